Source: an optimization exercise on an open RTL-to-GDS flow (aim: small area). Production flows keep margins and buffers that such runs may drop.
In this exercise RTL edits were held to simulation tests only and were not proved equivalent to the original.
Runs are listed by start time; runs that overlapped did not see each other's results, and the first one shown may already differ from the original design.
Not every run is shown, and edits may drop behaviour that the tests do not exercise.
No activity file was given, so power comes from the tool's default toggle rates.

$ cat flow/config.mk
export PLATFORM = sky130hd
export DESIGN_NAME = vga_top
export DESIGN_NICKNAME = vga_top
export VERILOG_FILES = /design/flow/design.v
export SDC_FILE = /design/flow/constraint.sdc
export NUM_CORES = 4
export LEC_CHECK = 0
export CAP_MARGIN = 20
export CORE_MARGIN = 2
export CORE_UTILIZATION = 40
export PLACE_DENSITY = 0.6
export SLEW_MARGIN = 20
$ cat flow/constraint.sdc
create_clock -name core_clock -period 12.0 [get_ports {ClkPort}]
set_input_delay 2.4000 -clock core_clock [delete_from_list [all_inputs] [get_ports {ClkPort}]]
set_output_delay 2.4000 -clock core_clock [all_outputs]
set_load 0.01 [all_outputs]
$ cat flow/design.v
`timescale 1ns / 1ps
module display_controller(
	input clk,  
	input rst,
	output hSync, vSync,
	output reg bright,
	output reg[9:0] hCount, 
	output reg [9:0] vCount  
	);
	always @ (posedge clk, posedge rst)
		begin
		if (rst)
			begin
			hCount <= 0;
			vCount <= 0;
			end
		else if (hCount < 10'd799)
			begin
			hCount <= hCount + 1;
			end
		else if (vCount < 10'd524)
			begin
			hCount <= 0;
			vCount <= vCount + 1;
			end
		else
			begin
			hCount <= 0;
			vCount <= 0;
			end
		end
	assign hSync = (hCount < 96) ? 0:1;
	assign vSync = (vCount < 2) ? 0:1;
	always @(posedge clk, posedge rst)
		begin
		if (rst)
			bright <= 0;
		else if(hCount > 10'd143 && hCount < 10'd784 && vCount > 10'd34 && vCount < 10'd516)
			bright <= 1;
		else
			bright <= 0;
		end	
endmodule
`timescale 1ns / 1ps
module game_control(
	input clk,
	input en,  
	input bright,
	input rst,
	input up, input left, input right, input down,
	input [9:0] hCount, vCount,
	output reg [11:0] rgb,
	output reg [3:0] lives 
   );
	wire block_fill;
	wire block_white_fill_2;
	wire block_white_fill_3;
	wire block_white_fill_4;
	wire block_white_fill_5;
	wire block_white_fill_6;
	wire block_white_fill_7;
	wire block_white_fill_8;
	wire block_white_fill_9;
	wire block_white_fill_10;
	wire block_white_fill_11;
	wire block_red_fill_2;
	wire block_red_fill_3;
	wire block_red_fill_4;
	wire block_red_fill_5;
	wire block_red_fill_6;
	wire block_red_fill_7;
	wire block_red_fill_8;
	wire block_red_fill_9;
	wire block_red_fill_10;
	wire block_red_fill_11;
	wire block_blue_fill_2;
	wire block_blue_fill_3;
	wire block_blue_fill_4;
	wire block_blue_fill_5;
	wire block_blue_fill_6;
	wire block_blue_fill_7;
	wire block_blue_fill_8;
	wire block_blue_fill_9;
	wire block_blue_fill_10;
	wire block_blue_fill_11;
	wire ball_fill;
	wire start_screen;
	wire win_screen;
	wire lost_screen;
	reg [1:0] enablewhite2;
	reg [1:0] enablewhite3;
	reg [1:0] enablewhite4;
	reg [1:0] enablewhite5;
	reg [1:0] enablewhite6;
	reg [1:0] enablewhite7;
	reg [1:0] enablewhite8;
	reg [1:0] enablewhite9;
	reg [1:0] enablewhite10;
	reg [1:0] enablewhite11;
	reg [1:0] enablered2;
	reg [1:0] enablered3;
	reg [1:0] enablered4;
	reg [1:0] enablered5;
	reg [1:0] enablered6;
	reg [1:0] enablered7;
	reg [1:0] enablered8;
	reg [1:0] enablered9;
	reg [1:0] enablered10;
	reg [1:0] enablered11;
	reg [1:0] enableblue2;
	reg [1:0] enableblue3;
	reg [1:0] enableblue4;
	reg [1:0] enableblue5;
	reg [1:0] enableblue6;
	reg [1:0] enableblue7;
	reg [1:0] enableblue8;
	reg [1:0] enableblue9;
	reg [1:0] enableblue10;
	reg [1:0] enableblue11;
	reg reg_down;
	reg [9:0] xpos, ypos;
	reg [9:0] xpos2, ypos2;
	reg [1:0] move;
	reg [1:0] ydirection;
	reg [1:0] ydir_b, ydir_n;
	reg ydir_nset;
	reg [1:0] xdirection;
	reg [1:0] xspeed;
	parameter BLACK  = 12'b0000_0000_0000;
	parameter WHITE  = 12'b1111_1111_1111;
	parameter RED    = 12'b1111_0000_0000;
	parameter GREEN  = 12'b0000_1111_0000;
	parameter GREY   = 12'b0101_0101_0101;
	parameter YELLOW = 12'b1111_1111_0000;
	parameter CYAN   = 12'b0000_1111_1111;
	parameter BLUE   = 12'b0000_0000_1111;
	always@ (*) begin
		if(reg_down == 1)
			if(~bright )	 
				rgb = 12'b0000_0000_0000;
			else if (lives < 1 && lost_screen && !(enableblue2 == 0 && enableblue3 == 0 && enableblue4 == 0 && enableblue5 == 0 && enableblue6 == 0 && enableblue7 == 0 
			&& enableblue8 == 0 && enableblue9 == 0 && enableblue10 == 0 && enableblue11 == 0 && enablered2 == 0 && enablered3 == 0 && enablered4 == 0 
			&& enablered5 == 0 && enablered6 == 0 && enablered7 == 0 && enablered8 == 0 && enablered9 == 0 && enablered10 == 0 && enablered11 == 0 &&
			enablewhite2 == 0 && enablewhite3 == 0 && enablewhite4 == 0 && enablewhite5 == 0 && enablewhite6 == 0 && enablewhite7 == 0 && enablewhite8 == 0 && 
			enablewhite9 == 0 && enablewhite10 == 0 && enablewhite11 == 0))
				rgb = RED;
			else if (lives >= 1 && block_fill && !(enableblue2 == 0 && enableblue3 == 0 && enableblue4 == 0 && enableblue5 == 0 && enableblue6 == 0 && enableblue7 == 0 
			&& enableblue8 == 0 && enableblue9 == 0 && enableblue10 == 0 && enableblue11 == 0 && enablered2 == 0 && enablered3 == 0 && enablered4 == 0 
			&& enablered5 == 0 && enablered6 == 0 && enablered7 == 0 && enablered8 == 0 && enablered9 == 0 && enablered10 == 0 && enablered11 == 0 &&
			enablewhite2 == 0 && enablewhite3 == 0 && enablewhite4 == 0 && enablewhite5 == 0 && enablewhite6 == 0 && enablewhite7 == 0 && enablewhite8 == 0 && 
			enablewhite9 == 0 && enablewhite10 == 0 && enablewhite11 == 0)) 
				rgb = GREY; 
			else if (lives >= 1 && block_white_fill_2 || block_white_fill_3 || block_white_fill_4 || block_white_fill_5 || block_white_fill_6 || block_white_fill_7|| 
			block_white_fill_8 || block_white_fill_9 || block_white_fill_10 || block_white_fill_11) 
				rgb = WHITE; 
			else if (lives >= 1 && block_red_fill_2 || block_red_fill_3 || block_red_fill_4 || block_red_fill_5 || block_red_fill_6 || block_red_fill_7|| 
			block_red_fill_8 || block_red_fill_9 || block_red_fill_10 || block_red_fill_11)
				rgb = RED; 
			else if (lives >= 1 && block_blue_fill_2 || block_blue_fill_3 || block_blue_fill_4 || block_blue_fill_5 || block_blue_fill_6 || block_blue_fill_7|| 
			block_blue_fill_8 || block_blue_fill_9 || block_blue_fill_10 || block_blue_fill_11)
				rgb = BLUE;
			else if (lives >= 1 && ball_fill && !(enableblue2 == 0 && enableblue3 == 0 && enableblue4 == 0 && enableblue5 == 0 && enableblue6 == 0 && enableblue7 == 0 
			&& enableblue8 == 0 && enableblue9 == 0 && enableblue10 == 0 && enableblue11 == 0 && enablered2 == 0 && enablered3 == 0 && enablered4 == 0 
			&& enablered5 == 0 && enablered6 == 0 && enablered7 == 0 && enablered8 == 0 && enablered9 == 0 && enablered10 == 0 && enablered11 == 0 &&
			enablewhite2 == 0 && enablewhite3 == 0 && enablewhite4 == 0 && enablewhite5 == 0 && enablewhite6 == 0 && enablewhite7 == 0 && enablewhite8 == 0 && 
			enablewhite9 == 0 && enablewhite10 == 0 && enablewhite11 == 0))
				rgb = CYAN;
			else if(lives >= 1 && enableblue2 == 0 && enableblue3 == 0 && enableblue4 == 0 && enableblue5 == 0 && enableblue6 == 0 && enableblue7 == 0 
			&& enableblue8 == 0 && enableblue9 == 0 && enableblue10 == 0 && enableblue11 == 0 && enablered2 == 0 && enablered3 == 0 && enablered4 == 0 
			&& enablered5 == 0 && enablered6 == 0 && enablered7 == 0 && enablered8 == 0 && enablered9 == 0 && enablered10 == 0 && enablered11 == 0 &&
			enablewhite2 == 0 && enablewhite3 == 0 && enablewhite4 == 0 && enablewhite5 == 0 && enablewhite6 == 0 && enablewhite7 == 0 && enablewhite8 == 0 && 
			enablewhite9 == 0 && enablewhite10 == 0 && enablewhite11 == 0 && win_screen)
				rgb = GREEN;
			else	
				rgb= BLACK;	
		else
		  if(~bright )	 
		      rgb = 12'b0000_0000_0000;
		  else if (start_screen)
		      rgb = YELLOW;
		  else
		      rgb = BLACK;
	end
	assign block_fill= vCount>=(ypos-5) && vCount<=(ypos+5) && hCount>=(xpos-50) && hCount<=(xpos+50);
	assign start_screen = ((hCount>= 10'd148) && (hCount <= 10'd776)) && ((vCount >= 10'd40) && (vCount <= 10'd600));
	assign win_screen = ((hCount>= 10'd148) && (hCount <= 10'd776)) && ((vCount >= 10'd40) && (vCount <= 10'd600));
	assign lost_screen = ((hCount>= 10'd148) && (hCount <= 10'd776)) && ((vCount >= 10'd40) && (vCount <= 10'd600));
	assign block_white_fill_2= ((hCount>= 10'd148) && (hCount <= 10'd209)) && ((vCount >= 10'd40) && (vCount <= 10'd90) && (enablewhite2)) ? 1 : 0;
	assign block_white_fill_3= ((hCount>= 10'd211) && (hCount <= 10'd272)) && ((vCount >= 10'd40) && (vCount <= 10'd90) && (enablewhite3)) ? 1 : 0;
	assign block_white_fill_4= ((hCount>= 10'd274) && (hCount <= 10'd335)) && ((vCount >= 10'd40) && (vCount <= 10'd90) && (enablewhite4)) ? 1 : 0;
	assign block_white_fill_5= ((hCount>= 10'd337) && (hCount <= 10'd398)) && ((vCount >= 10'd40) && (vCount <= 10'd90) && (enablewhite5)) ? 1 : 0;
	assign block_white_fill_6= ((hCount>= 10'd400) && (hCount <= 10'd461)) && ((vCount >= 10'd40) && (vCount <= 10'd90) && (enablewhite6)) ? 1 : 0;
	assign block_white_fill_7= ((hCount>= 10'd463) && (hCount <= 10'd524)) && ((vCount >= 10'd40) && (vCount <= 10'd90) && (enablewhite7)) ? 1 : 0;
	assign block_white_fill_8= ((hCount>= 10'd526) && (hCount <= 10'd587)) && ((vCount >= 10'd40) && (vCount <= 10'd90) && (enablewhite8)) ? 1 : 0;
	assign block_white_fill_9= ((hCount>= 10'd589) && (hCount <= 10'd650)) && ((vCount >= 10'd40) && (vCount <= 10'd90) && (enablewhite9)) ? 1 : 0;
	assign block_white_fill_10= ((hCount>= 10'd652) && (hCount <= 10'd713)) && ((vCount >= 10'd40) && (vCount <= 10'd90) && (enablewhite10)) ? 1 : 0;
	assign block_white_fill_11= ((hCount>= 10'd715) && (hCount <= 10'd776)) && ((vCount >= 10'd40) && (vCount <= 10'd90) && (enablewhite11)) ? 1 : 0;
	assign block_red_fill_2= ((hCount>= 10'd148) && (hCount <= 10'd209)) && ((vCount >= 10'd91) && (vCount <= 10'd141) && (enablered2)) ? 1 : 0;
	assign block_red_fill_3= ((hCount>= 10'd211) && (hCount <= 10'd272)) && ((vCount >= 10'd91) && (vCount <= 10'd141) && (enablered3)) ? 1 : 0;
	assign block_red_fill_4= ((hCount>= 10'd274) && (hCount <= 10'd335)) && ((vCount >= 10'd91) && (vCount <= 10'd141) && (enablered4)) ? 1 : 0;
	assign block_red_fill_5= ((hCount>= 10'd337) && (hCount <= 10'd398)) && ((vCount >= 10'd91) && (vCount <= 10'd141) && (enablered5)) ? 1 : 0;
	assign block_red_fill_6= ((hCount>= 10'd400) && (hCount <= 10'd461)) && ((vCount >= 10'd91) && (vCount <= 10'd141) && (enablered6)) ? 1 : 0;
	assign block_red_fill_7= ((hCount>= 10'd463) && (hCount <= 10'd524)) && ((vCount >= 10'd91) && (vCount <= 10'd141) && (enablered7)) ? 1 : 0;
	assign block_red_fill_8= ((hCount>= 10'd526) && (hCount <= 10'd587)) && ((vCount >= 10'd91) && (vCount <= 10'd141) && (enablered8)) ? 1 : 0;
	assign block_red_fill_9= ((hCount>= 10'd589) && (hCount <= 10'd650)) && ((vCount >= 10'd91) && (vCount <= 10'd141) && (enablered9)) ? 1 : 0;
	assign block_red_fill_10= ((hCount>= 10'd652) && (hCount <= 10'd713)) && ((vCount >= 10'd91) && (vCount <= 10'd141) && (enablered10)) ? 1 : 0;
	assign block_red_fill_11= ((hCount>= 10'd715) && (hCount <= 10'd776)) && ((vCount >= 10'd91) && (vCount <= 10'd141) && (enablered11)) ? 1 : 0;
	assign block_blue_fill_2= ((hCount>= 10'd148) && (hCount <= 10'd209)) && ((vCount >= 10'd142) && (vCount <= 10'd192) && (enableblue2)) ? 1 : 0;
	assign block_blue_fill_3= ((hCount>= 10'd211) && (hCount <= 10'd272)) && ((vCount >= 10'd142) && (vCount <= 10'd192) && (enableblue3)) ? 1 : 0;
	assign block_blue_fill_4= ((hCount>= 10'd274) && (hCount <= 10'd335)) && ((vCount >= 10'd142) && (vCount <= 10'd192) && (enableblue4)) ? 1 : 0;
	assign block_blue_fill_5= ((hCount>= 10'd337) && (hCount <= 10'd398)) && ((vCount >= 10'd142) && (vCount <= 10'd192) && (enableblue5)) ? 1 : 0;
	assign block_blue_fill_6= ((hCount>= 10'd400) && (hCount <= 10'd461)) && ((vCount >= 10'd142) && (vCount <= 10'd192) && (enableblue6)) ? 1 : 0;
	assign block_blue_fill_7= ((hCount>= 10'd463) && (hCount <= 10'd524)) && ((vCount >= 10'd142) && (vCount <= 10'd192) && (enableblue7)) ? 1 : 0;
	assign block_blue_fill_8= ((hCount>= 10'd526) && (hCount <= 10'd587)) && ((vCount >= 10'd142) && (vCount <= 10'd192) && (enableblue8)) ? 1 : 0;
	assign block_blue_fill_9= ((hCount>= 10'd589) && (hCount <= 10'd650)) && ((vCount >= 10'd142) && (vCount <= 10'd192) && (enableblue9)) ? 1 : 0;
	assign block_blue_fill_10= ((hCount>= 10'd652) && (hCount <= 10'd713)) && ((vCount >= 10'd142) && (vCount <= 10'd192) && (enableblue10)) ? 1 : 0;
	assign block_blue_fill_11= ((hCount>= 10'd715) && (hCount <= 10'd776)) && ((vCount >= 10'd142) && (vCount <= 10'd192) && (enableblue11)) ? 1 : 0;
	assign ball_fill =  (vCount>=(ypos2) && vCount<=(ypos2) && hCount>=(xpos2-10) && hCount<=(xpos2+10) || 
	                     vCount>=(ypos2-1) && vCount<=(ypos2+1) && hCount>=(xpos2-10) && hCount<=(xpos2+10)||
						 vCount>=(ypos2-2) && vCount<=(ypos2+2) && hCount>=(xpos2-10) && hCount<=(xpos2+10)|| 
	                     vCount>=(ypos2-3) && vCount<=(ypos2+3) && hCount>=(xpos2-8) && hCount<=(xpos2+8)||
						 vCount>=(ypos2-4) && vCount<=(ypos2+4) && hCount>=(xpos2-8) && hCount<=(xpos2+8) ||
	                     vCount>=(ypos2-5) && vCount<=(ypos2+5) && hCount>=(xpos2-6) && hCount<=(xpos2+6) ||
						 vCount>=(ypos2-6) && vCount<=(ypos2+6) && hCount>=(xpos2-6) && hCount<=(xpos2+6) ||
	                     vCount>=(ypos2-7) && vCount<=(ypos2+7) && hCount>=(xpos2-4) && hCount<=(xpos2+4)||
						 vCount>=(ypos2-7) && vCount<=(ypos2+7) && hCount>=(xpos2-4) && hCount<=(xpos2+4)||
	                     vCount>=(ypos2-8) && vCount<=(ypos2+8) && hCount>=(xpos2-2) && hCount<=(xpos2+2) ||
	                     vCount>=(ypos2-9) && vCount<=(ypos2+9) && hCount>=(xpos2-1) && hCount<=(xpos2+1));
	always@ (posedge clk, posedge rst)
		begin
			if(rst)
			begin
				reg_down <= 0;
				move <= 0;
			end	
		    else if (en && down) 
				reg_down <= 1;
			else if(en && up && reg_down == 1)
				move <=1;
		end
	always@(posedge clk, posedge rst) 
	begin
		if(rst)
			begin 
				lives <= 3'd3;
				enablewhite2 <= 1;
				enablewhite3 <= 1;
				enablewhite4 <= 1;
				enablewhite5 <= 1;
				enablewhite6 <= 1;
				enablewhite7 <= 1;
				enablewhite8 <= 1;
				enablewhite9 <= 1;
				enablewhite10 <= 1;
				enablewhite11 <= 1;
				enablered2 <= 1;
				enablered3 <= 1;
				enablered4 <= 1;
				enablered5 <= 1;
				enablered6 <= 1;
				enablered7 <= 1;
				enablered8 <= 1;
				enablered9 <= 1;
				enablered10 <= 1;
				enablered11 <= 1;
				enableblue2 <= 1;
				enableblue3 <= 1;
				enableblue4 <= 1;
				enableblue5 <= 1;
				enableblue6 <= 1;
				enableblue7 <= 1;
				enableblue8 <= 1;
				enableblue9 <= 1;
				enableblue10 <= 1;
				enableblue11 <= 1;
				xpos <= 450;
				ypos <= 470;
				xpos2 <= 450;
				ypos2 <= 456;
				ydirection <= 1;
				xdirection <= 2;
				xspeed <= 0;
			end
		else if (en && reg_down == 1)
			begin
			ydir_b = ydirection;
			ydir_n = ydirection;
			ydir_nset = 1'b0;
			if ((ypos2 + 4 > 465) && (ypos2 + 4 < 467) && ydir_b == 0) 
				begin
					if ((xpos2 >= xpos - 50) && (xpos2 <= xpos + 50))
						begin ydir_n = 1; ydir_nset = 1'b1; end
					if ((xpos2 >= xpos - 1) && (xpos2 <= xpos + 1))
						begin
							xdirection <= 2;
							xspeed <= 0;
						end
					if ((xpos2 >= xpos - 50) && (xpos2 <= xpos -27))
						begin
							xdirection <= 0;
							xspeed <= 2;
						end
					if ((xpos2 >= xpos - 26) && (xpos2 <= xpos - 2))
						begin
							xdirection <= 0;
							xspeed <= 1;
						end
					if ((xpos2 >= xpos + 2) && (xpos2 <= xpos + 26))
						begin
							xdirection <= 1;
							xspeed <= 1;
						end
					if ((xpos2 >= xpos + 27) && (xpos2 <= xpos +50))
					begin
						xdirection <= 1;
						xspeed <= 2;
					end
			end
			begin
				if ((ypos2 - 4 <= 192))
					begin
						if ((xpos2 - 10 >= 148) && (xpos2 + 10 <= 210) && (enableblue2))
						begin
							enableblue2 <= 0;
							ydir_b = 0;
						end
						if ((xpos2 - 10 >= 211) && (xpos2 + 10 <= 273) && (enableblue3))
						begin
							enableblue3 <= 0;
							ydir_b = 0;
						end
						if ((xpos2 - 10 >= 274) && (xpos2 + 10 <= 336) && (enableblue4))
						begin
							enableblue4 <= 0;
							ydir_b = 0;
						end
						if ((xpos2 - 10 >= 337) && (xpos2 + 10 <= 399) && (enableblue5))
						begin
							enableblue5 <= 0;
							ydir_b = 0;
						end
						if ((xpos2 - 10 >= 400) && (xpos2 + 10 <= 462) && (enableblue6))
						begin
							enableblue6 <= 0;
							ydir_b = 0;
						end
						if ((xpos2 - 10 >= 461) && (xpos2 + 10 <= 525) && (enableblue7))
						begin
							enableblue7 <= 0;
							ydir_b = 0;
						end
						if ((xpos2 - 10 >= 526) && (xpos2 + 10 <= 588) && (enableblue8))
						begin
							enableblue8 <= 0;
							ydir_b = 0;
						end
						if ((xpos2 - 10 >= 589) && (xpos2 + 10 <= 651) && (enableblue9))
						begin
							enableblue9 <= 0;
							ydir_b = 0;
						end
						if ((xpos2 - 10 >= 652) && (xpos2 + 10 <= 714) && (enableblue10))
						begin
							enableblue10 <= 0;
							ydir_b = 0;
						end
						if ((xpos2 - 10 >= 715) && (xpos2 + 10 <= 778) && (enableblue11))
						begin
							enableblue11 <= 0;
							ydir_b = 0;
						end
					end
			end
			begin
				if ((ypos2 + 4 <= 146) && (ypos2 + 4 >= 142) && (ydir_b == 0))
					begin
						if ((xpos2 - 10 >= 148) && (xpos2 + 10 <= 210) && (enableblue2))
						begin
							enableblue2 <= 0;
							ydir_b = 1;
						end
						if ((xpos2 - 10 >= 211) && (xpos2 + 10 <= 273) && (enableblue3))
						begin
							enableblue3 <= 0;
							ydir_b = 1;
						end
						if ((xpos2 - 10 >= 274) && (xpos2 + 10 <= 336) && (enableblue4))
						begin
							enableblue4 <= 0;
							ydir_b = 1;
						end
						if ((xpos2 - 10 >= 337) && (xpos2 + 10 <= 399) && (enableblue5))
						begin
							enableblue5 <= 0;
							ydir_b = 1;
						end
						if ((xpos2 - 10 >= 400) && (xpos2 + 10 <= 462) && (enableblue6))
						begin
							enableblue6 <= 0;
							ydir_b = 1;
						end
						if ((xpos2 - 10 >= 463) && (xpos2 + 10 <= 525) && (enableblue7))
						begin
							enableblue7 <= 0;
							ydir_b = 1;
						end
						if ((xpos2 - 10 >= 526) && (xpos2 + 10 <= 588) && (enableblue8))
						begin
							enableblue8 <= 0;
							ydir_b = 1;
						end
						if ((xpos2 - 10 >= 589) && (xpos2 + 10 <= 651) && (enableblue9))
						begin
							enableblue9 <= 0;
							ydir_b = 1;
						end
						if ((xpos2 - 10 >= 652) && (xpos2 + 10 <= 714) && (enableblue10))
						begin
							enableblue10 <= 0;
							ydir_b = 1;
						end
						if ((xpos2 - 10 >= 715) && (xpos2 + 10 <= 776) && (enableblue11))
						begin
							enableblue11 <= 0;
							ydir_b = 1;
						end
					end
			end
			begin
				if ((ypos2 - 4 <= 192) && (ypos2 - 4 >= 142))
					begin
						if ((xpos2 - 10 >= 205) && (xpos2 - 10 <= 209) && (enableblue2))
						begin
							enableblue2 <= 0;
							xdirection <= 1;
						end
						if ((xpos2 + 10 >= 148) && (xpos2 + 10 <= 152) && (enableblue2))
						begin
							enableblue2 <= 0;
							xdirection <= 0;
						end
						if ((xpos2 - 10 >= 268) && (xpos2 - 10 <= 272) && (enableblue3))
						begin
							enableblue3 <= 0;
							xdirection <= 1;
						end
						if ((xpos2 + 10 >= 211) && (xpos2 + 10 <= 215) && (enableblue3))
						begin
							enableblue3 <= 0;
							xdirection <= 0;
						end
						if ((xpos2 - 10 >= 331) && (xpos2 - 10 <= 335) && (enableblue4))
						begin
							enableblue4 <= 0;
							xdirection <= 1;
						end
						if ((xpos2 + 10 >= 274) && (xpos2 + 10 <= 278) && (enableblue4))
						begin
							enableblue4 <= 0;
							xdirection <= 0;
						end
						if ((xpos2 - 10 >= 394) && (xpos2 - 10 <= 398) && (enableblue5))
						begin
							enableblue5 <= 0;
							xdirection <= 1;
						end
						if ((xpos2 + 10 >= 337) && (xpos2 + 10 <= 341) && (enableblue5))
						begin
							enableblue5 <= 0;
							xdirection <= 0;
						end
						if ((xpos2 - 10 >= 457) && (xpos2 - 10 <= 461) && (enableblue6))
						begin
							enableblue6 <= 0;
							xdirection <= 1;
						end
						if ((xpos2 + 10 >= 400) && (xpos2 + 10 <= 404) && (enableblue6))
						begin
							enableblue6 <= 0;
							xdirection <= 0;
						end
						if ((xpos2 - 10 >= 520) && (xpos2 - 10 <= 524) && (enableblue7))
						begin
							enableblue7 <= 0;
							xdirection <= 1;
						end
						if ((xpos2 + 10 >= 463) && (xpos2 + 10 <= 467) && (enableblue7))
						begin
							enableblue7 <= 0;
							xdirection <= 0;
						end
						if ((xpos2 - 10 >= 583) && (xpos2 - 10 <= 587) && (enableblue8))
						begin
							enableblue8 <= 0;
							xdirection <= 1;
						end
						if ((xpos2 + 10 >= 526) && (xpos2 + 10 <= 530) && (enableblue8))
						begin
							enableblue8 <= 0;
							xdirection <= 0;
						end
						if ((xpos2 - 10 >= 646) && (xpos2 - 10 <= 650) && (enableblue9))
						begin
							enableblue9 <= 0;
							xdirection <= 1;
						end
						if ((xpos2 + 10 >= 589) && (xpos2 + 10 <= 593) && (enableblue9))
						begin
							enableblue9 <= 0;
							xdirection <= 0;
						end
						if ((xpos2 - 10 >= 709) && (xpos2 - 10 <= 713) && (enableblue10))
						begin
							enableblue10 <= 0;
							xdirection <= 1;
						end
						if ((xpos2 + 10 >= 652) && (xpos2 + 10 <= 656) && (enableblue10))
						begin
							enableblue10 <= 0;
							xdirection <= 0;
						end
						if ((xpos2 - 10 >= 772) && (xpos2 - 10 <= 776) && (enableblue11))
						begin
							enableblue11 <= 0;
							xdirection <= 1;
						end
						if ((xpos2 + 10 >= 715) && (xpos2 + 10 <= 719) && (enableblue11))
						begin
							enableblue11 <= 0;
							xdirection <= 0;
						end
					end
			end
			begin
				if ((ypos2 - 4 <= 141))
					begin
						if ((xpos2 - 10 >= 148) && (xpos2 + 10 <= 210) && (enablered2))
						begin
							enablered2 <= 0;
							ydir_b = 0;
						end
						if ((xpos2 - 10 >= 211) && (xpos2 + 10 <= 273) && (enablered3))
						begin
							enablered3 <= 0;
							ydir_b = 0;
						end
						if ((xpos2 - 10 >= 274) && (xpos2 + 10 <= 336) && (enablered4))
						begin
							enablered4 <= 0;
							ydir_b = 0;
						end
						if ((xpos2 - 10 >= 337) && (xpos2 + 10 <= 399) && (enablered5))
						begin
							enablered5 <= 0;
							ydir_b = 0;
						end
						if ((xpos2 - 10 >= 400) && (xpos2 + 10 <= 462) && (enablered6))
						begin
							enablered6 <= 0;
							ydir_b = 0;
						end
						if ((xpos2 - 10 >= 463) && (xpos2 + 10 <= 525) && (enablered7))
						begin
							enablered7 <= 0;
							ydir_b = 0;
						end
						if ((xpos2 - 10 >= 526) && (xpos2 + 10 <= 588) && (enablered8))
						begin
							enablered8 <= 0;
							ydir_b = 0;
						end
						if ((xpos2 - 10 >= 589) && (xpos2 + 10 <= 651) && (enablered9))
						begin
							enablered9 <= 0;
							ydir_b = 0;
						end
						if ((xpos2 - 10 >= 652) && (xpos2 + 10 <= 714) && (enablered10))
						begin
							enablered10 <= 0;
							ydir_b = 0;
						end
						if ((xpos2 - 10 >= 715) && (xpos2 + 10 <= 778) && (enablered11))
						begin
							enablered11 <= 0;
							ydir_b = 0;
						end
					end
			end	
			begin
				if ((ypos2 + 4 <= 92) && ydir_b == 0)
					begin
						if ((xpos2 - 10 >= 148) && (xpos2 + 10 <= 210) && (enablered2))
						begin
							enablered2 <= 0;
							ydir_b = 1;
						end
						if ((xpos2 - 10 >= 211) && (xpos2 + 10 <= 273) && (enablered3))
						begin
							enablered3 <= 0;
							ydir_b = 1;
						end
						if ((xpos2 - 10 >= 274) && (xpos2 + 10 <= 336) && (enablered4))
						begin
							enablered4 <= 0;
							ydir_b = 1;
						end
						if ((xpos2 - 10 >= 337) && (xpos2 + 10 <= 399) && (enablered5))
						begin
							enablered5 <= 0;
							ydir_b = 1;
						end
						if ((xpos2 - 10 >= 400) && (xpos2 + 10 <= 462) && (enablered6))
						begin
							enablered6 <= 0;
							ydir_b = 1;
						end
						if ((xpos2 - 10 >= 463) && (xpos2 + 10 <= 525) && (enablered7))
						begin
							enablered7 <= 0;
							ydir_b = 1;
						end
						if ((xpos2 - 10 >= 526) && (xpos2 + 10 <= 588) && (enablered8))
						begin
							enablered8 <= 0;
							ydir_b = 1;
						end
						if ((xpos2 - 10 >= 589) && (xpos2 + 10 <= 651) && (enablered9))
						begin
							enablered9 <= 0;
							ydir_b = 1;
						end
						if ((xpos2 - 10 >= 652) && (xpos2 + 10 <= 714) && (enablered10))
						begin
							enablered10 <= 0;
							ydir_b = 1;
						end
						if ((xpos2 - 10 >= 715) && (xpos2 + 10 <= 778) && (enablered11))
						begin
							enablered11 <= 0;
							ydir_b = 1;
						end
					end
			end	
			begin
				if ((ypos2 - 4 <= 141) && (ypos2 - 4 >= 91))
					begin
						if ((xpos2 - 10 >= 205) && (xpos2 - 10 <= 209) && (enablered2))
						begin
							enablered2 <= 0;
							xdirection <= 1;
						end
						if ((xpos2 + 10 >= 148) && (xpos2 + 10 <= 152) && (enablered2))
						begin
							enablered2 <= 0;
							xdirection <= 0;
						end
						if ((xpos2 - 10 >= 268) && (xpos2 - 10 <= 272) && (enablered3))
						begin
							enablered3 <= 0;
							xdirection <= 1;
						end
						if ((xpos2 + 10 >= 211) && (xpos2 + 10 <= 215) && (enablered3))
						begin
							enablered3 <= 0;
							xdirection <= 0;
						end
						if ((xpos2 - 10 >= 331) && (xpos2 - 10 <= 335) && (enablered4))
						begin
							enablered4 <= 0;
							xdirection <= 1;
						end
						if ((xpos2 + 10 >= 274) && (xpos2 + 10 <= 278) && (enablered4))
						begin
							enablered4 <= 0;
							xdirection <= 0;
						end
						if ((xpos2 - 10 >= 394) && (xpos2 - 10 <= 398) && (enablered5))
						begin
							enablered5 <= 0;
							xdirection <= 1;
						end
						if ((xpos2 + 10 >= 337) && (xpos2 + 10 <= 341) && (enablered5))
						begin
							enablered5 <= 0;
							xdirection <= 0;
						end
						if ((xpos2 - 10 >= 457) && (xpos2 - 10 <= 461) && (enablered6))
						begin
							enablered6 <= 0;
							xdirection <= 1;
						end
						if ((xpos2 + 10 >= 400) && (xpos2 + 10 <= 404) && (enablered6))
						begin
							enablered6 <= 0;
							xdirection <= 0;
						end
						if ((xpos2 - 10 >= 520) && (xpos2 - 10 <= 524) && (enablered7))
						begin
							enablered7 <= 0;
							xdirection <= 1;
						end
						if ((xpos2 + 10 >= 463) && (xpos2 + 10 <= 467) && (enablered7))
						begin
							enablered7 <= 0;
							xdirection <= 0;
						end
						if ((xpos2 - 10 >= 583) && (xpos2 - 10 <= 587) && (enablered8))
						begin
							enablered8 <= 0;
							xdirection <= 1;
						end
						if ((xpos2 + 10 >= 526) && (xpos2 + 10 <= 530) && (enablered8))
						begin
							enablered8 <= 0;
							xdirection <= 0;
						end
						if ((xpos2 - 10 >= 646) && (xpos2 - 10 <= 650) && (enablered9))
						begin
							enablered9 <= 0;
							xdirection <= 1;
						end
						if ((xpos2 + 10 >= 589) && (xpos2 + 10 <= 593) && (enablered9))
						begin
							enablered9 <= 0;
							xdirection <= 0;
						end
						if ((xpos2 - 10 >= 709) && (xpos2 - 10 <= 713) && (enablered10))
						begin
							enablered10 <= 0;
							xdirection <= 1;
						end
						if ((xpos2 + 10 >= 652) && (xpos2 + 10 <= 656) && (enablered10))
						begin
							enablered10 <= 0;
							xdirection <= 0;
						end
						if ((xpos2 - 10 >= 772) && (xpos2 - 10 <= 776) && (enablered11))
						begin
							enablered11 <= 0;
							xdirection <= 1;
						end
						if ((xpos2 + 10 >= 715) && (xpos2 + 10 <= 719) && (enablered11))
						begin
							enablered11 <= 0;
							xdirection <= 0;
						end
					end
			end
			begin
				if ((ypos2 - 4 <= 90))
					begin
						if ((xpos2 - 10 >= 148) && (xpos2 + 10 <= 210) && (enablewhite2))
						begin
							enablewhite2 <= 0;
							ydir_b = 0;
						end
						if ((xpos2 - 10 >= 211) && (xpos2 + 10 <= 273) && (enablewhite3))
						begin
							enablewhite3 <= 0;
							ydir_b = 0;
						end
						if ((xpos2 - 10 >= 274) && (xpos2 + 10 <= 336) && (enablewhite4))
						begin
							enablewhite4 <= 0;
							ydir_b = 0;
						end
						if ((xpos2 - 10 >= 337) && (xpos2 + 10 <= 399) && (enablewhite5))
						begin
							enablewhite5 <= 0;
							ydir_b = 0;
						end
						if ((xpos2 - 10 >= 400) && (xpos2 + 10 <= 462) && (enablewhite6))
						begin
							enablewhite6 <= 0;
							ydir_b = 0;
						end
						if ((xpos2 - 10 >= 463) && (xpos2 + 10 <= 525) && (enablewhite7))
						begin
							enablewhite7 <= 0;
							ydir_b = 0;
						end
						if ((xpos2 - 10 >= 526) && (xpos2 + 10 <= 588) && (enablewhite8))
						begin
							enablewhite8 <= 0;
							ydir_b = 0;
						end
						if ((xpos2 - 10 >= 589) && (xpos2 + 10 <= 651) && (enablewhite9))
						begin
							enablewhite9 <= 0;
							ydir_b = 0;
						end
						if ((xpos2 - 10 >= 652) && (xpos2 + 10 <= 714) && (enablewhite10))
						begin
							enablewhite10 <= 0;
							ydir_b = 0;
						end
						if ((xpos2 - 10 >= 715) && (xpos2 + 10 <= 778) && (enablewhite11))
						begin
							enablewhite11 <= 0;
							ydir_b = 0;
						end
					end
			end
			begin
				if ((ypos2 - 4 <= 90) && (ypos2 - 4 >= 40))
					begin
						if ((xpos2 - 10 >= 205) && (xpos2 - 10 <= 209) && (enablewhite2))
						begin
							enablewhite2 <= 0;
							xdirection <= 1;
						end
						if ((xpos2 + 10 >= 148) && (xpos2 + 10 <= 152) && (enablewhite2))
						begin
							enablewhite2 <= 0;
							xdirection <= 0;
						end
						if ((xpos2 - 10 >= 268) && (xpos2 - 10 <= 272) && (enablewhite3))
						begin
							enablewhite3 <= 0;
							xdirection <= 1;
						end
						if ((xpos2 + 10 >= 211) && (xpos2 + 10 <= 215) && (enablewhite3))
						begin
							enablewhite3 <= 0;
							xdirection <= 0;
						end
						if ((xpos2 - 10 >= 331) && (xpos2 - 10 <= 335) && (enablewhite4))
						begin
							enablewhite4 <= 0;
							xdirection <= 1;
						end
						if ((xpos2 + 10 >= 274) && (xpos2 + 10 <= 278) && (enablewhite4))
						begin
							enablewhite4 <= 0;
							xdirection <= 0;
						end
						if ((xpos2 - 10 >= 394) && (xpos2 - 10 <= 398) && (enablewhite5))
						begin
							enablewhite5 <= 0;
							xdirection <= 1;
						end
						if ((xpos2 + 10 >= 337) && (xpos2 + 10 <= 341) && (enablewhite5))
						begin
							enablewhite5 <= 0;
							xdirection <= 0;
						end
						if ((xpos2 - 10 >= 457) && (xpos2 - 10 <= 461) && (enablewhite6))
						begin
							enablewhite6 <= 0;
							xdirection <= 1;
						end
						if ((xpos2 + 10 >= 400) && (xpos2 + 10 <= 404) && (enablewhite6))
						begin
							enablewhite6 <= 0;
							xdirection <= 0;
						end
						if ((xpos2 - 10 >= 520) && (xpos2 - 10 <= 524) && (enablewhite7))
						begin
							enablewhite7 <= 0;
							xdirection <= 1;
						end
						if ((xpos2 + 10 >= 463) && (xpos2 + 10 <= 467) && (enablewhite7))
						begin
							enablewhite7 <= 0;
							xdirection <= 0;
						end
						if ((xpos2 - 10 >= 583) && (xpos2 - 10 <= 587) && (enablewhite8))
						begin
							enablewhite8 <= 0;
							xdirection <= 1;
						end
						if ((xpos2 + 10 >= 526) && (xpos2 + 10 <= 530) && (enablewhite8))
						begin
							enablewhite8 <= 0;
							xdirection <= 0;
						end
						if ((xpos2 - 10 >= 646) && (xpos2 - 10 <= 650) && (enablewhite9))
						begin
							enablewhite9 <= 0;
							xdirection <= 1;
						end
						if ((xpos2 + 10 >= 589) && (xpos2 + 10 <= 593) && (enablewhite9))
						begin
							enablewhite9 <= 0;
							xdirection <= 0;
						end
						if ((xpos2 - 10 >= 709) && (xpos2 - 10 <= 713) && (enablewhite10))
						begin
							enablewhite10 <= 0;
							xdirection <= 1;
						end
						if ((xpos2 + 10 >= 652) && (xpos2 + 10 <= 656) && (enablewhite10))
						begin
							enablewhite10 <= 0;
							xdirection <= 0;
						end
						if ((xpos2 - 10 >= 772) && (xpos2 - 10 <= 776) && (enablewhite11))
						begin
							enablewhite11 <= 0;
							xdirection <= 1;
						end
						if ((xpos2 + 10 >= 715) && (xpos2 + 10 <= 719) && (enablewhite11))
						begin
							enablewhite11 <= 0;
							xdirection <= 0;
						end
					end
			end
		if ((ypos2 - 4 <= 41) && (ydir_b)) 
			begin ydir_n = 0; ydir_nset = 1'b1; end
		if ((xpos2 - 5 <= 147) && (xdirection == 0)) 
			xdirection <= 1;
		if ((xpos2 + 5 >= 777) && (xdirection == 1)) 
			xdirection <= 0;
		if(move && ypos2 <= 475)
			begin
				if (ydir_b == 1)
					ypos2 <= ypos2 - 2;
				else if (ydir_b == 0)
					ypos2 <= ypos2 + 2;
				else if (ydir_b == 2)
					ypos2 <= ypos2 - 1;
				if (xdirection == 0)
				begin
					if (xspeed == 2)
					begin
						if( xpos2 - 4 >= 148)
							xpos2 <= xpos2 - 4;
					end
					else if (xspeed == 1)
					begin
						if( xpos2 - 2 >= 148)
							xpos2 <= xpos2 - 2;
					end
				end
				else if (xdirection == 1)
				begin
					if (xspeed == 2)
					begin
						if( xpos2 + 4 <= 776)
							xpos2 <= xpos2 + 4;
					end
					else if (xspeed == 1)
					begin
						if( xpos2 + 2 <= 776)
							xpos2 <= xpos2 + 2;
					end
				end
				else if (xdirection == 2)
				begin
					xpos2 <= xpos2;
				end
			end
		else if (ypos2 >= 471)
			begin 
				lives <= lives - 3'd1;
				if (ypos2 >= 472)
					begin
						xpos <= 450;
						ypos <= 470;
						xpos2 <= 450;
						ypos2 <= 456;
						begin ydir_n = 1; ydir_nset = 1'b1; end
						xdirection <= 2;
					end
			end
		if(right) 
			begin
				xpos<=xpos+4;  
				if(xpos>=730)  
					xpos<=730;
			end
		else if(left) 
			begin
				xpos<=xpos-4;
				if(xpos<=200)
					xpos<=200;
			end
			ydirection <= ydir_nset ? ydir_n : ydir_b;
		end
	end
endmodule
module display_lives(
	input clk,
	input[3:0] displayNumber,
	output reg [3:0] anode,
	output reg [6:0] ssdOut	
    );
	reg [20:0] refresh;
	reg [3:0] LEDNumber;
	wire [1:0] LEDCounter;
	always @ (posedge clk)
	begin
		refresh <= refresh + 21'd1;
	end
	assign LEDCounter = refresh[20:19];
	always @ (*)
	 begin
		begin
			anode = 4'b1110;
			LEDNumber = displayNumber;
		end	
	end
	always @ (*)
    begin
        case (LEDNumber)
        4'd0: ssdOut = 7'b0000001;     
        4'd1: ssdOut = 7'b1001111; 
        4'd2: ssdOut = 7'b0010010; 
        4'd3: ssdOut = 7'b0000110;  
        default: ssdOut = 7'b0000110; 
        endcase
    end
endmodule
`timescale 1ns / 1ps
module vga_top(
	input ClkPort,
	input BtnC,
	input BtnU,
	input BtnD,
	input BtnR,
	input BtnL,
	input MoveTick,  
	output hSync, vSync,
	output [3:0] vgaR, vgaG, vgaB,
	output An0, An1, An2, An3, An4, An5, An6, An7,
	output Ca, Cb, Cc, Cd, Ce, Cf, Cg, Dp,
	output MemOE, MemWR, RamCS, QuadSpiFlashCS
	);
	wire Reset;
	assign Reset=BtnC;
	wire bright;
	wire[9:0] hc, vc;
	wire[3:0] lives;
	wire [6:0] ssdOut;
	wire [3:0] anode;
	wire [11:0] rgb;
	display_controller dc(.clk(ClkPort), .rst(Reset), .hSync(hSync), .vSync(vSync), .bright(bright), .hCount(hc), .vCount(vc));
	game_control sc(.clk(ClkPort), .en(MoveTick), .bright(bright), .rst(BtnC), .up(BtnU), .down(BtnD),.left(BtnL),.right(BtnR),.hCount(hc), .vCount(vc), .rgb(rgb), .lives(lives));
	display_lives cnt(.clk(ClkPort), .displayNumber(lives), .anode(anode), .ssdOut(ssdOut));
	assign vgaR = rgb[11 : 8];
	assign vgaG = rgb[7  : 4];
	assign vgaB = rgb[3  : 0];
	assign {MemOE, MemWR, RamCS, QuadSpiFlashCS} = 4'b1111;
	assign {An7, An6, An5, An4, An3, An2, An1, An0} = {4'b1111, anode};
	assign {Ca, Cb, Cc, Cd, Ce, Cf, Cg} = ssdOut[6 : 0];
	assign Dp = 1'b1;  
endmodule
$ cat flow/run.sh
#!/bin/bash
# synth_recipe.tcl (not shown) runs the flow's synth.tcl, then flattens the netlist and writes it again
# the make line also repeats each setting of config.mk as NAME=value (left out here)
make -C /OpenROAD-flow-scripts/flow DESIGN_CONFIG=/design/flow/config.mk WORK_HOME=/design/flow/orfs CLKGATE_MAP_FILE= SYNTH_SCRIPT=/design/flow/synth_recipe.tcl finish
==> key figures, run 1 <==
Global routing
  • First-pass GRT wire length: between 100,000 and 150,000 microns
  • Largest net degree at the start of global routing: 74
  • Grt ovf: 0
  • Met3 usage: 5.39%
  • Vias in the first global route: 22,300
  • Met1 Use GR: 41.2%
  • Busiest grt layer: met2
  • GRT Resource Usage Total: a little under a third
  • Initial antenna violation count: 0
  • GR Layer Usage met2: 48.5%

Timing
  • Hold Violations, Final: 0
  • Max Freq: around 110 MHz
  • Minimum clock period: 9160 ps
  • Max-slew violations: 0
  • Setup Viol. Count Final: 0
  • Fin Clk Skew: approximately 18 ps
  • Setup TNS: 0 ps
  • RSZ-0062 raised after global routing: no
  • Setup slack after layout: between 2000 and 3000 ps
  • Measured slew at the worst slew-check pin: around 1200 ps
  • Fin crit share: 76.4%
  • Max-Slew Margin vs Limit: 17.3%

Worst setup path
  • Cell with the largest stage delay on the worst path: dfstp_2
  • CP startpoint kind: flip-flop
  • Critical-path cell list: inv_1, ha_1, xnor2_1, inv_1, ha_1, a21o_1, a21o_1, a21oi_1, nor2b_1, o211ai_1, a221oi_1, a2111oi_0, buf_4, a21oi_1, a31oi_1, a21boi_0, clkdlybuf4s50_1
  • CP Capture Type: primary output
  • Slowest Stage Delay on Critical Path: 1070 ps
  • Top Family by Delay on Critical Path: compound AO/OA/AOI/OAI gates
  • WP data arrival: between 6000 and 7000 ps
  • Worst Path Max Fanout: 35
  • Critical path buffer and inverter count: 4
  • Critical path required time: 9600 ps
  • Critical path class: reg -> out

Floorplanning
  • Num rows: 85
  • Starting Density: ~40%
  • Die width: 237 microns
  • Die Area: 56,300 sq um
  • Ports: 41
  • Die span in y: 237 microns
  • Core Footprint: between 50,000 and 60,000 sq um

Placement
  • Final HPWL DP: 65,400 microns
  • Port Buf Inserts: 26
  • Placed insts: 3,458
  • Gpl congestion: about 1.0
  • Placed inst area: 22,700 sq um
  • Pre-CTS WS: between 3000 and 4000 ps

Power
  • Logic pwr share: 80.1%
  • Pint: 2.41 mW
  • Clock power share: 8.6%
  • Switching share of total power: 58.3%
  • Leakage: ~10 nW
  • Seq pwr share: 11.3%
  • Worst vdd ir: 113 uV
  • Sw Pwr: between 3 and 4 mW
  • Pwr Density: 249 nW/um^2

Logic synthesis
  • Most used DFF post-synth: dfrtp_1
  • Synthesized cell area: 21,800 sq um
  • #FFs+latches synth: 121
  • Count of cell types in the netlist: around 110
  • Yosys Warn Count: 3
  • Ys async rst share: 100%
  • Synth Area per Inst: about 7.7 sq um
  • Register area share after synthesis: 14.2%
  • Synthesized netlist cell count: about 2,800
  • Post-synth EDFFs: 0

Final layout
  • Nets: between 3,000 and 4,000
  • Final non-filler cell total: 3,490
  • Finished Core Util: a little over two fifths
  • Fillers: 5,445
  • P&R area growth vs syn: 6.63%
  • Finished Cell Area: about 23,000 sq um
  • Number of diodes: 0
  • Layout cells sized above 1: 8.02%

Clock network
  • Cts hold-fix bufs: 0
  • Clock Latency Late Sink: 480 ps
  • H-Tree Depth: 4
  • Clk buf depth: 2
  • CTS root buf: clkbuf_16
  • Sink Count: 121
  • Post-CTS setup buffers: 0
  • CTS tree: done
  • Clk slew on worst S/H paths: 60 ps
  • Post-CTS resize count: 0
  • Num CTS Buffers: 17

Routing
  • DR vias: approximately 23,000
  • Wirelength per Cell: between 20 and 25 microns
  • First-pass iteration count of the detailed router: 6
  • Post-Route WL: 86,800 microns
  • Vias per cell: 6.48
  • # DRC: 0
  • Routed Antenna Nets: 0
  • Initial drt markers: 2,481

Worst hold path
  • Worst Hold Class: reg -> reg

Run status
  • Outcome: finished clean

Run
  • Max Cap Viol: 0
==> routing by layer <==
metal  routed length, microns  up-vias
met1                    37100    10900
li1                         -    10200
met4                     3320        0
met3                     7890      234
met5                        0        -
met2                    38400     1236
==> placed cells by master (no fill, tap or decap), types with 75 or more instances in the layout <==
master	synthesis	routed
a21oi_1	195	195
inv_1	90	89
nor2_1	253	253
nor2b_1	87	87
nand2_1	247	247
o21ai_0	158	157
a21o_1	97	97
dfrtp_1	75	75
xnor2_1	185	185
ha_1	380	380
==> cells in the mapped netlist, drive strengths merged, types with 9 or more instances <==
| cell type | instances | area, sq um |
|---|---|---|
| or4 | 11 | 86.3 |
| a2bb2oi | 9 | 97.6 |
| xnor2 | 189 | 1690 |
| nor2b | 87 | 544 |
| a21oi | 199 | 1030 |
| a22oi | 11 | 82.6 |
| o21bai | 9 | 67.6 |
| nor4 | 29 | 200 |
| a21boi | 12 | 90.1 |
| a21o | 97 | 728 |
| nand3 | 71 | 355 |
| nand4 | 61 | 394 |
| or3 | 16 | 100 |
| o211ai | 24 | 185 |
| dfstp | 46 | 1210 |
| inv | 103 | 387 |
| xor2 | 56 | 490 |
| dfrtp | 75 | 1880 |
| nand2b | 32 | 200 |
| or2 | 25 | 156 |
| o31ai | 19 | 143 |
| clkbuf | 76 | 285 |
| a31oi | 28 | 188 |
| nor2 | 255 | 967 |
| o21ai | 170 | 858 |
| ha | 380 | 4750 |
| nor3 | 61 | 310 |
| and2 | 38 | 240 |
| o221ai | 18 | 170 |
| o22ai | 22 | 151 |
| and3 | 18 | 118 |
| o21a | 56 | 420 |
| o2111ai | 15 | 131 |
| a211oi | 34 | 255 |
| a2111oi | 22 | 275 |
| buf | 61 | 377 |
| nand2 | 248 | 933 |
==> stage by stage <==
step / power, mW / hold slack, ps
2_1_floorplan: 3.82 / 433
3_3_place_gp: 5.05 / 469
3_5_place_dp: 5.14 / 476
4_1_cts: 5.67 / 486
5_1_grt: 6.23 / 495
6_report: 5.77 / 485
==> path summary, 6_finish.rpt <==
check,to,slack (ps),from,cells after the start
setup / recovery,vgaG[1],2840,sc.xpos2[1],17
hold / removal,sc.enablewhite7[0],480,sc.enablewhite7[0],1
setup reg to reg,sc.ypos2[1],5890,sc.xpos2[1],13
hold reg to reg,sc.enablewhite7[0],480,sc.enablewhite7[0],1
max in group asynchronous,sc.enablewhite3[1],8120,BtnC,3
min in group asynchronous,sc.enablered3[1],2400,BtnC,2
==> cell type report <==
type / instances / area [sq um] / share of cell area (%)
clock buffers: 18 / 429 / 1.85
clock inverters: 14 / 113 / 0.485
inverters: 105 / 397 / 1.71
multi-input cells: 2461 / 17700 / 76.2
flip-flops and latches: 121 / 3090 / 13.3
well taps: 696 / 871 / 3.75
repair buffers: 75 / 628 / 2.71
==> cell families (layout without fill, tap and decap cells) <==
kind of cell / count (synthesis) / count (layout) / synth area share [%]
AND/OR/NAND/NOR: 976 / 976 / 22.1
adder cells (fa/ha/maj): 380 / 380 / 21.8
buffers and inverters: 242 / 212 / 4.85
other: 2 / 14 / 0.0345
flip-flops: 121 / 121 / 14.2
AO/OA/AOI/OAI: 838 / 838 / 26.4
XOR/XNOR: 245 / 245 / 9.99
multiplexers: 8 / 8 / 0.615
==> power by group through the flow <==
stage	clock network (mW)	registers (mW)	logic, mW
6_report	0.498	0.652	4.62
5_1_grt	0.522	0.663	5.04
4_1_cts	0.508	0.646	4.52
3_5_place_dp	0	0.652	4.49
3_3_place_gp	0	0.651	4.40
2_1_floorplan	0	0.560	3.26
==> registers in the layout (all words and copies together), names as in the netlist, 4 cells and up <==
signal / count
dc.hCount: 10
dc.vCount: 10
sc.ypos2: 10
sc.xpos2: 9
sc.xpos: 9
sc.lives: 4
==> run 2: changes to the inputs <==
==> flow/design.v (replaced) <==
`timescale 1ns / 1ps
module display_controller(
	input clk,  
	input rst,
	output hSync, vSync,
	output reg bright,
	output reg [9:0] hCount,
	output reg [9:0] vCount
	);
	wire hEnd = (hCount == 10'd799);
	wire vEnd = (vCount == 10'd524);
	always @(posedge clk, posedge rst)
		if (rst) begin
			hCount <= 0;
			vCount <= 0;
		end else begin
			hCount <= hEnd ? 10'd0 : hCount + 10'd1;
			if (hEnd)
				vCount <= vEnd ? 10'd0 : vCount + 10'd1;
		end
	assign hSync = (hCount >= 10'd96);
	assign vSync = (vCount >= 10'd2);
	always @(posedge clk, posedge rst)
		if (rst)
			bright <= 0;
		else
			bright <= (hCount > 10'd143) && (hCount < 10'd784) && (vCount > 10'd34) && (vCount < 10'd516);
endmodule
`timescale 1ns / 1ps
module game_control(
	input clk,
	input en,  
	input bright,
	input rst,
	input up, input left, input right, input down,
	input [9:0] hCount, vCount,
	output reg [11:0] rgb,
	output reg [3:0] lives
	);
	localparam [11:0] BLACK  = 12'b0000_0000_0000;
	localparam [11:0] WHITE  = 12'b1111_1111_1111;
	localparam [11:0] RED    = 12'b1111_0000_0000;
	localparam [11:0] GREEN  = 12'b0000_1111_0000;
	localparam [11:0] GREY   = 12'b0101_0101_0101;
	localparam [11:0] YELLOW = 12'b1111_1111_0000;
	localparam [11:0] CYAN   = 12'b0000_1111_1111;
	localparam [11:0] BLUE   = 12'b0000_0000_1111;
	reg reg_down, move;
	reg [8:0] px, bx, by;
	reg ydir;
	reg [1:0] xdir, xspd;
	reg [9:0] ew, er, eb;  
	wire [9:0] P = {px, 1'b0};
	wire [9:0] X = {bx, 1'b0};
	wire [9:0] Y = {by, 1'b0};
	wire any_brick = |{ew, er, eb};
	wire live = |lives;
	wire scr = (hCount >= 10'd148) && (hCount <= 10'd776) && (vCount >= 10'd40);
	wire [10:0] tpx = {1'b0, hCount} + 11'd50 - {1'b0, P};
	wire paddle = (vCount >= 10'd465) && (vCount <= 10'd475) && (tpx <= 11'd100);
	wire [10:0] tx = {1'b0, hCount} + 11'd10 - {1'b0, X};
	wire [10:0] ty = {1'b0, vCount} + 11'd9 - {1'b0, Y};
	reg ball_shape;
	always @(*) begin
		if (ty >= 11'd7 && ty <= 11'd11)      ball_shape = (tx <= 11'd20);
		else if (ty >= 11'd5 && ty <= 11'd13) ball_shape = (tx >= 11'd2) && (tx <= 11'd18);
		else if (ty >= 11'd3 && ty <= 11'd15) ball_shape = (tx >= 11'd4) && (tx <= 11'd16);
		else if (ty >= 11'd2 && ty <= 11'd16) ball_shape = (tx >= 11'd6) && (tx <= 11'd14);
		else if (ty >= 11'd1 && ty <= 11'd17) ball_shape = (tx >= 11'd8) && (tx <= 11'd12);
		else if (ty <= 11'd18)                ball_shape = (tx >= 11'd9) && (tx <= 11'd11);
		else                                  ball_shape = 1'b0;
	end
	wire ball = ball_shape && ((ty <= 11'd9) || (Y >= 10'd10) || (ty[3:0] - 4'd9 <= Y[3:0]));
	reg [9:0] hcol;
	integer i;
	always @(*)
		for (i = 0; i < 10; i = i + 1)
			hcol[i] = (hCount >= 148 + 63*i) && (hCount <= 209 + 63*i);
	wire row_w = (vCount >= 10'd40) && (vCount <= 10'd90);
	wire row_r = (vCount >= 10'd91) && (vCount <= 10'd141);
	wire row_b = (vCount >= 10'd142) && (vCount <= 10'd192);
	wire pix_w = row_w && |(hcol & ew);
	wire pix_r = row_r && |(hcol & er);
	wire pix_b = row_b && |(hcol & eb);
	always @(*) begin
		if (~bright)
			rgb = BLACK;
		else if (~reg_down)
			rgb = scr ? YELLOW : BLACK;
		else if (~live)
			rgb = (scr && any_brick) ? RED : BLACK;
		else if (paddle && any_brick)
			rgb = GREY;
		else if (pix_w)
			rgb = WHITE;
		else if (pix_r)
			rgb = RED;
		else if (pix_b)
			rgb = BLUE;
		else if (ball && any_brick)
			rgb = CYAN;
		else if (~any_brick && scr)
			rgb = GREEN;
		else
			rgb = BLACK;
	end
	function in_rng(input [9:0] v, input integer lo, input integer hi);
		in_rng = (v >= lo) && (v <= hi);
	endfunction
	reg [9:0] xb_b, xt_b, xb_r, xt_r, xb_w, xs_r, xs_l;
	always @(*)
		for (i = 0; i < 10; i = i + 1) begin
			xb_b[i] = in_rng(X, 158 + 63*i + (i == 5 ? -2 : 0), 200 + 63*i + (i == 9 ? 1 : 0));
			xt_b[i] = in_rng(X, 158 + 63*i, 200 + 63*i + (i == 9 ? -1 : 0));
			xb_r[i] = in_rng(X, 158 + 63*i, 200 + 63*i + (i == 9 ? 1 : 0));
			xt_r[i] = xb_r[i];
			xb_w[i] = xb_r[i];
			xs_r[i] = in_rng(X, 215 + 63*i, 219 + 63*i);  
			xs_l[i] = in_rng(X, 138 + 63*i, 142 + 63*i);  
		end
	wire y_bb = in_rng(Y, 4, 196);    
	wire y_bt = in_rng(Y, 138, 142);  
	wire y_bs = in_rng(Y, 146, 196);  
	wire y_rb = in_rng(Y, 4, 145);    
	wire y_rt = (Y <= 10'd88);        
	wire y_rs = in_rng(Y, 95, 145);   
	wire y_wb = in_rng(Y, 4, 94);     
	wire y_ws = in_rng(Y, 44, 94);    
	wire y_top = in_rng(Y, 4, 45);    
	wire hb_b = y_bb && |(xb_b & eb);
	wire b1 = ydir && !hb_b;
	wire tb_on = y_bt && !b1;
	wire ht_b = tb_on && |(xt_b & eb);
	wire b2 = b1 || ht_b;
	wire hb_r = y_rb && |(xb_r & er);
	wire b3 = b2 && !hb_r;
	wire tr_on = y_rt && !b3;
	wire ht_r = tr_on && |(xt_r & er);
	wire b4 = b3 || ht_r;
	wire hb_w = y_wb && |(xb_w & ew);
	wire b5 = b4 && !hb_w;
	wire [9:0] sr = xs_r & (y_bs ? eb : y_rs ? er : y_ws ? ew : 10'd0);
	wire [9:0] sl = xs_l & (y_bs ? eb : y_rs ? er : y_ws ? ew : 10'd0);
	wire [9:0] ew_n = ew & ~((y_wb ? xb_w : 10'd0) | (y_ws ? (xs_r | xs_l) : 10'd0));
	wire [9:0] er_n = er & ~((y_rb ? xb_r : 10'd0) | (tr_on ? xt_r : 10'd0) | (y_rs ? (xs_r | xs_l) : 10'd0));
	wire [9:0] eb_n = eb & ~((y_bb ? xb_b : 10'd0) | (tb_on ? xt_b : 10'd0) | (y_bs ? (xs_r | xs_l) : 10'd0));
	wire [10:0] tp = {1'b0, X} + 11'd50 - {1'b0, P};
	wire bar = (Y == 10'd462) && !ydir;
	wire bar_hit = bar && (tp <= 11'd100);
	wire moving = move && (Y <= 10'd475);
	wire lost = !moving && (Y >= 10'd471);
	wire restart = !moving && (Y >= 10'd472);
	always @(posedge clk, posedge rst)
		if (rst) begin
			reg_down <= 0;
			move <= 0;
		end else if (en && down)
			reg_down <= 1;
		else if (en && up && reg_down)
			move <= 1;
	always @(posedge clk, posedge rst)
		if (rst) begin
			lives <= 4'd3;
			ew <= 10'h3ff;
			er <= 10'h3ff;
			eb <= 10'h3ff;
			px <= 9'd225;
			bx <= 9'd225;
			by <= 9'd228;
			ydir <= 1;
			xdir <= 2;
			xspd <= 0;
		end else if (en && reg_down) begin
			ew <= ew_n;
			er <= er_n;
			eb <= eb_n;
			if (bar) begin
				if (tp == 11'd50)
					xspd <= 0;
				else if (tp <= 11'd23)
					xspd <= 2;
				else if (tp <= 11'd48)
					xspd <= 1;
				else if (tp >= 11'd52 && tp <= 11'd76)
					xspd <= 1;
				else if (tp >= 11'd77 && tp <= 11'd100)
					xspd <= 2;
			end
			if (restart)
				xdir <= 2;
			else if (X <= 10'd152 && xdir == 0)
				xdir <= 1;
			else if (X >= 10'd772 && xdir == 1)
				xdir <= 0;
			else if (|sl)
				xdir <= 0;
			else if (|sr)
				xdir <= 1;
			else if (bar) begin
				if (tp == 11'd50)
					xdir <= 2;
				else if (tp <= 11'd48)
					xdir <= 0;
				else if (tp >= 11'd52 && tp <= 11'd100)
					xdir <= 1;
			end
			if (bar_hit)
				ydir <= 1;
			else if (y_top && b5)
				ydir <= 0;
			else if (restart)
				ydir <= 1;
			else
				ydir <= b5;
			if (moving) begin
				by <= b5 ? by - 9'd1 : by + 9'd1;
				if (xdir == 0) begin
					if (xspd == 2) begin
						if (X >= 10'd152) bx <= bx - 9'd2;
					end else if (xspd == 1) begin
						if (X >= 10'd150) bx <= bx - 9'd1;
					end
				end else if (xdir == 1) begin
					if (xspd == 2) begin
						if (X <= 10'd772) bx <= bx + 9'd2;
					end else if (xspd == 1) begin
						if (X <= 10'd774) bx <= bx + 9'd1;
					end
				end
			end else if (lost) begin
				lives <= lives - 4'd1;
				if (restart) begin
					bx <= 9'd225;
					by <= 9'd228;
				end
			end
			if (right)
				px <= (P >= 10'd730) ? 9'd365 : px + 9'd2;
			else if (left)
				px <= (P <= 10'd200) ? 9'd100 : px - 9'd2;
			else if (restart)
				px <= 9'd225;
		end
endmodule
module display_lives(
	input [3:0] displayNumber,
	output [3:0] anode,
	output reg [6:0] ssdOut
	);
	assign anode = 4'b1110;
	always @(*)
		case (displayNumber)
		4'd0: ssdOut = 7'b0000001;
		4'd1: ssdOut = 7'b1001111;
		4'd2: ssdOut = 7'b0010010;
		default: ssdOut = 7'b0000110;
		endcase
endmodule
`timescale 1ns / 1ps
module vga_top(
	input ClkPort,
	input BtnC,
	input BtnU,
	input BtnD,
	input BtnR,
	input BtnL,
	input MoveTick,  
	output hSync, vSync,
	output [3:0] vgaR, vgaG, vgaB,
	output An0, An1, An2, An3, An4, An5, An6, An7,
	output Ca, Cb, Cc, Cd, Ce, Cf, Cg, Dp,
	output MemOE, MemWR, RamCS, QuadSpiFlashCS
	);
	wire bright;
	wire [9:0] hc, vc;
	wire [3:0] lives;
	wire [6:0] ssdOut;
	wire [3:0] anode;
	wire [11:0] rgb;
	display_controller dc(.clk(ClkPort), .rst(BtnC), .hSync(hSync), .vSync(vSync), .bright(bright), .hCount(hc), .vCount(vc));
	game_control sc(.clk(ClkPort), .en(MoveTick), .bright(bright), .rst(BtnC), .up(BtnU), .down(BtnD), .left(BtnL), .right(BtnR), .hCount(hc), .vCount(vc), .rgb(rgb), .lives(lives));
	display_lives cnt(.displayNumber(lives), .anode(anode), .ssdOut(ssdOut));
	assign vgaR = rgb[11 : 8];
	assign vgaG = rgb[7  : 4];
	assign vgaB = rgb[3  : 0];
	assign {MemOE, MemWR, RamCS, QuadSpiFlashCS} = 4'b1111;
	assign {An7, An6, An5, An4, An3, An2, An1, An0} = {4'b1111, anode};
	assign {Ca, Cb, Cc, Cd, Ce, Cf, Cg} = ssdOut[6 : 0];
	assign Dp = 1'b1;  
endmodule
==> run 2 against run 1 <==
Net effect:
- cell count shrank 51%
- utilization down 0.20 points
- sequential share of layout area grew 6.6 points
- global-route usage is 4.9 points lower
- final area down 50%
- combinational power down 64%
- die area down 49%
- area after synthesis decreased by 50%
- register-to-register slack improved by 540 ps
- non-clock buffer count down 38
- critical path type unchanged
- critical endpoint unchanged
- largest cell class unchanged
- largest power group unchanged
==> key figures, run 2 <==
Run status
  • Outcome: finished clean (unchanged)

Final layout
  • Layout cells sized above 1: 8.88% (was 8.02%)
  • Commonest non-fill, non-tap cell in the layout: nand2_1 (was ha_1)
  • Finished Cell Area: 11,500 sq um (was 23,200 sq um)
  • FF+latch area: 2280 sq um (was 3090 sq um)
  • Footprint of the multi-input gates: 7810 sq um (was 17,700 sq um)
  • P&R area growth vs syn: 5.76% (was 6.63%)
  • Most frequent cells in the layout: 125 x nand2_1, 113 x nor2_1, 110 x ha_1, 102 x a21oi_1, 90 x inv_1 (was 380 x ha_1, 253 x nor2_1, 247 x nand2_1, 195 x a21oi_1, 185 x xnor2_1)
  • Nets: 1,491 (was 3,168)
  • Fillers: 2,722 (was 5,445)
  • Number of diodes: 0 (unchanged)

Clock network
  • Post-CTS resize count: 0 (unchanged)
  • Clock Latency Late Sink: 370 ps (was 480 ps)
  • Cts hold-fix bufs: 0 (unchanged)
  • CTS tree: done (unchanged)
  • CTS root buf: clkbuf_16 (unchanged)
  • Num CTS Buffers: 9 (was 17)
  • Clk slew on worst S/H paths: 80 ps (was 60 ps)
  • H-Tree Depth: 3 (was 4)
  • Post-CTS setup buffers: 0 (unchanged)
  • Clk buf depth: 2 (unchanged)
  • Sink Count: 89 (was 121)

Worst hold path
  • Hold EP: sc.lives[3] (was sc.enablewhite7[0])
  • Hold Path Depth: 1 (unchanged)
  • Min-delay src: sc.lives[3] (was sc.enablewhite7[0])
  • Worst Hold Class: reg -> reg (unchanged)

Timing
  • Max Freq: 130 MHz (was 109 MHz)
  • Minimum clock period: 7690 ps (was 9160 ps)
  • Setup TNS: 0 ps (unchanged)
  • Max-Slew Margin vs Limit: 25.3% (was 17.3%)
  • Measured slew at the worst slew-check pin: 1100 ps (was 1230 ps)
  • Setup Viol. Count Final: 0 (unchanged)
  • Fin Clk Skew: 15.0 ps (was 18.5 ps)
  • Hold Violations, Final: 0 (unchanged)
  • Setup slack after layout: 4310 ps (was 2840 ps)
  • Max-slew violations: 0 (unchanged)
  • RSZ-0062 raised after global routing: no (unchanged)
  • Fin crit share: 64.1% (was 76.4%)

Global routing
  • First-pass GRT wire length: 58,000 microns (was 134,000 microns)
  • Vias in the first global route: 10,300 (was 22,300)
  • Initial antenna violation count: 0 (unchanged)
  • Grt ovf: 0 (unchanged)
  • Largest net degree at the start of global routing: 59 (was 74)
  • GRT Resource Usage Total: 25.7% (was 30.6%)

Worst setup path
  • Worst Path Max Fanout: 10 (was 35)
  • R2R cell count: 19 (was 13)
  • R2r endpoint: sc.by[8] (was sc.ypos2[1])
  • CP Capture Type: primary output (unchanged)
  • Slowest Stage Delay on Critical Path: 620 ps (was 1070 ps)
  • Most numerous cell on the critical path: ha_1
  • CP startpoint kind: flip-flop (unchanged)
  • Critical path required time: 9600 ps (about the same)
  • WP data arrival: 5290 ps (was 6760 ps)
  • Critical path class: reg -> out (unchanged)
  • Setup slack, reg-to-reg: 6430 ps (was 5890 ps)
  • Cell with the largest stage delay on the worst path: dfrtp_1 (was dfstp_2)
  • Critical-path cell list: ha_1, inv_1, ha_1, inv_1, fa_1, xor2_1, and2_1, nor2b_1, nor2_1, ha_1, nand4_1, nand2_1, nor4b_1, nand2_1, o211ai_1, nor4b_1, a311oi_1, o31ai_1, o21ba_1, clkdlybuf4s50_1 (was inv_1, ha_1, xnor2_1, inv_1, ha_1, a21o_1, a21o_1, a21oi_1, nor2b_1, o211ai_1, a221oi_1, a2111oi_0, buf_4, a21oi_1, a31oi_1, a21boi_0, clkdlybuf4s50_1)
  • Worst R2R Start: sc.bx[1] (was sc.xpos2[1])

Logic synthesis
  • Count of cell types in the netlist: 110 (was 105)
  • Most used DFF post-synth: dfstp_2 (was dfrtp_1)
  • Most instantiated library cell after synthesis: nand2_1 (was ha_1)
  • Register area share after synthesis: 21.0% (was 14.2%)
  • Share of the synthesized area in the top cell type: 12.6% (was 21.8%)
  • Synth top area cells: ha_1 13%, dfstp_2 11%, dfrtp_1 9.9% (was ha_1 22%, dfrtp_1 8.6%, xnor2_1 7.4%)
  • Synthesized netlist cell count: 1,394 (was 2,812)
  • Synthesized cell area: 10,900 sq um (was 21,800 sq um)
  • Post-synth top area cell: ha_1 (unchanged)
  • Post-synth EDFFs: 0 (unchanged)
  • #FFs+latches synth: 89 (was 121)
  • Most frequent cells after synthesis: 125 x nand2_1, 113 x nor2_1, 110 x ha_1 (was 380 x ha_1, 253 x nor2_1, 247 x nand2_1)
  • Ys async rst share: 100% (unchanged)
  • Synth Area per Inst: 7.81 sq um (was 7.74 sq um)
  • Yosys Warn Count: 3 (unchanged)

Placement
  • Final HPWL DP: 27,800 microns (was 65,400 microns)
  • Pre-CTS WS: 4760 ps (was 3540 ps)
  • Gpl congestion: 0.984 (was 1.03)
  • Port Buf Inserts: 26 (unchanged)
  • Placed inst area: 11,200 sq um (was 22,700 sq um)

Power
  • Worst vdd ir: 109 uV (was 113 uV)
  • Design Power: 2.46 mW (was 5.77 mW)
  • Pwr Density: 214 nW/um^2 (was 249 nW/um^2)
  • Leakage: 4.65 nW (was 10.2 nW)

Routing
  • Wirelength per Cell: 21.3 microns (was 24.9 microns)
  • Vias per cell: 6.30 (was 6.48)
  • DR vias: 10,800 (was 22,600)
  • Post-Route WL: 36,500 microns (was 86,800 microns)
  • Initial drt markers: 973 (was 2,481)
  • # DRC: 0 (unchanged)
  • Routed Antenna Nets: 0 (unchanged)
  • First-pass iteration count of the detailed router: 6 (unchanged)

Floorplanning
  • Num rows: 60 (was 85)
  • Die Area: 28,500 sq um (was 56,300 sq um)
  • Die span in y: 169 microns (was 237 microns)
  • Starting Density: 40.6% (was 40.5%)
  • Ports: 41 (unchanged)
  • Die width: 169 microns (was 237 microns)
  • Core Footprint: 26,800 sq um (was 53,800 sq um)

Run
  • Max Cap Viol: 0 (unchanged)
==> run 2: cell type report <==
| type | instances | area share, % |
|---|---|---|
| timing repair buffer | 37 | 2.98 |
| clock inverter | 7 | 0.587 |
| multi-input combinational | 1140 | 67.9 |
| inverter | 92 | 3.02 |
| tap | 341 | 3.71 |
| clock buffer | 9 | 1.96 |
| sequential | 89 | 19.9 |
==> run 2: critical path: cells and delay by family, from the launching register on <==
kind	cells	cell delay, ps
simple gates	8	1300
fa+ha+maj	4	1290
buf+inv	3	700
compound gates	4	670
flops	1	620
xor+xnor	1	350
==> run 2: kinds of logic (layout without fill, tap and decap cells) <==
kind of cell    after synthesis  in the layout  synth area share (%)
simple gates                491            491                  22.9
compound gates              452            452                  29.0
buf+inv                     177            145                  7.61
fa+ha+maj                   115            115                  13.6
flops                        89             89                  21.0
xor+xnor                     55             55                  4.50
mux                          13             13                  1.31
other cells                   2             14                0.0690
==> run 2: where the power goes <==
group / total (mW) / leakage, nW / switching [mW] / internal [mW]
logic: 1.68 / 3.48 / 1.02 / 0.657
registers: 0.484 / 1.03 / 0.118 / 0.366
clock network: 0.301 / 0.142 / 0.155 / 0.147
==> run 2: how the worst max path moves through the flow <==
stage	start	end	slack (ps)	cells past startpoint
after global placement	sc.by[0]	vgaG[1]	4880	20
after detailed placement	sc.by[0]	vgaG[1]	4760	20
after floorplan	dc.vCount[1]	vgaG[2]	5630	21
final	sc.by[0]	vgaG[1]	4310	20
after CTS	sc.by[0]	vgaG[1]	4360	20
after global routing	sc.by[0]	vgaG[1]	3850	20
==> run 2: routing by layer <==
metal | vias up | wire, microns | track usage [%]
met5 | - | 0 | 0
met4 | 0 | 1030 | 8.55
met3 | 73 | 2810 | 3.81
met2 | 496 | 16200 | 40.6
met1 | 5180 | 16500 | 36.0
li1 | 5055 | - | -
==> run 2: metrics by stage <==
| stage | utilization, % | cells | hold WS, ps |
|---|---|---|---|
| final | 42.9 | 1715 | 473 |
| after global routing | 42.9 | 1715 | 488 |
| after global placement | 41.8 | 1699 | 462 |
| after CTS | 42.9 | 1715 | 482 |
| after detailed placement | 41.8 | 1699 | 467 |
| after floorplan | - | 1406 | 435 |
==> run 3: changes to the inputs <==
--- a/flow/design.v
+++ b/flow/design.v
@@ -46,31 +46,37 @@
 	localparam [11:0] CYAN   = 12'b0000_1111_1111;
 	localparam [11:0] BLUE   = 12'b0000_0000_1111;
 	reg reg_down, move;
-	reg [8:0] px, bx, by;
+	reg [8:0] npx, nbx, nby;
 	reg ydir;
 	reg [1:0] xdir, xspd;
 	reg [9:0] ew, er, eb;  
-	wire [9:0] P = {px, 1'b0};
-	wire [9:0] X = {bx, 1'b0};
-	wire [9:0] Y = {by, 1'b0};
+	wire [9:0] P = ~{npx, 1'b1};
+	wire [9:0] X = ~{nbx, 1'b1};
+	wire [9:0] Y = ~{nby, 1'b1};
 	wire any_brick = |{ew, er, eb};
 	wire live = |lives;
 	wire scr = (hCount >= 10'd148) && (hCount <= 10'd776) && (vCount >= 10'd40);
-	wire [10:0] tpx = {1'b0, hCount} + 11'd50 - {1'b0, P};
-	wire paddle = (vCount >= 10'd465) && (vCount <= 10'd475) && (tpx <= 11'd100);
-	wire [10:0] tx = {1'b0, hCount} + 11'd10 - {1'b0, X};
-	wire [10:0] ty = {1'b0, vCount} + 11'd9 - {1'b0, Y};
-	reg ball_shape;
+	wire [9:0] dpx;  
+	rca #(9) a_dpx(.a(hCount[9:1]), .b(npx), .ci(1'b1), .s(dpx[9:1]), .co());
+	assign dpx[0] = hCount[0];
+	wire paddle = (vCount >= 10'd465) && (vCount <= 10'd475) && ((dpx <= 10'd50) || (dpx >= 10'd974));
+	wire [10:0] dx, dy;  
+	rca #(9) a_dx(.a(hCount[9:1]), .b(nbx), .ci(1'b1), .s(dx[9:1]), .co(dx[10]));
+	rca #(9) a_dy(.a(vCount[9:1]), .b(nby), .ci(1'b1), .s(dy[9:1]), .co(dy[10]));
+	assign dx[0] = hCount[0];
+	assign dy[0] = vCount[0];
+	wire xs = (dx[10:4] == 7'b1000000) || (dx[10:4] == 7'b0111111);
+	wire ys = (dy[10:4] == 7'b1000000) || (dy[10:4] == 7'b0111111);
+	reg shape;
+	integer ix, iy;
 	always @(*) begin
-		if (ty >= 11'd7 && ty <= 11'd11)      ball_shape = (tx <= 11'd20);
-		else if (ty >= 11'd5 && ty <= 11'd13) ball_shape = (tx >= 11'd2) && (tx <= 11'd18);
-		else if (ty >= 11'd3 && ty <= 11'd15) ball_shape = (tx >= 11'd4) && (tx <= 11'd16);
-		else if (ty >= 11'd2 && ty <= 11'd16) ball_shape = (tx >= 11'd6) && (tx <= 11'd14);
-		else if (ty >= 11'd1 && ty <= 11'd17) ball_shape = (tx >= 11'd8) && (tx <= 11'd12);
-		else if (ty <= 11'd18)                ball_shape = (tx >= 11'd9) && (tx <= 11'd11);
-		else                                  ball_shape = 1'b0;
+		ix = dx[4] ? {27'h7ffffff, dx[4:0]} : {27'd0, dx[4:0]};
+		iy = dy[4] ? {27'h7ffffff, dy[4:0]} : {27'd0, dy[4:0]};
+		if (ix < 0) ix = -ix;
+		if (iy < 0) iy = -iy;
+		shape = (iy <= 2 && ix <= 10) || (iy <= 4 && ix <= 8) || (iy <= 6 && ix <= 6) || (iy <= 7 && ix <= 4) || (iy <= 8 && ix <= 2) || (iy <= 9 && ix <= 1);
 	end
-	wire ball = ball_shape && ((ty <= 11'd9) || (Y >= 10'd10) || (ty[3:0] - 4'd9 <= Y[3:0]));
+	wire ball = xs && ys && shape && (!dy[10] || (Y >= 10'd10) || (dy[3:0] <= Y[3:0]));
 	reg [9:0] hcol;
 	integer i;
 	always @(*)
@@ -107,14 +113,12 @@
 	function in_rng(input [9:0] v, input integer lo, input integer hi);
 		in_rng = (v >= lo) && (v <= hi);
 	endfunction
-	reg [9:0] xb_b, xt_b, xb_r, xt_r, xb_w, xs_r, xs_l;
+	reg [9:0] xb_b, xt_b, xb_r, xs_r, xs_l;
 	always @(*)
 		for (i = 0; i < 10; i = i + 1) begin
 			xb_b[i] = in_rng(X, 158 + 63*i + (i == 5 ? -2 : 0), 200 + 63*i + (i == 9 ? 1 : 0));
 			xt_b[i] = in_rng(X, 158 + 63*i, 200 + 63*i + (i == 9 ? -1 : 0));
-			xb_r[i] = in_rng(X, 158 + 63*i, 200 + 63*i + (i == 9 ? 1 : 0));
-			xt_r[i] = xb_r[i];
-			xb_w[i] = xb_r[i];
+			xb_r[i] = in_rng(X, 158 + 63*i, 200 + 63*i + (i == 9 ? 1 : 0));  
 			xs_r[i] = in_rng(X, 215 + 63*i, 219 + 63*i);  
 			xs_l[i] = in_rng(X, 138 + 63*i, 142 + 63*i);  
 		end
@@ -135,21 +139,37 @@
 	wire hb_r = y_rb && |(xb_r & er);
 	wire b3 = b2 && !hb_r;
 	wire tr_on = y_rt && !b3;
-	wire ht_r = tr_on && |(xt_r & er);
+	wire ht_r = tr_on && |(xb_r & er);
 	wire b4 = b3 || ht_r;
-	wire hb_w = y_wb && |(xb_w & ew);
+	wire hb_w = y_wb && |(xb_r & ew);
 	wire b5 = b4 && !hb_w;
-	wire [9:0] sr = xs_r & (y_bs ? eb : y_rs ? er : y_ws ? ew : 10'd0);
-	wire [9:0] sl = xs_l & (y_bs ? eb : y_rs ? er : y_ws ? ew : 10'd0);
-	wire [9:0] ew_n = ew & ~((y_wb ? xb_w : 10'd0) | (y_ws ? (xs_r | xs_l) : 10'd0));
-	wire [9:0] er_n = er & ~((y_rb ? xb_r : 10'd0) | (tr_on ? xt_r : 10'd0) | (y_rs ? (xs_r | xs_l) : 10'd0));
+	wire [9:0] srow = y_bs ? eb : y_rs ? er : y_ws ? ew : 10'd0;
+	wire sr = |(xs_r & srow);
+	wire sl = |(xs_l & srow);
+	wire [9:0] ew_n = ew & ~((y_wb ? xb_r : 10'd0) | (y_ws ? (xs_r | xs_l) : 10'd0));
+	wire [9:0] er_n = er & ~((y_rb ? xb_r : 10'd0) | (tr_on ? xb_r : 10'd0) | (y_rs ? (xs_r | xs_l) : 10'd0));
 	wire [9:0] eb_n = eb & ~((y_bb ? xb_b : 10'd0) | (tb_on ? xt_b : 10'd0) | (y_bs ? (xs_r | xs_l) : 10'd0));
-	wire [10:0] tp = {1'b0, X} + 11'd50 - {1'b0, P};
+	wire [9:0] tp;
+	rca #(9) a_tp(.a(~nbx), .b(npx), .ci(1'b1), .s(tp[9:1]), .co());
+	assign tp[0] = 1'b0;
 	wire bar = (Y == 10'd462) && !ydir;
-	wire bar_hit = bar && (tp <= 11'd100);
+	wire tp_neg = (tp >= 10'd974);    
+	wire tp_pos = (tp >= 10'd2) && (tp <= 10'd50);
+	wire tp_zero = (tp == 10'd0);
+	wire tp_fast = (tp >= 10'd974 && tp <= 10'd997) || (tp >= 10'd27 && tp <= 10'd50);
+	wire bar_hit = bar && (tp_neg || tp_pos || tp_zero);
 	wire moving = move && (Y <= 10'd475);
 	wire lost = !moving && (Y >= 10'd471);
 	wire restart = !moving && (Y >= 10'd472);
+	wire bx_dec = (xdir == 2'd0) && ((xspd == 2'd2 && X >= 10'd152) || (xspd == 2'd1 && X >= 10'd150));
+	wire bx_inc = (xdir == 2'd1) && ((xspd == 2'd2 && X <= 10'd772) || (xspd == 2'd1 && X <= 10'd774));
+	wire bx_two = (xspd == 2'd2);
+	wire [8:0] nbx_mv;
+	rca #(9) a_bx(.a(nbx), .b({{7{bx_inc}}, bx_two ? 2'b10 : {bx_inc, 1'b1}}), .ci(1'b0), .s(nbx_mv), .co());
+	wire [8:0] nby_mv;
+	rca #(9) a_by(.a(nby), .b({{8{!b5}}, 1'b1}), .ci(1'b0), .s(nby_mv), .co());
+	wire [8:0] npx_mv;
+	rca #(9) a_px(.a(npx), .b({{7{right}}, 2'b10}), .ci(1'b0), .s(npx_mv), .co());
 	always @(posedge clk, posedge rst)
 		if (rst) begin
 			reg_down <= 0;
@@ -164,9 +184,9 @@
 			ew <= 10'h3ff;
 			er <= 10'h3ff;
 			eb <= 10'h3ff;
-			px <= 9'd225;
-			bx <= 9'd225;
-			by <= 9'd228;
+			npx <= ~9'd225;
+			nbx <= ~9'd225;
+			nby <= ~9'd228;
 			ydir <= 1;
 			xdir <= 2;
 			xspd <= 0;
@@ -175,16 +195,12 @@
 			er <= er_n;
 			eb <= eb_n;
 			if (bar) begin
-				if (tp == 11'd50)
+				if (tp_zero)
 					xspd <= 0;
-				else if (tp <= 11'd23)
+				else if (tp_fast)
 					xspd <= 2;
-				else if (tp <= 11'd48)
+				else if (tp_neg || tp_pos)
 					xspd <= 1;
-				else if (tp >= 11'd52 && tp <= 11'd76)
-					xspd <= 1;
-				else if (tp >= 11'd77 && tp <= 11'd100)
-					xspd <= 2;
 			end
 			if (restart)
 				xdir <= 2;
@@ -192,16 +208,16 @@
 				xdir <= 1;
 			else if (X >= 10'd772 && xdir == 1)
 				xdir <= 0;
-			else if (|sl)
+			else if (sl)
 				xdir <= 0;
-			else if (|sr)
+			else if (sr)
 				xdir <= 1;
 			else if (bar) begin
-				if (tp == 11'd50)
+				if (tp_zero)
 					xdir <= 2;
-				else if (tp <= 11'd48)
+				else if (tp_neg)
 					xdir <= 0;
-				else if (tp >= 11'd52 && tp <= 11'd100)
+				else if (tp_pos)
 					xdir <= 1;
 			end
 			if (bar_hit)
@@ -213,35 +229,39 @@
 			else
 				ydir <= b5;
 			if (moving) begin
-				by <= b5 ? by - 9'd1 : by + 9'd1;
-				if (xdir == 0) begin
-					if (xspd == 2) begin
-						if (X >= 10'd152) bx <= bx - 9'd2;
-					end else if (xspd == 1) begin
-						if (X >= 10'd150) bx <= bx - 9'd1;
-					end
-				end else if (xdir == 1) begin
-					if (xspd == 2) begin
-						if (X <= 10'd772) bx <= bx + 9'd2;
-					end else if (xspd == 1) begin
-						if (X <= 10'd774) bx <= bx + 9'd1;
-					end
-				end
+				nby <= nby_mv;
+				if (bx_dec || bx_inc)
+					nbx <= nbx_mv;
 			end else if (lost) begin
 				lives <= lives - 4'd1;
 				if (restart) begin
-					bx <= 9'd225;
-					by <= 9'd228;
+					nbx <= ~9'd225;
+					nby <= ~9'd228;
 				end
 			end
 			if (right)
-				px <= (P >= 10'd730) ? 9'd365 : px + 9'd2;
+				npx <= (P >= 10'd730) ? ~9'd365 : npx_mv;
 			else if (left)
-				px <= (P <= 10'd200) ? 9'd100 : px - 9'd2;
+				npx <= (P <= 10'd200) ? ~9'd100 : npx_mv;
 			else if (restart)
-				px <= 9'd225;
+				npx <= ~9'd225;
 		end
 endmodule
+module rca #(parameter W = 9) (
+	input [W-1:0] a, b,
+	input ci,
+	output [W-1:0] s,
+	output co
+	);
+	wire [W:0] c;
+	assign c[0] = ci;
+	genvar k;
+	generate for (k = 0; k < W; k = k + 1) begin : bit_
+		assign s[k] = a[k] ^ b[k] ^ c[k];
+		assign c[k+1] = (a[k] & b[k]) | (a[k] & c[k]) | (b[k] & c[k]);
+	end endgenerate
+	assign co = c[W];
+endmodule
 module display_lives(
 	input [3:0] displayNumber,
 	output [3:0] anode,
==> run 3 against run 2 <==
Net effect:
- clock power increased by 1%
- critical path depth decreased by 3
- power decreased by 22%
- cell count decreased by 21%
- clock-buffer cell count increased by 1
- critical path type unchanged
- still clean
- non-clock buffer count decreased by 2
- fmax decreased by 25%
- sequential power increased by 6.8%
- highest routed layer unchanged
- largest cell class unchanged
- die area decreased by 17%
==> key figures, run 3 <==
Timing
  • Setup slack after layout: 1760 ps (was 4310 ps)
  • Fin crit share: 85.3% (was 64.1%)
  • Minimum clock period: 10,240 ps (was 7690 ps)
  • Setup Viol. Count Final: 0 (unchanged)
  • Setup TNS: 0 ps (unchanged)
  • RSZ-0062 raised after global routing: no (unchanged)
  • Max Freq: 97.6 MHz (was 130 MHz)
  • Hold WS: 467 ps (was 473 ps)
  • Hold Violations, Final: 0 (unchanged)
  • Fin Clk Skew: 9.70 ps (was 15.0 ps)
  • Max-slew violations: 0 (unchanged)
  • Max-Slew Margin vs Limit: 20.8% (was 25.3%)
  • Measured slew at the worst slew-check pin: 1180 ps (was 1100 ps)

Worst setup path
  • CP startpoint kind: flip-flop (unchanged)
  • Cell with the largest stage delay on the worst path: dfstp_2 (was dfrtp_1)
  • CP Capture Type: primary output (unchanged)
  • Critical path required time: 9600 ps (about the same)
  • Critical path class: reg -> out (unchanged)
  • Top Family by Delay on Critical Path: adder cells (was simple AND/OR/NAND/NOR gates)
  • Slowest Stage Delay on Critical Path: 790 ps (was 620 ps)
  • Most numerous cell on the critical path: fa_1 (was ha_1)
  • Worst Path Max Fanout: 24 (was 10)
  • Critical-path cell list: inv_1, fa_1, fa_1, fa_1, fa_1, fa_1, fa_1, fa_1, fa_1, or4b_2, nor4_1, o221ai_1, a2111oi_0, and4_1, o21ai_0, a211oi_1, clkdlybuf4s50_1 (was ha_1, inv_1, ha_1, inv_1, fa_1, xor2_1, and2_1, nor2b_1, nor2_1, ha_1, nand4_1, nand2_1, nor4b_1, nand2_1, o211ai_1, nor4b_1, a311oi_1, o31ai_1, o21ba_1, clkdlybuf4s50_1)
  • Critical path buffer and inverter count: 2 (was 3)
  • WP data arrival: 7840 ps (was 5290 ps)

Floorplanning
  • Ports: 41 (unchanged)
  • Die width: 154 microns (was 169 microns)
  • Core Footprint: 22,000 sq um (was 26,800 sq um)
  • Num rows: 54 (was 60)
  • Starting Density: 41.0% (was 40.6%)
  • Die span in y: 154 microns (was 169 microns)
  • Die Area: 23,700 sq um (was 28,500 sq um)

Logic synthesis
  • Most instantiated library cell after synthesis: nand2_1 (unchanged)
  • Count of cell types in the netlist: 83 (was 110)
  • Synth Area per Inst: 8.25 sq um (was 7.81 sq um)
  • Ys async rst share: 100% (unchanged)
  • Post-synth top area cell: dfstp_2 (was ha_1)
  • Synth top area cells: dfstp_2 14%, dfrtp_1 11%, fa_1 11% (was ha_1 13%, dfstp_2 11%, dfrtp_1 9.9%)
  • Most used DFF post-synth: dfstp_2 (unchanged)
  • Synthesized cell area: 9000 sq um (was 10,900 sq um)
  • Register area share after synthesis: 25.4% (was 21.0%)
  • Synthesized netlist cell count: 1,092 (was 1,394)
  • Yosys Warn Count: 3 (unchanged)
  • Post-synth EDFFs: 0 (unchanged)
  • Most frequent cells after synthesis: 89 x nand2_1, 82 x inv_1, 71 x nor2_1 (was 125 x nand2_1, 113 x nor2_1, 110 x ha_1)
  • #FFs+latches synth: 89 (unchanged)
  • Share of the synthesized area in the top cell type: 14.3% (was 12.6%)

Final layout
  • Finished Core Util: 44.0% (was 42.9%)
  • Most frequent cells in the layout: 89 x nand2_1, 81 x inv_1, 71 x nor2_1, 65 x o21ai_0, 57 x a21oi_1 (was 125 x nand2_1, 113 x nor2_1, 110 x ha_1, 102 x a21oi_1, 90 x inv_1)
  • Finished Cell Area: 9660 sq um (was 11,500 sq um)
  • Commonest non-fill, non-tap cell in the layout: nand2_1 (unchanged)
  • Layout cells sized above 1: 10.1% (was 8.88%)
  • P&R area growth vs syn: 7.28% (was 5.76%)
  • Final non-filler cell total: 1,360 (was 1,715)
  • Number of diodes: 0 (unchanged)
  • Nets: 1,153 (was 1,491)

Routing
  • Vias per cell: 6.36 (was 6.30)
  • Routed Antenna Nets: 0 (unchanged)
  • Initial drt markers: 983 (was 973)
  • DR vias: 8,655 (was 10,800)
  • First-pass iteration count of the detailed router: 6 (unchanged)
  • # DRC: 0 (unchanged)
  • Wirelength per Cell: 22.8 microns (was 21.3 microns)
  • Post-Route WL: 31,100 microns (was 36,500 microns)

Clock network
  • CTS tree: done (unchanged)
  • H-Tree Depth: 3 (unchanged)
  • Sink Count: 89 (unchanged)
  • Post-CTS setup buffers: 0 (unchanged)
  • Post-CTS resize count: 0 (unchanged)
  • Clk buf depth: 2 (unchanged)
  • Num CTS Buffers: 9 (unchanged)
  • Clock Latency Late Sink: 360 ps (was 370 ps)
  • CTS root buf: clkbuf_16 (unchanged)
  • Clk slew on worst S/H paths: 70 ps (was 80 ps)
  • Cts hold-fix bufs: 0 (unchanged)

Global routing
  • Initial antenna violation count: 0 (unchanged)
  • First-pass GRT wire length: 48,400 microns (was 58,000 microns)
  • Vias in the first global route: 8,104 (was 10,300)
  • Grt ovf: 0 (unchanged)
  • Largest net degree at the start of global routing: 62 (was 59)
  • GRT Resource Usage Total: 26.2% (was 25.7%)

Placement
  • Pre-CTS WS: 2240 ps (was 4760 ps)
  • Placed insts: 1,344 (was 1,699)
  • Port Buf Inserts: 26 (unchanged)
  • Final HPWL DP: 23,700 microns (was 27,800 microns)
  • Placed inst area: 9350 sq um (was 11,200 sq um)
  • Gpl congestion: 0.999 (was 0.984)

Power
  • Pwr Density: 200 nW/um^2 (was 214 nW/um^2)
  • Leakage: 3.56 nW (was 4.65 nW)
  • Worst vdd ir: 174 uV (was 109 uV)
  • Design Power: 1.93 mW (was 2.46 mW)

Worst hold path
  • Worst Hold Class: reg -> reg (unchanged)

Run status
  • Outcome: finished clean (unchanged)

Run
  • Max Cap Viol: 0 (unchanged)
==> run 3: cell types whose count changed after synthesis, moves of 9 or more <==
cell      delta
nand2_1     -36
a21oi_1     -45
o22ai_1     -11
fa_1        +45
xor2_1      -16
ha_1        -89
a21boi_0    -13
o21ai_0     -24
inv_1        -9
nor2_1      -42
nor2b_1     -11
o31ai_1      +9
a22oi_1     +16
nand2b_1    -14
==> run 3: kinds of logic after synthesis <==
| group | Yosys count | synth area share [%] |
|---|---|---|
| and+or+nand+nor | 402 | 23.5 |
| buffers and inverters | 161 | 7.79 |
| xor gates and xnor gates | 30 | 2.92 |
| muxes | 3 | 0.361 |
| AOI/OAI and AO/OA | 334 | 25.9 |
| other | 2 | 0.0834 |
| adders and majority gates | 71 | 14.0 |
| DFF | 89 | 25.4 |
==> run 3: final cells by class <==
class / count / area (sq um)
clock buffer: 10 / 239
clock inverter: 6 / 65.1
fill: 2155 / 12300
inverter: 86 / 324
multi-input combinational: 854 / 6070
sequential: 89 / 2290
tap: 280 / 350
timing repair buffer: 35 / 328
==> run 3: path summary, 6_finish.rpt <==
kind | start | to | slack (ps) | depth (start not counted)
worst max-delay path | sc.nbx[1] | vgaB[1] | 1760 | 17
worst min-delay path | sc.lives[3] | sc.lives[3] | 470 | 1
worst max register to register | sc.nbx[5] | sc.nby[8] | 5820 | 18
worst min register to register | sc.lives[3] | sc.lives[3] | 470 | 1
max in group asynchronous | BtnC | sc.move | 8410 | 3
min in group asynchronous | BtnC | sc.npx[7] | 2380 | 2
==> run 3: metal layers <==
| metal | routed length, microns | vias up | GRT usage (%) | part of all wire (%) |
|---|---|---|---|---|
| li1 | - | 3964 | - | - |
| met1 | 13500 | 4202 | 36.9 | 44 |
| met2 | 14200 | 431 | 41.5 | 46 |
| met3 | 2570 | 58 | 5.27 | 8.3 |
| met4 | 749 | 0 | 6.63 | 2.4 |
| met5 | 0 | - | 0 | 0 |
==> run 3: where the power goes <==
| part | leakage (nW) | internal, mW | switching [mW] |
|---|---|---|---|
| logic | 2.39 | 0.415 | 0.695 |
| clock network | 0.149 | 0.168 | 0.137 |
| registers | 1.02 | 0.373 | 0.143 |
==> run 4: changes to the inputs <==
--- a/flow/design.v
+++ b/flow/design.v
@@ -49,11 +49,12 @@
 	reg [8:0] npx, nbx, nby;
 	reg ydir;
 	reg [1:0] xdir, xspd;
-	reg [9:0] ew, er, eb;  
+	reg [9:0] gw, gr, gb;  
+	wire [9:0] ew = ~gw, er = ~gr, eb = ~gb;  
 	wire [9:0] P = ~{npx, 1'b1};
 	wire [9:0] X = ~{nbx, 1'b1};
 	wire [9:0] Y = ~{nby, 1'b1};
-	wire any_brick = |{ew, er, eb};
+	wire any_brick = ~&{gw, gr, gb};
 	wire live = |lives;
 	wire scr = (hCount >= 10'd148) && (hCount <= 10'd776) && (vCount >= 10'd40);
 	wire [9:0] dpx;  
@@ -146,9 +147,9 @@
 	wire [9:0] srow = y_bs ? eb : y_rs ? er : y_ws ? ew : 10'd0;
 	wire sr = |(xs_r & srow);
 	wire sl = |(xs_l & srow);
-	wire [9:0] ew_n = ew & ~((y_wb ? xb_r : 10'd0) | (y_ws ? (xs_r | xs_l) : 10'd0));
-	wire [9:0] er_n = er & ~((y_rb ? xb_r : 10'd0) | (tr_on ? xb_r : 10'd0) | (y_rs ? (xs_r | xs_l) : 10'd0));
-	wire [9:0] eb_n = eb & ~((y_bb ? xb_b : 10'd0) | (tb_on ? xt_b : 10'd0) | (y_bs ? (xs_r | xs_l) : 10'd0));
+	wire [9:0] gw_n = gw | (y_wb ? xb_r : 10'd0) | (y_ws ? (xs_r | xs_l) : 10'd0);
+	wire [9:0] gr_n = gr | (y_rb ? xb_r : 10'd0) | (tr_on ? xb_r : 10'd0) | (y_rs ? (xs_r | xs_l) : 10'd0);
+	wire [9:0] gb_n = gb | (y_bb ? xb_b : 10'd0) | (tb_on ? xt_b : 10'd0) | (y_bs ? (xs_r | xs_l) : 10'd0);
 	wire [9:0] tp;
 	rca #(9) a_tp(.a(~nbx), .b(npx), .ci(1'b1), .s(tp[9:1]), .co());
 	assign tp[0] = 1'b0;
@@ -181,9 +182,9 @@
 	always @(posedge clk, posedge rst)
 		if (rst) begin
 			lives <= 4'd3;
-			ew <= 10'h3ff;
-			er <= 10'h3ff;
-			eb <= 10'h3ff;
+			gw <= 10'h000;
+			gr <= 10'h000;
+			gb <= 10'h000;
 			npx <= ~9'd225;
 			nbx <= ~9'd225;
 			nby <= ~9'd228;
@@ -191,9 +192,9 @@
 			xdir <= 2;
 			xspd <= 0;
 		end else if (en && reg_down) begin
-			ew <= ew_n;
-			er <= er_n;
-			eb <= eb_n;
+			gw <= gw_n;
+			gr <= gr_n;
+			gb <= gb_n;
 			if (bar) begin
 				if (tp_zero)
 					xspd <= 0;
--- a/flow/config.mk
+++ b/flow/config.mk
@@ -8,5 +8,6 @@
 export CAP_MARGIN = 20
 export CORE_MARGIN = 2
 export CORE_UTILIZATION = 40
+export CTS_BUF_LIST = sky130_fd_sc_hd__clkbuf_8
 export PLACE_DENSITY = 0.6
 export SLEW_MARGIN = 20
==> run 4 against run 3 <==
Net effect:
- die area is 1.9% lower
- critical path depth is 1 higher
- clock-buffer cell count is 1 lower
- sequential share of layout area is 0.49 points higher
- worst setup slack better by 1100 ps
- first-iteration DRC count is 6.9% higher
- routed wire length is 6.7% lower
- clock skew is 15 ps higher
- still clean
- final area is 3.6% lower
- area after synthesis is 2.0% lower
- largest power group unchanged
- critical endpoint is now vgaG[3]
- hold slack better by 18 ps
==> key figures, run 4 <==
Floorplanning
  • Die width: 153 microns (was 154 microns)
  • Starting Density: 40.6% (was 41.0%)
  • Num rows: 54 (unchanged)
  • Ports: 41 (unchanged)
  • Die span in y: 153 microns (was 154 microns)
  • Die Area: 23,300 sq um (was 23,700 sq um)
  • Core Footprint: 21,800 sq um (was 22,000 sq um)

Worst setup path
  • Critical path required time: 9600 ps (about the same)
  • CP Capture Type: primary output (unchanged)
  • WP data arrival: 6740 ps (was 7840 ps)
  • Setup slack, reg-to-reg: 6230 ps (was 5820 ps)
  • CP startpoint kind: flip-flop (unchanged)
  • Critical path class: reg -> out (unchanged)
  • Worst Path Max Fanout: 20 (was 24)

Timing
  • Fin crit share: 76.2% (was 85.3%)
  • Hold WS: 485 ps (was 467 ps)
  • Fin Clk Skew: 24.6 ps (was 9.70 ps)
  • Setup TNS: 0 ps (unchanged)
  • Max-Slew Margin vs Limit: 29.2% (was 20.8%)
  • Hold Violations, Final: 0 (unchanged)
  • Setup Viol. Count Final: 0 (unchanged)
  • Measured slew at the worst slew-check pin: 1060 ps (was 1180 ps)
  • Minimum clock period: 9140 ps (was 10,240 ps)
  • Setup slack after layout: 2860 ps (was 1760 ps)
  • Max Freq: 109 MHz (was 97.6 MHz)
  • Max-slew violations: 0 (unchanged)
  • RSZ-0062 raised after global routing: no (unchanged)

Clock network
  • Cts hold-fix bufs: 0 (unchanged)
  • Clock Latency Late Sink: 400 ps (was 360 ps)
  • Clk buf depth: 2 (unchanged)
  • Post-CTS resize count: 0 (unchanged)
  • Post-CTS setup buffers: 0 (unchanged)
  • Sink Count: 89 (unchanged)
  • CTS tree: done (unchanged)
  • CTS root buf: clkbuf_8 (was clkbuf_16)
  • Clk slew on worst S/H paths: 110 ps (was 70 ps)
  • Num CTS Buffers: 9 (unchanged)
  • H-Tree Depth: 3 (unchanged)

Placement
  • Gpl congestion: 0.993 (was 0.999)
  • Placed insts: 1,296 (was 1,344)
  • Port Buf Inserts: 26 (unchanged)
  • Final HPWL DP: 22,000 microns (was 23,700 microns)
  • Pre-CTS WS: 3300 ps (was 2240 ps)
  • Placed inst area: 9140 sq um (was 9350 sq um)

Routing
  • Post-Route WL: 29,000 microns (was 31,100 microns)
  • Wirelength per Cell: 22.1 microns (was 22.8 microns)
  • Vias per cell: 6.36 (about the same)
  • Routed Antenna Nets: 0 (unchanged)
  • DR vias: 8,345 (was 8,655)
  • # DRC: 0 (unchanged)
  • Initial drt markers: 1,051 (was 983)
  • First-pass iteration count of the detailed router: 8 (was 6)

Worst hold path
  • Worst Hold Class: reg -> reg (unchanged)

Power
  • Pwr Density: 193 nW/um^2 (was 200 nW/um^2)
  • Leakage: 3.66 nW (was 3.56 nW)
  • Design Power: 1.80 mW (was 1.93 mW)
  • Worst vdd ir: 152 uV (was 174 uV)

Final layout
  • Final non-filler cell total: 1,312 (was 1,360)
  • P&R area growth vs syn: 5.49% (was 7.28%)
  • Finished Core Util: 42.8% (was 44.0%)
  • Nets: 1,104 (was 1,153)
  • Layout cells sized above 1: 8.04% (was 10.1%)
  • Most frequent cells in the layout: 89 x inv_1, 84 x nand2_1, 77 x nor2_1, 70 x dfrtp_1, 53 x o21ai_0 (was 89 x nand2_1, 81 x inv_1, 71 x nor2_1, 65 x o21ai_0, 57 x a21oi_1)
  • Number of diodes: 0 (unchanged)
  • Finished Cell Area: 9310 sq um (was 9660 sq um)
  • Commonest non-fill, non-tap cell in the layout: inv_1 (was nand2_1)

Logic synthesis
  • Most instantiated library cell after synthesis: inv_1 (was nand2_1)
  • Synth Area per Inst: 8.46 sq um (was 8.25 sq um)
  • Count of cell types in the netlist: 100 (was 83)
  • Yosys Warn Count: 3 (unchanged)
  • Ys async rst share: 100% (unchanged)
  • Post-synth EDFFs: 0 (unchanged)
  • Share of the synthesized area in the top cell type: 19.8% (was 14.3%)
  • Register area share after synthesis: 25.5% (was 25.4%)
  • Post-synth top area cell: dfrtp_1 (was dfstp_2)
  • Most used DFF post-synth: dfrtp_1 (was dfstp_2)
  • Most frequent cells after synthesis: 89 x inv_1, 84 x nand2_1, 77 x nor2_1 (was 89 x nand2_1, 82 x inv_1, 71 x nor2_1)
  • #FFs+latches synth: 89 (unchanged)
  • Synthesized netlist cell count: 1,043 (was 1,092)
  • Synth top area cells: dfrtp_1 20%, fa_1 11%, dfstp_2 5.7% (was dfstp_2 14%, dfrtp_1 11%, fa_1 11%)
  • Synthesized cell area: 8830 sq um (was 9000 sq um)

Global routing
  • First-pass GRT wire length: 45,800 microns (was 48,400 microns)
  • GRT Resource Usage Total: 24.8% (was 26.2%)
  • Busiest grt layer: met2 (unchanged)
  • Grt ovf: 0 (unchanged)
  • Largest net degree at the start of global routing: 68 (was 62)
  • Vias in the first global route: 8,002 (was 8,104)
  • Initial antenna violation count: 0 (unchanged)
  • Met3 usage: 5.38% (was 5.27%)
  • GR Layer Usage met2: 38.6% (was 41.5%)
  • Met1 Use GR: 34.2% (was 36.9%)

Run status
  • Outcome: finished clean (unchanged)

Run
  • Max Cap Viol: 0 (unchanged)
[run 4: changes by cell type after synthesis, moves of 8 or more]
| cell | delta |
|---|---|
| o22ai_1 | +11 |
| a21oi_1 | -12 |
| a31oi_1 | -8 |
| buf_2 | +17 |
| o21ai_0 | -12 |
| o221ai_1 | +8 |
| o21a_1 | -23 |
| dfrtp_1 | +30 |
| a22o_1 | -8 |
| a22oi_1 | -8 |
| dfstp_2 | -30 |
| clkbuf_1 | -23 |
[run 4: final timing paths]
path / start / end / depth (start not counted)
worst min-delay path: sc.lives[3] / sc.lives[3] / 1
worst max-delay path: sc.nbx[1] / vgaG[3] / 18
worst max register to register: sc.nbx[5] / sc.nby[8] / 19
worst min register to register: sc.lives[3] / sc.lives[3] / 1
min in group asynchronous: BtnC / sc.npx[7] / 2
max in group asynchronous: BtnC / sc.gb[0] / 3
[run 4: final cells by class]
class                           count  area [sq um]
Clock buffer                        9           124
Clock inverter                      7          46.3
Fill cell                        2209         12400
Inverter                           95           359
Multi-Input combinational cell    798          5860
Sequential cell                    89          2250
Tap cell                          280           350
Timing Repair Buffer               34           320
[run 4: metal layers]
layer | routed length [microns] | vias up
li1 | - | 3791
met1 | 12400 | 3999
met2 | 13000 | 468
met3 | 2470 | 87
met4 | 1130 | 0
met5 | 0 | -
[run 4: worst max-delay path, stage by stage, from the launching register on]
cell and delay, ps:
dfstp_2 770, inv_1 260, fa_1 460, fa_1 400, fa_1 390, fa_1 390, fa_1 390, fa_1 400
fa_1 400, fa_1 460, nor4b_1 300, nand2_1 80, o21ai_0 210, nand4_1 180, a211oi_1 240, nor2_1 90
a211o_1 260, o221ai_1 100, clkdlybuf4s50_1 590
[run 4: where the power goes]
part / leakage [nW] / total [mW] / internal [mW] / switching, mW
logic: 2.50 / 1.07 / 0.413 / 0.657
clock network: 0.0925 / 0.206 / 0.0760 / 0.130
registers: 1.06 / 0.525 / 0.377 / 0.148
[run 4: kinds of logic after synthesis]
family                     Yosys count  share of synthesized area [%]
AOI/OAI and AO/OA                  311                           25.7
xor gates and xnor gates            31                           3.08
adders and majority gates           72                           14.4
buffers and inverters              168                           8.75
DFF                                 89                           25.5
muxes                                5                          0.595
other                                2                         0.0851
and+or+nand+nor                    365                           21.9
==> run 5: changes to the inputs <==
==> flow/flow/run.sh (new file) <==
#!/bin/bash
# Standard layout, with power recovery (downsizing of gates that have timing slack)
# after global routing.
set -euo pipefail
export RECOVER_POWER=100
bash standard.sh > flow_make.log 2>&1
==> flow/standard.sh (new file) <==
#!/bin/bash
# synth_recipe.tcl (not shown) runs the flow's synth.tcl, then flattens the netlist and writes it again
# the make line also repeats each setting of config.mk as NAME=value (left out here)
make -C /OpenROAD-flow-scripts/flow DESIGN_CONFIG=/design/flow/config.mk WORK_HOME=/design/flow/orfs CLKGATE_MAP_FILE= SYNTH_SCRIPT=/design/flow/synth_recipe.tcl "${@:-finish}"
removed: flow/run.sh
==> run 5 against run 4 <==
Net effect:
- the layout now fails its checks (max-capacitance violations, max-slew violations)
- fmax shrank 3.5%
- power is 0.73% lower
- first-iteration DRC count decreased by 6.4%
- flip-flop and latch count stayed put
- combinational power about the same
- register-to-register slack got worse by 890 ps
- critical path type unchanged
==> key figures, run 5 <==
Final layout
  • P&R area growth vs syn: 5.08% (was 5.49%)
  • Most frequent cells in the layout: 89 x inv_1, 84 x nand2_1, 77 x nor2_1, 70 x dfrtp_1, 56 x o21ai_0 (was 89 x inv_1, 84 x nand2_1, 77 x nor2_1, 70 x dfrtp_1, 53 x o21ai_0)
  • Finished Core Util: 42.6% (was 42.8%)
  • Nets: 1,104 (unchanged)
  • Fillers: 2,215 (was 2,209)
  • Finished Cell Area: 9270 sq um (was 9310 sq um)
  • Layout cells sized above 1: 7.17% (was 8.04%)
  • Number of diodes: 0 (unchanged)
  • Commonest non-fill, non-tap cell in the layout: inv_1 (unchanged)

Timing
  • RSZ-0062 raised after global routing: no (unchanged)
  • Setup TNS: 0 ps (unchanged)
  • Setup slack after layout: 2530 ps (was 2860 ps)
  • Hold Violations, Final: 0 (unchanged)
  • Fin Clk Skew: 21.7 ps (was 24.6 ps)
  • Measured slew at the worst slew-check pin: 3670 ps (was 1060 ps)
  • Max-slew violations: 106 (was 0)
  • Minimum clock period: 9470 ps (was 9140 ps)
  • Setup Viol. Count Final: 0 (unchanged)
  • Max Freq: 106 MHz (was 109 MHz)
  • Max-Slew Margin vs Limit: -144% (was 29.2%)
  • Fin crit share: 78.9% (was 76.2%)

Worst setup path
  • WP data arrival: 7070 ps (was 6740 ps)
  • Critical path required time: 9600 ps (about the same)
  • Critical-path cell list: inv_1, fa_1, fa_1, fa_1, fa_1, fa_1, fa_1, fa_1, fa_1, nor4b_1, nand2_1, o21ai_0, nand4_1, a211oi_1, nor2_1, a211o_1, o221ai_1, dlygate4sd3_1 (was inv_1, fa_1, fa_1, fa_1, fa_1, fa_1, fa_1, fa_1, fa_1, nor4b_1, nand2_1, o21ai_0, nand4_1, a211oi_1, nor2_1, a211o_1, o221ai_1, clkdlybuf4s50_1)
  • Worst Path Max Fanout: 20 (unchanged)
  • Slowest Stage Delay on Critical Path: 950 ps (was 770 ps)
  • Most numerous cell on the critical path: fa_1 (unchanged)
  • CP startpoint kind: flip-flop (unchanged)
  • CP Capture Type: primary output (unchanged)
  • Cell with the largest stage delay on the worst path: dfstp_1 (was dfstp_2)
  • Critical path class: reg -> out (unchanged)
  • R2R cell count: 18 (was 19)

Routing
  • Routed Antenna Nets: 0 (unchanged)
  • Wirelength per Cell: 22.1 microns (about the same)
  • DR vias: 8,321 (was 8,345)
  • Post-Route WL: 29,000 microns (about the same)
  • Vias per cell: 6.34 (was 6.36)
  • Initial drt markers: 984 (was 1,051)
  • # DRC: 0 (unchanged)
  • First-pass iteration count of the detailed router: 8 (unchanged)

Run status
  • SO Faults: max-capacitance violations, max-slew violations
  • Outcome: finished with violations (was finished clean)

Power
  • Pwr Density: 193 nW/um^2 (about the same)
  • Seq pwr share: 29.3% (was 29.2%)
  • Logic pwr share: 59.1% (was 59.4%)
  • Pint: 0.856 mW (was 0.866 mW)
  • Sw Pwr: 0.932 mW (was 0.935 mW)
  • Worst vdd ir: 142 uV (was 152 uV)
  • Leakage: 3.68 nW (was 3.66 nW)
  • Clock power share: 11.6% (was 11.5%)
  • Switching share of total power: 52.1% (was 51.9%)

Logic synthesis
  • Synthesized cell area: 8830 sq um (unchanged)
  • Post-Synth Simple-Gate Area: 21.9% (unchanged)
  • Most instantiated library cell after synthesis: inv_1 (unchanged)
  • Count of cell types in the netlist: 100 (unchanged)
  • Most frequent cells after synthesis: 89 x inv_1, 84 x nand2_1, 77 x nor2_1 (unchanged)
  • #FFs+latches synth: 89 (unchanged)
  • Post-synth top area cell: dfrtp_1 (unchanged)
  • Synth top area cells: dfrtp_1 20%, fa_1 11%, dfstp_2 5.7% (unchanged)
  • Synth Area in Compound Gates: 25.7% (unchanged)
  • Post-synth EDFFs: 0 (unchanged)
  • Multiplexer share of the synthesized area: 0.595% (unchanged)
  • Post-synthesis xor/xnor area fraction: 3.08% (unchanged)
  • Ys async rst share: 100% (unchanged)
  • Synthesized netlist cell count: 1,043 (unchanged)
  • Synth Area per Inst: 8.46 sq um (unchanged)
  • Synth Area in Adders: 14.4% (unchanged)
  • Share of the synthesized area in the top cell type: 19.8% (unchanged)
  • Yosys Warn Count: 3 (unchanged)
  • Main combinational cell family by area after synthesis: compound AO/OA/AOI/OAI gates (unchanged)
  • Most used DFF post-synth: dfrtp_1 (unchanged)
  • Register area share after synthesis: 25.5% (unchanged)

Global routing
  • GRT Resource Usage Total: 24.8% (unchanged)
  • Vias in the first global route: 8,002 (unchanged)
  • Initial antenna violation count: 0 (unchanged)
  • First-pass GRT wire length: 45,800 microns (unchanged)
  • Grt ovf: 0 (unchanged)
  • Largest net degree at the start of global routing: 68 (unchanged)

Clock network
  • Post-CTS resize count: 0 (unchanged)
  • Num CTS Buffers: 9 (unchanged)
  • Clk slew on worst S/H paths: 110 ps (about the same)
  • CTS root buf: clkbuf_8 (unchanged)
  • H-Tree Depth: 3 (unchanged)
  • Post-CTS setup buffers: 0 (unchanged)
  • Clock Latency Late Sink: 400 ps (about the same)
  • Sink Count: 89 (unchanged)
  • Cts hold-fix bufs: 0 (unchanged)
  • Clk buf depth: 2 (unchanged)
  • CTS tree: done (unchanged)

Floorplanning
  • Num rows: 54 (unchanged)
  • Die span in y: 153 microns (unchanged)
  • Core Footprint: 21,800 sq um (unchanged)
  • Ports: 41 (unchanged)
  • Die Area: 23,300 sq um (unchanged)
  • Die width: 153 microns (unchanged)
  • Starting Density: 40.6% (unchanged)

Worst hold path
  • Hold Path Depth: 1 (unchanged)
  • Worst Hold Class: reg -> reg (unchanged)

Placement
  • Gpl congestion: 0.993 (unchanged)
  • Placed inst area: 9140 sq um (unchanged)
  • Port Buf Inserts: 26 (unchanged)
  • Pre-CTS WS: 3300 ps (unchanged)
  • Final HPWL DP: 22,000 microns (unchanged)

Run
  • Max Cap Viol: 3 (was 0)
==> run 5: changes by cell type in the layout (fill, tap and decap cells not counted), moves of 3 or more <==
cell             delta
clkdlybuf4s50_1    -22
o21ai_0             +3
clkbuf_1            +5
buf_4               -5
dlygate4sd3_1      +22
==> run 5: logic make-up (layout without fill, tap and decap cells) <==
family	count (synthesis)	after routing
simple gates	365	365
compound gates	311	311
buf+inv	168	145
flops	89	89
fa+ha+maj	72	72
xor+xnor	31	31
mux	5	5
other cells	2	14
==> run 5: cell type report <==
class	count	area, sq um	area share [%]
Tap cell	280	350	3.78
Sequential cell	89	2250	24.3
Timing Repair Buffer	34	302	3.25
Clock buffer	9	124	1.34
Clock inverter	7	46.3	0.499
Multi-Input combinational cell	798	5840	63.0
Inverter	95	358	3.86
==> run 5: critical path: cells and delay by family, from the launching register on <==
family / cells / cell delay [ps]
AO/OA/AOI/OAI: 4 / 810
AND/OR/NAND/NOR: 4 / 650
adder cells (fa/ha/maj): 8 / 3320
flip-flops: 1 / 950
buffers and inverters: 2 / 980
==> run 5: layer usage <==
layer	up-vias	wire length (microns)	GRT usage (%)
li1	3783	-	-
met1	3966	12300	34.2
met2	478	12900	38.6
met3	94	2560	5.38
met4	0	1240	8.91
met5	-	0	0
==> run 5: per-stage QoR <==
step                      hold slack (ps)  instances  total power [mW]
after CTS                             486       1312              1.79
after floorplan                       443       1055              1.29
after global routing                  506       1312              1.94
final                                 487       1312              1.79
after detailed placement              464       1296              1.57
after global placement                464       1296              1.57
==> run 5: path summary, 6_finish.rpt <==
kind,slack (ps),end,from
setup / recovery,2530,vgaG[3],sc.nbx[1]
hold / removal,490,sc.lives[3],sc.lives[3]
setup reg to reg,5340,sc.nby[7],sc.nbx[5]
hold reg to reg,490,sc.lives[3],sc.lives[3]
max in group asynchronous,5350,sc.gb[0],BtnC
min in group asynchronous,2680,sc.npx[7],BtnC
==> run 5: power by group through the flow <==
stage               Sequential [mW]  Clock, mW  Combinational, mW
floorplan                     0.431          0              0.863
global placement              0.526          0               1.04
detailed placement            0.526          0               1.05
CTS                           0.520      0.211               1.06
global route                  0.537      0.221               1.19
finish                        0.524      0.207               1.06
==> run 6: changes to the inputs <==
==> flow/run.sh (new file) <==
#!/bin/bash
# synth_recipe.tcl (not shown) runs the flow's synth.tcl, then flattens the netlist and writes it again
# the make line also repeats each setting of config.mk as NAME=value (left out here)
make -C /OpenROAD-flow-scripts/flow DESIGN_CONFIG=/design/flow/config.mk WORK_HOME=/design/flow/orfs CLKGATE_MAP_FILE= SYNTH_SCRIPT=/design/flow/synth_recipe.tcl finish
--- a/flow/config.mk
+++ b/flow/config.mk
@@ -7,7 +7,7 @@
 export LEC_CHECK = 0
 export CAP_MARGIN = 20
 export CORE_MARGIN = 2
-export CORE_UTILIZATION = 40
+export CORE_UTILIZATION = 65
 export CTS_BUF_LIST = sky130_fd_sc_hd__clkbuf_8
-export PLACE_DENSITY = 0.6
+export PLACE_DENSITY = 0.75
 export SLEW_MARGIN = 20
removed: flow/flow/run.sh
removed: flow/standard.sh
==> run 6 against run 5 <==
Net effect:
- now clean on timing, DRC and antenna
- cell count decreased by 7.9%
- clock skew shrank 9.1 ps
- first-iteration DRC count grew 44%
- final area shrank 0.55%
- power increased by 3.7%
- fmax up 3.4%
- largest cell class unchanged
- routed wire length fell by 3.4%
- synthesized cell count did not move
- utilization is 27 points higher
- sequential power is 1% lower
- global-route usage grew 15 points
- hold slack got worse by 3.1 ps
==> key figures, run 6 <==
Floorplanning
  • Num rows: 42 (was 54)
  • Die span in y: 121 microns (was 153 microns)
  • Die width: 121 microns (was 153 microns)
  • Ports: 41 (unchanged)
  • Starting Density: 66.6% (was 40.6%)
  • Core Footprint: 13,200 sq um (was 21,800 sq um)
  • Die Area: 14,500 sq um (was 23,300 sq um)

Logic synthesis
  • Post-synth top area cell: dfrtp_1 (unchanged)
  • Main combinational cell family by area after synthesis: compound AO/OA/AOI/OAI gates (unchanged)
  • #FFs+latches synth: 89 (unchanged)
  • Most used DFF post-synth: dfrtp_1 (unchanged)
  • Post-synth EDFFs: 0 (unchanged)
  • Synth Area in Adders: 14.4% (unchanged)
  • Post-synthesis xor/xnor area fraction: 3.08% (unchanged)
  • Share of the synthesized area in the top cell type: 19.8% (unchanged)
  • Multiplexer share of the synthesized area: 0.595% (unchanged)
  • Synth Area per Inst: 8.46 sq um (unchanged)
  • Yosys Warn Count: 3 (unchanged)
  • Ys async rst share: 100% (unchanged)
  • Synth top area cells: dfrtp_1 20%, fa_1 11%, dfstp_2 5.7% (unchanged)
  • Most frequent cells after synthesis: 89 x inv_1, 84 x nand2_1, 77 x nor2_1 (unchanged)
  • Count of cell types in the netlist: 100 (unchanged)
  • Synthesized netlist cell count: 1,043 (unchanged)
  • Register area share after synthesis: 25.5% (unchanged)
  • Post-Synth Simple-Gate Area: 21.9% (unchanged)
  • Most instantiated library cell after synthesis: inv_1 (unchanged)
  • Synth Area in Compound Gates: 25.7% (unchanged)
  • Synthesized cell area: 8830 sq um (unchanged)

Power
  • Design Power: 1.85 mW (was 1.79 mW)
  • Worst vdd ir: 208 uV (was 142 uV)
  • Pwr Density: 201 nW/um^2 (was 193 nW/um^2)
  • Leakage: 3.68 nW (about the same)

Routing
  • Routed Antenna Nets: 0 (unchanged)
  • Initial drt markers: 1,417 (was 984)
  • Post-Route WL: 28,000 microns (was 29,000 microns)
  • Wirelength per Cell: 23.2 microns (was 22.1 microns)
  • DR vias: 8,694 (was 8,321)
  • # DRC: 0 (unchanged)
  • First-pass iteration count of the detailed router: 9 (was 8)
  • Vias per cell: 7.19 (was 6.34)

Timing
  • Max-Slew Margin vs Limit: 36.5% (was -144%)
  • Fin crit share: 76.4% (was 78.9%)
  • RSZ-0062 raised after global routing: no (unchanged)
  • Minimum clock period: 9170 ps (was 9470 ps)
  • Hold WS: 483 ps (was 487 ps)
  • Max Freq: 109 MHz (was 106 MHz)
  • Setup TNS: 0 ps (unchanged)
  • Setup Viol. Count Final: 0 (unchanged)
  • Max-slew violations: 0 (was 106)
  • Measured slew at the worst slew-check pin: 949 ps (was 3670 ps)
  • Fin Clk Skew: 12.6 ps (was 21.7 ps)
  • Hold Violations, Final: 0 (unchanged)

Clock network
  • Clk slew on worst S/H paths: 100 ps (was 110 ps)
  • Cts hold-fix bufs: 0 (unchanged)
  • H-Tree Depth: 3 (unchanged)
  • Clk buf depth: 2 (unchanged)
  • Num CTS Buffers: 9 (unchanged)
  • Post-CTS setup buffers: 0 (unchanged)
  • CTS tree: done (unchanged)
  • Post-CTS resize count: 0 (unchanged)
  • Sink Count: 89 (unchanged)
  • Clock Latency Late Sink: 400 ps (about the same)
  • CTS root buf: clkbuf_8 (unchanged)

Worst setup path
  • Worst R2R Start: sc.nbx[3] (was sc.nbx[5])
  • WP data arrival: 6770 ps (was 7070 ps)
  • Setup slack, reg-to-reg: 6160 ps (was 5340 ps)
  • CP startpoint kind: flip-flop (unchanged)
  • Critical path class: reg -> out (unchanged)
  • Crit path from: sc.nbx[1] (unchanged)
  • R2r endpoint: sc.nby[8] (was sc.nby[7])
  • R2R cell count: 19 (was 18)
  • Critical path required time: 9600 ps (about the same)
  • Worst Path Max Fanout: 20 (unchanged)
  • CP Capture Type: primary output (unchanged)

Final layout
  • Number of diodes: 0 (unchanged)
  • Nets: 1,105 (was 1,104)
  • Layout cells sized above 1: 8.23% (was 7.17%)
  • Commonest non-fill, non-tap cell in the layout: inv_1 (unchanged)
  • P&R area growth vs syn: 4.49% (was 5.08%)
  • Fillers: 1,071 (was 2,215)
  • Most frequent cells in the layout: 89 x inv_1, 84 x nand2_1, 76 x nor2_1, 70 x dfrtp_1, 53 x o21ai_0 (was 89 x inv_1, 84 x nand2_1, 77 x nor2_1, 70 x dfrtp_1, 56 x o21ai_0)

Worst hold path
  • Worst Hold Class: reg -> reg (unchanged)
  • Hold EP: sc.lives[3] (unchanged)
  • Hold Path Depth: 1 (unchanged)
  • Min-delay src: sc.lives[3] (unchanged)

Run status
  • Outcome: finished clean (was finished with violations)

Placement
  • Final HPWL DP: 20,900 microns (was 22,000 microns)
  • Port Buf Inserts: 26 (unchanged)
  • Gpl congestion: 1.06 (was 0.993)

Global routing
  • First-pass GRT wire length: 44,700 microns (was 45,800 microns)
  • GRT Resource Usage Total: 39.9% (was 24.8%)
  • Grt ovf: 0 (unchanged)
  • Vias in the first global route: 8,191 (was 8,002)
  • Initial antenna violation count: 0 (unchanged)
  • Largest net degree at the start of global routing: 66 (was 68)

Run
  • Max Cap Viol: 0 (was 3)
## run 6: cell count changes in the layout (fill, tap and decap cells not counted), sizes merged
cell and delta:
buf +6, bufinv +1, clkbuf -4, clkdlybuf4s50 +22
clkinv -1, clkinvlp -1, dlygate4sd3 -22
## run 6: through the flow
step	utilization, %	cell area [sq um]	cells	setup WS (ps)
2_1_floorplan	-	8870	1055	4100
3_3_place_gp	68.1	9020	1193	3490
3_5_place_dp	68.1	9020	1193	3360
4_1_cts	69.6	9220	1209	2910
5_1_grt	69.6	9220	1209	2510
6_report	69.6	9220	1209	2830
## run 6: cells by family (layout without fill, tap and decap cells)
family	after synthesis	count (layout)
AOI/OAI and AO/OA	311	311
xor gates and xnor gates	31	31
adders and majority gates	72	72
buffers and inverters	168	146
DFF	89	89
muxes	5	5
other	2	14
and+or+nand+nor	365	365
## run 6: layout make-up
class / instances / area, sq um / area share (%)
Clock buffer: 10 / 138 / 1.49
Clock inverter: 6 / 66.3 / 0.719
Inverter: 95 / 358 / 3.88
Multi-Input combinational cell: 798 / 5860 / 63.6
Sequential cell: 89 / 2250 / 24.4
Tap cell: 176 / 220 / 2.39
Timing Repair Buffer: 35 / 328 / 3.55
## run 6: worst max path at each step
stage	end	slack, ps	cells after the start
after global routing	vgaB[0]	2510	17
after detailed placement	vgaG[1]	3360	18
after global placement	vgaG[3]	3490	18
final	vgaG[1]	2830	18
after floorplan	vgaG[3]	4100	20
after CTS	vgaG[1]	2910	18
## run 6: power breakdown
group	switching, mW	internal, mW	total [mW]	leakage [nW]
registers	0.140	0.378	0.517	1.06
clock network	0.130	0.103	0.233	0.106
logic	0.686	0.417	1.10	2.51
total	0.955	0.898	1.85	3.68
## run 6: worst max-delay path, cell delays in order, from the launching register on
cell,delay [ps]
dfstp_2,750
inv_1,240
fa_1,460
fa_1,400
fa_1,390
fa_1,390
fa_1,390
fa_1,410
fa_1,400
fa_1,480
nor4b_1,300
nand2_1,80
o21ai_0,190
nand4_1,180
a211oi_1,250
nor2_1,90
a211o_1,260
o221ai_1,100
clkdlybuf4s50_1,600
## run 6: per-layer routing
metal  share of wire [%]  GRT usage (%)
met5                   0              0
met4                 6.3           20.9
met3                  11           8.77
met2                  44           60.6
met1                  38           53.8
==> run 7: changes to the inputs <==
==> flow/flow/run.sh (new file) <==
#!/bin/bash
# Standard layout, with the smallest buffer cell on the ports.
set -euo pipefail
export BUFFER_PORTS_ARGS="-buffer_cell sky130_fd_sc_hd__buf_1"
bash standard.sh > flow_make.log 2>&1
==> flow/standard.sh (new file) <==
#!/bin/bash
# synth_recipe.tcl (not shown) runs the flow's synth.tcl, then flattens the netlist and writes it again
# the make line also repeats each setting of config.mk as NAME=value (left out here)
make -C /OpenROAD-flow-scripts/flow DESIGN_CONFIG=/design/flow/config.mk WORK_HOME=/design/flow/orfs CLKGATE_MAP_FILE= SYNTH_SCRIPT=/design/flow/synth_recipe.tcl "${@:-finish}"
--- a/flow/config.mk
+++ b/flow/config.mk
@@ -7,7 +7,7 @@
 export LEC_CHECK = 0
 export CAP_MARGIN = 20
 export CORE_MARGIN = 2
-export CORE_UTILIZATION = 65
+export CORE_UTILIZATION = 40
 export CTS_BUF_LIST = sky130_fd_sc_hd__clkbuf_8
-export PLACE_DENSITY = 0.75
+export PLACE_DENSITY = 0.6
 export SLEW_MARGIN = 20
removed: flow/run.sh
==> run 7 against run 6 <==
Net effect:
- power shrank 2.1%
- global-route usage shrank 15 points
- die area grew 60%
- area after synthesis is the same
- combinational power shrank 5%
- register-to-register slack lost 90 ps
- clock power is essentially flat
- sequential share of layout area grew 0.11 points
- clock-buffer cell count grew 1
- largest cell class unchanged
- critical endpoint is now vgaG[3]
- critical path type unchanged
==> key figures, run 7 <==
Power
  • Leakage: 3.60 nW (was 3.68 nW)
  • Worst vdd ir: 154 uV (was 208 uV)
  • Pwr Density: 198 nW/um^2 (was 201 nW/um^2)
  • Design Power: 1.81 mW (was 1.85 mW)

Clock network
  • Sink Count: 89 (unchanged)
  • Num CTS Buffers: 9 (unchanged)
  • Clk buf depth: 2 (unchanged)
  • Clock Latency Late Sink: 400 ps (about the same)
  • Cts hold-fix bufs: 0 (unchanged)
  • Clk slew on worst S/H paths: 100 ps (about the same)
  • Post-CTS resize count: 0 (unchanged)
  • CTS root buf: clkbuf_8 (unchanged)
  • Post-CTS setup buffers: 0 (unchanged)
  • H-Tree Depth: 3 (unchanged)
  • CTS tree: done (unchanged)

Timing
  • Setup TNS: 0 ps (unchanged)
  • RSZ-0062 raised after global routing: no (unchanged)
  • Max-Slew Margin vs Limit: 21.7% (was 36.5%)
  • Hold Violations, Final: 0 (unchanged)
  • Minimum clock period: 8760 ps (was 9170 ps)
  • Measured slew at the worst slew-check pin: 1160 ps (was 949 ps)
  • Fin crit share: 73.0% (was 76.4%)
  • Max Freq: 114 MHz (was 109 MHz)
  • Fin Clk Skew: 14.5 ps (was 12.6 ps)
  • Hold WS: 476 ps (was 483 ps)
  • Setup Viol. Count Final: 0 (unchanged)
  • Setup slack after layout: 3240 ps (was 2830 ps)
  • Max-slew violations: 0 (unchanged)

Logic synthesis
  • Post-synth EDFFs: 0 (unchanged)
  • Register area share after synthesis: 25.5% (unchanged)
  • Most used DFF post-synth: dfrtp_1 (unchanged)
  • Most frequent cells after synthesis: 89 x inv_1, 84 x nand2_1, 77 x nor2_1 (unchanged)
  • Synth Area per Inst: 8.46 sq um (unchanged)
  • #FFs+latches synth: 89 (unchanged)
  • Ys async rst share: 100% (unchanged)
  • Synth top area cells: dfrtp_1 20%, fa_1 11%, dfstp_2 5.7% (unchanged)
  • Post-synth top area cell: dfrtp_1 (unchanged)
  • Count of cell types in the netlist: 100 (unchanged)
  • Synthesized cell area: 8830 sq um (unchanged)
  • Synthesized netlist cell count: 1,043 (unchanged)
  • Most instantiated library cell after synthesis: inv_1 (unchanged)
  • Share of the synthesized area in the top cell type: 19.8% (unchanged)
  • Yosys Warn Count: 3 (unchanged)

Final layout
  • Commonest non-fill, non-tap cell in the layout: inv_1 (unchanged)
  • P&R area growth vs syn: 4.03% (was 4.49%)
  • Finished Core Util: 42.2% (was 69.6%)
  • Nets: 1,103 (was 1,105)
  • Layout cells sized above 1: 8.05% (was 8.23%)
  • FF+latch area: 2250 sq um (unchanged)
  • Number of diodes: 0 (unchanged)
  • Most frequent cells in the layout: 88 x inv_1, 84 x nand2_1, 77 x nor2_1, 70 x dfrtp_1, 53 x o21ai_0 (was 89 x inv_1, 84 x nand2_1, 76 x nor2_1, 70 x dfrtp_1, 53 x o21ai_0)
  • Footprint of the multi-input gates: 5860 sq um (about the same)
  • Fillers: 2,254 (was 1,071)

Worst setup path
  • R2R cell count: 17 (was 19)
  • CP startpoint kind: flip-flop (unchanged)
  • Critical-path cell list: inv_1, fa_1, fa_1, fa_1, fa_1, fa_1, fa_1, fa_1, fa_1, nor4b_1, nand2_1, o21ai_0, nand4_1, a211oi_1, nor2_1, a211o_1, o221ai_1, buf_1 (was inv_1, fa_1, fa_1, fa_1, fa_1, fa_1, fa_1, fa_1, fa_1, nor4b_1, nand2_1, o21ai_0, nand4_1, a211oi_1, nor2_1, a211o_1, o221ai_1, clkdlybuf4s50_1)
  • Setup slack, reg-to-reg: 6070 ps (was 6160 ps)
  • Top Family by Delay on Critical Path: adder cells (unchanged)
  • CP Capture Type: primary output (unchanged)
  • Cell with the largest stage delay on the worst path: dfstp_2 (unchanged)
  • Most numerous cell on the critical path: fa_1 (unchanged)
  • Critical path required time: 9600 ps (about the same)
  • R2r endpoint: sc.nby[8] (unchanged)
  • Worst Path Max Fanout: 20 (unchanged)
  • Worst R2R Start: sc.nbx[5] (was sc.nbx[3])
  • Slowest Stage Delay on Critical Path: 770 ps (was 750 ps)
  • WP data arrival: 6360 ps (was 6770 ps)
  • Critical path class: reg -> out (unchanged)
  • Critical path buffer and inverter count: 2 (unchanged)

Global routing
  • Grt ovf: 0 (unchanged)
  • Largest net degree at the start of global routing: 68 (was 66)
  • First-pass GRT wire length: 45,200 microns (was 44,700 microns)
  • Initial antenna violation count: 0 (unchanged)
  • Vias in the first global route: 7,769 (was 8,191)
  • GRT Resource Usage Total: 24.8% (was 39.9%)

Floorplanning
  • Num rows: 54 (was 42)
  • Starting Density: 40.6% (was 66.6%)
  • Die Area: 23,300 sq um (was 14,500 sq um)
  • Die width: 153 microns (was 121 microns)
  • Core Footprint: 21,800 sq um (was 13,200 sq um)
  • Ports: 41 (unchanged)
  • Die span in y: 153 microns (was 121 microns)

Worst hold path
  • Hold EP: sc.lives[3] (unchanged)
  • Hold Path Depth: 1 (unchanged)
  • Worst Hold Class: reg -> reg (unchanged)
  • Min-delay src: sc.lives[3] (unchanged)

Routing
  • Vias per cell: 6.28 (was 7.19)
  • # DRC: 0 (unchanged)
  • Routed Antenna Nets: 0 (unchanged)
  • Wirelength per Cell: 21.8 microns (was 23.2 microns)
  • Initial drt markers: 847 (was 1,417)
  • First-pass iteration count of the detailed router: 7 (was 9)
  • Post-Route WL: 28,600 microns (was 28,000 microns)
  • DR vias: 8,236 (was 8,694)

Run status
  • Outcome: finished clean (unchanged)

Placement
  • Final HPWL DP: 22,000 microns (was 20,900 microns)
  • Pre-CTS WS: 3700 ps (was 3360 ps)
  • Port Buf Inserts: 26 (unchanged)
  • Gpl congestion: 0.995 (was 1.06)

Run
  • Max Cap Viol: 0 (unchanged)
-- run 7: final cells by class --
type                       count  share of cell area (%)
multi-input combinational    798                    63.8
sequential                    89                    24.5
inverter                      95                    3.91
tap                          280                    3.82
clock buffer                  11                    1.65
timing repair buffer          33                    1.64
clock inverter                 5                   0.654
-- run 7: how the worst max path moves through the flow --
stage                     startpoint  endpoint  slack (ps)  cells after the start
final                      sc.nbx[1]   vgaG[3]        3240                     18
after global routing       sc.nbx[0]   vgaG[3]        2860                     19
after CTS                  sc.nbx[1]   vgaB[2]        3250                     17
after detailed placement   sc.nbx[1]   vgaG[3]        3700                     18
after global placement     sc.nbx[1]   vgaG[1]        3830                     17
after floorplan            sc.nbx[1]   vgaG[3]        4100                     20
-- run 7: report_power, final --
group,switching (mW),internal (mW),total [mW]
sequential,0.148,0.377,0.525
clock,0.126,0.109,0.235
combinational,0.654,0.399,1.05
-- run 7: worst reg2reg max path, cell delays in order, from the launching register on --
cell and delay [ps]:
dfrtp_1 950, nand4_1 320, o41ai_1 1000, a2111oi_0 300, nand3_1 190, and2_1 150
o21ai_2 180, fa_1 440, fa_1 380, inv_1 80, fa_1 180, fa_1 160
inv_1 50, fa_1 390, fa_1 390, fa_1 380, xor2_1 170, a21oi_1 170
-- run 7: cells by family after synthesis --
group / synth area share, %
xor+xnor: 3.08
flops: 25.5
mux: 0.595
fa+ha+maj: 14.4
other cells: 0.0851
simple gates: 21.9
buf+inv: 8.75
compound gates: 25.7
-- run 7: metrics by stage --
stage,std cells,area [sq um]
3_5_place_dp,1295,8970
5_1_grt,1311,9180
6_report,1311,9180
3_3_place_gp,1295,8970
4_1_cts,1311,9180
2_1_floorplan,1055,8870
-- run 7: per-layer routing --
metal	vias to the layer above	GRT usage (%)	share of wire, %
li1	3781	-	-
met1	3992	34.7	44
met2	387	37.5	44
met3	76	5.35	7.4
met4	0	9.83	4.0
met5	-	0	0
==> run 8: changes to the inputs <==
==> flow/flow/run.sh (replaced) <==
#!/bin/bash
set -euo pipefail
export BUFFER_PORTS_ARGS="-buffer_cell sky130_fd_sc_hd__buf_1"
export CTS_ARGS="-sink_clustering_enable -repair_clock_nets -buf_list sky130_fd_sc_hd__clkbuf_8 -dont_use_dummy_load"
bash standard.sh > flow_make.log 2>&1
==> run 8 against run 7 <==
Net effect:
- still clean
- fmax increased by 0.54%
- clock-buffer cell count decreased by 2
- combinational power is essentially flat
- power decreased by 3.2%
- synthesized cell count unchanged
- routed wire length about the same
- clock power down 25%
- sequential power about the same
- final area down 0.95%
- critical path type unchanged
- largest cell class unchanged
- highest routed layer unchanged
==> key figures, run 8 <==
Floorplanning
  • Core Footprint: 21,800 sq um (unchanged)
  • Die width: 153 microns (unchanged)
  • Die span in y: 153 microns (unchanged)
  • Starting Density: 40.6% (unchanged)
  • Die Area: 23,300 sq um (unchanged)
  • Ports: 41 (unchanged)
  • Num rows: 54 (unchanged)

Placement
  • Placed inst area: 8970 sq um (unchanged)
  • Final HPWL DP: 22,000 microns (unchanged)
  • Port Buf Inserts: 26 (unchanged)
  • Gpl congestion: 0.995 (unchanged)

Worst hold path
  • Hold EP: sc.lives[3] (unchanged)
  • Min-delay src: sc.lives[3] (unchanged)
  • Worst Hold Class: reg -> reg (unchanged)
  • Hold Path Depth: 1 (unchanged)

Routing
  • DR vias: 8,290 (was 8,236)
  • Post-Route WL: 28,600 microns (about the same)
  • First-pass iteration count of the detailed router: 9 (was 7)
  • Wirelength per Cell: 22.0 microns (was 21.8 microns)
  • Vias per cell: 6.36 (was 6.28)
  • # DRC: 0 (unchanged)
  • Initial drt markers: 855 (was 847)
  • Routed Antenna Nets: 0 (unchanged)

Global routing
  • Initial antenna violation count: 0 (unchanged)
  • GRT Resource Usage Total: 24.8% (about the same)
  • Grt ovf: 0 (unchanged)
  • Vias in the first global route: 7,760 (was 7,769)
  • First-pass GRT wire length: 45,200 microns (about the same)
  • Largest net degree at the start of global routing: 68 (unchanged)

Worst setup path
  • Most numerous cell on the critical path: fa_1 (unchanged)
  • Critical-path cell list: inv_1, fa_1, fa_1, fa_1, fa_1, fa_1, fa_1, fa_1, fa_1, nor4b_1, nand2_1, o21ai_0, nand4_1, a211oi_1, nor2_1, a211o_1, o221ai_1, buf_1 (unchanged)
  • Cell with the largest stage delay on the worst path: dfstp_2 (unchanged)
  • Critical path required time: 9600 ps (about the same)
  • R2r endpoint: sc.nby[8] (unchanged)
  • Setup slack, reg-to-reg: 6160 ps (was 6070 ps)
  • Worst R2R Start: sc.nbx[5] (unchanged)
  • R2R cell count: 17 (unchanged)
  • Worst Path Max Fanout: 20 (unchanged)
  • Critical path buffer and inverter count: 2 (unchanged)
  • Critical path class: reg -> out (unchanged)
  • CP startpoint kind: flip-flop (unchanged)
  • Top Family by Delay on Critical Path: adder cells (unchanged)
  • WP data arrival: 6310 ps (was 6360 ps)
  • Slowest Stage Delay on Critical Path: 760 ps (was 770 ps)
  • CP Capture Type: primary output (unchanged)

Clock network
  • Sink Count: 89 (unchanged)
  • Clk buf depth: 2 (unchanged)
  • Clock Latency Late Sink: 400 ps (about the same)
  • Num CTS Buffers: 9 (unchanged)
  • Post-CTS setup buffers: 0 (unchanged)
  • Clk slew on worst S/H paths: 100 ps (about the same)
  • Post-CTS resize count: 0 (unchanged)
  • CTS tree: done (unchanged)
  • H-Tree Depth: 3 (unchanged)
  • Cts hold-fix bufs: 0 (unchanged)
  • CTS root buf: clkbuf_8 (unchanged)

Logic synthesis
  • Ys async rst share: 100% (unchanged)
  • Yosys Warn Count: 3 (unchanged)
  • Post-synth EDFFs: 0 (unchanged)
  • Most frequent cells after synthesis: 89 x inv_1, 84 x nand2_1, 77 x nor2_1 (unchanged)
  • Register area share after synthesis: 25.5% (unchanged)
  • Synthesized cell area: 8830 sq um (unchanged)
  • Most instantiated library cell after synthesis: inv_1 (unchanged)
  • Synthesized netlist cell count: 1,043 (unchanged)
  • Synth top area cells: dfrtp_1 20%, fa_1 11%, dfstp_2 5.7% (unchanged)
  • Share of the synthesized area in the top cell type: 19.8% (unchanged)
  • Synth Area per Inst: 8.46 sq um (unchanged)
  • Most used DFF post-synth: dfrtp_1 (unchanged)
  • Count of cell types in the netlist: 100 (unchanged)
  • #FFs+latches synth: 89 (unchanged)
  • Post-synth top area cell: dfrtp_1 (unchanged)

Final layout
  • P&R area growth vs syn: 3.03% (was 4.03%)
  • Most frequent cells in the layout: 88 x inv_1, 84 x nand2_1, 77 x nor2_1, 70 x dfrtp_1, 53 x o21ai_0 (unchanged)
  • Fillers: 2,260 (was 2,254)
  • Finished Cell Area: 9090 sq um (was 9180 sq um)
  • Number of diodes: 0 (unchanged)
  • Layout cells sized above 1: 7.42% (was 8.05%)
  • Nets: 1,103 (unchanged)
  • Commonest non-fill, non-tap cell in the layout: inv_1 (unchanged)

Power
  • Pwr Density: 193 nW/um^2 (was 198 nW/um^2)
  • Leakage: 3.56 nW (was 3.60 nW)
  • Worst vdd ir: 154 uV (about the same)

Timing
  • Fin crit share: 72.6% (was 73.0%)
  • Setup TNS: 0 ps (unchanged)
  • Max Freq: 115 MHz (was 114 MHz)
  • Max-slew violations: 0 (unchanged)
  • Fin Clk Skew: 30.1 ps (was 14.5 ps)
  • Minimum clock period: 8710 ps (was 8760 ps)
  • RSZ-0062 raised after global routing: no (unchanged)
  • Hold Violations, Final: 0 (unchanged)
  • Setup Viol. Count Final: 0 (unchanged)
  • Max-Slew Margin vs Limit: 26.3% (was 21.7%)
  • Measured slew at the worst slew-check pin: 1090 ps (was 1160 ps)

Run status
  • Outcome: finished clean (unchanged)

Run
  • Max Cap Viol: 0 (unchanged)
run 8: cell counts after synthesis:
Identical to the previous run, type by type.
run 8: area by class of cell:
type | instances | area [sq um] | area share (%)
flip-flops and latches | 89 | 2250 | 24.8
well taps | 280 | 350 | 3.85
multi-input cells | 798 | 5860 | 64.4
repair buffers | 33 | 150 | 1.65
clock buffers | 9 | 124 | 1.36
inverters | 95 | 359 | 3.95
run 8: power by group:
group,switching (mW),internal [mW]
clock,0.109,0.0675
combinational,0.655,0.399
sequential,0.148,0.378
total,0.912,0.844
run 8: worst max path at each step:
stage	start	endpoint	slack (ps)	cells past startpoint
2_1_floorplan	sc.nbx[1]	vgaG[3]	4100	20
3_3_place_gp	sc.nbx[1]	vgaG[1]	3830	17
3_5_place_dp	sc.nbx[1]	vgaG[3]	3700	18
4_1_cts	sc.nbx[1]	vgaB[2]	3280	17
5_1_grt	sc.nbx[0]	vgaG[3]	2870	19
6_report	sc.nbx[1]	vgaG[3]	3290	18
run 8: per-stage QoR:
step           hold slack [ps]  instances  setup slack, ps  total power, mW  utilization [%]
2_1_floorplan              443       1055             4100             1.29                -
3_3_place_gp               459       1295             3830             1.55             41.2
3_5_place_dp               464       1295             3700             1.56             41.2
4_1_cts                    480       1304             3280             1.75             41.8
5_1_grt                    488       1304             2870             1.91             41.8
6_report                   473       1304             3290             1.76             41.8
run 8: kinds of logic (layout without fill, tap and decap cells):
kind of cell	Yosys count	in the layout	share of synthesized area, %
xor+xnor	31	31	3.08
compound gates	311	311	25.7
buf+inv	168	137	8.75
flops	89	89	25.5
simple gates	365	365	21.9
mux	5	5	0.595
fa+ha+maj	72	72	14.4
other cells	2	14	0.0851
run 8: layer usage:
metal	up-vias	global-route usage [%]	share of wire, %	wire length (microns)
met5	-	0	0	0
met4	0	9.74	4.0	1150
met3	81	5.46	7.3	2100
met2	384	37.6	44	12600
met1	4056	34.6	45	12800
li1	3769	-	-	-
run 8: worst reg2reg max path: stages, from the launching register on:
cell and delay (ps):
dfrtp_1 930, nand4_1 320, o41ai_1 950, a2111oi_0 290, nand3_1 190, and2_1 150, o21ai_2 180, fa_1 440
fa_1 380, inv_1 80, fa_1 180, fa_1 160, inv_1 50, fa_1 380, fa_1 390, fa_1 380
xor2_1 170, a21oi_1 170
==> run 9: changes to the inputs <==
--- a/flow/design.v
+++ b/flow/design.v
@@ -162,15 +162,24 @@
 	wire moving = move && (Y <= 10'd475);
 	wire lost = !moving && (Y >= 10'd471);
 	wire restart = !moving && (Y >= 10'd472);
-	wire bx_dec = (xdir == 2'd0) && ((xspd == 2'd2 && X >= 10'd152) || (xspd == 2'd1 && X >= 10'd150));
-	wire bx_inc = (xdir == 2'd1) && ((xspd == 2'd2 && X <= 10'd772) || (xspd == 2'd1 && X <= 10'd774));
+	wire step = en && reg_down;
+	wire bx_dec = step && moving && (xdir == 2'd0) && ((xspd == 2'd2 && X >= 10'd152) || (xspd == 2'd1 && X >= 10'd150));
+	wire bx_inc = step && moving && (xdir == 2'd1) && ((xspd == 2'd2 && X <= 10'd772) || (xspd == 2'd1 && X <= 10'd774));
 	wire bx_two = (xspd == 2'd2);
-	wire [8:0] nbx_mv;
-	rca #(9) a_bx(.a(nbx), .b({{7{bx_inc}}, bx_two ? 2'b10 : {bx_inc, 1'b1}}), .ci(1'b0), .s(nbx_mv), .co());
-	wire [8:0] nby_mv;
-	rca #(9) a_by(.a(nby), .b({{8{!b5}}, 1'b1}), .ci(1'b0), .s(nby_mv), .co());
-	wire [8:0] npx_mv;
-	rca #(9) a_px(.a(npx), .b({{7{right}}, 2'b10}), .ci(1'b0), .s(npx_mv), .co());
+	wire [8:0] nbx_sum;
+	rca #(9) a_bx(.a(nbx), .b({{7{bx_inc}}, (bx_inc || bx_dec) && (bx_two || bx_inc), (bx_inc || bx_dec) && !bx_two}),
+		.ci(1'b0), .s(nbx_sum), .co());
+	wire by_mv = step && moving;
+	wire [8:0] nby_sum;
+	rca #(9) a_by(.a(nby), .b({{8{by_mv && !b5}}, by_mv}), .ci(1'b0), .s(nby_sum), .co());
+	wire px_r = step && right;
+	wire px_l = step && !right && left;
+	wire px_dn = (px_r && P <= 10'd728) || (px_l && P == 10'd198);  
+	wire px_up = (px_r && P == 10'd732) || (px_l && P >= 10'd202);  
+	wire px_two = (px_r && P <= 10'd728) || (px_l && P >= 10'd202);
+	wire [8:0] npx_sum;
+	rca #(9) a_px(.a(npx), .b({{7{px_dn}}, (px_dn || px_up) && (px_two || px_dn), (px_dn || px_up) && !px_two}),
+		.ci(1'b0), .s(npx_sum), .co());
 	always @(posedge clk, posedge rst)
 		if (rst) begin
 			reg_down <= 0;
@@ -181,13 +190,21 @@
 			move <= 1;
 	always @(posedge clk, posedge rst)
 		if (rst) begin
+			npx <= ~9'd225;
+			nbx <= ~9'd225;
+			nby <= ~9'd228;
 			lives <= 4'd3;
+		end else begin
+			nbx <= (step && restart) ? ~9'd225 : nbx_sum;
+			nby <= (step && restart) ? ~9'd228 : nby_sum;
+			npx <= (step && restart && !right && !left) ? ~9'd225 : npx_sum;
+			lives <= lives + {4{step && lost}};
+		end
+	always @(posedge clk, posedge rst)
+		if (rst) begin
 			gw <= 10'h000;
 			gr <= 10'h000;
 			gb <= 10'h000;
-			npx <= ~9'd225;
-			nbx <= ~9'd225;
-			nby <= ~9'd228;
 			ydir <= 1;
 			xdir <= 2;
 			xspd <= 0;
@@ -229,23 +246,6 @@
 				ydir <= 1;
 			else
 				ydir <= b5;
-			if (moving) begin
-				nby <= nby_mv;
-				if (bx_dec || bx_inc)
-					nbx <= nbx_mv;
-			end else if (lost) begin
-				lives <= lives - 4'd1;
-				if (restart) begin
-					nbx <= ~9'd225;
-					nby <= ~9'd228;
-				end
-			end
-			if (right)
-				npx <= (P >= 10'd730) ? ~9'd365 : npx_mv;
-			else if (left)
-				npx <= (P <= 10'd200) ? ~9'd100 : npx_mv;
-			else if (restart)
-				npx <= ~9'd225;
 		end
 endmodule
 module rca #(parameter W = 9) (
==> run 9 against run 8 <==
Net effect:
- utilization is 0.11 points lower
- synthesized cell count is 0.29% lower
- clock skew is 8.5 ps lower
- worst setup slack lost 430 ps
- final area shrank 0.88%
- area after synthesis is 1.2% lower
- register-to-register slack lost 440 ps
- power shrank 28%
- die area decreased by 1.2%
- critical path type unchanged
==> key figures, run 9 <==
Global routing
  • Initial antenna violation count: 0 (unchanged)
  • GRT Resource Usage Total: 24.6% (was 24.8%)
  • Largest net degree at the start of global routing: 62 (was 68)
  • Grt ovf: 0 (unchanged)
  • Vias in the first global route: 7,417 (was 7,760)
  • First-pass GRT wire length: 43,300 microns (was 45,200 microns)

Final layout
  • P&R area growth vs syn: 3.39% (was 3.03%)
  • Number of diodes: 0 (unchanged)
  • Layout cells sized above 1: 8.03% (was 7.42%)
  • Finished Cell Area: 9010 sq um (was 9090 sq um)
  • Most frequent cells in the layout: 88 x nor2_1, 81 x nand2_1, 77 x inv_1, 70 x dfrtp_1, 55 x o21ai_0 (was 88 x inv_1, 84 x nand2_1, 77 x nor2_1, 70 x dfrtp_1, 53 x o21ai_0)
  • Commonest non-fill, non-tap cell in the layout: nor2_1 (was inv_1)
  • Nets: 1,105 (was 1,103)

Power
  • Worst vdd ir: 99.6 uV (was 154 uV)
  • Seq pwr share: 38.0% (was 29.9%)
  • Sw Pwr: 0.564 mW (was 0.912 mW)
  • Pwr Density: 139 nW/um^2 (was 193 nW/um^2)
  • Pint: 0.693 mW (was 0.844 mW)
  • Design Power: 1.26 mW (was 1.76 mW)
  • Clock power share: 14.4% (was 10.1%)
  • Switching share of total power: 44.9% (was 51.9%)
  • Leakage: 3.59 nW (was 3.56 nW)
  • Logic pwr share: 47.5% (was 60.0%)

Worst setup path
  • CP Capture Type: primary output (unchanged)
  • Critical path class: reg -> out (unchanged)
  • Critical path required time: 9600 ps (about the same)
  • Cell with the largest stage delay on the worst path: dfrtp_1 (was dfstp_2)
  • CP startpoint kind: flip-flop (unchanged)
  • WP data arrival: 6740 ps (was 6310 ps)
  • Setup slack, reg-to-reg: 5720 ps (was 6160 ps)
  • Critical-path cell list: inv_1, ha_1, fa_1, fa_1, fa_1, fa_1, fa_1, fa_1, fa_1, fa_1, or4b_2, nor4_1, a41oi_1, nor4b_1, nand4_1, o21ai_0, nand2_1, a31oi_1, buf_1 (was inv_1, fa_1, fa_1, fa_1, fa_1, fa_1, fa_1, fa_1, fa_1, nor4b_1, nand2_1, o21ai_0, nand4_1, a211oi_1, nor2_1, a211o_1, o221ai_1, buf_1)
  • Slowest Stage Delay on Critical Path: 710 ps (was 760 ps)
  • Most numerous cell on the critical path: fa_1 (unchanged)
  • Worst Path Max Fanout: 18 (was 20)

Timing
  • Max-slew violations: 0 (unchanged)
  • Hold WS: 537 ps (was 473 ps)
  • Setup slack after layout: 2860 ps (was 3290 ps)
  • Max Freq: 109 MHz (was 115 MHz)
  • Setup TNS: 0 ps (unchanged)
  • RSZ-0062 raised after global routing: no (unchanged)
  • Minimum clock period: 9140 ps (was 8710 ps)
  • Max-Slew Margin vs Limit: 34.1% (was 26.3%)
  • Fin crit share: 76.2% (was 72.6%)
  • Measured slew at the worst slew-check pin: 987 ps (was 1090 ps)
  • Setup Viol. Count Final: 0 (unchanged)
  • Hold Violations, Final: 0 (unchanged)
  • Fin Clk Skew: 21.6 ps (was 30.1 ps)

Clock network
  • CTS root buf: clkbuf_8 (unchanged)
  • Post-CTS setup buffers: 0 (unchanged)
  • Num CTS Buffers: 9 (unchanged)
  • H-Tree Depth: 3 (unchanged)
  • Cts hold-fix bufs: 0 (unchanged)
  • Sink Count: 89 (unchanged)
  • Post-CTS resize count: 0 (unchanged)
  • CTS tree: done (unchanged)
  • Clock Latency Late Sink: 390 ps (was 400 ps)
  • Clk buf depth: 2 (unchanged)
  • Clk slew on worst S/H paths: 80 ps (was 100 ps)

Worst hold path
  • Worst Hold Class: reg -> reg (unchanged)

Logic synthesis
  • Yosys Warn Count: 3 (unchanged)
  • Most used DFF post-synth: dfrtp_1 (unchanged)
  • Synth Area per Inst: 8.38 sq um (was 8.46 sq um)
  • Share of the synthesized area in the top cell type: 20.1% (was 19.8%)
  • Synthesized netlist cell count: 1,040 (was 1,043)
  • Synth top area cells: dfrtp_1 20%, fa_1 12%, dfstp_2 5.7% (was dfrtp_1 20%, fa_1 11%, dfstp_2 5.7%)
  • #FFs+latches synth: 89 (unchanged)
  • Most instantiated library cell after synthesis: nor2_1 (was inv_1)
  • Post-synth EDFFs: 0 (unchanged)
  • Post-synth top area cell: dfrtp_1 (unchanged)
  • Ys async rst share: 100% (unchanged)
  • Synthesized cell area: 8720 sq um (was 8830 sq um)
  • Count of cell types in the netlist: 91 (was 100)
  • Most frequent cells after synthesis: 88 x nor2_1, 81 x nand2_1, 78 x inv_1 (was 89 x inv_1, 84 x nand2_1, 77 x nor2_1)
  • Register area share after synthesis: 25.8% (was 25.5%)

Routing
  • # DRC: 0 (unchanged)
  • Initial drt markers: 1,015 (was 855)
  • DR vias: 7,968 (was 8,290)
  • Vias per cell: 6.12 (was 6.36)
  • Post-Route WL: 27,400 microns (was 28,600 microns)
  • First-pass iteration count of the detailed router: 6 (was 9)
  • Wirelength per Cell: 21.0 microns (was 22.0 microns)
  • Routed Antenna Nets: 0 (unchanged)

Floorplanning
  • Num rows: 54 (unchanged)
  • Ports: 41 (unchanged)
  • Die span in y: 152 microns (was 153 microns)
  • Starting Density: 40.3% (was 40.6%)
  • Die Area: 23,000 sq um (was 23,300 sq um)
  • Core Footprint: 21,600 sq um (was 21,800 sq um)
  • Die width: 152 microns (was 153 microns)

Placement
  • Pre-CTS WS: 3330 ps (was 3700 ps)
  • Port Buf Inserts: 26 (unchanged)
  • Final HPWL DP: 20,600 microns (was 22,000 microns)
  • Placed inst area: 8890 sq um (was 8970 sq um)
  • Gpl congestion: 0.972 (was 0.995)

Run
  • Max Cap Viol: 0 (unchanged)

Run status
  • Outcome: finished clean (unchanged)
[run 9: layout make-up]
class	count	area (sq um)
fill	2242	12600
multi-input combinational	811	5840
sequential	89	2250
tap	280	350
inverter	80	302
timing repair buffer	32	143
clock buffer	9	124
[run 9: cells by family (layout without fill, tap and decap cells)]
group	Yosys count	after routing	synth area share [%]
compound gates	279	279	22.7
xor+xnor	33	33	3.47
fa+ha+maj	76	76	15.4
buf+inv	152	121	7.81
flops	89	89	25.8
mux	5	5	0.660
other cells	2	14	0.0861
simple gates	404	404	24.1
[run 9: routing by layer]
metal / routed length, microns / vias to the layer above / GRT usage [%]
li1: - / 3679 / -
met1: 12100 / 3854 / 35.2
met2: 12300 / 379 / 37.6
met3: 2440 / 56 / 5.39
met4: 621 / 0 / 6.71
met5: 0 / - / 0
[run 9: per-stage QoR]
step / std cells / util, %
floorplan: 1052 / -
global route: 1301 / 41.7
finish: 1301 / 41.7
detailed placement: 1292 / 41.1
global placement: 1292 / 41.1
CTS: 1301 / 41.7
[run 9: power by group through the flow]
stage	registers, mW	logic [mW]	clock network (mW)
final	0.478	0.598	0.182
after global routing	0.488	0.689	0.195
after CTS	0.476	0.598	0.186
after detailed placement	0.481	0.592	0
after global placement	0.483	0.582	0
after floorplan	0.427	0.482	0
[run 9: worst max-delay path, delay by kind of cell, from the launching register on]
family	cells	cell delay, ps
AO/OA/AOI/OAI	3	540
adder cells (fa/ha/maj)	9	3420
buffers and inverters	2	310
flip-flops	1	710
AND/OR/NAND/NOR	5	1390
[run 9: worst paths after layout]
kind                            startpoint            to  cells past startpoint
worst max-delay path             sc.nbx[0]       vgaB[2]                     19
worst min-delay path            sc.xspd[1]    sc.xspd[1]                      1
worst max register to register   sc.nbx[1]    sc.xspd[1]                     16
max in group asynchronous             BtnC     sc.nby[5]                      3
worst min register to register  sc.xspd[1]    sc.xspd[1]                      1
min in group asynchronous             BtnC  dc.hCount[9]                      2
==> run 10: changes to the inputs <==
==> flow/flow/run.sh (replaced) <==
#!/bin/bash
set -euo pipefail
export BUFFER_PORTS_ARGS="-buffer_cell sky130_fd_sc_hd__buf_1"
export CTS_ARGS="-sink_clustering_enable -repair_clock_nets -buf_list sky130_fd_sc_hd__clkbuf_8 -dont_use_dummy_load -sink_clustering_size 16 -sink_clustering_max_diameter 150"
bash standard.sh > flow_make.log 2>&1
==> run 10 against run 9 <==
Net effect:
- first-iteration DRC count unchanged
- fmax did not move
- highest routed layer unchanged
- sequential power about the same
- via count is the same
- still clean
- combinational power about the same
- worst setup slack did not move
==> key figures, run 10 <==
Clock network
  • Clk buf depth: 2 (unchanged)
  • Num CTS Buffers: 9 (unchanged)
  • Cts hold-fix bufs: 0 (unchanged)
  • CTS tree: done (unchanged)
  • Post-CTS setup buffers: 0 (unchanged)
  • Clk slew on worst S/H paths: 80 ps (about the same)
  • CTS root buf: clkbuf_8 (unchanged)
  • Post-CTS resize count: 0 (unchanged)
  • Sink Count: 89 (unchanged)
  • Clock Latency Late Sink: 390 ps (about the same)
  • H-Tree Depth: 3 (unchanged)

Final layout
  • FF+latch area: 2250 sq um (unchanged)
  • Fillers: 2,242 (unchanged)
  • Layout cells sized above 1: 8.03% (unchanged)
  • Commonest non-fill, non-tap cell in the layout: nor2_1 (unchanged)
  • P&R area growth vs syn: 3.39% (unchanged)
  • Final non-filler cell total: 1,301 (unchanged)
  • Number of diodes: 0 (unchanged)
  • Nets: 1,105 (unchanged)
  • Footprint of the multi-input gates: 5840 sq um (unchanged)
  • Most frequent cells in the layout: 88 x nor2_1, 81 x nand2_1, 77 x inv_1, 70 x dfrtp_1, 55 x o21ai_0 (unchanged)
  • Finished Core Util: 41.7% (unchanged)

Run status
  • Outcome: finished clean (unchanged)

Logic synthesis
  • Register area share after synthesis: 25.8% (unchanged)
  • Share of the synthesized area in the top cell type: 20.1% (unchanged)
  • Most used DFF post-synth: dfrtp_1 (unchanged)
  • Most instantiated library cell after synthesis: nor2_1 (unchanged)
  • Count of cell types in the netlist: 91 (unchanged)
  • Synth top area cells: dfrtp_1 20%, fa_1 12%, dfstp_2 5.7% (unchanged)
  • Synth Area per Inst: 8.38 sq um (unchanged)
  • Ys async rst share: 100% (unchanged)
  • Post-synth EDFFs: 0 (unchanged)
  • Yosys Warn Count: 3 (unchanged)
  • Synthesized cell area: 8720 sq um (unchanged)
  • Most frequent cells after synthesis: 88 x nor2_1, 81 x nand2_1, 78 x inv_1 (unchanged)
  • Synthesized netlist cell count: 1,040 (unchanged)
  • Post-synth top area cell: dfrtp_1 (unchanged)
  • #FFs+latches synth: 89 (unchanged)

Worst setup path
  • Critical-path cell list: inv_1, ha_1, fa_1, fa_1, fa_1, fa_1, fa_1, fa_1, fa_1, fa_1, or4b_2, nor4_1, a41oi_1, nor4b_1, nand4_1, o21ai_0, nand2_1, a31oi_1, buf_1 (unchanged)
  • Top Family by Delay on Critical Path: adder cells (unchanged)
  • Worst Path Max Fanout: 18 (unchanged)
  • Critical path buffer and inverter count: 2 (unchanged)
  • Worst path depth: 19 (unchanged)
  • Most numerous cell on the critical path: fa_1 (unchanged)
  • WP data arrival: 6740 ps (about the same)
  • Cell with the largest stage delay on the worst path: dfrtp_1 (unchanged)
  • CP Capture Type: primary output (unchanged)
  • CP startpoint kind: flip-flop (unchanged)
  • Critical path required time: 9600 ps (about the same)
  • R2R cell count: 16 (unchanged)
  • Critical path class: reg -> out (unchanged)
  • Slowest Stage Delay on Critical Path: 710 ps (about the same)

Timing
  • Measured slew at the worst slew-check pin: 987 ps (unchanged)
  • Hold Violations, Final: 0 (unchanged)
  • Max-Slew Margin vs Limit: 34.1% (unchanged)
  • Setup Viol. Count Final: 0 (unchanged)
  • Setup TNS: 0 ps (unchanged)
  • RSZ-0062 raised after global routing: no (unchanged)
  • Max-slew violations: 0 (unchanged)
  • Fin Clk Skew: 21.6 ps (unchanged)
  • Setup slack after layout: 2860 ps (unchanged)
  • Minimum clock period: 9140 ps (unchanged)
  • Fin crit share: 76.2% (unchanged)
  • Hold WS: 537 ps (unchanged)
  • Max Freq: 109 MHz (unchanged)

Power
  • Leakage: 3.59 nW (unchanged)
  • Worst vdd ir: 99.6 uV (unchanged)
  • Sw Pwr: 0.564 mW (unchanged)
  • Seq pwr share: 38.0% (about the same)
  • Logic pwr share: 47.5% (about the same)
  • Pint: 0.693 mW (unchanged)
  • Switching share of total power: 44.9% (unchanged)
  • Pwr Density: 139 nW/um^2 (unchanged)
  • Clock power share: 14.4% (about the same)

Placement
  • Gpl congestion: 0.972 (unchanged)
  • Port Buf Inserts: 26 (unchanged)
  • Placed insts: 1,292 (unchanged)
  • Pre-CTS WS: 3330 ps (unchanged)
  • Final HPWL DP: 20,600 microns (unchanged)

Routing
  • DR WL met2: 12,300 microns (unchanged)
  • Max layer used: met4 (unchanged)
  • Routed Antenna Nets: 0 (unchanged)
  • Wl on met1: 12,100 microns (unchanged)
  • Wirelength per Cell: 21.0 microns (unchanged)
  • Met3 WL post-DR: 2440 microns (unchanged)
  • DR vias: 7,968 (unchanged)
  • First-pass iteration count of the detailed router: 6 (unchanged)
  • Initial drt markers: 1,015 (unchanged)
  • # DRC: 0 (unchanged)
  • Vias per cell: 6.12 (unchanged)
  • Post-Route WL: 27,400 microns (unchanged)

Floorplanning
  • Core Footprint: 21,600 sq um (unchanged)
  • Num rows: 54 (unchanged)
  • Die span in y: 152 microns (unchanged)
  • Die width: 152 microns (unchanged)
  • Die Area: 23,000 sq um (unchanged)
  • Ports: 41 (unchanged)
  • Starting Density: 40.3% (unchanged)

Global routing
  • Largest net degree at the start of global routing: 62 (unchanged)
  • GRT Resource Usage Total: 24.6% (unchanged)
  • First-pass GRT wire length: 43,300 microns (unchanged)
  • Grt ovf: 0 (unchanged)
  • Vias in the first global route: 7,417 (unchanged)
  • Initial antenna violation count: 0 (unchanged)

Worst hold path
  • Hold Path Depth: 1 (unchanged)
  • Worst Hold Class: reg -> reg (unchanged)

Run
  • Max Cap Viol: 0 (unchanged)
[run 10: cell counts after synthesis]
No cell type changed its count.
[run 10: cells by family after synthesis]
group           after synthesis  synth area share, %
compound gates              279                 22.7
xor+xnor                     33                 3.47
simple gates                404                 24.1
buf+inv                     152                 7.81
fa+ha+maj                    76                 15.4
other cells                   2               0.0861
flops                        89                 25.8
mux                           5                0.660
[run 10: power by group through the flow]
stage	Sequential (mW)	Combinational [mW]	Clock (mW)
floorplan	0.427	0.482	0
global placement	0.483	0.582	0
detailed placement	0.481	0.592	0
CTS	0.476	0.598	0.186
global route	0.488	0.689	0.195
finish	0.478	0.598	0.182
[run 10: through the flow]
stage	area [sq um]	total power, mW
floorplan	8760	0.910
global placement	8890	1.07
detailed placement	8890	1.07
CTS	9010	1.26
global route	9010	1.37
finish	9010	1.26
[run 10: worst paths after layout]
path	start	endpoint	slack, ps
max reg2reg	sc.nbx[1]	sc.xspd[1]	5720
min	sc.xspd[1]	sc.xspd[1]	540
min reg2reg	sc.xspd[1]	sc.xspd[1]	540
max	sc.nbx[0]	vgaB[2]	2860
max in group asynchronous	BtnC	sc.nby[5]	8760
min in group asynchronous	BtnC	dc.hCount[9]	2000
[run 10: final cells by class]
class	count	area share, %
Multi-Input combinational cell	811	64.8
Sequential cell	89	25.0
Tap cell	280	3.89
Inverter	80	3.35
Timing Repair Buffer	32	1.58
Clock buffer	9	1.37
[run 10: metal layers]
layer / global-route usage, % / up-vias
li1: - / 3679
met1: 35.2 / 3854
met2: 37.6 / 379
met3: 5.39 / 56
met4: 6.71 / 0
met5: 0 / -
==> run 11: changes to the inputs <==
==> flow/flow/run.sh (replaced) <==
#!/bin/bash
set -euo pipefail
export BUFFER_PORTS_ARGS="-buffer_cell sky130_fd_sc_hd__buf_1"
export CTS_ARGS="-sink_clustering_enable -repair_clock_nets -buf_list sky130_fd_sc_hd__clkbuf_8 -dont_use_dummy_load -sink_clustering_size 24 -sink_clustering_max_diameter 250"
bash standard.sh > flow_make.log 2>&1
==> run 11 against run 10 <==
Net effect:
- critical endpoint unchanged
- clock power about the same
- utilization stayed put
- via count did not move
- sequential share of layout area stayed put
- routed wire length unchanged
- worst setup slack is the same
- largest cell class unchanged
- hold slack is the same
- die area stayed put
- area after synthesis is the same
- highest routed layer unchanged
- clock-buffer cell count unchanged
==> key figures, run 11 <==
Clock network
  • CTS tree: done (unchanged)
  • Cts hold-fix bufs: 0 (unchanged)
  • Sink Count: 89 (unchanged)
  • Num CTS Buffers: 9 (unchanged)
  • Post-CTS resize count: 0 (unchanged)
  • H-Tree Depth: 3 (unchanged)
  • CTS root buf: clkbuf_8 (unchanged)
  • Clock Latency Late Sink: 390 ps (about the same)
  • Post-CTS setup buffers: 0 (unchanged)
  • Clk buf depth: 2 (unchanged)
  • Clk slew on worst S/H paths: 80 ps (about the same)

Logic synthesis
  • Synth Area in Adders: 15.4% (unchanged)
  • Yosys Warn Count: 3 (unchanged)
  • Ys async rst share: 100% (unchanged)
  • Main combinational cell family by area after synthesis: simple AND/OR/NAND/NOR gates (unchanged)
  • Register area share after synthesis: 25.8% (unchanged)
  • Most instantiated library cell after synthesis: nor2_1 (unchanged)
  • Share of the synthesized area in the top cell type: 20.1% (unchanged)
  • #FFs+latches synth: 89 (unchanged)
  • Synth Area per Inst: 8.38 sq um (unchanged)
  • Post-synthesis xor/xnor area fraction: 3.47% (unchanged)
  • Most frequent cells after synthesis: 88 x nor2_1, 81 x nand2_1, 78 x inv_1 (unchanged)
  • Count of cell types in the netlist: 91 (unchanged)
  • Synth top area cells: dfrtp_1 20%, fa_1 12%, dfstp_2 5.7% (unchanged)
  • Post-synth EDFFs: 0 (unchanged)
  • Post-synth top area cell: dfrtp_1 (unchanged)
  • Multiplexer share of the synthesized area: 0.660% (unchanged)
  • Synthesized cell area: 8720 sq um (unchanged)
  • Post-Synth Simple-Gate Area: 24.1% (unchanged)
  • Synthesized netlist cell count: 1,040 (unchanged)
  • Synth Area in Compound Gates: 22.7% (unchanged)
  • Most used DFF post-synth: dfrtp_1 (unchanged)

Timing
  • Max-slew violations: 0 (unchanged)
  • Measured slew at the worst slew-check pin: 987 ps (unchanged)
  • RSZ-0062 raised after global routing: no (unchanged)
  • Fin Clk Skew: 21.6 ps (unchanged)
  • Fin crit share: 76.2% (unchanged)
  • Hold Violations, Final: 0 (unchanged)
  • Minimum clock period: 9140 ps (unchanged)
  • Max-Slew Margin vs Limit: 34.1% (unchanged)
  • Max Freq: 109 MHz (unchanged)
  • Setup Viol. Count Final: 0 (unchanged)
  • Setup TNS: 0 ps (unchanged)

Floorplanning
  • Ports: 41 (unchanged)
  • Die width: 152 microns (unchanged)
  • Core Footprint: 21,600 sq um (unchanged)
  • Die span in y: 152 microns (unchanged)
  • Die Area: 23,000 sq um (unchanged)
  • Starting Density: 40.3% (unchanged)
  • Num rows: 54 (unchanged)

Run status
  • Outcome: finished clean (unchanged)

Worst hold path
  • Hold EP: sc.xspd[1] (unchanged)
  • Worst Hold Class: reg -> reg (unchanged)
  • Hold Path Depth: 1 (unchanged)
  • Min-delay src: sc.xspd[1] (unchanged)

Final layout
  • Number of diodes: 0 (unchanged)
  • Finished Core Util: 41.7% (unchanged)
  • P&R area growth vs syn: 3.39% (unchanged)
  • Final non-filler cell total: 1,301 (unchanged)
  • Layout cells sized above 1: 8.03% (unchanged)
  • Most frequent cells in the layout: 88 x nor2_1, 81 x nand2_1, 77 x inv_1, 70 x dfrtp_1, 55 x o21ai_0 (unchanged)
  • Nets: 1,105 (unchanged)
  • Finished Cell Area: 9010 sq um (unchanged)
  • Commonest non-fill, non-tap cell in the layout: nor2_1 (unchanged)

Routing
  • Vias per cell: 6.12 (unchanged)
  • Wirelength per Cell: 21.0 microns (unchanged)
  • Routed Antenna Nets: 0 (unchanged)
  • Initial drt markers: 1,015 (unchanged)
  • First-pass iteration count of the detailed router: 6 (unchanged)
  • # DRC: 0 (unchanged)
  • DR vias: 7,968 (unchanged)
  • Post-Route WL: 27,400 microns (unchanged)

Worst setup path
  • Critical path buffer and inverter count: 2 (unchanged)
  • CP Capture Type: primary output (unchanged)
  • R2R cell count: 16 (unchanged)
  • Worst Path Max Fanout: 18 (unchanged)
  • Critical path class: reg -> out (unchanged)
  • WP data arrival: 6740 ps (about the same)
  • Critical path required time: 9600 ps (about the same)
  • Top Family by Delay on Critical Path: adder cells (unchanged)
  • Slowest Stage Delay on Critical Path: 710 ps (about the same)
  • Worst R2R Start: sc.nbx[1] (unchanged)
  • Cell with the largest stage delay on the worst path: dfrtp_1 (unchanged)
  • CP startpoint kind: flip-flop (unchanged)
  • Critical-path cell list: inv_1, ha_1, fa_1, fa_1, fa_1, fa_1, fa_1, fa_1, fa_1, fa_1, or4b_2, nor4_1, a41oi_1, nor4b_1, nand4_1, o21ai_0, nand2_1, a31oi_1, buf_1 (unchanged)
  • Setup slack, reg-to-reg: 5720 ps (about the same)
  • R2r endpoint: sc.xspd[1] (unchanged)
  • Most numerous cell on the critical path: fa_1 (unchanged)

Placement
  • Placed insts: 1,292 (unchanged)
  • Port Buf Inserts: 26 (unchanged)
  • Placed inst area: 8890 sq um (unchanged)
  • Gpl congestion: 0.972 (unchanged)
  • Final HPWL DP: 20,600 microns (unchanged)

Global routing
  • Vias in the first global route: 7,417 (unchanged)
  • GRT Resource Usage Total: 24.6% (unchanged)
  • Largest net degree at the start of global routing: 62 (unchanged)
  • First-pass GRT wire length: 43,300 microns (unchanged)
  • Initial antenna violation count: 0 (unchanged)
  • Grt ovf: 0 (unchanged)

Power
  • Leakage: 3.59 nW (unchanged)
  • Design Power: 1.26 mW (unchanged)
  • Pwr Density: 139 nW/um^2 (unchanged)
  • Worst vdd ir: 99.6 uV (unchanged)

Run
  • Max Cap Viol: 0 (unchanged)
-- run 11: cells by family (layout without fill, tap and decap cells) --
family / count (synthesis) / in the layout
buffers and inverters: 152 / 121
and+or+nand+nor: 404 / 404
muxes: 5 / 5
other: 2 / 14
adders and majority gates: 76 / 76
xor gates and xnor gates: 33 / 33
AOI/OAI and AO/OA: 279 / 279
DFF: 89 / 89
-- run 11: worst max path at each step --
stage / startpoint / endpoint / slack (ps) / depth (start not counted)
global placement: sc.nbx[0] / vgaB[0] / 3430 / 19
detailed placement: sc.nbx[1] / vgaB[2] / 3330 / 18
global route: sc.nbx[0] / vgaB[2] / 2510 / 19
floorplan: sc.nbx[0] / vgaB[2] / 3520 / 20
CTS: sc.nbx[0] / vgaB[2] / 2920 / 19
finish: sc.nbx[0] / vgaB[2] / 2860 / 19
-- run 11: metal layers --
layer / vias up / track usage (%) / part of all wire (%)
met3: 56 / 5.39 / 8.9
met4: 0 / 6.71 / 2.3
li1: 3679 / - / -
met2: 379 / 37.6 / 45
met1: 3854 / 35.2 / 44
met5: - / 0 / 0
-- run 11: per-stage QoR --
| step | hold WS, ps | setup slack [ps] |
|---|---|---|
| after floorplan | 465 | 3520 |
| after CTS | 538 | 2920 |
| after detailed placement | 519 | 3330 |
| after global placement | 509 | 3430 |
| after global routing | 565 | 2510 |
| final | 537 | 2860 |
-- run 11: power by group --
group / leakage [nW] / switching, mW / internal [mW] / total, mW
Sequential: 1.12 / 0.105 / 0.374 / 0.478
Clock: 0.0647 / 0.114 / 0.0677 / 0.182
Combinational: 2.41 / 0.346 / 0.252 / 0.598
-- run 11: final cells by class --
cell class                 instances  area [sq um]
inverter                          80           302
multi-input combinational        811          5840
tap                              280           350
clock buffer                       9           124
fill                            2242         12600
timing repair buffer              32           143
sequential                        89          2250
==> run 12: changes to the inputs <==
--- a/flow/design.v
+++ b/flow/design.v
@@ -114,14 +114,26 @@
 	function in_rng(input [9:0] v, input integer lo, input integer hi);
 		in_rng = (v >= lo) && (v <= hi);
 	endfunction
+	wire [3:0] xa = X[9:6];
+	wire [6:0] xsum;
+	rca #(6) a_xs(.a(X[5:0]), .b({2'b00, xa}), .ci(1'b0), .s(xsum[5:0]), .co(xsum[6]));
+	reg [12:0] xa_is;
+	always @(*)
+		for (i = 0; i < 13; i = i + 1)
+			xa_is[i] = (xa == i);
+	wire s_le = (xsum >= 7'd12) && (xsum <= 7'd16);  
+	wire s_re = (xsum >= 7'd26) && (xsum <= 7'd30);  
+	wire s_hi = (xsum >= 7'd32);                      
+	wire s_hi5 = (xsum >= 7'd31);                     
+	wire s_lo = (xsum <= 7'd11);                      
 	reg [9:0] xb_b, xt_b, xb_r, xs_r, xs_l;
 	always @(*)
 		for (i = 0; i < 10; i = i + 1) begin
-			xb_b[i] = in_rng(X, 158 + 63*i + (i == 5 ? -2 : 0), 200 + 63*i + (i == 9 ? 1 : 0));
-			xt_b[i] = in_rng(X, 158 + 63*i, 200 + 63*i + (i == 9 ? -1 : 0));
-			xb_r[i] = in_rng(X, 158 + 63*i, 200 + 63*i + (i == 9 ? 1 : 0));  
-			xs_r[i] = in_rng(X, 215 + 63*i, 219 + 63*i);  
-			xs_l[i] = in_rng(X, 138 + 63*i, 142 + 63*i);  
+			xt_b[i] = (xa_is[i + 2] && s_hi) || (xa_is[i + 3] && s_lo);
+			xb_r[i] = xt_b[i] || (i == 9 && xa_is[12] && xsum == 7'd12);  
+			xb_b[i] = (i == 5) ? ((xa_is[7] && s_hi5) || (xa_is[8] && s_lo)) : xb_r[i];
+			xs_r[i] = (i != 9) && xa_is[i + 3 > 12 ? 12 : i + 3] && s_re;
+			xs_l[i] = (i != 0) && xa_is[i + 2] && s_le;
 		end
 	wire y_bb = in_rng(Y, 4, 196);    
 	wire y_bt = in_rng(Y, 138, 142);  
==> flow/flow/run.sh (replaced) <==
#!/bin/bash
# The standard layout (standard.sh: ORFS synthesis through finish), with:
#  - synthesis: synth_recipe.tcl unchanged, except that its technology mapping
#    step runs an area-oriented ABC script (flow/synth.tcl, flow/abc_area.script);
#  - the port buffers that global placement inserts on every input and output use
#    the smallest buffer cell;
#  - clock tree synthesis adds no dummy loads (its other arguments are the
#    standard ones, with the clkbuf_8 buffer list of config.mk).
# Each make call's output goes to its own flow_make_*.log; each ORFS step keeps its
# own log under orfs/logs/.
set -euo pipefail
W="$PWD"
export FLOW_ABC_SCRIPT="$W/flow/abc_area.script"
export FLOW_SYNTH_TCL="$W/synth_recipe.tcl"
export BUFFER_PORTS_ARGS="-buffer_cell sky130_fd_sc_hd__buf_1"
export CTS_ARGS="-sink_clustering_enable -repair_clock_nets -buf_list sky130_fd_sc_hd__clkbuf_8 -dont_use_dummy_load"
bash standard.sh synth SYNTH_SCRIPT="$W/flow/synth.tcl" > flow_make_synth.log 2>&1
bash standard.sh finish SYNTH_SCRIPT="$W/flow/synth.tcl" > flow_make_finish.log 2>&1
==> flow/flow/abc_area.script (new file) <==
&get -n
&st
&synch2
&dch -f
&nf -p -R 1000
&st
&syn2
&synch2
&dch -f
&nf -p -R 1000
&st
&synch2
&dch -f
&nf -p -R 1000
&put
==> flow/flow/synth.tcl (new file) <==
# The standard flow's synthesis script (synth_recipe.tcl in the flow's work folder), with the
# technology mapping step (ORFS's final "abc -script ..." call) run with
# flow/abc_area.script, an area-oriented ABC script, in place of ORFS's script.
# Flip-flops are mapped before this step, so the registers are the standard ones.
proc abc {args} {
  set i [lsearch -exact $args -script]
  if {$i >= 0} {
    set args [lreplace $args [expr {$i + 1}] [expr {$i + 1}] $::env(FLOW_ABC_SCRIPT)]
  }
  puts "abc mapping script: $::env(FLOW_ABC_SCRIPT)"
  yosys abc {*}$args
}
source $::env(FLOW_SYNTH_TCL)
==> run 12 against run 11 <==
Net effect:
- still clean
- routed wire length decreased by 14%
- worst setup slack improved by 410 ps
- clock-buffer cell count unchanged
- via count decreased by 9.1%
- non-clock buffer count unchanged
- first-iteration DRC count decreased by 15%
- global-route usage decreased by 0.83 points
- sequential share of layout area increased by 2.2 points
- highest routed layer unchanged
==> key figures, run 12 <==
Run status
  • Outcome: finished clean (unchanged)

Floorplanning
  • Num rows: 51 (was 54)
  • Core Footprint: 19,300 sq um (was 21,600 sq um)
  • Ports: 41 (unchanged)
  • Die Area: 20,700 sq um (was 23,000 sq um)
  • Die width: 144 microns (was 152 microns)
  • Starting Density: 40.4% (was 40.3%)
  • Die span in y: 144 microns (was 152 microns)

Routing
  • Routed Antenna Nets: 0 (unchanged)
  • Met3 WL post-DR: 1800 microns (was 2440 microns)
  • Wirelength per Cell: 19.6 microns (was 21.0 microns)
  • DR WL met2: 9820 microns (was 12,300 microns)
  • First-pass iteration count of the detailed router: 6 (unchanged)
  • Max layer used: met4 (unchanged)
  • Wl on met1: 10,800 microns (was 12,100 microns)
  • DR vias: 7,240 (was 7,968)
  • Post-Route WL: 23,600 microns (was 27,400 microns)
  • # DRC: 0 (unchanged)
  • Initial drt markers: 865 (was 1,015)
  • Vias per cell: 6.01 (was 6.12)

Timing
  • Measured slew at the worst slew-check pin: 1110 ps (was 987 ps)
  • Setup Viol. Count Final: 0 (unchanged)
  • Hold WS: 514 ps (was 537 ps)
  • Max-Slew Margin vs Limit: 25.7% (was 34.1%)
  • Max Freq: 114 MHz (was 109 MHz)
  • RSZ-0062 raised after global routing: no (unchanged)
  • Fin crit share: 72.8% (was 76.2%)
  • Max-slew violations: 0 (unchanged)
  • Setup TNS: 0 ps (unchanged)
  • Fin Clk Skew: 35.2 ps (was 21.6 ps)
  • Minimum clock period: 8740 ps (was 9140 ps)
  • Hold Violations, Final: 0 (unchanged)

Clock network
  • Clk slew on worst S/H paths: 90 ps (was 80 ps)
  • Num CTS Buffers: 9 (unchanged)
  • Clk buf depth: 2 (unchanged)
  • CTS root buf: clkbuf_8 (unchanged)
  • Sink Count: 89 (unchanged)
  • Clock Latency Late Sink: 410 ps (was 390 ps)
  • CTS tree: done (unchanged)
  • Post-CTS setup buffers: 0 (unchanged)
  • H-Tree Depth: 3 (unchanged)
  • Cts hold-fix bufs: 0 (unchanged)
  • Post-CTS resize count: 0 (unchanged)

Placement
  • Placed inst area: 8170 sq um (was 8890 sq um)
  • Final HPWL DP: 17,900 microns (was 20,600 microns)
  • Port Buf Inserts: 26 (unchanged)
  • Gpl congestion: 0.994 (was 0.972)

Worst setup path
  • WP data arrival: 6340 ps (was 6740 ps)
  • Critical path class: reg -> out (unchanged)
  • Critical path required time: 9600 ps (about the same)
  • Worst Path Max Fanout: 7 (was 18)
  • R2r endpoint: sc.nby[8] (was sc.xspd[1])
  • CP startpoint kind: flip-flop (unchanged)
  • Crit path from: dc.vCount[1] (was sc.nbx[0])
  • Setup slack, reg-to-reg: 3710 ps (was 5720 ps)
  • CP Capture Type: primary output (unchanged)
  • Critical Path Sink: vgaB[2] (unchanged)
  • Worst R2R Start: sc.nbx[6] (was sc.nbx[1])
  • R2R cell count: 35 (was 16)

Logic synthesis
  • Post-synth EDFFs: 0 (unchanged)
  • Ys async rst share: 100% (unchanged)
  • Count of cell types in the netlist: 58 (was 91)
  • #FFs+latches synth: 89 (unchanged)
  • Synth Area per Inst: 8.61 sq um (was 8.38 sq um)
  • Share of the synthesized area in the top cell type: 22.4% (was 20.1%)
  • Most frequent cells after synthesis: 97 x nor2_1, 79 x clkinv_1, 74 x nand2_1 (was 88 x nor2_1, 81 x nand2_1, 78 x inv_1)
  • Most used DFF post-synth: dfrtp_1 (unchanged)
  • Most instantiated library cell after synthesis: nor2_1 (unchanged)
  • Post-synth top area cell: dfrtp_1 (unchanged)
  • Synthesized netlist cell count: 907 (was 1,040)
  • Register area share after synthesis: 28.8% (was 25.8%)
  • Synth top area cells: dfrtp_1 22%, fa_1 14%, dfstp_2 6.4% (was dfrtp_1 20%, fa_1 12%, dfstp_2 5.7%)
  • Yosys Warn Count: 3 (unchanged)
  • Synthesized cell area: 7810 sq um (was 8720 sq um)

Global routing
  • Vias in the first global route: 6,866 (was 7,417)
  • First-pass GRT wire length: 37,700 microns (was 43,300 microns)
  • GRT Resource Usage Total: 23.7% (was 24.6%)
  • Largest net degree at the start of global routing: 49 (was 62)
  • Initial antenna violation count: 0 (unchanged)
  • Grt ovf: 0 (unchanged)

Final layout
  • Commonest non-fill, non-tap cell in the layout: nor2_1 (unchanged)
  • Finished Core Util: 42.9% (was 41.7%)
  • Number of diodes: 0 (unchanged)
  • Nets: 1,030 (was 1,105)
  • Finished Cell Area: 8290 sq um (was 9010 sq um)
  • P&R area growth vs syn: 6.23% (was 3.39%)
  • Layout cells sized above 1: 3.73% (was 8.03%)
  • Most frequent cells in the layout: 97 x nor2_1, 78 x clkinv_1, 74 x nand2_1, 70 x dfrtp_1, 63 x o22ai_1 (was 88 x nor2_1, 81 x nand2_1, 77 x inv_1, 70 x dfrtp_1, 55 x o21ai_0)

Power
  • Worst vdd ir: 98.6 uV (was 99.6 uV)
  • Pwr Density: 150 nW/um^2 (was 139 nW/um^2)
  • Leakage: 3.24 nW (was 3.59 nW)

Worst hold path
  • Min-delay src: sc.xspd[1] (unchanged)
  • Worst Hold Class: reg -> reg (unchanged)

Run
  • Max Cap Viol: 0 (unchanged)
[run 12: cell count changes after synthesis, moves of 14 or more]
cell / before / now
o22ai_1: 22 / 63
and3_1: 15 / 1
and2_1: 15 / 0
o21ai_0: 55 / 41
inv_1: 78 / 0
o21bai_1: 19 / 0
a21o_1: 7 / 35
clkbuf_1: 37 / 0
clkinv_1: 0 / 79
a22oi_1: 19 / 1
nand3_1: 38 / 24
[run 12: cell type report]
cell class                      count  area (sq um)
Clock buffer                        9           124
Fill cell                        1978         11000
Inverter                           79           298
Multi-Input combinational cell    730          5150
Sequential cell                    89          2250
Tap cell                          265           332
Timing Repair Buffer               32           143
[run 12: worst max-delay path: stages (launching register included)]
cell and delay [ps]:
dfrtp_1 480, clkinv_1 250, ha_1 280, fa_1 390, fa_1 390, fa_1 380
fa_1 400, fa_1 400, fa_1 390, fa_1 380, clkinv_1 70, fa_1 420
o31ai_1 340, nand4_1 160, a41oi_1 250, o2111ai_1 190, a21oi_1 180, nor2b_1 80
a211oi_1 330, buf_1 190
[run 12: worst min path at each step]
stage	cells after the start	endpoint	slack [ps]
after detailed placement	1	sc.xspd[1]	500
final	1	sc.xspd[1]	510
after floorplan	1	sc.move	460
after global placement	1	sc.xspd[1]	490
after global routing	1	sc.xspd[1]	540
after CTS	1	sc.xspd[1]	520
[run 12: per-stage QoR]
step	worst slack, ps	std cells	power, mW
after CTS	3290	1204	1.24
after global placement	3780	1195	1.06
final	3260	1204	1.24
after global routing	2780	1204	1.35
after floorplan	4190	919	0.904
after detailed placement	3750	1195	1.06
[run 12: power by group]
group | internal, mW | total, mW | switching (mW)
clock network | 0.0674 | 0.175 | 0.108
logic | 0.246 | 0.598 | 0.352
registers | 0.374 | 0.467 | 0.0926
[run 12: cell families after synthesis]
family,Yosys count,synth area share (%)
and+or+nand+nor,343,21.5
AOI/OAI and AO/OA,262,22.1
buffers and inverters,100,5.82
DFF,89,28.8
adders and majority gates,82,18.3
xor gates and xnor gates,27,3.03
other,2,0.0962
muxes,2,0.288
[run 12: layer usage]
metal | up-vias | track usage, %
li1 | 3353 | -
met1 | 3455 | 34.5
met2 | 360 | 33.5
met3 | 72 | 4.37
met4 | 0 | 12.6
met5 | - | 0
==> run 13: changes to the inputs <==
--- a/flow/design.v
+++ b/flow/design.v
@@ -114,26 +114,14 @@
 	function in_rng(input [9:0] v, input integer lo, input integer hi);
 		in_rng = (v >= lo) && (v <= hi);
 	endfunction
-	wire [3:0] xa = X[9:6];
-	wire [6:0] xsum;
-	rca #(6) a_xs(.a(X[5:0]), .b({2'b00, xa}), .ci(1'b0), .s(xsum[5:0]), .co(xsum[6]));
-	reg [12:0] xa_is;
-	always @(*)
-		for (i = 0; i < 13; i = i + 1)
-			xa_is[i] = (xa == i);
-	wire s_le = (xsum >= 7'd12) && (xsum <= 7'd16);  
-	wire s_re = (xsum >= 7'd26) && (xsum <= 7'd30);  
-	wire s_hi = (xsum >= 7'd32);                      
-	wire s_hi5 = (xsum >= 7'd31);                     
-	wire s_lo = (xsum <= 7'd11);                      
 	reg [9:0] xb_b, xt_b, xb_r, xs_r, xs_l;
 	always @(*)
 		for (i = 0; i < 10; i = i + 1) begin
-			xt_b[i] = (xa_is[i + 2] && s_hi) || (xa_is[i + 3] && s_lo);
-			xb_r[i] = xt_b[i] || (i == 9 && xa_is[12] && xsum == 7'd12);  
-			xb_b[i] = (i == 5) ? ((xa_is[7] && s_hi5) || (xa_is[8] && s_lo)) : xb_r[i];
-			xs_r[i] = (i != 9) && xa_is[i + 3 > 12 ? 12 : i + 3] && s_re;
-			xs_l[i] = (i != 0) && xa_is[i + 2] && s_le;
+			xb_b[i] = in_rng(X, 158 + 63*i + (i == 5 ? -2 : 0), 200 + 63*i + (i == 9 ? 1 : 0));
+			xt_b[i] = in_rng(X, 158 + 63*i, 200 + 63*i + (i == 9 ? -1 : 0));
+			xb_r[i] = in_rng(X, 158 + 63*i, 200 + 63*i + (i == 9 ? 1 : 0));  
+			xs_r[i] = in_rng(X, 215 + 63*i, 219 + 63*i);  
+			xs_l[i] = in_rng(X, 138 + 63*i, 142 + 63*i);  
 		end
 	wire y_bb = in_rng(Y, 4, 196);    
 	wire y_bt = in_rng(Y, 138, 142);  
==> flow/flow/abc_area.script (replaced) <==
&get -n
&st
&synch2
&dch
&nf -p -R 1000
&st
&syn2
&synch2
&dch
&nf -p -R 1000
&st
&synch2
&dch
&nf -p -R 1000
&put
==> run 13 against run 12 <==
Net effect:
- still clean on timing, DRC and antenna
- hold slack got worse by 19 ps
- clock-buffer cell count unchanged
- global-route usage increased by 2.1 points
- sequential power increased by 9.9%
- cell count increased by 3.3%
- critical path depth unchanged
- sequential share of layout area decreased by 0.51 points
- area after synthesis increased by 1.9%
- critical endpoint is now vgaG[0]
==> key figures, run 13 <==
Run status
  • Outcome: finished clean (unchanged)

Worst setup path
  • Critical-path cell list: clkinv_1, ha_1, fa_1, fa_1, fa_1, fa_1, fa_1, fa_1, fa_1, fa_1, or4b_1, o41ai_1, nand4_1, a31oi_1, o2111ai_1, a21oi_1, o21ai_0, a21oi_1, buf_1 (was clkinv_1, ha_1, fa_1, fa_1, fa_1, fa_1, fa_1, fa_1, fa_1, clkinv_1, fa_1, o31ai_1, nand4_1, a41oi_1, o2111ai_1, a21oi_1, nor2b_1, a211oi_1, buf_1)
  • Critical path required time: 9600 ps (about the same)
  • CP Capture Type: primary output (unchanged)
  • Worst path depth: 19 (unchanged)
  • CP startpoint kind: flip-flop (unchanged)
  • Critical path buffer and inverter count: 2 (was 3)
  • Top Family by Delay on Critical Path: adder cells (unchanged)
  • Cell with the largest stage delay on the worst path: dfrtp_1 (unchanged)
  • WP data arrival: 6910 ps (was 6340 ps)
  • R2R cell count: 26 (was 35)
  • Most numerous cell on the critical path: fa_1 (unchanged)
  • Worst Path Max Fanout: 11 (was 7)
  • Slowest Stage Delay on Critical Path: 600 ps (was 480 ps)
  • Critical path class: reg -> out (unchanged)

Routing
  • Initial drt markers: 719 (was 865)
  • # DRC: 0 (unchanged)
  • Routed Antenna Nets: 0 (unchanged)
  • Vias per cell: 6.23 (was 6.01)
  • Wirelength per Cell: 21.5 microns (was 19.6 microns)
  • First-pass iteration count of the detailed router: 7 (was 6)
  • Post-Route WL: 26,700 microns (was 23,600 microns)
  • DR vias: 7,751 (was 7,240)

Power
  • Design Power: 1.50 mW (was 1.24 mW)
  • Worst vdd ir: 113 uV (was 98.6 uV)
  • Pwr Density: 178 nW/um^2 (was 150 nW/um^2)
  • Leakage: 3.31 nW (was 3.24 nW)

Global routing
  • Initial antenna violation count: 0 (unchanged)
  • Largest net degree at the start of global routing: 49 (unchanged)
  • First-pass GRT wire length: 42,800 microns (was 37,700 microns)
  • GRT Resource Usage Total: 25.8% (was 23.7%)
  • Vias in the first global route: 7,386 (was 6,866)
  • Grt ovf: 0 (unchanged)

Floorplanning
  • Starting Density: 40.9% (was 40.4%)
  • Die span in y: 145 microns (was 144 microns)
  • Num rows: 51 (unchanged)
  • Die width: 145 microns (was 144 microns)
  • Die Area: 21,000 sq um (was 20,700 sq um)
  • Ports: 41 (unchanged)
  • Core Footprint: 19,500 sq um (was 19,300 sq um)

Clock network
  • CTS root buf: clkbuf_8 (unchanged)
  • Cts hold-fix bufs: 0 (unchanged)
  • Post-CTS resize count: 0 (unchanged)
  • Sink Count: 89 (unchanged)
  • H-Tree Depth: 3 (unchanged)
  • Post-CTS setup buffers: 0 (unchanged)
  • Num CTS Buffers: 9 (unchanged)
  • Clk slew on worst S/H paths: 100 ps (was 90 ps)
  • Clk buf depth: 2 (unchanged)
  • Clock Latency Late Sink: 390 ps (was 410 ps)
  • CTS tree: done (unchanged)

Logic synthesis
  • #FFs+latches synth: 89 (unchanged)
  • Most frequent cells after synthesis: 99 x nand2_1, 96 x nor2_1, 75 x clkinv_1 (was 97 x nor2_1, 79 x clkinv_1, 74 x nand2_1)
  • Synth top area cells: dfrtp_1 22%, fa_1 13%, dfstp_2 6.3% (was dfrtp_1 22%, fa_1 14%, dfstp_2 6.4%)
  • Synthesized netlist cell count: 948 (was 907)
  • Ys async rst share: 100% (unchanged)
  • Post-synth top area cell: dfrtp_1 (unchanged)
  • Synth Area per Inst: 8.40 sq um (was 8.61 sq um)
  • Most instantiated library cell after synthesis: nand2_1 (was nor2_1)
  • Most used DFF post-synth: dfrtp_1 (unchanged)
  • Register area share after synthesis: 28.3% (was 28.8%)
  • Count of cell types in the netlist: 57 (was 58)
  • Share of the synthesized area in the top cell type: 22.0% (was 22.4%)
  • Post-synth EDFFs: 0 (unchanged)
  • Yosys Warn Count: 3 (unchanged)
  • Synthesized cell area: 7960 sq um (was 7810 sq um)

Final layout
  • Number of diodes: 0 (unchanged)
  • P&R area growth vs syn: 6.21% (was 6.23%)
  • Finished Cell Area: 8450 sq um (was 8290 sq um)
  • Most frequent cells in the layout: 99 x nand2_1, 96 x nor2_1, 74 x clkinv_1, 70 x dfrtp_1, 54 x o22ai_1 (was 97 x nor2_1, 78 x clkinv_1, 74 x nand2_1, 70 x dfrtp_1, 63 x o22ai_1)
  • Layout cells sized above 1: 3.58% (was 3.73%)
  • Nets: 1,063 (was 1,030)
  • Commonest non-fill, non-tap cell in the layout: nand2_1 (was nor2_1)

Timing
  • Setup TNS: 0 ps (unchanged)
  • Max-Slew Margin vs Limit: 35.5% (was 25.7%)
  • Fin crit share: 77.6% (was 72.8%)
  • Max-slew violations: 0 (unchanged)
  • RSZ-0062 raised after global routing: no (unchanged)
  • Setup Viol. Count Final: 0 (unchanged)
  • Measured slew at the worst slew-check pin: 961 ps (was 1110 ps)
  • Max Freq: 107 MHz (was 114 MHz)
  • Hold Violations, Final: 0 (unchanged)
  • Fin Clk Skew: 31.2 ps (was 35.2 ps)
  • Minimum clock period: 9310 ps (was 8740 ps)

Placement
  • Port Buf Inserts: 26 (unchanged)
  • Final HPWL DP: 20,300 microns (was 17,900 microns)
  • Gpl congestion: 1.04 (was 0.994)
  • Placed inst area: 8330 sq um (was 8170 sq um)

Worst hold path
  • Hold Path Depth: 2 (was 1)
  • Worst Hold Class: reg -> reg (unchanged)

Run
  • Max Cap Viol: 0 (unchanged)
run 13: changes by cell type after synthesis, moves of 6 or more:
cell	change
o22ai_1	-9
a21oi_1	+6
nand2_1	+25
o22a_1	-12
nand4_1	+14
and3_1	+6
a31oi_1	+8
nand2b_1	-8
run 13: cell type report:
type / count / area, sq um
Fill cell: 1989 / 11000
Multi-Input combinational cell: 775 / 5330
Sequential cell: 89 / 2250
Tap cell: 265 / 332
Inverter: 75 / 283
Timing Repair Buffer: 31 / 135
Clock buffer: 9 / 124
run 13: power by group:
part | switching, mW | internal, mW | total, mW
Sequential | 0.130 | 0.383 | 0.513
Clock | 0.114 | 0.0677 | 0.181
Combinational | 0.500 | 0.309 | 0.808
Total | 0.743 | 0.760 | 1.50
run 13: routing by layer:
layer	vias to the layer above	track usage, %	part of all wire, %
met1	3746	37.0	45
met2	372	39.8	45
met3	68	3.84	7.1
met5	-	0	0
li1	3565	-	-
met4	0	9.17	3.0
run 13: worst min-delay path, delay by kind of cell, from the launching register on:
kind | cells | cell delay (ps)
AO/OA/AOI/OAI | 1 | 70
flip-flops | 1 | 390
buffers and inverters | 1 | 40
run 13: logic make-up after synthesis:
group | Yosys count | synth area share, %
xor gates and xnor gates | 27 | 2.97
muxes | 1 | 0.126
and+or+nand+nor | 378 | 22.9
buffers and inverters | 96 | 5.52
other | 2 | 0.0944
adders and majority gates | 75 | 16.7
DFF | 89 | 28.3
AOI/OAI and AO/OA | 280 | 23.5
run 13: path summary, 6_finish.rpt:
| check | slack [ps] | endpoint | start |
|---|---|---|---|
| worst max-delay path | 2690 | vgaG[0] | sc.nbx[0] |
| worst min-delay path | 490 | sc.xdir[1] | sc.xdir[1] |
| worst max register to register | 5230 | sc.nby[8] | sc.nbx[4] |
| worst min register to register | 490 | sc.xdir[1] | sc.xdir[1] |
| max in group asynchronous | 8780 | sc.nbx[0] | BtnC |
| min in group asynchronous | 2120 | dc.vCount[2] | BtnC |
run 13: metrics by stage:
step / hold slack (ps) / std cells / worst slack, ps / util, %
after floorplan: 454 / 960 / 3810 / -
after global placement: 482 / 1235 / 3350 / 42.8
after detailed placement: 480 / 1235 / 3180 / 42.8
after CTS: 497 / 1244 / 2750 / 43.4
after global routing: 517 / 1244 / 2330 / 43.4
final: 494 / 1244 / 2690 / 43.4
==> run 14: changes to the inputs <==
--- a/flow/design.v
+++ b/flow/design.v
@@ -114,14 +114,26 @@
 	function in_rng(input [9:0] v, input integer lo, input integer hi);
 		in_rng = (v >= lo) && (v <= hi);
 	endfunction
+	wire [3:0] xa = X[9:6];
+	wire [6:0] xsum;
+	rca #(6) a_xs(.a(X[5:0]), .b({2'b00, xa}), .ci(1'b0), .s(xsum[5:0]), .co(xsum[6]));
+	reg [12:0] xa_is;
+	always @(*)
+		for (i = 0; i < 13; i = i + 1)
+			xa_is[i] = (xa == i);
+	wire s_le = (xsum >= 7'd12) && (xsum <= 7'd16);  
+	wire s_re = (xsum >= 7'd26) && (xsum <= 7'd30);  
+	wire s_hi = (xsum >= 7'd32);                      
+	wire s_hi5 = (xsum >= 7'd31);                     
+	wire s_lo = (xsum <= 7'd11);                      
 	reg [9:0] xb_b, xt_b, xb_r, xs_r, xs_l;
 	always @(*)
 		for (i = 0; i < 10; i = i + 1) begin
-			xb_b[i] = in_rng(X, 158 + 63*i + (i == 5 ? -2 : 0), 200 + 63*i + (i == 9 ? 1 : 0));
-			xt_b[i] = in_rng(X, 158 + 63*i, 200 + 63*i + (i == 9 ? -1 : 0));
-			xb_r[i] = in_rng(X, 158 + 63*i, 200 + 63*i + (i == 9 ? 1 : 0));  
-			xs_r[i] = in_rng(X, 215 + 63*i, 219 + 63*i);  
-			xs_l[i] = in_rng(X, 138 + 63*i, 142 + 63*i);  
+			xt_b[i] = (xa_is[i + 2] && s_hi) || (xa_is[i + 3] && s_lo);
+			xb_r[i] = xt_b[i] || (i == 9 && xa_is[12] && xsum == 7'd12);  
+			xb_b[i] = (i == 5) ? ((xa_is[7] && s_hi5) || (xa_is[8] && s_lo)) : xb_r[i];
+			xs_r[i] = (i != 9) && xa_is[i + 3 > 12 ? 12 : i + 3] && s_re;
+			xs_l[i] = (i != 0) && xa_is[i + 2] && s_le;
 		end
 	wire y_bb = in_rng(Y, 4, 196);    
 	wire y_bt = in_rng(Y, 138, 142);  
@@ -147,9 +159,10 @@
 	wire [9:0] srow = y_bs ? eb : y_rs ? er : y_ws ? ew : 10'd0;
 	wire sr = |(xs_r & srow);
 	wire sl = |(xs_l & srow);
-	wire [9:0] gw_n = gw | (y_wb ? xb_r : 10'd0) | (y_ws ? (xs_r | xs_l) : 10'd0);
-	wire [9:0] gr_n = gr | (y_rb ? xb_r : 10'd0) | (tr_on ? xb_r : 10'd0) | (y_rs ? (xs_r | xs_l) : 10'd0);
-	wire [9:0] gb_n = gb | (y_bb ? xb_b : 10'd0) | (tb_on ? xt_b : 10'd0) | (y_bs ? (xs_r | xs_l) : 10'd0);
+	wire [9:0] xsd = xs_r | xs_l;
+	wire [9:0] gw_n = gw | ({10{en && reg_down && y_wb}} & xb_r) | ({10{en && reg_down && y_ws}} & xsd);
+	wire [9:0] gr_n = gr | ({10{en && reg_down && (y_rb || tr_on)}} & xb_r) | ({10{en && reg_down && y_rs}} & xsd);
+	wire [9:0] gb_n = gb | ({10{en && reg_down && y_bb}} & xb_b) | ({10{en && reg_down && tb_on}} & xt_b) | ({10{en && reg_down && y_bs}} & xsd);
 	wire [9:0] tp;
 	rca #(9) a_tp(.a(~nbx), .b(npx), .ci(1'b1), .s(tp[9:1]), .co());
 	assign tp[0] = 1'b0;
@@ -194,24 +207,24 @@
 			nbx <= ~9'd225;
 			nby <= ~9'd228;
 			lives <= 4'd3;
+			gw <= 10'h000;
+			gr <= 10'h000;
+			gb <= 10'h000;
 		end else begin
 			nbx <= (step && restart) ? ~9'd225 : nbx_sum;
 			nby <= (step && restart) ? ~9'd228 : nby_sum;
 			npx <= (step && restart && !right && !left) ? ~9'd225 : npx_sum;
 			lives <= lives + {4{step && lost}};
+			gw <= gw_n;
+			gr <= gr_n;
+			gb <= gb_n;
 		end
 	always @(posedge clk, posedge rst)
 		if (rst) begin
-			gw <= 10'h000;
-			gr <= 10'h000;
-			gb <= 10'h000;
 			ydir <= 1;
 			xdir <= 2;
 			xspd <= 0;
 		end else if (en && reg_down) begin
-			gw <= gw_n;
-			gr <= gr_n;
-			gb <= gb_n;
 			if (bar) begin
 				if (tp_zero)
 					xspd <= 0;
==> flow/flow/abc_area.script (replaced) <==
&get -n
&st
&synch2
&dch -f
&nf -p -R 1000
&st
&syn2
&synch2
&dch -f
&nf -p -R 1000
&st
&synch2
&dch -f
&nf -p -R 1000
&st
&synch2
&dch -f
&nf -p -R 1000
&st
&synch2
&dch -f
&nf -p -R 1000
&put
==> run 14 against run 13 <==
Net effect:
- register-to-register slack worse by 1400 ps
- worst setup slack better by 540 ps
- routed wire length fell by 9.0%
- non-clock buffer count unchanged
- critical path type unchanged
- final area down 2.3%
- still clean on timing, DRC and antenna
- via count is 4.8% lower
- fmax increased by 6.1%
- sequential power down 6.4%
- largest cell class unchanged
- cell count is 0.80% lower
- combinational power is 26% lower
==> key figures, run 14 <==
Clock network
  • CTS root buf: clkbuf_8 (unchanged)
  • Post-CTS setup buffers: 0 (unchanged)
  • Clk slew on worst S/H paths: 70 ps (was 100 ps)
  • CTS tree: done (unchanged)
  • Cts hold-fix bufs: 0 (unchanged)
  • Clk buf depth: 2 (unchanged)
  • Post-CTS resize count: 0 (unchanged)
  • Sink Count: 89 (unchanged)
  • H-Tree Depth: 3 (unchanged)
  • Num CTS Buffers: 9 (unchanged)
  • Clock Latency Late Sink: 390 ps (about the same)

Worst setup path
  • CP Capture Type: primary output (unchanged)
  • R2R cell count: 33 (was 26)
  • Worst Path Max Fanout: 7 (was 11)
  • WP data arrival: 6380 ps (was 6910 ps)
  • R2r endpoint: sc.nby[8] (unchanged)
  • CP startpoint kind: flip-flop (unchanged)
  • Critical path class: reg -> out (unchanged)
  • Setup slack, reg-to-reg: 3810 ps (was 5230 ps)
  • Worst R2R Start: sc.nbx[6] (was sc.nbx[4])
  • Critical path required time: 9600 ps (about the same)

Logic synthesis
  • Post-synth EDFFs: 0 (unchanged)
  • Ys async rst share: 100% (unchanged)
  • Most used DFF post-synth: dfrtp_1 (unchanged)
  • Share of the synthesized area in the top cell type: 22.5% (was 22.0%)
  • Most frequent cells after synthesis: 122 x nor2_1, 91 x nand2_1, 82 x clkinv_1 (was 99 x nand2_1, 96 x nor2_1, 75 x clkinv_1)
  • Yosys Warn Count: 3 (unchanged)
  • Synthesized cell area: 7780 sq um (was 7960 sq um)
  • #FFs+latches synth: 89 (unchanged)
  • Most instantiated library cell after synthesis: nor2_1 (was nand2_1)
  • Count of cell types in the netlist: 57 (unchanged)
  • Synth top area cells: dfrtp_1 23%, fa_1 14%, dfstp_2 6.4% (was dfrtp_1 22%, fa_1 13%, dfstp_2 6.3%)
  • Synth Area per Inst: 8.30 sq um (was 8.40 sq um)
  • Post-synth top area cell: dfrtp_1 (unchanged)
  • Synthesized netlist cell count: 938 (was 948)
  • Register area share after synthesis: 28.9% (was 28.3%)

Timing
  • Max Freq: 114 MHz (was 107 MHz)
  • Setup TNS: 0 ps (unchanged)
  • RSZ-0062 raised after global routing: no (unchanged)
  • Max-Slew Margin vs Limit: 36.3% (was 35.5%)
  • Setup Viol. Count Final: 0 (unchanged)
  • Setup slack after layout: 3220 ps (was 2690 ps)
  • Max-slew violations: 0 (unchanged)
  • Fin crit share: 73.1% (was 77.6%)
  • Minimum clock period: 8780 ps (was 9310 ps)
  • Hold WS: 511 ps (was 494 ps)
  • Fin Clk Skew: 36.8 ps (was 31.2 ps)
  • Hold Violations, Final: 0 (unchanged)
  • Measured slew at the worst slew-check pin: 952 ps (was 961 ps)

Final layout
  • Most frequent cells in the layout: 122 x nor2_1, 91 x nand2_1, 81 x clkinv_1, 77 x o21ai_0, 70 x dfrtp_1 (was 99 x nand2_1, 96 x nor2_1, 74 x clkinv_1, 70 x dfrtp_1, 54 x o22ai_1)
  • Final non-filler cell total: 1,234 (was 1,244)
  • Finished Core Util: 42.9% (was 43.4%)
  • Commonest non-fill, non-tap cell in the layout: nor2_1 (was nand2_1)
  • Nets: 1,058 (was 1,063)
  • P&R area growth vs syn: 6.16% (was 6.21%)
  • Number of diodes: 0 (unchanged)
  • Finished Cell Area: 8260 sq um (was 8450 sq um)
  • Layout cells sized above 1: 3.51% (was 3.58%)

Routing
  • DR vias: 7,378 (was 7,751)
  • First-pass iteration count of the detailed router: 6 (was 7)
  • # DRC: 0 (unchanged)
  • Vias per cell: 5.98 (was 6.23)
  • Routed Antenna Nets: 0 (unchanged)
  • Wirelength per Cell: 19.7 microns (was 21.5 microns)
  • Initial drt markers: 898 (was 719)
  • Post-Route WL: 24,300 microns (was 26,700 microns)

Floorplanning
  • Die Area: 20,600 sq um (was 21,000 sq um)
  • Core Footprint: 19,300 sq um (was 19,500 sq um)
  • Starting Density: 40.4% (was 40.9%)
  • Num rows: 51 (unchanged)
  • Die span in y: 143 microns (was 145 microns)
  • Ports: 41 (unchanged)
  • Die width: 143 microns (was 145 microns)

Worst hold path
  • Min-delay src: sc.move (was sc.xdir[1])
  • Hold EP: sc.move (was sc.xdir[1])
  • Worst Hold Class: reg -> reg (unchanged)
  • Hold Path Depth: 1 (was 2)

Power
  • Worst vdd ir: 72.2 uV (was 113 uV)
  • Design Power: 1.25 mW (was 1.50 mW)
  • Pwr Density: 151 nW/um^2 (was 178 nW/um^2)
  • Leakage: 3.04 nW (was 3.31 nW)

Placement
  • Final HPWL DP: 18,800 microns (was 20,300 microns)
  • Port Buf Inserts: 26 (unchanged)
  • Placed inst area: 8140 sq um (was 8330 sq um)
  • Pre-CTS WS: 3690 ps (was 3180 ps)
  • Placed insts: 1,225 (was 1,235)
  • Gpl congestion: 1.00 (was 1.04)

Global routing
  • GRT Resource Usage Total: 24.6% (was 25.8%)
  • Vias in the first global route: 6,999 (was 7,386)
  • First-pass GRT wire length: 39,000 microns (was 42,800 microns)
  • Grt ovf: 0 (unchanged)
  • Initial antenna violation count: 0 (unchanged)
  • Largest net degree at the start of global routing: 59 (was 49)

Run
  • Max Cap Viol: 0 (unchanged)

Run status
  • Outcome: finished clean (unchanged)
## run 14: report_power, final
group | internal [mW] | switching [mW] | total (mW)
logic | 0.242 | 0.352 | 0.595
registers | 0.373 | 0.107 | 0.480
clock network | 0.0674 | 0.103 | 0.170
## run 14: layout make-up
| class | instances | area (sq um) |
|---|---|---|
| inverter | 82 | 309 |
| fill | 1976 | 11000 |
| clock buffer | 9 | 124 |
| timing repair buffer | 31 | 135 |
| sequential | 89 | 2250 |
| tap | 265 | 332 |
| multi-input combinational | 758 | 5110 |
## run 14: how the worst max path moves through the flow
stage	slack [ps]	startpoint	to	cells after the start
after floorplan	4070	dc.hCount[1]	vgaG[2]	23
after global placement	3770	dc.hCount[1]	vgaG[2]	23
after detailed placement	3690	dc.hCount[1]	vgaG[2]	23
after CTS	3260	dc.hCount[1]	vgaG[2]	23
after global routing	2810	dc.hCount[1]	vgaG[2]	23
final	3220	dc.hCount[1]	vgaG[2]	23
## run 14: kinds of logic after synthesis
group,synth area share [%]
XOR/XNOR,3.04
flip-flops,28.9
AO/OA/AOI/OAI,21.0
AND/OR/NAND/NOR,22.7
buffers and inverters,5.98
multiplexers,0.129
adder cells (fa/ha/maj),18.1
other,0.0965
## run 14: metal layers
layer | wire length (microns) | part of all wire, % | track usage, % | up-vias
met1 | 11100 | 46 | 35.0 | 3512
met5 | 0 | 0 | 0 | -
met3 | 1770 | 7.3 | 4.23 | 61
met4 | 817 | 3.4 | 10.3 | 0
met2 | 10700 | 44 | 37.2 | 369
li1 | - | - | - | 3436
## run 14: worst max-delay path: stages, from the launching register on
cell	delay, ps
dfrtp_1	410
clkinv_1	220
ha_1	270
fa_1	380
fa_1	400
fa_1	390
fa_1	390
fa_1	390
fa_1	390
fa_1	420
fa_1	460
nor2_1	110
nand3_1	80
a31oi_1	160
o22ai_1	90
a41oi_1	170
nand3_1	90
a21oi_1	120
o21a_1	150
a31oi_1	50
o21ai_0	340
o21ai_0	120
a21oi_1	210
buf_1	170
==> run 15: changes to the inputs <==
--- a/flow/flow/run.sh
+++ b/flow/flow/run.sh
@@ -12,6 +12,7 @@
 W="$PWD"
 export FLOW_ABC_SCRIPT="$W/flow/abc_area.script"
 export FLOW_SYNTH_TCL="$W/synth_recipe.tcl"
+export SKIP_REPAIR_TIE_FANOUT=1
 export BUFFER_PORTS_ARGS="-buffer_cell sky130_fd_sc_hd__buf_1"
 export CTS_ARGS="-sink_clustering_enable -repair_clock_nets -buf_list sky130_fd_sc_hd__clkbuf_8 -dont_use_dummy_load"
 bash standard.sh synth SYNTH_SCRIPT="$W/flow/synth.tcl" > flow_make_synth.log 2>&1
==> run 15 against run 14 <==
Net effect:
- combinational power about the same
- utilization decreased by 0.23 points
- hold slack better by 16 ps
- die area stayed put
- worst setup slack worse by 47 ps
- largest power group unchanged
==> key figures, run 15 <==
Worst setup path
  • Cell with the largest stage delay on the worst path: fa_1 (unchanged)
  • Worst path depth: 23 (unchanged)
  • Critical path required time: 9600 ps (about the same)
  • Critical path buffer and inverter count: 2 (unchanged)
  • Worst Path Max Fanout: 7 (unchanged)
  • Slowest Stage Delay on Critical Path: 460 ps (about the same)
  • Most numerous cell on the critical path: fa_1 (unchanged)
  • Top Family by Delay on Critical Path: adder cells (unchanged)
  • Critical path class: reg -> out (unchanged)
  • WP data arrival: 6430 ps (was 6380 ps)
  • R2R cell count: 33 (unchanged)
  • Worst R2R Start: sc.nbx[6] (unchanged)
  • CP Capture Type: primary output (unchanged)
  • Setup slack, reg-to-reg: 3940 ps (was 3810 ps)
  • Critical-path cell list: clkinv_1, ha_1, fa_1, fa_1, fa_1, fa_1, fa_1, fa_1, fa_1, fa_1, nor2_1, nand3_1, a31oi_1, o22ai_1, a41oi_1, nand3_1, a21oi_1, o21a_1, a31oi_1, o21ai_0, o21ai_0, a21oi_1, buf_1 (unchanged)
  • CP startpoint kind: flip-flop (unchanged)
  • R2r endpoint: sc.nby[8] (unchanged)

Logic synthesis
  • Post-synth EDFFs: 0 (unchanged)
  • Yosys Warn Count: 3 (unchanged)
  • #FFs+latches synth: 89 (unchanged)
  • Count of cell types in the netlist: 57 (unchanged)
  • Synthesized cell area: 7780 sq um (unchanged)
  • Synth Area per Inst: 8.30 sq um (unchanged)
  • Ys async rst share: 100% (unchanged)
  • Most used DFF post-synth: dfrtp_1 (unchanged)
  • Register area share after synthesis: 28.9% (unchanged)
  • Synth top area cells: dfrtp_1 23%, fa_1 14%, dfstp_2 6.4% (unchanged)
  • Most frequent cells after synthesis: 122 x nor2_1, 91 x nand2_1, 82 x clkinv_1 (unchanged)
  • Most instantiated library cell after synthesis: nor2_1 (unchanged)
  • Share of the synthesized area in the top cell type: 22.5% (unchanged)
  • Synthesized netlist cell count: 938 (unchanged)
  • Post-synth top area cell: dfrtp_1 (unchanged)

Global routing
  • Largest net degree at the start of global routing: 51 (was 59)
  • Grt ovf: 0 (unchanged)
  • First-pass GRT wire length: 38,700 microns (was 39,000 microns)
  • Vias in the first global route: 7,040 (was 6,999)
  • Initial antenna violation count: 0 (unchanged)
  • GRT Resource Usage Total: 24.4% (was 24.6%)

Final layout
  • Nets: 1,046 (was 1,058)
  • Commonest non-fill, non-tap cell in the layout: nor2_1 (unchanged)
  • Layout cells sized above 1: 3.55% (was 3.51%)
  • FF+latch area: 2250 sq um (unchanged)
  • Most frequent cells in the layout: 122 x nor2_1, 91 x nand2_1, 81 x clkinv_1, 77 x o21ai_0, 70 x dfrtp_1 (unchanged)
  • Footprint of the multi-input gates: 5060 sq um (was 5110 sq um)
  • P&R area growth vs syn: 5.58% (was 6.16%)
  • Fillers: 1,969 (was 1,976)
  • Number of diodes: 0 (unchanged)

Routing
  • Post-Route WL: 24,000 microns (was 24,300 microns)
  • DR vias: 7,409 (was 7,378)
  • Wirelength per Cell: 19.7 microns (about the same)
  • Initial drt markers: 862 (was 898)
  • Vias per cell: 6.06 (was 5.98)
  • # DRC: 0 (unchanged)
  • Routed Antenna Nets: 0 (unchanged)
  • First-pass iteration count of the detailed router: 6 (unchanged)

Timing
  • Max-Slew Margin vs Limit: 36.1% (was 36.3%)
  • Fin crit share: 73.5% (was 73.1%)
  • Minimum clock period: 8830 ps (was 8780 ps)
  • Fin Clk Skew: 33.1 ps (was 36.8 ps)
  • RSZ-0062 raised after global routing: no (unchanged)
  • Hold Violations, Final: 0 (unchanged)
  • Max Freq: 113 MHz (was 114 MHz)
  • Measured slew at the worst slew-check pin: 949 ps (was 952 ps)
  • Setup Viol. Count Final: 0 (unchanged)
  • Setup TNS: 0 ps (unchanged)
  • Max-slew violations: 0 (unchanged)

Worst hold path
  • Hold EP: sc.move (unchanged)
  • Hold Path Depth: 1 (unchanged)
  • Min-delay src: sc.move (unchanged)
  • Worst Hold Class: reg -> reg (unchanged)

Placement
  • Gpl congestion: 0.979 (was 1.00)
  • Port Buf Inserts: 26 (unchanged)
  • Final HPWL DP: 18,400 microns (was 18,800 microns)

Floorplanning
  • Starting Density: 40.4% (unchanged)
  • Die width: 143 microns (unchanged)
  • Die span in y: 143 microns (unchanged)
  • Die Area: 20,600 sq um (unchanged)
  • Num rows: 51 (unchanged)
  • Core Footprint: 19,300 sq um (unchanged)
  • Ports: 41 (unchanged)

Run
  • Max Cap Viol: 0 (unchanged)

Clock network
  • Clock Latency Late Sink: 400 ps (was 390 ps)
  • Clk slew on worst S/H paths: 80 ps (was 70 ps)
  • Sink Count: 89 (unchanged)
  • CTS root buf: clkbuf_8 (unchanged)
  • Post-CTS setup buffers: 0 (unchanged)
  • H-Tree Depth: 3 (unchanged)
  • Num CTS Buffers: 9 (unchanged)
  • CTS tree: done (unchanged)
  • Post-CTS resize count: 0 (unchanged)
  • Clk buf depth: 2 (unchanged)
  • Cts hold-fix bufs: 0 (unchanged)

Run status
  • Outcome: finished clean (unchanged)

Power
  • Pwr Density: 151 nW/um^2 (about the same)
  • Worst vdd ir: 65.4 uV (was 72.2 uV)
  • Leakage: 3.01 nW (was 3.04 nW)
  • Design Power: 1.24 mW (was 1.25 mW)
==> run 15: cell families after synthesis <==
kind of cell / share of synthesized area, %
flops: 28.9
compound gates: 21.0
simple gates: 22.7
mux: 0.129
other cells: 0.0965
buf+inv: 5.98
xor+xnor: 3.04
fa+ha+maj: 18.1
==> run 15: worst max path at each step <==
stage | slack (ps) | start | end
2_1_floorplan | 4070 | dc.hCount[1] | vgaG[2]
3_3_place_gp | 3770 | dc.hCount[1] | vgaG[2]
3_5_place_dp | 3670 | dc.hCount[1] | vgaG[3]
4_1_cts | 3260 | dc.hCount[1] | vgaG[3]
5_1_grt | 2790 | dc.hCount[1] | vgaG[0]
6_report | 3170 | dc.hCount[1] | vgaG[0]
==> run 15: layout make-up <==
class                   count  share of cell area, %
clock buffers               9                   1.51
well taps                 265                   4.04
flip-flops and latches     89                   27.4
inverters                  82                   3.76
repair buffers             31                   1.64
multi-input cells         746                   61.7
==> run 15: per-stage QoR <==
step	hold slack (ps)	worst slack, ps	cells	utilization (%)	instance area, sq um
after detailed placement	495	3670	1213	42.0	8090
after global placement	490	3770	1213	42.0	8090
final	527	3170	1222	42.6	8220
after floorplan	454	4070	938	-	7780
after CTS	523	3260	1222	42.6	8220
after global routing	547	2790	1222	42.6	8220
==> run 15: power breakdown <==
group,leakage [nW],switching [mW],internal [mW]
combinational,1.81,0.351,0.241
sequential,1.13,0.107,0.373
clock,0.0647,0.104,0.0673
total,3.01,0.561,0.682
==> run 15: worst register-to-register path: cells and delay by family, from the launching register on <==
family                   cells  cell delay [ps]
adder cells (fa/ha/maj)     11             3350
AO/OA/AOI/OAI               10             1810
AND/OR/NAND/NOR              4             1080
buffers and inverters        7             1030
flip-flops                   1              530
XOR/XNOR                     1              160
==> run 15: routing by layer <==
layer / global-route usage (%) / wire (microns) / up-vias / share of wire (%)
met1: 35.4 / 10800 / 3549 / 45
met5: 0 / 0 / - / 0
met3: 4.10 / 1950 / 56 / 8.1
met2: 35.5 / 10300 / 386 / 43
met4: 11.5 / 1040 / 0 / 4.3
li1: - / - / 3418 / -
==> run 16: changes to the inputs <==
--- a/flow/flow/run.sh
+++ b/flow/flow/run.sh
@@ -4,6 +4,7 @@
 #    step runs an area-oriented ABC script (flow/synth.tcl, flow/abc_area.script);
 #  - the port buffers that global placement inserts on every input and output use
 #    the smallest buffer cell;
+#  - the constant outputs share the tie cells synthesis gives them (no tie fanout repair);
 #  - clock tree synthesis adds no dummy loads (its other arguments are the
 #    standard ones, with the clkbuf_8 buffer list of config.mk).
 # Each make call's output goes to its own flow_make_*.log; each ORFS step keeps its
==> run 16 against run 15 <==
Net effect:
- largest cell class unchanged
- largest power group unchanged
- register-to-register slack barely moved
- synthesized cell count is the same
- still clean
- first-iteration DRC count stayed put
- sequential share of layout area unchanged
- final area did not move
- via count stayed put
- sequential power is essentially flat
- non-clock buffer count stayed put
- flip-flop and latch count stayed put
- power is the same
- clock-buffer cell count did not move
- combinational power about the same
- critical endpoint unchanged
==> key figures, run 16 <==
Timing
  • Fin crit share: 73.5% (unchanged)
  • RSZ-0062 raised after global routing: no (unchanged)
  • Max-slew violations: 0 (unchanged)
  • Max Freq: 113 MHz (unchanged)
  • Hold WS: 527 ps (unchanged)
  • Setup TNS: 0 ps (unchanged)
  • Fin Clk Skew: 33.1 ps (unchanged)
  • Minimum clock period: 8830 ps (unchanged)
  • Max-Slew Margin vs Limit: 36.1% (unchanged)
  • Hold Violations, Final: 0 (unchanged)
  • Setup slack after layout: 3170 ps (unchanged)
  • Setup Viol. Count Final: 0 (unchanged)
  • Measured slew at the worst slew-check pin: 949 ps (unchanged)

Power
  • Seq pwr share: 38.6% (about the same)
  • Logic pwr share: 47.6% (about the same)
  • Pwr Density: 151 nW/um^2 (unchanged)
  • Switching share of total power: 45.1% (unchanged)
  • Worst vdd ir: 65.4 uV (unchanged)
  • Pint: 0.682 mW (unchanged)
  • Sw Pwr: 0.561 mW (unchanged)
  • Leakage: 3.01 nW (unchanged)
  • Clock power share: 13.8% (about the same)

Clock network
  • Clk slew on worst S/H paths: 80 ps (about the same)
  • Clk buf depth: 2 (unchanged)
  • CTS root buf: clkbuf_8 (unchanged)
  • Cts hold-fix bufs: 0 (unchanged)
  • Num CTS Buffers: 9 (unchanged)
  • Clock Latency Late Sink: 400 ps (about the same)
  • CTS tree: done (unchanged)
  • Sink Count: 89 (unchanged)
  • Post-CTS resize count: 0 (unchanged)
  • Post-CTS setup buffers: 0 (unchanged)
  • H-Tree Depth: 3 (unchanged)

Routing
  • First-pass iteration count of the detailed router: 6 (unchanged)
  • # DRC: 0 (unchanged)
  • Max layer used: met4 (unchanged)
  • DR vias: 7,409 (unchanged)
  • Met3 WL post-DR: 1950 microns (unchanged)
  • Vias per cell: 6.06 (unchanged)
  • Wirelength per Cell: 19.7 microns (unchanged)
  • Post-Route WL: 24,000 microns (unchanged)
  • Routed Antenna Nets: 0 (unchanged)
  • Initial drt markers: 862 (unchanged)
  • DR WL met2: 10,300 microns (unchanged)
  • Wl on met1: 10,800 microns (unchanged)

Worst setup path
  • Crit path from: dc.hCount[1] (unchanged)
  • Critical path class: reg -> out (unchanged)
  • Worst Path Max Fanout: 7 (unchanged)
  • Critical-path cell list: clkinv_1, ha_1, fa_1, fa_1, fa_1, fa_1, fa_1, fa_1, fa_1, fa_1, nor2_1, nand3_1, a31oi_1, o22ai_1, a41oi_1, nand3_1, a21oi_1, o21a_1, a31oi_1, o21ai_0, o21ai_0, a21oi_1, buf_1 (unchanged)
  • Slowest Stage Delay on Critical Path: 460 ps (about the same)
  • Most numerous cell on the critical path: fa_1 (unchanged)
  • Cell with the largest stage delay on the worst path: fa_1 (unchanged)
  • Critical path buffer and inverter count: 2 (unchanged)
  • CP Capture Type: primary output (unchanged)
  • Top Family by Delay on Critical Path: adder cells (unchanged)
  • Worst R2R Start: sc.nbx[6] (unchanged)
  • WP data arrival: 6430 ps (about the same)
  • Critical path required time: 9600 ps (about the same)
  • CP startpoint kind: flip-flop (unchanged)

Placement
  • Pre-CTS WS: 3670 ps (unchanged)
  • Gpl congestion: 0.979 (unchanged)
  • Port Buf Inserts: 26 (unchanged)
  • Final HPWL DP: 18,400 microns (unchanged)

Final layout
  • P&R area growth vs syn: 5.58% (unchanged)
  • Most frequent cells in the layout: 122 x nor2_1, 91 x nand2_1, 81 x clkinv_1, 77 x o21ai_0, 70 x dfrtp_1 (unchanged)
  • Fillers: 1,969 (unchanged)
  • Commonest non-fill, non-tap cell in the layout: nor2_1 (unchanged)
  • Nets: 1,046 (unchanged)
  • Layout cells sized above 1: 3.55% (unchanged)
  • Number of diodes: 0 (unchanged)

Logic synthesis
  • Most used DFF post-synth: dfrtp_1 (unchanged)
  • Post-Synth Simple-Gate Area: 22.7% (unchanged)
  • Yosys Warn Count: 3 (unchanged)
  • Most frequent cells after synthesis: 122 x nor2_1, 91 x nand2_1, 82 x clkinv_1 (unchanged)
  • Share of the synthesized area in the top cell type: 22.5% (unchanged)
  • Synth top area cells: dfrtp_1 23%, fa_1 14%, dfstp_2 6.4% (unchanged)
  • Main combinational cell family by area after synthesis: simple AND/OR/NAND/NOR gates (unchanged)
  • Ys async rst share: 100% (unchanged)
  • #FFs+latches synth: 89 (unchanged)
  • Synthesized cell area: 7780 sq um (unchanged)
  • Count of cell types in the netlist: 57 (unchanged)
  • Synth Area in Adders: 18.1% (unchanged)
  • Register area share after synthesis: 28.9% (unchanged)
  • Post-synth top area cell: dfrtp_1 (unchanged)
  • Synthesized netlist cell count: 938 (unchanged)
  • Post-synth EDFFs: 0 (unchanged)
  • Synth Area per Inst: 8.30 sq um (unchanged)
  • Multiplexer share of the synthesized area: 0.129% (unchanged)
  • Synth Area in Compound Gates: 21.0% (unchanged)
  • Most instantiated library cell after synthesis: nor2_1 (unchanged)
  • Post-synthesis xor/xnor area fraction: 3.04% (unchanged)

Floorplanning
  • Ports: 41 (unchanged)
  • Die Area: 20,600 sq um (unchanged)
  • Num rows: 51 (unchanged)
  • Die span in y: 143 microns (unchanged)
  • Die width: 143 microns (unchanged)
  • Starting Density: 40.4% (unchanged)
  • Core Footprint: 19,300 sq um (unchanged)

Global routing
  • GRT Resource Usage Total: 24.4% (unchanged)
  • Grt ovf: 0 (unchanged)
  • Vias in the first global route: 7,040 (unchanged)
  • Largest net degree at the start of global routing: 51 (unchanged)
  • Initial antenna violation count: 0 (unchanged)
  • First-pass GRT wire length: 38,700 microns (unchanged)

Run status
  • Outcome: finished clean (unchanged)

Worst hold path
  • Min-delay src: sc.move (unchanged)
  • Worst Hold Class: reg -> reg (unchanged)

Run
  • Max Cap Viol: 0 (unchanged)
-- run 16: cell counts after synthesis --
Identical to the previous run, type by type.
-- run 16: worst paths after layout --
kind	end	slack (ps)	depth (start not counted)
worst max register to register	sc.nby[8]	3940	33
worst min-delay path	sc.move	530	1
worst min register to register	sc.move	530	1
min in group asynchronous	sc.gr[2]	2070	2
worst max-delay path	vgaG[0]	3170	23
max in group asynchronous	sc.npx[6]	8760	3
-- run 16: kinds of logic after synthesis --
| group | Yosys count |
|---|---|
| simple gates | 378 |
| mux | 1 |
| fa+ha+maj | 80 |
| buf+inv | 103 |
| flops | 89 |
| other cells | 2 |
| xor+xnor | 27 |
| compound gates | 258 |
-- run 16: routing by layer --
| metal | vias to the layer above | global-route usage, % |
|---|---|---|
| met2 | 386 | 35.5 |
| met5 | - | 0 |
| met1 | 3549 | 35.4 |
| met3 | 56 | 4.10 |
| met4 | 0 | 11.5 |
| li1 | 3418 | - |
-- run 16: worst register-to-register path: cells and delay by family, from the launching register on --
family                   cells  cell delay, ps
AO/OA/AOI/OAI               10            1810
XOR/XNOR                     1             160
adder cells (fa/ha/maj)     11            3350
buffers and inverters        7            1030
flip-flops                   1             530
AND/OR/NAND/NOR              4            1080
-- run 16: area by class of cell --
class	instances	area (sq um)	share of cell area [%]
Sequential cell	89	2250	27.4
Multi-Input combinational cell	746	5060	61.7
Clock buffer	9	124	1.51
Inverter	82	309	3.76
Timing Repair Buffer	31	135	1.64
Tap cell	265	332	4.04
-- run 16: per-stage QoR --
stage | cell area, sq um | utilization [%] | std cells | power [mW]
after floorplan | 7780 | - | 938 | 0.900
after global placement | 8090 | 42.0 | 1213 | 1.06
after detailed placement | 8090 | 42.0 | 1213 | 1.06
after CTS | 8220 | 42.6 | 1222 | 1.24
after global routing | 8220 | 42.6 | 1222 | 1.36
final | 8220 | 42.6 | 1222 | 1.24
-- run 16: power groups by stage --
stage          clock network, mW  registers [mW]  logic, mW
6_report                   0.171           0.480      0.592
5_1_grt                    0.189           0.488      0.680
4_1_cts                    0.179           0.475      0.590
3_5_place_dp                   0           0.479      0.585
3_3_place_gp                   0           0.482      0.579
2_1_floorplan                  0           0.442      0.458
==> run 17: changes to the inputs <==
--- a/flow/config.mk
+++ b/flow/config.mk
@@ -7,7 +7,7 @@
 export LEC_CHECK = 0
 export CAP_MARGIN = 20
 export CORE_MARGIN = 2
-export CORE_UTILIZATION = 40
+export CORE_UTILIZATION = 50
 export CTS_BUF_LIST = sky130_fd_sc_hd__clkbuf_8
-export PLACE_DENSITY = 0.6
+export PLACE_DENSITY = 0.65
 export SLEW_MARGIN = 20
==> run 17 against run 16 <==
Net effect:
- hold slack better by 2.4 ps
- non-clock buffer count is 1 lower
- cell count is 6.4% lower
- utilization is 11 points higher
- largest power group unchanged
- largest cell class unchanged
- final area is 1.3% lower
==> key figures, run 17 <==
Clock network
  • Clk buf depth: 2 (unchanged)
  • Cts hold-fix bufs: 0 (unchanged)
  • H-Tree Depth: 3 (unchanged)
  • Num CTS Buffers: 9 (unchanged)
  • Post-CTS setup buffers: 0 (unchanged)
  • Clock Latency Late Sink: 380 ps (was 400 ps)
  • CTS root buf: clkbuf_8 (unchanged)
  • CTS tree: done (unchanged)
  • Post-CTS resize count: 0 (unchanged)
  • Sink Count: 89 (unchanged)
  • Clk slew on worst S/H paths: 80 ps (about the same)

Worst setup path
  • Critical-path cell list: clkinv_1, ha_1, fa_1, fa_1, fa_1, fa_1, fa_1, fa_1, fa_1, fa_1, nor2_1, nand3_1, a31oi_1, o22ai_1, a41oi_1, nand3_1, a21oi_1, o21a_1, a31oi_1, o21ai_0, o21ai_0, a21oi_1, buf_1 (unchanged)
  • Critical path class: reg -> out (unchanged)
  • Slowest Stage Delay on Critical Path: 460 ps (about the same)
  • WP data arrival: 6190 ps (was 6430 ps)
  • Most numerous cell on the critical path: fa_1 (unchanged)
  • Worst Path Max Fanout: 7 (unchanged)
  • CP Capture Type: primary output (unchanged)
  • Critical path required time: 9600 ps (about the same)
  • Cell with the largest stage delay on the worst path: fa_1 (unchanged)
  • CP startpoint kind: flip-flop (unchanged)

Final layout
  • Nets: 1,045 (was 1,046)
  • Finished Core Util: 53.4% (was 42.6%)
  • Number of diodes: 0 (unchanged)
  • Most frequent cells in the layout: 122 x nor2_1, 91 x nand2_1, 81 x clkinv_1, 77 x o21ai_0, 70 x dfrtp_1 (unchanged)
  • Commonest non-fill, non-tap cell in the layout: nor2_1 (unchanged)
  • P&R area growth vs syn: 4.25% (was 5.58%)
  • Layout cells sized above 1: 3.45% (was 3.55%)
  • Finished Cell Area: 8110 sq um (was 8220 sq um)

Logic synthesis
  • Post-synth EDFFs: 0 (unchanged)
  • Post-synth top area cell: dfrtp_1 (unchanged)
  • Count of cell types in the netlist: 57 (unchanged)
  • #FFs+latches synth: 89 (unchanged)
  • Most frequent cells after synthesis: 122 x nor2_1, 91 x nand2_1, 82 x clkinv_1 (unchanged)
  • Synth top area cells: dfrtp_1 23%, fa_1 14%, dfstp_2 6.4% (unchanged)
  • Synthesized cell area: 7780 sq um (unchanged)
  • Synth Area per Inst: 8.30 sq um (unchanged)
  • Yosys Warn Count: 3 (unchanged)
  • Register area share after synthesis: 28.9% (unchanged)
  • Ys async rst share: 100% (unchanged)
  • Synthesized netlist cell count: 938 (unchanged)
  • Share of the synthesized area in the top cell type: 22.5% (unchanged)
  • Most used DFF post-synth: dfrtp_1 (unchanged)
  • Most instantiated library cell after synthesis: nor2_1 (unchanged)

Floorplanning
  • Die span in y: 129 microns (was 143 microns)
  • Die Area: 16,600 sq um (was 20,600 sq um)
  • Num rows: 45 (was 51)
  • Die width: 129 microns (was 143 microns)
  • Starting Density: 51.2% (was 40.4%)
  • Core Footprint: 15,200 sq um (was 19,300 sq um)
  • Ports: 41 (unchanged)

Placement
  • Final HPWL DP: 18,400 microns (about the same)
  • Pre-CTS WS: 3760 ps (was 3670 ps)
  • Port Buf Inserts: 26 (unchanged)
  • Gpl congestion: 1.01 (was 0.979)
  • Placed inst area: 7990 sq um (was 8090 sq um)

Timing
  • Max-Slew Margin vs Limit: 17.9% (was 36.1%)
  • Fin crit share: 71.6% (was 73.5%)
  • Setup TNS: 0 ps (unchanged)
  • Fin Clk Skew: 30.3 ps (was 33.1 ps)
  • Measured slew at the worst slew-check pin: 1220 ps (was 949 ps)
  • Max Freq: 116 MHz (was 113 MHz)
  • Minimum clock period: 8590 ps (was 8830 ps)
  • Setup Viol. Count Final: 0 (unchanged)
  • RSZ-0062 raised after global routing: no (unchanged)
  • Hold Violations, Final: 0 (unchanged)
  • Setup slack after layout: 3410 ps (was 3170 ps)
  • Max-slew violations: 0 (unchanged)

Power
  • Worst vdd ir: 104 uV (was 65.4 uV)
  • Leakage: 3.00 nW (was 3.01 nW)
  • Pwr Density: 153 nW/um^2 (was 151 nW/um^2)

Routing
  • DR vias: 7,448 (was 7,409)
  • Wirelength per Cell: 21.1 microns (was 19.7 microns)
  • Routed Antenna Nets: 0 (unchanged)
  • Vias per cell: 6.51 (was 6.06)
  • Post-Route WL: 24,100 microns (was 24,000 microns)
  • Initial drt markers: 907 (was 862)
  • # DRC: 0 (unchanged)
  • First-pass iteration count of the detailed router: 7 (was 6)

Global routing
  • Met3 usage: 4.16% (was 4.10%)
  • First-pass GRT wire length: 38,500 microns (was 38,700 microns)
  • Met1 Use GR: 44.6% (was 35.4%)
  • GRT Resource Usage Total: 30.3% (was 24.4%)
  • Grt ovf: 0 (unchanged)
  • Busiest grt layer: met1 (was met2)
  • Vias in the first global route: 6,953 (was 7,040)
  • GR Layer Usage met2: 44.4% (was 35.5%)
  • Largest net degree at the start of global routing: 58 (was 51)
  • Initial antenna violation count: 0 (unchanged)

Run status
  • Outcome: finished clean (unchanged)

Worst hold path
  • Worst Hold Class: reg -> reg (unchanged)

Run
  • Max Cap Viol: 0 (unchanged)
run 17: final timing paths:
check	start	endpoint	slack, ps	depth (start not counted)
setup / recovery	dc.hCount[1]	vgaG[0]	3410	23
hold / removal	sc.xspd[1]	sc.xspd[1]	530	1
setup reg to reg	sc.nbx[6]	sc.nby[8]	3980	33
hold reg to reg	sc.xspd[1]	sc.xspd[1]	530	1
max in group asynchronous	BtnC	dc.hCount[5]	8750	3
min in group asynchronous	BtnC	sc.gr[2]	2020	2
run 17: layout make-up:
class,count,area [sq um]
clock buffer,9,124
timing repair buffer,30,128
sequential,89,2250
inverter,82,309
multi-input combinational,746,5060
tap,188,235
fill,1469,7090
run 17: through the flow:
step / std cells / power [mW] / hold slack, ps
floorplan: 938 / 0.900 / 454
global placement: 1135 / 1.05 / 514
detailed placement: 1135 / 1.06 / 517
CTS: 1144 / 1.24 / 537
global route: 1144 / 1.36 / 539
finish: 1144 / 1.24 / 529
run 17: logic make-up after synthesis:
family                     after synthesis  share of synthesized area (%)
DFF                                     89                           28.9
muxes                                    1                          0.129
other                                    2                         0.0965
xor gates and xnor gates                27                           3.04
and+or+nand+nor                        378                           22.7
buffers and inverters                  103                           5.98
AOI/OAI and AO/OA                      258                           21.0
adders and majority gates               80                           18.1
run 17: per-layer routing:
layer | vias up | routed length [microns]
met5 | - | 0
met1 | 3496 | 10500
li1 | 3413 | -
met2 | 457 | 10400
met4 | 0 | 1100
met3 | 82 | 2150
run 17: critical path: cells and delay by family (launching register included):
| family | cells | cell delay [ps] |
|---|---|---|
| AO/OA/AOI/OAI | 9 | 1270 |
| buffers and inverters | 2 | 390 |
| adder cells (fa/ha/maj) | 9 | 3490 |
| flip-flops | 1 | 410 |
| AND/OR/NAND/NOR | 3 | 290 |
run 17: where the power goes:
| group | internal (mW) | switching, mW | leakage [nW] | total (mW) |
|---|---|---|---|---|
| Combinational | 0.240 | 0.348 | 1.81 | 0.589 |
| Sequential | 0.373 | 0.108 | 1.13 | 0.481 |
| Clock | 0.0675 | 0.107 | 0.0647 | 0.174 |
==> run 18: changes to the inputs <==
--- a/flow/flow/abc_area.script
+++ b/flow/flow/abc_area.script
@@ -20,4 +20,24 @@
 &synch2
 &dch -f
 &nf -p -R 1000
+&st
+&synch2
+&dch -f
+&nf -p -R 1000
+&st
+&synch2
+&dch -f
+&nf -p -R 1000
+&st
+&synch2
+&dch -f
+&nf -p -R 1000
+&st
+&synch2
+&dch -f
+&nf -p -R 1000
+&st
+&synch2
+&dch -f
+&nf -p -R 1000
 &put
--- a/flow/config.mk
+++ b/flow/config.mk
@@ -7,7 +7,7 @@
 export LEC_CHECK = 0
 export CAP_MARGIN = 20
 export CORE_MARGIN = 2
-export CORE_UTILIZATION = 50
+export CORE_UTILIZATION = 40
 export CTS_BUF_LIST = sky130_fd_sc_hd__clkbuf_8
-export PLACE_DENSITY = 0.65
+export PLACE_DENSITY = 0.6
 export SLEW_MARGIN = 20
==> run 18 against run 17 <==
Net effect:
- synthesized cell count down 4.3%
- hold slack got worse by 5.2 ps
- critical path depth shrank 4
- area after synthesis is 1.3% lower
- die area increased by 23%
- register-to-register slack better by 130 ps
- first-iteration DRC count shrank 28%
- power is 0.27% higher
- utilization down 10 points
- final area fell by 0.32%
- highest routed layer unchanged
==> key figures, run 18 <==
Run status
  • Outcome: finished clean (unchanged)

Global routing
  • Initial antenna violation count: 0 (unchanged)
  • Largest net degree at the start of global routing: 66 (was 58)
  • First-pass GRT wire length: 37,600 microns (was 38,500 microns)
  • Vias in the first global route: 6,935 (was 6,953)
  • Grt ovf: 0 (unchanged)
  • GRT Resource Usage Total: 23.6% (was 30.3%)

Floorplanning
  • Die span in y: 143 microns (was 129 microns)
  • Die width: 143 microns (was 129 microns)
  • Core Footprint: 18,800 sq um (was 15,200 sq um)
  • Ports: 41 (unchanged)
  • Die Area: 20,300 sq um (was 16,600 sq um)
  • Num rows: 50 (was 45)
  • Starting Density: 40.9% (was 51.2%)

Power
  • Worst vdd ir: 89.8 uV (was 104 uV)
  • Pwr Density: 154 nW/um^2 (was 153 nW/um^2)
  • Leakage: 3.00 nW (about the same)

Logic synthesis
  • Share of the synthesized area in the top cell type: 22.8% (was 22.5%)
  • Synth Area in Adders: 18.3% (was 18.1%)
  • Post-Synth Simple-Gate Area: 21.9% (was 22.7%)
  • Most used DFF post-synth: dfrtp_1 (unchanged)
  • Yosys Warn Count: 3 (unchanged)
  • Synth Area in Compound Gates: 21.3% (was 21.0%)
  • #FFs+latches synth: 89 (unchanged)
  • Post-synthesis xor/xnor area fraction: 3.19% (was 3.04%)
  • Synthesized netlist cell count: 898 (was 938)
  • Synth Area per Inst: 8.56 sq um (was 8.30 sq um)
  • Main combinational cell family by area after synthesis: simple AND/OR/NAND/NOR gates (unchanged)
  • Post-synth top area cell: dfrtp_1 (unchanged)
  • Most frequent cells after synthesis: 94 x nor2_1, 81 x nand2_1, 78 x clkinv_1 (was 122 x nor2_1, 91 x nand2_1, 82 x clkinv_1)
  • Count of cell types in the netlist: 60 (was 57)
  • Synthesized cell area: 7680 sq um (was 7780 sq um)
  • Register area share after synthesis: 29.3% (was 28.9%)
  • Most instantiated library cell after synthesis: nor2_1 (unchanged)
  • Post-synth EDFFs: 0 (unchanged)
  • Synth top area cells: dfrtp_1 23%, fa_1 14%, dfstp_2 6.5% (was dfrtp_1 23%, fa_1 14%, dfstp_2 6.4%)
  • Ys async rst share: 100% (unchanged)
  • Multiplexer share of the synthesized area: 0.130% (was 0.129%)

Final layout
  • Number of diodes: 0 (unchanged)
  • Final non-filler cell total: 1,151 (was 1,144)
  • Most frequent cells in the layout: 94 x nor2_1, 81 x nand2_1, 77 x clkinv_1, 70 x dfrtp_1, 57 x a21oi_1 (was 122 x nor2_1, 91 x nand2_1, 81 x clkinv_1, 77 x o21ai_0, 70 x dfrtp_1)
  • Nets: 1,006 (was 1,045)
  • Layout cells sized above 1: 3.82% (was 3.45%)
  • Fillers: 1,905 (was 1,469)
  • Finished Core Util: 43.1% (was 53.4%)
  • P&R area growth vs syn: 5.23% (was 4.25%)
  • FF+latch area: 2250 sq um (unchanged)
  • Footprint of the multi-input gates: 4990 sq um (was 5060 sq um)
  • Commonest non-fill, non-tap cell in the layout: nor2_1 (unchanged)

Routing
  • Wirelength per Cell: 20.1 microns (was 21.1 microns)
  • DR vias: 7,209 (was 7,448)
  • Post-Route WL: 23,100 microns (was 24,100 microns)
  • # DRC: 0 (unchanged)
  • Routed Antenna Nets: 0 (unchanged)
  • First-pass iteration count of the detailed router: 6 (was 7)
  • Vias per cell: 6.26 (was 6.51)
  • Initial drt markers: 653 (was 907)

Worst setup path
  • Most numerous cell on the critical path: fa_1 (unchanged)
  • Critical path class: reg -> out (unchanged)
  • R2R cell count: 33 (unchanged)
  • Slowest Stage Delay on Critical Path: 610 ps (was 460 ps)
  • Setup slack, reg-to-reg: 4110 ps (was 3980 ps)
  • Top Family by Delay on Critical Path: adder cells (unchanged)
  • Worst path depth: 19 (was 23)
  • Worst Path Max Fanout: 5 (was 7)
  • CP startpoint kind: flip-flop (unchanged)
  • CP Capture Type: primary output (unchanged)
  • Worst R2R Start: sc.nbx[6] (unchanged)
  • Cell with the largest stage delay on the worst path: dfstp_2 (was fa_1)
  • R2r endpoint: sc.nby[8] (unchanged)
  • WP data arrival: 6330 ps (was 6190 ps)
  • Critical path buffer and inverter count: 2 (unchanged)
  • Critical-path cell list: clkinv_1, fa_1, fa_1, fa_1, fa_1, fa_1, fa_1, fa_1, fa_1, and4b_1, nand4_1, a21oi_1, o2111ai_1, a221oi_1, a21oi_1, o21ai_0, o21ai_0, a21oi_1, buf_1 (was clkinv_1, ha_1, fa_1, fa_1, fa_1, fa_1, fa_1, fa_1, fa_1, fa_1, nor2_1, nand3_1, a31oi_1, o22ai_1, a41oi_1, nand3_1, a21oi_1, o21a_1, a31oi_1, o21ai_0, o21ai_0, a21oi_1, buf_1)
  • Critical path required time: 9600 ps (about the same)

Timing
  • Hold Violations, Final: 0 (unchanged)
  • Max-slew violations: 0 (unchanged)
  • Measured slew at the worst slew-check pin: 1000 ps (was 1220 ps)
  • Max-Slew Margin vs Limit: 33.1% (was 17.9%)
  • RSZ-0062 raised after global routing: no (unchanged)
  • Setup slack after layout: 3270 ps (was 3410 ps)
  • Minimum clock period: 8730 ps (was 8590 ps)
  • Fin crit share: 72.8% (was 71.6%)
  • Max Freq: 114 MHz (was 116 MHz)
  • Fin Clk Skew: 24.7 ps (was 30.3 ps)
  • Hold WS: 524 ps (was 529 ps)
  • Setup TNS: 0 ps (unchanged)
  • Setup Viol. Count Final: 0 (unchanged)

Clock network
  • Clk slew on worst S/H paths: 90 ps (was 80 ps)
  • Sink Count: 89 (unchanged)
  • Post-CTS resize count: 0 (unchanged)
  • CTS root buf: clkbuf_8 (unchanged)
  • Cts hold-fix bufs: 0 (unchanged)
  • Num CTS Buffers: 9 (unchanged)
  • Clock Latency Late Sink: 400 ps (was 380 ps)
  • CTS tree: done (unchanged)
  • Clk buf depth: 2 (unchanged)
  • H-Tree Depth: 3 (unchanged)
  • Post-CTS setup buffers: 0 (unchanged)

Placement
  • Placed insts: 1,142 (was 1,135)
  • Port Buf Inserts: 26 (unchanged)
  • Final HPWL DP: 17,600 microns (was 18,400 microns)
  • Pre-CTS WS: 3720 ps (was 3760 ps)
  • Gpl congestion: 0.983 (was 1.01)

Worst hold path
  • Hold Path Depth: 2 (was 1)
  • Min-delay src: sc.ydir (was sc.xspd[1])
  • Worst Hold Class: reg -> reg (unchanged)
  • Hold EP: sc.ydir (was sc.xspd[1])

Run
  • Max Cap Viol: 0 (unchanged)
==> run 18: cell types whose count changed in the layout (fill, tap and decap cells not counted), moves of 5 or more <==
| cell | delta |
|---|---|
| o21ai_0 | -26 |
| nor2_1 | -28 |
| a21oi_1 | +13 |
| nor3_1 | +7 |
| a21o_1 | +7 |
| or3_1 | -5 |
| nand2_1 | -10 |
| nand2b_1 | +8 |
| nand4_1 | -11 |
==> run 18: final cells by class <==
type	instances	share of cell area, %
clock buffer	9	1.53
inverter	78	3.64
multi-input combinational	710	61.7
sequential	89	27.8
tap	234	3.62
timing repair buffer	31	1.67
==> run 18: how the worst max path moves through the flow <==
stage | endpoint | slack (ps) | startpoint
2_1_floorplan | vgaG[2] | 4150 | sc.nbx[1]
5_1_grt | vgaG[0] | 2910 | dc.hCount[2]
4_1_cts | vgaG[0] | 3280 | sc.nbx[1]
3_5_place_dp | vgaG[0] | 3720 | sc.nbx[1]
3_3_place_gp | vgaG[2] | 3830 | sc.nbx[1]
6_report | vgaG[0] | 3270 | sc.nbx[1]
==> run 18: layer usage <==
layer	share of wire, %	GRT usage (%)	wire length (microns)	vias to the layer above
met5	0	0	0	-
met4	3.0	8.44	691	0
met3	7.7	3.67	1780	67
met2	44	37.0	10300	362
met1	45	33.2	10400	3496
li1	-	-	-	3284
==> run 18: cells by family (layout without fill, tap and decap cells) <==
logic type	Yosys count	count (layout)
flip-flops	89	89
other	2	2
AND/OR/NAND/NOR	346	346
AO/OA/AOI/OAI	253	253
XOR/XNOR	28	28
multiplexers	1	1
buffers and inverters	99	118
adder cells (fa/ha/maj)	80	80
==> run 18: worst min-delay path, stage by stage, from the launching register on <==
cell and delay, ps:
dfstp_2 390, nor2_1 90, a21oi_1 40
==> run 18: per-stage QoR <==
| stage | area, sq um | total power, mW |
|---|---|---|
| finish | 8090 | 1.25 |
| global route | 8090 | 1.35 |
| CTS | 8080 | 1.24 |
| detailed placement | 7960 | 1.06 |
| global placement | 7960 | 1.05 |
| floorplan | 7680 | 0.900 |
==> run 18: report_power, final <==
| group | switching [mW] | total, mW | internal [mW] |
|---|---|---|---|
| combinational | 0.353 | 0.595 | 0.242 |
| sequential | 0.102 | 0.476 | 0.374 |
| clock | 0.109 | 0.176 | 0.0675 |
| total | 0.564 | 1.25 | 0.684 |
==> run 19: changes to the inputs <==
--- a/flow/flow/run.sh
+++ b/flow/flow/run.sh
@@ -15,6 +15,6 @@
 export FLOW_SYNTH_TCL="$W/synth_recipe.tcl"
 export SKIP_REPAIR_TIE_FANOUT=1
 export BUFFER_PORTS_ARGS="-buffer_cell sky130_fd_sc_hd__buf_1"
-export CTS_ARGS="-sink_clustering_enable -repair_clock_nets -buf_list sky130_fd_sc_hd__clkbuf_8 -dont_use_dummy_load"
+export CTS_ARGS="-sink_clustering_enable -repair_clock_nets -root_buf sky130_fd_sc_hd__clkbuf_8 -buf_list sky130_fd_sc_hd__clkbuf_4 -dont_use_dummy_load"
 bash standard.sh synth SYNTH_SCRIPT="$W/flow/synth.tcl" > flow_make_synth.log 2>&1
 bash standard.sh finish SYNTH_SCRIPT="$W/flow/synth.tcl" > flow_make_finish.log 2>&1
==> run 19 against run 18 <==
Net effect:
- hold slack did not move
- highest routed layer unchanged
- still clean
- power did not move
- worst setup slack did not move
- sequential share of layout area did not move
- sequential power barely moved
- combinational power barely moved
- clock power barely moved
- largest cell class unchanged
==> key figures, run 19 <==
Timing
  • RSZ-0062 raised after global routing: no (unchanged)
  • Max-Slew Margin vs Limit: 33.1% (unchanged)
  • Minimum clock period: 8730 ps (unchanged)
  • Hold Violations, Final: 0 (unchanged)
  • Measured slew at the worst slew-check pin: 1000 ps (unchanged)
  • Hold WS: 524 ps (unchanged)
  • Fin Clk Skew: 24.7 ps (unchanged)
  • Max-slew violations: 0 (unchanged)
  • Max Freq: 114 MHz (unchanged)
  • Setup Viol. Count Final: 0 (unchanged)
  • Setup TNS: 0 ps (unchanged)
  • Fin crit share: 72.8% (unchanged)

Final layout
  • Nets: 1,006 (unchanged)
  • Finished Cell Area: 8090 sq um (unchanged)
  • Number of diodes: 0 (unchanged)
  • P&R area growth vs syn: 5.23% (unchanged)
  • Layout cells sized above 1: 3.82% (unchanged)
  • Most frequent cells in the layout: 94 x nor2_1, 81 x nand2_1, 77 x clkinv_1, 70 x dfrtp_1, 57 x a21oi_1 (unchanged)
  • Commonest non-fill, non-tap cell in the layout: nor2_1 (unchanged)

Logic synthesis
  • Synthesized cell area: 7680 sq um (unchanged)
  • Post-synth EDFFs: 0 (unchanged)
  • Yosys Warn Count: 3 (unchanged)
  • Register area share after synthesis: 29.3% (unchanged)
  • #FFs+latches synth: 89 (unchanged)
  • Count of cell types in the netlist: 60 (unchanged)
  • Ys async rst share: 100% (unchanged)
  • Synth top area cells: dfrtp_1 23%, fa_1 14%, dfstp_2 6.5% (unchanged)
  • Most used DFF post-synth: dfrtp_1 (unchanged)
  • Synth Area per Inst: 8.56 sq um (unchanged)
  • Synthesized netlist cell count: 898 (unchanged)
  • Share of the synthesized area in the top cell type: 22.8% (unchanged)
  • Most instantiated library cell after synthesis: nor2_1 (unchanged)
  • Most frequent cells after synthesis: 94 x nor2_1, 81 x nand2_1, 78 x clkinv_1 (unchanged)
  • Post-synth top area cell: dfrtp_1 (unchanged)

Clock network
  • Clock Latency Late Sink: 400 ps (about the same)
  • Post-CTS resize count: 0 (unchanged)
  • Clk buf depth: 2 (unchanged)
  • Clk slew on worst S/H paths: 90 ps (about the same)
  • Sink Count: 89 (unchanged)
  • Post-CTS setup buffers: 0 (unchanged)
  • CTS tree: done (unchanged)
  • Cts hold-fix bufs: 0 (unchanged)
  • CTS root buf: clkbuf_8 (unchanged)
  • Num CTS Buffers: 9 (unchanged)
  • H-Tree Depth: 3 (unchanged)

Power
  • Worst vdd ir: 89.8 uV (unchanged)
  • Pwr Density: 154 nW/um^2 (unchanged)
  • Leakage: 3.00 nW (unchanged)

Run
  • Max Cap Viol: 0 (unchanged)

Floorplanning
  • Die width: 143 microns (unchanged)
  • Starting Density: 40.9% (unchanged)
  • Die Area: 20,300 sq um (unchanged)
  • Ports: 41 (unchanged)
  • Num rows: 50 (unchanged)
  • Core Footprint: 18,800 sq um (unchanged)
  • Die span in y: 143 microns (unchanged)

Placement
  • Placed inst area: 7960 sq um (unchanged)
  • Port Buf Inserts: 26 (unchanged)
  • Gpl congestion: 0.983 (unchanged)
  • Final HPWL DP: 17,600 microns (unchanged)

Routing
  • DR vias: 7,209 (unchanged)
  • Post-Route WL: 23,100 microns (unchanged)
  • Initial drt markers: 653 (unchanged)
  • Routed Antenna Nets: 0 (unchanged)
  • # DRC: 0 (unchanged)
  • Wirelength per Cell: 20.1 microns (unchanged)
  • First-pass iteration count of the detailed router: 6 (unchanged)
  • Vias per cell: 6.26 (unchanged)

Global routing
  • Vias in the first global route: 6,935 (unchanged)
  • Largest net degree at the start of global routing: 66 (unchanged)
  • Initial antenna violation count: 0 (unchanged)
  • First-pass GRT wire length: 37,600 microns (unchanged)
  • Grt ovf: 0 (unchanged)
  • GRT Resource Usage Total: 23.6% (unchanged)

Worst setup path
  • Setup slack, reg-to-reg: 4110 ps (about the same)
  • CP Capture Type: primary output (unchanged)
  • CP startpoint kind: flip-flop (unchanged)
  • Worst Path Max Fanout: 5 (unchanged)
  • WP data arrival: 6330 ps (about the same)
  • Critical path required time: 9600 ps (about the same)
  • Critical path class: reg -> out (unchanged)

Run status
  • Outcome: finished clean (unchanged)

Worst hold path
  • Worst Hold Class: reg -> reg (unchanged)
run 19: cell counts in the layout (fill, tap and decap cells not counted):
Identical to the previous run, type by type.
run 19: power by group:
group	total (mW)	switching [mW]	internal (mW)
combinational	0.595	0.353	0.242
sequential	0.476	0.102	0.374
clock	0.176	0.109	0.0675
total	1.25	0.564	0.684
run 19: metrics by stage:
| step | setup WS, ps | util, % | power, mW | instances |
|---|---|---|---|---|
| global placement | 3830 | 42.4 | 1.05 | 1142 |
| CTS | 3280 | 43.1 | 1.24 | 1151 |
| floorplan | 4150 | - | 0.900 | 898 |
| finish | 3270 | 43.1 | 1.25 | 1151 |
| global route | 2910 | 43.1 | 1.35 | 1151 |
| detailed placement | 3720 | 42.4 | 1.06 | 1142 |
run 19: cells by family after synthesis:
logic type / synth area share [%]
compound gates: 21.3
simple gates: 21.9
flops: 29.3
mux: 0.130
fa+ha+maj: 18.3
xor+xnor: 3.19
buf+inv: 5.86
other cells: 0.0977
run 19: final cells by class:
cell class | count | area, sq um
repair buffers | 31 | 135
inverters | 78 | 294
flip-flops and latches | 89 | 2250
clock buffers | 9 | 124
well taps | 234 | 293
multi-input cells | 710 | 4990
fillers | 1905 | 10700
run 19: final timing paths:
check	from	end	depth (start not counted)
setup / recovery	sc.nbx[1]	vgaG[0]	19
max in group asynchronous	BtnC	sc.gw[5]	3
hold reg to reg	sc.ydir	sc.ydir	2
setup reg to reg	sc.nbx[6]	sc.nby[8]	33
min in group asynchronous	BtnC	dc.hCount[4]	2
hold / removal	sc.ydir	sc.ydir	2
run 19: worst max-delay path, stage by stage (launching register included):
cell	delay (ps)
dfstp_2	610
clkinv_1	220
fa_1	460
fa_1	390
fa_1	390
fa_1	400
fa_1	400
fa_1	390
fa_1	390
fa_1	510
and4b_1	180
nand4_1	140
a21oi_1	160
o2111ai_1	120
a221oi_1	350
a21oi_1	90
o21ai_0	230
o21ai_0	110
a21oi_1	230
buf_1	170
run 19: metal layers:
layer | vias up | track usage (%) | wire [microns]
met5 | - | 0 | 0
met4 | 0 | 8.44 | 691
met3 | 67 | 3.67 | 1780
met2 | 362 | 37.0 | 10300
met1 | 3496 | 33.2 | 10400
li1 | 3284 | - | -
==> run 20: changes to the inputs <==
--- a/flow/config.mk
+++ b/flow/config.mk
@@ -7,7 +7,7 @@
 export LEC_CHECK = 0
 export CAP_MARGIN = 20
 export CORE_MARGIN = 2
-export CORE_UTILIZATION = 40
+export CORE_UTILIZATION = 50
 export CTS_BUF_LIST = sky130_fd_sc_hd__clkbuf_8
-export PLACE_DENSITY = 0.6
+export PLACE_DENSITY = 0.65
 export SLEW_MARGIN = 20
==> run 20 against run 19 <==
Net effect:
- still clean on timing, DRC and antenna
- worst setup slack gained 95 ps
- fmax grew 1.1%
- sequential power is essentially flat
- final area shrank 0.79%
- cell count shrank 4.0%
- global-route usage grew 4.8 points
- area after synthesis is the same
- clock-buffer cell count is the same
- routed wire length shrank 3.7%
- clock power shrank 3%
- critical endpoint unchanged
==> key figures, run 20 <==
Placement
  • Placed insts: 1,096 (was 1,142)
  • Pre-CTS WS: 3810 ps (was 3720 ps)
  • Placed inst area: 7900 sq um (was 7960 sq um)
  • Gpl congestion: 0.991 (was 0.983)
  • Final HPWL DP: 17,100 microns (was 17,600 microns)
  • Port Buf Inserts: 26 (unchanged)

Timing
  • Setup TNS: 0 ps (unchanged)
  • Setup slack after layout: 3360 ps (was 3270 ps)
  • Max-Slew Margin vs Limit: 27.4% (was 33.1%)
  • Minimum clock period: 8640 ps (was 8730 ps)
  • Max Freq: 116 MHz (was 114 MHz)
  • Fin crit share: 72.0% (was 72.8%)
  • Fin Clk Skew: 26.2 ps (was 24.7 ps)
  • Max-slew violations: 0 (unchanged)
  • Hold Violations, Final: 0 (unchanged)
  • Measured slew at the worst slew-check pin: 1090 ps (was 1000 ps)
  • RSZ-0062 raised after global routing: no (unchanged)
  • Setup Viol. Count Final: 0 (unchanged)

Final layout
  • P&R area growth vs syn: 4.40% (was 5.23%)
  • Commonest non-fill, non-tap cell in the layout: nor2_1 (unchanged)
  • Most frequent cells in the layout: 94 x nor2_1, 81 x nand2_1, 77 x clkinv_1, 70 x dfrtp_1, 57 x a21oi_1 (unchanged)
  • Nets: 1,006 (unchanged)
  • Final non-filler cell total: 1,105 (was 1,151)
  • Layout cells sized above 1: 3.71% (was 3.82%)
  • Number of diodes: 0 (unchanged)
  • Finished Cell Area: 8020 sq um (was 8090 sq um)
  • Fillers: 1,442 (was 1,905)

Logic synthesis
  • Yosys Warn Count: 3 (unchanged)
  • Post-synthesis xor/xnor area fraction: 3.19% (unchanged)
  • Post-Synth Simple-Gate Area: 21.9% (unchanged)
  • Synth Area in Adders: 18.3% (unchanged)
  • Synthesized cell area: 7680 sq um (unchanged)
  • Most frequent cells after synthesis: 94 x nor2_1, 81 x nand2_1, 78 x clkinv_1 (unchanged)
  • Main combinational cell family by area after synthesis: simple AND/OR/NAND/NOR gates (unchanged)
  • Synth top area cells: dfrtp_1 23%, fa_1 14%, dfstp_2 6.5% (unchanged)
  • Synth Area per Inst: 8.56 sq um (unchanged)
  • Register area share after synthesis: 29.3% (unchanged)
  • Most instantiated library cell after synthesis: nor2_1 (unchanged)
  • Most used DFF post-synth: dfrtp_1 (unchanged)
  • Share of the synthesized area in the top cell type: 22.8% (unchanged)
  • Count of cell types in the netlist: 60 (unchanged)
  • Post-synth top area cell: dfrtp_1 (unchanged)
  • Synthesized netlist cell count: 898 (unchanged)
  • #FFs+latches synth: 89 (unchanged)
  • Post-synth EDFFs: 0 (unchanged)
  • Synth Area in Compound Gates: 21.3% (unchanged)
  • Multiplexer share of the synthesized area: 0.130% (unchanged)
  • Ys async rst share: 100% (unchanged)

Clock network
  • Post-CTS setup buffers: 0 (unchanged)
  • Clk buf depth: 2 (unchanged)
  • Cts hold-fix bufs: 0 (unchanged)
  • Post-CTS resize count: 0 (unchanged)
  • Num CTS Buffers: 9 (unchanged)
  • Clock Latency Late Sink: 400 ps (about the same)
  • Sink Count: 89 (unchanged)
  • H-Tree Depth: 3 (unchanged)
  • Clk slew on worst S/H paths: 90 ps (about the same)
  • CTS tree: done (unchanged)
  • CTS root buf: clkbuf_8 (unchanged)

Global routing
  • First-pass GRT wire length: 36,400 microns (was 37,600 microns)
  • Initial antenna violation count: 0 (unchanged)
  • Largest net degree at the start of global routing: 67 (was 66)
  • Grt ovf: 0 (unchanged)
  • GRT Resource Usage Total: 28.4% (was 23.6%)
  • Vias in the first global route: 6,832 (was 6,935)

Floorplanning
  • Core Footprint: 15,100 sq um (was 18,800 sq um)
  • Starting Density: 50.9% (was 40.9%)
  • Die span in y: 128 microns (was 143 microns)
  • Num rows: 45 (was 50)
  • Ports: 41 (unchanged)
  • Die Area: 16,400 sq um (was 20,300 sq um)
  • Die width: 128 microns (was 143 microns)

Power
  • Pwr Density: 153 nW/um^2 (was 154 nW/um^2)
  • Worst vdd ir: 106 uV (was 89.8 uV)
  • Design Power: 1.23 mW (was 1.25 mW)
  • Leakage: 3.00 nW (about the same)

Run
  • Max Cap Viol: 0 (unchanged)

Routing
  • Initial drt markers: 667 (was 653)
  • # DRC: 0 (unchanged)
  • Routed Antenna Nets: 0 (unchanged)
  • Post-Route WL: 22,300 microns (was 23,100 microns)
  • DR vias: 7,088 (was 7,209)
  • First-pass iteration count of the detailed router: 5 (was 6)
  • Wirelength per Cell: 20.1 microns (about the same)
  • Vias per cell: 6.41 (was 6.26)

Worst setup path
  • Worst Path Max Fanout: 5 (unchanged)
  • WP data arrival: 6240 ps (was 6330 ps)
  • Critical path class: reg -> out (unchanged)
  • CP Capture Type: primary output (unchanged)
  • CP startpoint kind: flip-flop (unchanged)
  • Critical path required time: 9600 ps (about the same)
  • Crit path from: sc.nbx[1] (unchanged)
  • Worst R2R Start: sc.nbx[6] (unchanged)

Run status
  • Outcome: finished clean (unchanged)

Worst hold path
  • Worst Hold Class: reg -> reg (unchanged)
  • Min-delay src: sc.move (was sc.ydir)
## run 20: changes by cell type in the layout (fill, tap and decap cells not counted)
cell / before / now
a2111oi_0: 2 / 3
a2111oi_2: 1 / 0
## run 20: area by class of cell
cell class                      count  area, sq um  share of cell area (%)
Inverter                           78          294                    3.67
Multi-Input combinational cell    710         4980                    62.1
Sequential cell                    89         2250                    28.1
Tap cell                          188          235                    2.93
Timing Repair Buffer               31          135                    1.68
Clock buffer                        9          124                    1.54
## run 20: worst paths after layout
| kind | endpoint | slack, ps | depth (start not counted) |
|---|---|---|---|
| worst min register to register | sc.move | 520 | 1 |
| min in group asynchronous | dc.hCount[4] | 1970 | 2 |
| worst max register to register | sc.nby[8] | 4030 | 33 |
| max in group asynchronous | sc.gb[5] | 8810 | 3 |
| worst min-delay path | sc.move | 520 | 1 |
| worst max-delay path | vgaG[0] | 3360 | 19 |
## run 20: logic make-up after synthesis
family,count (synthesis)
fa+ha+maj,80
flops,89
compound gates,253
buf+inv,99
simple gates,346
mux,1
other cells,2
xor+xnor,28
## run 20: through the flow
stage | hold slack (ps) | util [%]
floorplan | 453 | -
global placement | 488 | 52.3
detailed placement | 489 | 52.3
CTS | 512 | 53.2
global route | 560 | 53.2
finish | 523 | 53.2
## run 20: layer usage
layer | up-vias | wire (microns) | track usage, %
met5 | - | 0 | 0
met4 | 0 | 656 | 11.4
met3 | 65 | 1960 | 7.39
met2 | 373 | 10100 | 43.3
met1 | 3364 | 9570 | 38.9
li1 | 3286 | - | -
## run 20: where the power goes
part,switching (mW),internal (mW),total (mW)
clock,0.103,0.0673,0.170
sequential,0.0993,0.374,0.474
combinational,0.345,0.238,0.584
total,0.548,0.680,1.23
## run 20: critical path: stages (launching register included)
cell       delay, ps
dfstp_2          610
clkinv_1         220
fa_1             460
fa_1             390
fa_1             390
fa_1             400
fa_1             400
fa_1             400
fa_1             390
fa_1             510
and4b_1          190
nand4_1          160
a21oi_1          170
o2111ai_1        120
a221oi_1         310
a21oi_1           80
o21ai_0          210
o21ai_0          100
a21oi_1          180
buf_1            170

==> port drivers added, routing unchanged <==
No port has a modelled driver above. Below, the same layouts with a new extraction and two added sets of constraints. Step 1 assumes that a clkbuf_16 drives the clock port and a buf_2 every other input. Step 2 adds t to the input delays and takes it off the output delays; t is the mean of the earliest and latest rising clock arrival at the registers after step 1. Input paths then give back, and output paths get back, about the clock's delay inside the block. Slacks: ideal ports / drivers / drivers and shift; pairs: ideal ports / drivers.
run	t (ns)	slack for setup (ns)	worst register clock-pin slew, ns	worst data-port slew with drivers (ns)
run 1	0.527	2.837 / 2.782 / 3.309	0.07 / 0.07	0.04
run 2	0.411	4.309 / 4.260 / 4.671	0.09 / 0.09	0.05
run 3	0.401	1.758 / 1.712 / 2.114	0.08 / 0.08	0.03
run 4	0.422	2.859 / 2.820 / 3.242	0.12 / 0.12	0.03
run 5	0.424	2.526 / 2.488 / 2.912	0.11 / 0.11	0.03
run 6	0.434	2.834 / 2.795 / 3.229	0.11 / 0.11	0.03
run 7	0.431	3.240 / 3.203 / 3.634	0.10 / 0.10	0.03
run 8	0.421	3.288 / 3.250 / 3.671	0.10 / 0.10	0.03
run 9	0.422	2.855 / 2.812 / 3.234	0.10 / 0.10	0.04
run 10	0.422	2.855 / 2.812 / 3.234	0.10 / 0.10	0.04
run 11	0.422	2.855 / 2.812 / 3.234	0.10 / 0.10	0.04
run 12	0.426	3.261 / 3.222 / 3.648	0.11 / 0.11	0.05
run 13	0.416	2.685 / 2.649 / 3.065	0.11 / 0.11	0.03
run 14	0.408	3.222 / 3.186 / 3.594	0.10 / 0.10	0.06
run 15	0.416	3.175 / 3.139 / 3.555	0.11 / 0.11	0.05
run 16	0.416	3.175 / 3.139 / 3.555	0.11 / 0.11	0.05
run 17	0.410	3.409 / 3.368 / 3.779	0.11 / 0.11	0.05
run 18	0.425	3.266 / 3.225 / 3.650	0.10 / 0.10	0.03
run 19	0.425	3.266 / 3.225 / 3.650	0.10 / 0.10	0.03
run 20	0.417	3.361 / 3.324 / 3.741	0.10 / 0.10	0.03
